Background: an optimization exercise with open tools, aiming at small area. Do not read the settings as production practice.
RTL that was checked went through simulation tests only; none was proved equivalent to the original.
The runs stand in the order in which they began. Some may have run side by side, so a run need not build on the results above it, and the first need not be the original design.
Not every run is shown, and edits may drop behaviour that the tests do not exercise.
For run 13, only the layout was checked, not whether the RTL still works.
Power figures rest on the tool's default switching activity, not on a simulated workload.

<file path="run.sh">
#!/bin/bash
# synth_recipe.tcl (not shown) runs the flow's synth.tcl, then flattens the netlist and writes it again
# the make line also repeats each setting of config.mk as NAME=value (left out here)
make -C /OpenROAD-flow-scripts/flow DESIGN_CONFIG=/design/flow/config.mk WORK_HOME=/design/flow/orfs CLKGATE_MAP_FILE= SYNTH_SCRIPT=/design/flow/synth_recipe.tcl finish
</file>
<file path="design.v">
module regfile(
        addr1, addr2, addr3, data1, data2, data3, clk, wr, rst
    );
    input clk, wr, rst;
    input [1:0] addr1, addr2, addr3;
    input [32-1:0] data3;
    output [32-1:0] data1, data2;
    reg [32-1:0] register[3:0];
    assign data1 = register[addr1];
    assign data2 = register[addr2];
    always @(posedge clk) begin
        if(rst) begin
            register[0] <= 32'h12345678;
            register[1] <= 32'h9ABCDEF0;
            register[2] <= 32'hFFFFFFFF;
            register[3] <= 32'h00000001;
        end
        if(wr) begin
            register[addr3] <= data3;
        end
    end
endmodule
module ZeroExtender(
    input  wire       in,     
    output wire [31:0] out     
);
    assign out = {31'b0, in};
endmodule
module Adder(
    input  wire [31:0] A,
    input  wire [31:0] B,
    output wire [31:0] Result
);
    assign Result = A + B;
endmodule
module Subtractor(
    input  wire [31:0] A,
    input  wire [31:0] B,
    output wire [31:0] Result
);
    assign Result = A - B;
endmodule
module And32(
    input  wire [31:0] A,
    input  wire [31:0] B,
    output wire [31:0] Result
);
    assign Result = A & B;
endmodule
module Xor32(
    input  wire [31:0] A,
    input  wire [31:0] B,
    output wire [31:0] Result
);
    assign Result = A ^ B;
endmodule
module SLT(
    input  wire [31:0] A,
    input  wire [31:0] B,
    output wire [31:0] Result
);
    wire less_bit;
    assign less_bit = (A < B) ? 1'b1 : 1'b0;
    ZeroExtender ze(.in(less_bit), .out(Result));
endmodule
module ALU(
    input  wire [31:0] A,
    input  wire [31:0] B,
    input  wire [2:0]  ALUControl,
    output reg  [31:0] Result,
    output wire        Zero
);
    wire [31:0] addRes, subRes, andRes, xorRes, sltRes;
    Adder       add(.A(A), .B(B),           .Result(addRes));
    Subtractor  sub(.A(A), .B(B),           .Result(subRes));
    And32       _and(.A(A), .B(B),          .Result(andRes));
    Xor32       _xor(.A(A), .B(B),          .Result(xorRes));
    SLT         slt(.A(A), .B(B),           .Result(sltRes));
    always @(*) begin
        case (ALUControl)
            3'b000: Result = addRes;
            3'b001: Result = subRes;
            3'b010: Result = andRes;
            3'b011: Result = xorRes;
            3'b101: Result = sltRes;
            default: Result = 32'b0;
        endcase
    end
    assign Zero = (Result == 32'b0);
endmodule
module Datapath(
    input  wire           clk,
    input  wire           rst,
    input  wire           wr,
    input  wire [2:0]     ALUControl,
    input  wire [1:0]     addr1,
    input  wire [1:0]     addr2,
    input  wire [1:0]     addr3,
    output wire           Zero,
    output wire [31:0]    Result
);
    wire [31:0] data1;
    wire [31:0] data2;
    wire [31:0] alu_result;
    assign Result = alu_result;
    regfile rf (
        .addr1(addr1),
        .addr2(addr2),
        .addr3(addr3),
        .data1(data1),
        .data2(data2),
        .data3(alu_result),
        .clk(clk),
        .wr(wr),
        .rst(rst)
    );
    ALU alu_unit (
        .A(data1),
        .B(data2),
        .ALUControl(ALUControl),
        .Result(alu_result),
        .Zero(Zero)
    );
endmodule
</file>
<file path="config.mk">
export PLATFORM = sky130hd
export DESIGN_NAME = Datapath
export DESIGN_NICKNAME = Datapath
export VERILOG_FILES = /design/flow/design.v
export SDC_FILE = /design/flow/constraint.sdc
export NUM_CORES = 4
export LEC_CHECK = 0
export CAP_MARGIN = 20
export CORE_MARGIN = 2
export CORE_UTILIZATION = 40
export SLEW_MARGIN = 20
</file>
<file path="constraint.sdc">
create_clock -name core_clock -period 8.5 [get_ports {clk}]
set_input_delay 1.7000 -clock core_clock [delete_from_list [all_inputs] [get_ports {clk}]]
set_output_delay 1.7000 -clock core_clock [all_outputs]
set_load 0.01 [all_outputs]
</file>
==> metrics.yaml, run 1 <==
finish:
  regMostFlops: "rf.register"
  synthToLayoutAreaGrowth_pct: 18.09
  final_cell_area_mm2: 0.01314
  nets: 1305
  finalCoreUtilization_pct: 47.69
  largest_reg_flops: 128
  diodes: 0
  final_layout_size_suffix_gt1_share_pct: 20.81
  top_regs: "rf.register x128"
  fill_cells: 2604
logic_synthesis:
  async_flop_share_pct: 0
  synth.area.mux_share_pct: 15.48
  synth_commonest_cells: "131 x nor2_1, 128 x edfxtp_1, 111 x nand2_1"
  synth_top_area_share_pct: 34.54
  ys_types: 91
  synth_top_cell_by_area: "edfxtp_1"
  synthTopCellsByArea: "edfxtp_1 35%, mux4_2 13%, ha_1 7.2%, nor2_1 4.4%, nand2_1 3.7%"
  synth_top_family_by_area: "compound AO/OA/AOI/OAI gates"
  synth-xor-area-share_pct: 1.259
  yosysWarningCount: 2
  synthAdderAreaFrac_pct: 7.557
  synth_compound_area_share_pct: 17.87
  synth_edf_count: 128
  synthCells: 1144
  ys_seq_area_share_pct: 34.54
  ys.flop_type: "edfxtp_1"
  yosysMostFrequentCell: "nor2_1"
  yosys.area_share.simple_pct: 17.15
  netlist_area_mm2: 0.01113
  synth-seq-cells: 128
  synth.avg_cell_area_um2: 9.726
sta:
  skew_ns: 0.01475
  setup_violations: 0
  finalMaxSlewViolations: 0
  tightest_slew_ns: 1.185
  holdWs_ns: 1.232
  rsz0062_at_grt: "no"
  fin_ws_ns: 0.2956
  max-slew-margin-rel_pct: 20.68
  hold_violations: 0
  fin_crit_ns: 8.204
  min_period_over_period_pct: 96.52
  clock.fmax_mhz: 121.9
placement:
  port_buffers: 44
  dp_slack_ns: -0.01262
  place_congestion: 0.9476
  place_area_mm2: 0.01249
  place_hpwl_um: 28020
detailed_routing:
  routedWlPerCell_um: 23.84
  drtPass1Iterations: 7
  ant_nets: 0
  wl_um: 38570
  via_per_inst: 6.186
  drc: 0
  drtIter0Drc: 1216
  vias: 10010
global_routing:
  grt_pass1_wl_um: 58240
  grt_max_degree: 43
  grt_pass1_vias: 9596
  overflow: 0
  track_usage_pct: 26.64
  antenna_found_initial: 0
min_path:
  holdCritStartpoint: "rf.register[0][2]"
  hold_path_class: "reg2reg"
power_and_ir_drop:
  combPwrFrac_pct: 44.6
  switching_share_pct: 37.86
  p_leak_uw: 0.005089
  seq_power_share_pct: 28.3
  pwr-share-clk_pct: 27.0
  switchingPower_uw: 1011
  ir_worst_vdd_uv: 135.9
  power.total_uw: 2671
  power_per_cell_area_mw_per_mm2: 203.3
  internal-power_uw: 1660
critical_path:
  endpoint_kind: "primary output"
  startpoint: "addr1[0]"
  r2r_cells: 14
  crit_type: "in2out"
  max_stage_delay_ns: 0.56
  slowest_stage: "or4_4"
  cp_cell_sequence: "buf_2 > buf_12 > mux4_2 > ha_1 > buf_4 > or4_4 > a21oi_4 > a2111oi_2 > buf_4 > or3_1 > a21oi_1 > nor3_1 > o32a_1 > a31oi_2 > buf_4 > inv_1 > clkdlybuf4s50_1"
  critPathCapture: "Result[30]"
  r2r_start: "rf.register[3][4]"
  cp.arrival_ns: 6.50
  cp_max_fo: 9
  cp-start-kind: "input pin"
  path_common_cell: "buf_4"
  worstPathRequired_ns: 6.80
  r2r-end: "rf.register[0][30]"
  r2r_slack_ns: 3.91
clock_network:
  root_buffer: "clkbuf_16"
  post_cts_buffers: 0
  clock_latency_ns: 0.42
  clk_pin_slew_worst_paths_ns: 0.05
  h-tree-depth: 4
  tritoncts: "yes"
  cts_num_sinks: 128
  clock_path_buffers: 2
  cts_buffers: 17
floorplan:
  ios: 45
  die_x_um: 170.8
  rows: 61
  fp.dieH_um: 170.8
  core_mm2: 0.02755
  die_area_mm2: 0.02917
  start_util_pct: 40.38
outcome:
  status: "finished clean"
run:
  drv_cap: 0
[per-layer routing]
metal | share of wire, % | vias up | track usage (%)
li1 | - | 4448 | -
met1 | 43 | 4935 | 38.35
met2 | 45 | 552 | 41.58
met3 | 9.0 | 74 | 3.493
met4 | 2.8 | 0 | 8.770
met5 | 0 | - | 0
[final cells by class]
cell class | count | area (µm²) | share of cell area [%]
Clock buffer | 17 | 425.4 | 3.237
Clock inverter | 15 | 160.2 | 1.219
Inverter | 97 | 364.1 | 2.771
Multi-Input combinational cell | 842 | 6678 | 50.82
Sequential cell | 128 | 3844 | 29.25
Tap cell | 378 | 473.0 | 3.599
Timing Repair Buffer | 141 | 1196 | 9.103
[placed cells by master, fill, tap and decap left out, drive strengths merged, types with 5 or more instances in the layout]
master | synthesis | layout
xnor2 | 13 | 13
a211oi | 17 | 17
mux2i | 21 | 21
a211o | 7 | 7
clkdlybuf4s50 | 0 | 39
nor4 | 14 | 14
and3 | 10 | 10
inv | 96 | 99
o21ai | 36 | 36
a2111oi | 6 | 6
and2 | 5 | 5
edfxtp | 128 | 128
o211a | 5 | 5
a21o | 16 | 16
buf | 26 | 101
a22oi | 8 | 8
ha | 64 | 64
or2 | 7 | 7
nand2b | 26 | 26
o211ai | 7 | 7
nor3 | 28 | 28
a221oi | 9 | 9
o21a | 10 | 10
mux4 | 65 | 65
or3 | 11 | 11
o21bai | 9 | 9
clkinvlp | 0 | 5
nand2 | 111 | 111
o22ai | 7 | 7
nand4 | 13 | 13
a31oi | 13 | 13
nand3 | 16 | 16
clkbuf | 51 | 17
clkinv | 1 | 6
nor2 | 131 | 131
o31ai | 7 | 7
a21oi | 61 | 61
nor2b | 12 | 12
[power groups by stage]
stage	sequential [µW]	clock, µW	combinational (µW)
6_report	756	722	1190
5_1_grt	760	753	1270
4_1_cts	756	725	1160
3_5_place_dp	769	0	1150
3_3_place_gp	766	0	1150
2_1_floorplan	761	0	727
[through the flow]
step           cells  setup TNS, ns
6_report        1618              0
5_1_grt         1618              0
4_1_cts         1618              0
3_5_place_dp    1586       -0.01262
3_3_place_gp    1586     -0.0009979
2_1_floorplan   1144              0
[worst min-delay path by stage]
stage                        endpoint  slack (ns)  cells past startpoint
global route        rf.register[2][2]        1.33                      5
detailed placement  rf.register[2][2]        1.21                      5
floorplan           rf.register[2][2]        1.06                      4
finish              rf.register[2][2]        1.23                      5
CTS                 rf.register[2][2]        1.23                      5
global placement    rf.register[2][2]        1.20                      5
[critical path, delay by kind of cell]
kind,cells,cell delay [ns]
buffers and inverters,7,1.43
AO/OA/AOI/OAI,5,1.37
AND/OR/NAND/NOR,3,1.02
multiplexers,1,0.53
adder cells (fa/ha/maj),1,0.41
[logic make-up after synthesis]
kind of cell             after synthesis
buffers and inverters                174
AO/OA/AOI/OAI                        268
multiplexers                          90
AND/OR/NAND/NOR                      402
flip-flops                           128
adder cells (fa/ha/maj)               66
XOR/XNOR                              16
[timing repair]
| action | CTS | global route |
|---|---|---|
| resized for setup | 1 | 13 |
| setup endpoints to repair | 1 | 2 |
| pin swaps | 0 | 4 |
| cloned | 0 | 0 |
| hold buffers | 0 | 0 |
==> inputs of run 2 (changes only) <==
==> design.v (replaced) <==
module regfile(
    input  wire        clk,
    input  wire        rst,
    input  wire        wr,
    input  wire [1:0]  addr1,
    input  wire [1:0]  addr2,
    input  wire [1:0]  addr3,
    input  wire [31:0] data3,
    output wire [31:0] data1,
    output wire [31:0] data2
);
    localparam [31:0] C0 = 32'h12345678;
    localparam [31:0] C1 = 32'h9ABCDEF0;
    localparam [31:0] C2 = 32'hFFFFFFFF;
    localparam [31:0] C3 = 32'h00000001;
    reg [31:0] register [0:3];
    wire [31:0] keep = {32{~rst}};
    wire [31:0] load = {32{rst}};
    always @(posedge clk) begin
        register[0] <= (register[0] & keep) | (C0 & load);
        register[1] <= (register[1] & keep) | (C1 & load);
        register[2] <= (register[2] & keep) | (C2 & load);
        register[3] <= (register[3] & keep) | (C3 & load);
        if (wr)
            register[addr3] <= data3;
    end
    assign data1 = register[addr1];
    assign data2 = register[addr2];
endmodule
module ALU(
    input  wire [31:0] A,
    input  wire [31:0] B,
    input  wire [2:0]  ALUControl,
    output wire [31:0] Result,
    output wire        Zero
);
    wire op_add = (ALUControl == 3'b000);
    wire op_sub = (ALUControl == 3'b001);
    wire op_and = (ALUControl == 3'b010);
    wire op_xor = (ALUControl == 3'b011);
    wire op_slt = (ALUControl == 3'b101);
    wire inv    = op_sub | op_slt;       
    wire arith  = op_add | op_sub;
    wire [31:0] bx = B ^ {32{inv}};
    wire [31:0] p  = A ^ bx;
    wire [31:0] g  = A & bx;
    wire [7:0] bg, bp;
    genvar k, j;
    generate
        for (k = 0; k < 8; k = k + 1) begin : blk
            assign bg[k] = g[4*k+3] | (p[4*k+3] & g[4*k+2]) |
                           (p[4*k+3] & p[4*k+2] & g[4*k+1]) |
                           (p[4*k+3] & p[4*k+2] & p[4*k+1] & g[4*k]);
            assign bp[k] = &p[4*k+3:4*k];
        end
    endgenerate
    wire [7:0] g0 = {bg[7:1], bg[0] | (bp[0] & inv)};
    wire [7:0] p0 = {bp[7:1], 1'b0};
    wire [7:0] g1, p1;
    wire [7:0] g2, p2;
    wire [7:0] g3, p3;
    generate
        for (k = 0; k < 8; k = k + 1) begin : l1
            if (k % 2 == 1) begin : m
                assign g1[k] = g0[k] | (p0[k] & g0[k-1]);
                assign p1[k] = p0[k] & p0[k-1];
            end else begin : n
                assign g1[k] = g0[k];
                assign p1[k] = p0[k];
            end
        end
        for (k = 0; k < 8; k = k + 1) begin : l2
            if (k % 4 >= 2) begin : m
                assign g2[k] = g1[k] | (p1[k] & g1[(k/4)*4+1]);
                assign p2[k] = p1[k] & p1[(k/4)*4+1];
            end else begin : n
                assign g2[k] = g1[k];
                assign p2[k] = p1[k];
            end
        end
        for (k = 0; k < 8; k = k + 1) begin : l3
            if (k >= 4) begin : m
                assign g3[k] = g2[k] | (p2[k] & g2[3]);
                assign p3[k] = p2[k] & p2[3];
            end else begin : n
                assign g3[k] = g2[k];
                assign p3[k] = p2[k];
            end
        end
    endgenerate
    wire [32:0] c;
    assign c[0] = inv;
    generate
        for (k = 0; k < 8; k = k + 1) begin : bc
            if (k > 0) begin : cin
                assign c[4*k] = g3[k-1];
            end
            for (j = 1; j < 4; j = j + 1) begin : rip
                assign c[4*k+j] = g[4*k+j-1] | (p[4*k+j-1] & c[4*k+j-1]);
            end
        end
    endgenerate
    assign c[32] = g3[7];
    wire [31:0] sum = p ^ c[31:0];
    wire less = ~c[32];                  
    assign Result = ({32{arith}} & sum) | ({32{op_and}} & g) |
                    ({32{op_xor}} & p) | {31'b0, op_slt & less};
    assign Zero = ~|Result;
endmodule
module Datapath(
    input  wire           clk,
    input  wire           rst,
    input  wire           wr,
    input  wire [2:0]     ALUControl,
    input  wire [1:0]     addr1,
    input  wire [1:0]     addr2,
    input  wire [1:0]     addr3,
    output wire           Zero,
    output wire [31:0]    Result
);
    wire [31:0] data1;
    wire [31:0] data2;
    regfile rf (
        .clk(clk), .rst(rst), .wr(wr),
        .addr1(addr1), .addr2(addr2), .addr3(addr3),
        .data3(Result), .data1(data1), .data2(data2)
    );
    ALU alu_unit (
        .A(data1), .B(data2), .ALUControl(ALUControl),
        .Result(Result), .Zero(Zero)
    );
endmodule
--- a/config.mk
+++ b/config.mk
@@ -5,6 +5,7 @@
 export SDC_FILE = /design/flow/constraint.sdc
 export NUM_CORES = 4
 export LEC_CHECK = 0
+export ABC_AREA = 1
 export CAP_MARGIN = 20
 export CORE_MARGIN = 2
 export CORE_UTILIZATION = 40
==> run 2 against run 1 <==
- flip-flop and latch count unchanged
- clock power is 7.3% higher
- via count decreased by 10%
- cell count increased by 4.7%
- die area is 21% lower
- cell area decreased by 17%
- critical path type unchanged
- fmax down 1.1%
- sequential share of layout area fell by 5.8 points
- largest power group unchanged
- synthesized cell count rose by 13%
- largest cell class unchanged
- global-route usage is 1.1 points lower
- register-to-register slack improved by 0.07 ns
==> metrics.yaml, run 2 <==
logic_synthesis:
  synth-seq-cells: 128  # unchanged
  yosysWarningCount: 1  # -1
  async_flop_share_pct: 0  # unchanged
  synth_commonest_cells: "254 x inv_1, 173 x nand2_1, 128 x dfxtp_1, 128 x nor2_1, 123 x o21ai_0"
  ys.flop_type: "dfxtp_1"
  synth_top_area_share_pct: 29.27  # -5.3 points
  synthTopCellsByArea: "dfxtp_1 29%, inv_1 11%, nand2_1 7.4%, o21ai_0 7.0%, a21oi_1 6.2%"
  ys_seq_area_share_pct: 29.27  # -5.3 points
  synth.avg_cell_area_um2: 6.781  # -30%
  synth_top_cell_by_area: "dfxtp_1"
  netlist_area_mm2: 0.008755  # -21%
  yosysMostFrequentCell: "inv_1"
  ys_types: 34  # -63%
  synth_edf_count: 0  # -100%
  synthCells: 1291  # +13%
power_and_ir_drop:
  pwr-share-clk_pct: 32.9  # +5.9 points
  seq_power_share_pct: 28.9  # +0.6 points
  p_leak_uw: 0.005531  # +8.7%
  switching_share_pct: 34.88  # -3.0 points
  power_per_cell_area_mw_per_mm2: 214.9  # +5.7%
  switchingPower_uw: 820.8  # -19%
  ir_worst_vdd_uv: 99.70  # -27%
  combPwrFrac_pct: 38.1  # -6.5 points
  internal-power_uw: 1533  # -7.7%
floorplan:
  fp.dieH_um: 151.9  # -11%
  die_area_mm2: 0.02309  # -21%
  rows: 54  # -11%
  start_util_pct: 40.49  # +0.11 points
  core_mm2: 0.02162  # -22%
  ios: 45  # unchanged
  die_x_um: 151.9  # -11%
sta:
  finalMaxSlewViolations: 0  # unchanged
  max-slew-margin-rel_pct: 35.16  # +14 points
  rsz0062_at_grt: "yes"
  fin_ws_ns: 0.2071  # -0.08846 ns
  skew_ns: 0.01797  # +0.003220 ns
  tightest_slew_ns: 0.9703  # -0.2152 ns
  hold_violations: 0  # unchanged
  min_period_over_period_pct: 97.56  # +1.0 points
  fin_crit_ns: 8.293  # +0.08845 ns
  setup_violations: 0  # unchanged
  clock.fmax_mhz: 120.6  # -1.1%
critical_path:
  cp_max_fo: 10  # +1
  worstPathRequired_ns: 6.80  # about the same
  slowest_stage: "clkdlybuf4s50_1"
  crit_type: "in2out"
  cp-start-kind: "input pin"
  max_stage_delay_ns: 0.50  # -0.06 ns
  r2r_cells: 24  # +10
  r2r_start: "rf.register[1][0]"
  endpoint_kind: "primary output"
  cp.arrival_ns: 6.59  # +0.09 ns
  startpoint: "addr2[1]"
clock_network:
  cts_buffers: 17  # unchanged
  cts_num_sinks: 128  # unchanged
  tritoncts: "yes"
  root_buffer: "clkbuf_16"
  clk_pin_slew_worst_paths_ns: 0.06  # about the same
  clock_path_buffers: 2  # unchanged
  clock_latency_ns: 0.44  # +0.02 ns
  h-tree-depth: 4  # unchanged
finish:
  nets: 1467  # +12%
  fill_cells: 2162  # -17%
  final_layout_size_suffix_gt1_share_pct: 13.94  # -6.9 points
  largest_reg_flops: 128  # unchanged
  synthToLayoutAreaGrowth_pct: 25.07
  regMostFlops: "rf.register"
  final_cell_area_mm2: 0.01095  # -17%
  final_common_cell: "inv_1"
  top_regs: "rf.register x128"
  layout_common_cells: "254 x inv_1, 172 x nand2_1, 128 x dfxtp_1"
detailed_routing:
  routedWlPerCell_um: 17.14  # -28%
  via_per_inst: 5.295  # -14%
  vias: 8970  # -10%
  drc: 0  # unchanged
  ant_nets: 0  # unchanged
  drtIter0Drc: 750  # -38%
  wl_um: 29040  # -25%
  drtPass1Iterations: 5  # -2
global_routing:
  antenna_found_initial: 0  # unchanged
  grt_pass1_wl_um: 47150  # -19%
  grt_pass1_vias: 8700  # -9.3%
  grt_max_degree: 54  # +26%
  overflow: 0  # unchanged
  track_usage_pct: 25.51  # -1.1 points
min_path:
  holdCritStartpoint: "rf.register[1][0]"
  hold_depth: 2  # -3
  hold_path_class: "reg2reg"
placement:
  port_buffers: 44  # unchanged
  dp_slack_ns: -0.2706  # -0.2579 ns
  place_hpwl_um: 19850  # -29%
  place_congestion: 0.9262  # -2.3%
  place_area_mm2: 0.01022  # -18%
outcome:
  status: "finished clean"
run:
  drv_cap: 0  # unchanged
-- run 2: critical path: cells and delay by family --
family                     cells  cell delay, ns
xor gates and xnor gates       1            0.20
AOI/OAI and AO/OA              7            0.83
buffers and inverters          6            1.10
and+or+nand+nor                9            1.12
adders and majority gates      4            1.65
-- run 2: power groups by stage --
stage	registers, µW	logic, µW	clock network [µW]
floorplan	685	519	0
global placement	691	859	0
detailed placement	692	868	0
CTS	679	879	784
global route	686	1010	810
finish	680	898	775
-- run 2: area by class of cell --
class,count,area [µm²],share of cell area (%)
clock inverters,9,130.1,1.188
multi-input cells,832,5010,45.75
clock buffers,23,488.0,4.457
flip-flops and latches,128,2562,23.40
diodes,1,2.502,0.02285
inverters,261,982.2,8.970
repair buffers,160,1424,13.00
well taps,280,350.3,3.200
-- run 2: worst paths after layout --
check,endpoint,slack (ns)
hold / removal,rf.register[1][0],0.48
setup reg to reg,rf.register[2][31],3.98
hold reg to reg,rf.register[1][0],0.48
setup / recovery,Zero,0.21
-- run 2: routing by layer --
layer,track usage [%],vias to the layer above,wire [µm]
li1,-,4431,-
met1,35.84,4165,13620
met2,39.73,326,12890
met3,4.250,48,1871
met4,8.901,0,656
met5,0,-,0
-- run 2: through the flow --
step / setup TNS (ns) / utilization, % / hold WS, ns / std cells / total power (µW)
floorplan: 0 / - / 0.4410 / 1291 / 1204
finish: 0 / 50.64 / 0.4751 / 1694 / 2353
CTS: 0 / 50.24 / 0.4718 / 1690 / 2342
global route: -0.1363 / 50.63 / 0.4882 / 1693 / 2506
detailed placement: -0.2706 / 47.25 / 0.4626 / 1656 / 1560
global placement: -0.2716 / 47.25 / 0.4580 / 1656 / 1551
-- run 2: timing repair --
item,4_1_cts,5_1_grt
setup endpoints to repair,1,10
gates resized for setup,6,20
hold buffers,0,0
pin swaps,1,7
setup buffers,2,3
-- run 2: kinds of logic (layout without fill, tap and decap cells) --
| logic type | count (synthesis) | after routing | share of synthesized area [%] |
|---|---|---|---|
| AND/OR/NAND/NOR | 381 | 381 | 18.88 |
| AO/OA/AOI/OAI | 361 | 361 | 24.10 |
| buffers and inverters | 331 | 453 | 14.42 |
| flip-flops | 128 | 128 | 29.27 |
| adder cells (fa/ha/maj) | 55 | 55 | 9.833 |
| XOR/XNOR | 35 | 35 | 3.501 |
| other | 0 | 1 | 0 |
==> inputs of run 3 (changes only) <==
--- a/design.v
+++ b/design.v
@@ -24,8 +24,16 @@
         if (wr)
             register[addr3] <= data3;
     end
-    assign data1 = register[addr1];
-    assign data2 = register[addr2];
+    wire [3:0] s1 = 4'b0001 << addr1;
+    wire [3:0] s2 = 4'b0001 << addr2;
+    wire [31:0] r0 = register[0];
+    wire [31:0] r1 = register[1];
+    wire [31:0] r2 = register[2];
+    wire [31:0] r3 = register[3];
+    assign data1 = ({32{s1[0]}} & r0) | ({32{s1[1]}} & r1) |
+                   ({32{s1[2]}} & r2) | ({32{s1[3]}} & r3);
+    assign data2 = ({32{s2[0]}} & r0) | ({32{s2[1]}} & r1) |
+                   ({32{s2[2]}} & r2) | ({32{s2[3]}} & r3);
 endmodule
 module ALU(
     input  wire [31:0] A,
@@ -41,9 +49,9 @@
     wire op_slt = (ALUControl == 3'b101);
     wire inv    = op_sub | op_slt;       
     wire arith  = op_add | op_sub;
-    wire [31:0] bx = B ^ {32{inv}};
-    wire [31:0] p  = A ^ bx;
-    wire [31:0] g  = A & bx;
+    wire en_s   = arith | op_xor;       
+    wire [31:0] p  = A ^ B ^ {32{inv}};
+    wire [31:0] g  = A & ~p & {32{~op_xor}};
     wire [7:0] bg, bp;
     genvar k, j;
     generate
@@ -103,8 +111,8 @@
     assign c[32] = g3[7];
     wire [31:0] sum = p ^ c[31:0];
     wire less = ~c[32];                  
-    assign Result = ({32{arith}} & sum) | ({32{op_and}} & g) |
-                    ({32{op_xor}} & p) | {31'b0, op_slt & less};
+    assign Result = ({32{en_s}} & sum) | ({32{op_and}} & g) |
+                    {31'b0, op_slt & less};
     assign Zero = ~|Result;
 endmodule
 module Datapath(
==> flow/run.sh (new file) <==
#!/bin/bash
# Own flow: the standard synthesis, then its combinational logic re-mapped
# by ABC with an area-oriented script (flip-flops untouched), then the
# standard layout steps from floorplan to finish.
set -euo pipefail
W=$PWD
R=$W/orfs/results/$FLOW_PLATFORM/Datapath/base
LIB=$FLOW_HOME/platforms/$FLOW_PLATFORM/lib/sky130_fd_sc_hd__tt_025C_1v80.lib

bash standard.sh synth > $W/synth_standard.log 2>&1
cp $R/1_2_yosys.v $W/synth_standard.v

DONTUSE=$(sed -n '/DONT_USE_CELLS +=/,/^#/p' $FLOW_HOME/platforms/$FLOW_PLATFORM/config.mk \
    | grep -o 'sky130_fd_sc_hd__[a-z0-9_]*' | sed 's/^/-dont_use /' | tr '\n' ' ')
sed -e "s#@IN@#$W/synth_standard.v#" -e "s#@OUT@#$W/synth_remap.v#" -e "s#@LIB@#$LIB#g" \
    -e "s#@ABC@#$W/flow/remap.abc#" -e "s#@DONTUSE@#$DONTUSE#" $W/flow/remap.ys > $W/remap_run.ys
yosys -q -l $W/remap.log $W/remap_run.ys > /dev/null 2>&1

cp $W/synth_remap.v $R/1_2_yosys.v
rm -f $R/1_synth.odb
bash standard.sh synth > $W/synth_odb.log 2>&1
bash standard.sh "BUFFER_PORTS_ARGS=-buffer_cell sky130_fd_sc_hd__buf_1" finish > $W/layout.log 2>&1
==> flow/remap.abc (new file) <==
strash
&get -n
&dch -f
&nf -R 1000
&put
topo
stime -c
==> flow/remap.ys (new file) <==
# Re-map the combinational logic of the standard synthesis netlist with a
# different ABC script; the flip-flops (kept as black boxes) and their
# names are left exactly as the standard synthesis made them.
read_verilog @IN@
read_liberty -overwrite -ignore_miss_func @LIB@
setattr -mod -set blackbox 1 sky130_fd_sc_hd__df* sky130_fd_sc_hd__edf* sky130_fd_sc_hd__sdf* sky130_fd_sc_hd__sedf*
hierarchy -top Datapath
flatten
opt_clean -purge
abc -liberty @LIB@ @DONTUSE@ -script @ABC@
read_liberty -lib -overwrite -ignore_miss_func @LIB@
opt_clean -purge
splitnets
opt_clean -purge
hilomap -singleton -hicell sky130_fd_sc_hd__conb_1 HI -locell sky130_fd_sc_hd__conb_1 LO
insbuf -buf sky130_fd_sc_hd__buf_4 A X
check -assert
stat -liberty @LIB@
select Datapath
write_verilog -noattr -nohex -nodec -selected @OUT@
==> standard.sh (new file) <==
#!/bin/bash
# synth_recipe.tcl (not shown) runs the flow's synth.tcl, then flattens the netlist and writes it again
# the make line also repeats each setting of config.mk as NAME=value (left out here)
make -C /OpenROAD-flow-scripts/flow DESIGN_CONFIG=/design/flow/config.mk WORK_HOME=/design/flow/orfs CLKGATE_MAP_FILE= SYNTH_SCRIPT=/design/flow/synth_recipe.tcl "${@:-finish}"
--- a/config.mk
+++ b/config.mk
@@ -9,4 +9,6 @@
 export CAP_MARGIN = 20
 export CORE_MARGIN = 2
 export CORE_UTILIZATION = 40
+export CTS_BUF_LIST = sky130_fd_sc_hd__clkbuf_8
+export GPL_TIMING_DRIVEN = 0
 export SLEW_MARGIN = 20
removed: run.sh
==> run 3 against run 2 <==
- still clean on timing, DRC and antenna
- die area shrank 18%
- total power fell by 11%
- routed wire length is 6.0% lower
- combinational power down 3.6%
- cell count fell by 25%
- sequential share of layout area grew 5.4 points
- synthesized cell count fell by 29%
- critical path depth fell by 1
- hold slack better by 0.0068 ns
- area after synthesis shrank 18%
- critical path type unchanged
- critical endpoint unchanged
==> metrics.yaml, run 3 <==
min_path:
  hold_depth: 2  # unchanged
  holdCritStartpoint: "rf.register[3][5]"
  whs_endpoint: "rf.register[3][5]"
  hold_path_class: "reg2reg"
floorplan:
  start_util_pct: 41.16  # +0.66 points
  core_mm2: 0.01742  # -19%
  fp.dieH_um: 137.9  # -9.3%
  rows: 48  # -11%
  ios: 45  # unchanged
  die_area_mm2: 0.01901  # -18%
  die_x_um: 137.9  # -9.3%
critical_path:
  r2r-end: "rf.register[0][31]"
  slowest_stage: "or4_4"
  crit_buf_inv: 3  # -3
  cp_max_fo: 7  # -3
  r2r_slack_ns: 3.86  # -0.12 ns
  r2r_start: "rf.register[0][0]"
  startpoint: "addr2[1]"
  max_stage_delay_ns: 0.45  # -0.05 ns
  cp.arrival_ns: 6.60  # about the same
  r2r_cells: 24  # unchanged
  cp-start-kind: "input pin"
  worstPathRequired_ns: 6.80  # about the same
  path_delay_family: "simple AND/OR/NAND/NOR gates"
  crit_type: "in2out"
  path_common_cell: "a21oi_2"
  endpoint_kind: "primary output"
sta:
  finalMaxSlewViolations: 0  # unchanged
  hold_violations: 0  # unchanged
  tightest_slew_ns: 1.198  # +0.2281 ns
  min_period_over_period_pct: 97.64  # about the same
  fin_crit_ns: 8.300  # +0.006761 ns
  rsz0062_at_grt: "yes"
  setup_violations: 0  # unchanged
  max-slew-margin-rel_pct: 19.81  # -15 points
  skew_ns: 0.01194  # -0.006029 ns
  clock.fmax_mhz: 120.5  # about the same
detailed_routing:
  drtPass1Iterations: 10  # +5
  drc: 0  # unchanged
  routed.top_layer: "met4"
  via_per_inst: 6.049  # +14%
  dr_wl_met3_um: 2696  # +44%
  route.met2.wl_um: 12410  # -3.8%
  drtIter0Drc: 1040  # +39%
  wl_met1_um: 11150  # -18%
  vias: 7718  # -14%
  ant_nets: 0  # unchanged
  wl_um: 27290  # -6.0%
  routedWlPerCell_um: 21.39  # +25%
clock_network:
  clock_path_buffers: 2  # unchanged
  tritoncts: "yes"
  clk_pin_slew_worst_paths_ns: 0.07  # about the same
  cts_num_sinks: 128  # unchanged
  clock_latency_ns: 0.45  # about the same
  cts_buffers: 17  # unchanged
  root_buffer: "clkbuf_8"
  h-tree-depth: 4  # unchanged
finish:
  nets: 1050  # -28%
  regMostFlops: "rf.register"
  top_regs: "rf.register x128"
  final_layout_size_suffix_gt1_share_pct: 17.13  # +3.2 points
  diodes: 0  # -1
  final_common_cell: "nand2_1"
  final_cell_area_mm2: 0.008900  # -19%
  largest_reg_flops: 128  # unchanged
  finalCoreUtilization_pct: 51.10  # +0.46 points
  layout_common_cells: "196 x nand2_1, 128 x dfxtp_1, 78 x nor2_1"
  synthToLayoutAreaGrowth_pct: 24.16
global_routing:
  grt_pass1_wl_um: 40490  # -14%
  antenna_found_initial: 0  # unchanged
  track_usage_pct: 28.81  # +3.3 points
  overflow: 0  # unchanged
  grt_pass1_vias: 6859  # -21%
  grt_max_degree: 23  # -57%
placement:
  place_congestion: 0.8670  # -6.4%
  port_buffers: 44  # unchanged
  place_hpwl_um: 15420  # -22%
  place_area_mm2: 0.007895  # -23%
logic_synthesis:
  netlist_area_mm2: 0.007168  # -18%
  synth.avg_cell_area_um2: 7.783  # +15%
  synthCells: 921  # -29%
  yosysWarningCount: 1  # unchanged
power_and_ir_drop:
  power.total_uw: 2103  # -11%
  power_per_cell_area_mw_per_mm2: 236.3  # +10%
  ir_worst_vdd_uv: 126.2  # +27%
  p_leak_uw: 0.003374  # -39%
run:
  drv_cap: 0  # unchanged
outcome:
  status: "finished clean"
-- run 3: metal layers --
layer,vias up,global-route usage (%)
li1,3592,-
met1,3622,36.66
met2,433,46.23
met3,71,7.200
met4,0,12.59
met5,-,0
-- run 3: layout make-up --
class	instances	area [µm²]
flip-flops and latches	128	2562
clock buffers	20	275.3
repair buffers	92	676.9
fillers	1704	8517
inverters	32	122.6
plain buffers	32	240.2
clock inverters	12	117.6
well taps	225	281.5
multi-input cells	735	4623
-- run 3: metrics by stage --
stage | hold slack, ns | instances | TNS [ns] | setup WS [ns]
floorplan | 0.4425 | 921 | 0 | 0.02504
global route | 0.5016 | 1276 | -0.07619 | -0.07619
global placement | 0.4612 | 1190 | -19.74 | -2.244
finish | 0.4818 | 1276 | 0 | 0.2003
detailed placement | 0.4715 | 1198 | -11.01 | -1.928
CTS | 0.4860 | 1261 | 0 | 0.004406
-- run 3: timing repair --
item	4_1_cts	5_1_grt
pin swaps	17	28
gates cloned	6	0
setup buffers	25	16
hold buffers	0	0
endpoints found under the setup margin	22	2
gates resized for setup	35	33
-- run 3: power by group --
group / internal (µW) / switching, µW
sequential: 660 / 46.3
clock: 280 / 251
combinational: 364 / 502
-- run 3: how the worst max path moves through the flow --
stage               depth (start not counted)   end  slack (ns)
detailed placement                         27  Zero       -1.93
global route                               27  Zero       -0.08
finish                                     26  Zero        0.20
global placement                           27  Zero       -2.24
floorplan                                  25  Zero        0.03
CTS                                        27  Zero       0.004
-- run 3: tightest hold or removal path, delay by kind of cell, from the launching register on --
| family | cells | cell delay, ns |
|---|---|---|
| flip-flops | 1 | 0.32 |
| AND/OR/NAND/NOR | 1 | 0.05 |
| AO/OA/AOI/OAI | 1 | 0.06 |
==> inputs of run 4 (changes only) <==
--- a/flow/run.sh
+++ b/flow/run.sh
@@ -19,4 +19,7 @@
 cp $W/synth_remap.v $R/1_2_yosys.v
 rm -f $R/1_synth.odb
 bash standard.sh synth > $W/synth_odb.log 2>&1
-bash standard.sh "BUFFER_PORTS_ARGS=-buffer_cell sky130_fd_sc_hd__buf_1" finish > $W/layout.log 2>&1
+bash standard.sh REMOVE_ABC_BUFFERS=1 \
+    "BUFFER_PORTS_ARGS=-buffer_cell sky130_fd_sc_hd__buf_1" \
+    "CTS_ARGS=-sink_clustering_enable -repair_clock_nets -buf_list sky130_fd_sc_hd__clkbuf_8 -dont_use_dummy_load" \
+    finish > $W/layout.log 2>&1
--- a/config.mk
+++ b/config.mk
@@ -9,6 +9,4 @@
 export CAP_MARGIN = 20
 export CORE_MARGIN = 2
 export CORE_UTILIZATION = 40
-export CTS_BUF_LIST = sky130_fd_sc_hd__clkbuf_8
-export GPL_TIMING_DRIVEN = 0
 export SLEW_MARGIN = 20
==> run 4 against run 3 <==
- cell count shrank 2.0%
- worst setup slack gained 0.031 ns
- core utilization shrank 3.2 points
- flip-flop and latch count is the same
- synthesized cell count is the same
- area after synthesis is the same
- hold slack is essentially flat
- still clean on timing, DRC and antenna
- combinational power shrank 7.2%
- sequential share of layout area grew 1.9 points
- register-to-register slack gained 0.22 ns
- clock power shrank 26%
==> metrics.yaml, run 4 <==
outcome:
  status: "finished clean"
floorplan:
  die_area_mm2: 0.01901  # unchanged
  start_util_pct: 41.16  # unchanged
  fp.dieH_um: 137.9  # unchanged
  core_mm2: 0.01742  # unchanged
  die_x_um: 137.9  # unchanged
  rows: 48  # unchanged
  ios: 45  # unchanged
sta:
  tightest_slew_ns: 0.9068  # -0.2917 ns
  setup_violations: 0  # unchanged
  hold_violations: 0  # unchanged
  finalMaxSlewViolations: 0  # unchanged
  skew_ns: 0.02200  # +0.01006 ns
  fin_crit_ns: 8.269  # -0.03087 ns
  max-slew-margin-rel_pct: 39.40  # +20 points
  min_period_over_period_pct: 97.28  # -0.36 points
  clock.fmax_mhz: 120.9  # +0.37%
  holdWs_ns: 0.4815  # -0.0002780 ns
global_routing:
  grt_max_degree: 32  # +39%
  overflow: 0  # unchanged
  track_usage_pct: 28.64  # -0.17 points
  antenna_found_initial: 2  # +2
  grt_pass1_wl_um: 40770  # +0.70%
  grt_pass1_vias: 6939  # +1.2%
power_and_ir_drop:
  internal-power_uw: 1160  # -11%
  switchingPower_uw: 745.7  # -6.7%
  seq_power_share_pct: 37.2  # +3.6 points
  ir_worst_vdd_uv: 110.8  # -12%
  pwr-share-clk_pct: 20.6  # -4.6 points
  combPwrFrac_pct: 42.2  # +1.0 points
  power.total_uw: 1905  # -9.4%
  p_leak_uw: 0.003119  # -7.6%
  power_per_cell_area_mw_per_mm2: 228.3  # -3.4%
  switching_share_pct: 39.13  # +1.1 points
clock_network:
  clk_pin_slew_worst_paths_ns: 0.07  # about the same
  cts_buffers: 17  # unchanged
  clock_latency_ns: 0.46  # about the same
  root_buffer: "clkbuf_8"
  clock_path_buffers: 2  # unchanged
  h-tree-depth: 4  # unchanged
  cts_num_sinks: 128  # unchanged
  tritoncts: "yes"
critical_path:
  cp_max_fo: 15  # +8
  endpoint_kind: "primary output"
  cp-start-kind: "input pin"
  worstPathRequired_ns: 6.80  # about the same
  crit_type: "in2out"
  cp.arrival_ns: 6.57  # -0.03 ns
logic_synthesis:
  yosysWarningCount: 1  # unchanged
  synthCells: 921  # unchanged
  netlist_area_mm2: 0.007168  # unchanged
  synth.avg_cell_area_um2: 7.783  # unchanged
detailed_routing:
  routedWlPerCell_um: 21.38  # about the same
  drtPass1Iterations: 7  # -3
  wl_um: 26750  # -2.0%
  via_per_inst: 6.074  # +0.43%
  ant_nets: 0  # unchanged
  drc: 0  # unchanged
  drtIter0Drc: 1113  # +7.0%
  vias: 7599  # -1.5%
finish:
  finalCoreUtilization_pct: 47.92  # -3.2 points
  final_cell_area_mm2: 0.008347  # -6.2%
  final_layout_size_suffix_gt1_share_pct: 12.30  # -4.8 points
  nets: 1038  # -1.1%
  layout_common_cells: "197 x nand2_1, 128 x dfxtp_1, 81 x nor2_1"
  synthToLayoutAreaGrowth_pct: 16.44
  top_regs: "rf.register x128"
  stdcell_count: 1251  # -2.0%
  regMostFlops: "rf.register"
  largest_reg_flops: 128  # unchanged
  final_common_cell: "nand2_1"
min_path:
  hold_path_class: "reg2reg"
run:
  drv_cap: 0  # unchanged
placement:
  port_buffers: 44  # unchanged
  place_inst: 1229  # +2.6%
  place_area_mm2: 0.007970  # +0.95%
  place_congestion: 0.9297  # +7.2%
  place_hpwl_um: 17180  # +11%
run 4: per-layer routing:
layer	up-vias	GRT usage, %	share of wire, %
met3	64	6.579	10
li1	3544	-	-
met4	0	12.36	3.9
met1	3543	39.21	43
met2	448	43.10	43
met5	-	0	0
run 4: through the flow:
step           setup WS [ns]  setup TNS [ns]
2_1_floorplan        -0.7063         -0.7063
3_3_place_gp         0.02929               0
3_5_place_dp         -0.1109         -0.1109
6_report              0.2312               0
5_1_grt             -0.02195        -0.02195
4_1_cts              0.03563               0
run 4: worst max-delay path, stage by stage:
cell and delay (ns):
buf_1 0.12, and2_1 0.20, buf_4 0.14, buf_4 0.20, a222oi_1 0.28, a21boi_0 0.38, xnor2_1 0.18, or3_1 0.45
nor3_1 0.20, nor3_1 0.10, o21ai_4 0.08, nand4_1 0.10, nand2_1 0.07, a21oi_1 0.07, o21ai_1 0.20, buf_4 0.15
nand3_1 0.08, a222oi_1 0.43, nand3_1 0.16, nor3_2 0.17, nand3_1 0.11, nor4_1 0.31, nand4_1 0.19, nor4_2 0.31
buf_2 0.18
run 4: layout make-up:
class	count	area (µm²)
repair buffers	118	759.5
flip-flops and latches	128	2562
inverters	32	120.1
fillers	1775	9070
well taps	225	281.5
multi-input cells	729	4384
diodes	2	5.005
clock buffers	17	234.0
run 4: final timing paths:
path	startpoint	end	cells after the start	slack, ns
hold / removal	rf.register[3][23]	rf.register[3][23]	2	0.48
setup reg to reg	rf.register[2][0]	rf.register[0][31]	25	4.08
setup / recovery	addr1[1]	Zero	25	0.23
hold reg to reg	rf.register[3][23]	rf.register[3][23]	2	0.48
run 4: power groups by stage:
| stage | Combinational (µW) | Sequential [µW] | Clock (µW) |
|---|---|---|---|
| 2_1_floorplan | 492 | 706 | 0 |
| 3_3_place_gp | 749 | 719 | 0 |
| 3_5_place_dp | 752 | 720 | 0 |
| 4_1_cts | 758 | 707 | 400 |
| 5_1_grt | 876 | 716 | 423 |
| 6_report | 804 | 709 | 393 |
run 4: what timing repair did:
item | 4_1_cts | 5_1_grt
endpoints found under the hold margin | 0 | 0
gates resized for setup | 3 | 32
buffers inserted | 0 | 3
hold buffers | 0 | 0
endpoints found under the setup margin | 1 | 2
pin swaps | 0 | 15
==> inputs of run 5 (changes only) <==
--- a/flow/run.sh
+++ b/flow/run.sh
@@ -21,5 +21,5 @@
 bash standard.sh synth > $W/synth_odb.log 2>&1
 bash standard.sh REMOVE_ABC_BUFFERS=1 \
     "BUFFER_PORTS_ARGS=-buffer_cell sky130_fd_sc_hd__buf_1" \
-    "CTS_ARGS=-sink_clustering_enable -repair_clock_nets -buf_list sky130_fd_sc_hd__clkbuf_8 -dont_use_dummy_load" \
+    "CTS_ARGS=-sink_clustering_enable -repair_clock_nets -buf_list sky130_fd_sc_hd__clkbuf_8 -sink_clustering_size 24 -sink_clustering_max_diameter 80 -dont_use_dummy_load" \
     finish > $W/layout.log 2>&1
==> run 5 against run 4 <==
- still clean
- flip-flop and latch count stayed put
- count of clock-buffer cells in the layout stayed put
- clock skew stayed put
- routed wire length stayed put
- critical path depth stayed put
- via count stayed put
- register-to-register slack hardly changed
- non-clock buffer count stayed put
- die area stayed put
- worst setup slack stayed put
- global-route usage stayed put
==> metrics.yaml, run 5 <==
power_and_ir_drop:
  ir_worst_vdd_uv: 110.8  # unchanged
  p_leak_uw: 0.003119  # unchanged
  power_per_cell_area_mw_per_mm2: 228.3  # unchanged
  power.total_uw: 1905  # unchanged
  switchingPower_uw: 745.7  # unchanged
  switching_share_pct: 39.13  # unchanged
  internal-power_uw: 1160  # unchanged
  combPwrFrac_pct: 42.2  # about the same
  seq_power_share_pct: 37.2  # about the same
  pwr-share-clk_pct: 20.6  # about the same
placement:
  port_buffers: 44  # unchanged
  place_hpwl_um: 17180  # unchanged
  place_congestion: 0.9297  # unchanged
  place_inst: 1229  # unchanged
global_routing:
  overflow: 0  # unchanged
  track_usage_pct: 28.64  # unchanged
  grt_pass1_wl_um: 40770  # unchanged
  grt_max_degree: 32  # unchanged
  antenna_found_initial: 2  # unchanged
  grt_pass1_vias: 6939  # unchanged
sta:
  tightest_slew_ns: 0.9068  # unchanged
  setup_violations: 0  # unchanged
  fin_crit_ns: 8.269  # unchanged
  setup_tns_ns: 0  # unchanged
  hold_violations: 0  # unchanged
  finalMaxSlewViolations: 0  # unchanged
  max-slew-margin-rel_pct: 39.40  # unchanged
  clock.fmax_mhz: 120.9  # unchanged
  min_period_over_period_pct: 97.28  # unchanged
  skew_ns: 0.02200  # unchanged
min_path:
  holdCritStartpoint: "rf.register[3][23]"
  hold_path_class: "reg2reg"
clock_network:
  cts_buffers: 17  # unchanged
  clk_pin_slew_worst_paths_ns: 0.07  # about the same
  tritoncts: "yes"
  clock_latency_ns: 0.46  # about the same
  h-tree-depth: 4  # unchanged
  root_buffer: "clkbuf_8"
  cts_num_sinks: 128  # unchanged
  clock_path_buffers: 2  # unchanged
critical_path:
  endpoint_kind: "primary output"
  crit_type: "in2out"
  cp.arrival_ns: 6.57  # about the same
  cp_max_fo: 15  # unchanged
  worstPathRequired_ns: 6.80  # about the same
  cp-start-kind: "input pin"
  startpoint: "addr1[1]"
  r2r_start: "rf.register[2][0]"
finish:
  final_common_cell: "nand2_1"
  largest_reg_flops: 128  # unchanged
  final_layout_size_suffix_gt1_share_pct: 12.30  # unchanged
  stdcell_count: 1251  # unchanged
  layout_common_cells: "197 x nand2_1, 128 x dfxtp_1, 81 x nor2_1"
  nets: 1038  # unchanged
  top_regs: "rf.register x128"
  synthToLayoutAreaGrowth_pct: 16.44  # unchanged
  regMostFlops: "rf.register"
floorplan:
  rows: 48  # unchanged
  die_area_mm2: 0.01901  # unchanged
  die_x_um: 137.9  # unchanged
  core_mm2: 0.01742  # unchanged
  ios: 45  # unchanged
  start_util_pct: 41.16  # unchanged
  fp.dieH_um: 137.9  # unchanged
logic_synthesis:
  netlist_area_mm2: 0.007168  # unchanged
  synthCells: 921  # unchanged
  synth.avg_cell_area_um2: 7.783  # unchanged
  yosysWarningCount: 1  # unchanged
detailed_routing:
  wl_um: 26750  # unchanged
  drc: 0  # unchanged
  drtPass1Iterations: 7  # unchanged
  drtIter0Drc: 1113  # unchanged
  ant_nets: 0  # unchanged
  via_per_inst: 6.074  # unchanged
  vias: 7599  # unchanged
  routedWlPerCell_um: 21.38  # unchanged
outcome:
  status: "finished clean"
run:
  drv_cap: 0  # unchanged
run 5: final timing paths:
kind / end / slack (ns) / depth (start not counted)
max: Zero / 0.23 / 25
max reg2reg: rf.register[0][31] / 4.08 / 25
min: rf.register[3][23] / 0.48 / 2
min reg2reg: rf.register[3][23] / 0.48 / 2
run 5: layer usage:
layer / vias up / GRT usage (%) / part of all wire, % / routed length, µm
met5: - / 0 / 0 / 0
met4: 0 / 12.36 / 3.9 / 1039
met3: 64 / 6.579 / 10 / 2687
met2: 448 / 43.10 / 43 / 11450
met1: 3543 / 39.21 / 43 / 11570
li1: 3544 / - / - / -
run 5: worst max-delay path, stage by stage:
cell      delay [ns]
buf_1           0.12
and2_1          0.20
buf_4           0.14
buf_4           0.20
a222oi_1        0.28
a21boi_0        0.38
xnor2_1         0.18
or3_1           0.45
nor3_1          0.20
nor3_1          0.10
o21ai_4         0.08
nand4_1         0.10
nand2_1         0.07
a21oi_1         0.07
o21ai_1         0.20
buf_4           0.15
nand3_1         0.08
a222oi_1        0.43
nand3_1         0.16
nor3_2          0.17
nand3_1         0.11
nor4_1          0.31
nand4_1         0.19
nor4_2          0.31
buf_2           0.18
run 5: area by class of cell:
class / count / area [µm²]
Clock buffer: 17 / 234.0
Tap cell: 225 / 281.5
Antenna cell: 2 / 5.005
Sequential cell: 128 / 2562
Inverter: 32 / 120.1
Timing Repair Buffer: 118 / 759.5
Fill cell: 1775 / 9070
Multi-Input combinational cell: 729 / 4384
run 5: repair_timing:
| action | in CTS | in global routing |
|---|---|---|
| hold buffers | 0 | 0 |
| pin swaps | 0 | 15 |
| endpoints found under the setup margin | 1 | 2 |
| resized for setup | 3 | 32 |
| setup buffers | 0 | 3 |
run 5: through the flow:
step                utilization, %  cell area (µm²)  setup slack (ns)  hold slack [ns]
floorplan                        -             6928           -0.7063           0.4425
global placement             45.76             7970           0.02929           0.4599
detailed placement           45.76             7970           -0.1109           0.4699
CTS                          47.18             8218           0.03563           0.4822
global route                 47.92             8347          -0.02195           0.4888
finish                       47.92             8347            0.2312           0.4815
run 5: power groups by stage:
| stage | Sequential [µW] | Clock (µW) | Combinational [µW] |
|---|---|---|---|
| final | 709 | 393 | 804 |
| after global routing | 716 | 423 | 876 |
| after CTS | 707 | 400 | 758 |
| after detailed placement | 720 | 0 | 752 |
| after global placement | 719 | 0 | 749 |
| after floorplan | 706 | 0 | 492 |
==> inputs of run 6 (changes only) <==
--- a/flow/run.sh
+++ b/flow/run.sh
@@ -21,5 +21,5 @@
 bash standard.sh synth > $W/synth_odb.log 2>&1
 bash standard.sh REMOVE_ABC_BUFFERS=1 \
     "BUFFER_PORTS_ARGS=-buffer_cell sky130_fd_sc_hd__buf_1" \
-    "CTS_ARGS=-sink_clustering_enable -repair_clock_nets -buf_list sky130_fd_sc_hd__clkbuf_8 -sink_clustering_size 24 -sink_clustering_max_diameter 80 -dont_use_dummy_load" \
+    "CTS_ARGS=-sink_clustering_enable -repair_clock_nets -buf_list sky130_fd_sc_hd__clkbuf_8 -dont_use_dummy_load" \
     finish > $W/layout.log 2>&1
==> flow/remap.abc (replaced) <==
strash
&get -n
&dch -f
&nf -R 60
&put
topo
stime -c
==> run 6 against run 5 <==
- sequential power hardly changed
- synthesized cell count is 0.22% higher
- routed wire length is 1.8% lower
- hold slack hardly changed
- largest power group unchanged
- highest routed layer unchanged
==> metrics.yaml, run 6 <==
power_and_ir_drop:
  internal-power_uw: 1187  # +2.3%
  switchingPower_uw: 760.1  # +1.9%
  switching_share_pct: 39.05  # -0.089 points
  pwr-share-clk_pct: 20.0  # -0.6 points
  ir_worst_vdd_uv: 115.8  # +4.6%
  seq_power_share_pct: 36.5  # -0.7 points
  combPwrFrac_pct: 43.4  # +1.2 points
  power_per_cell_area_mw_per_mm2: 229.1  # +0.37%
  p_leak_uw: 0.003216  # +3.1%
sta:
  fin_crit_ns: 8.256  # -0.01247 ns
  min_period_over_period_pct: 97.13  # -0.15 points
  skew_ns: 0.02594  # +0.003936 ns
  clock.fmax_mhz: 121.1  # +0.15%
  holdWs_ns: 0.4813  # -0.0002300 ns
  setup_violations: 0  # unchanged
  tightest_slew_ns: 1.095  # +0.1879 ns
  hold_violations: 0  # unchanged
  setup_tns_ns: 0  # unchanged
  max-slew-margin-rel_pct: 27.02  # -12 points
  fin_ws_ns: 0.2437  # +0.01247 ns
  finalMaxSlewViolations: 0  # unchanged
finish:
  final_layout_size_suffix_gt1_share_pct: 13.26  # +0.95 points
  nets: 1040  # +0.19%
  stdcell_count: 1255  # +0.32%
  diodes: 0  # -2
  final_common_cell: "nand2_1"
  layout_common_cells: "199 x nand2_1, 128 x dfxtp_1, 82 x nor2_1"
  top_regs: "rf.register x128"
  largest_reg_flops: 128  # unchanged
  synthToLayoutAreaGrowth_pct: 17.82
  regMostFlops: "rf.register"
  fill_cells: 1827  # +2.9%
placement:
  port_buffers: 44  # unchanged
  place_congestion: 0.9452  # +1.7%
  place_inst: 1235  # +0.49%
  dp_slack_ns: 0.04647  # +0.1574 ns
  place_hpwl_um: 16830  # -2.0%
clock_network:
  tritoncts: "yes"
  clock_latency_ns: 0.46  # about the same
  cts.hold.buffers_added: 0  # unchanged
  clock_path_buffers: 2  # unchanged
  cts_buffers: 17  # unchanged
  h-tree-depth: 4  # unchanged
  root_buffer: "clkbuf_8"
  clk_pin_slew_worst_paths_ns: 0.07  # about the same
  cts_num_sinks: 128  # unchanged
global_routing:
  overflow: 0  # unchanged
  antenna_found_initial: 0  # -2
  track_usage_pct: 26.73  # -1.9 points
  grt_max_degree: 33  # +3.1%
  grt_pass1_wl_um: 40420  # -0.86%
  grt_pass1_vias: 7152  # +3.1%
detailed_routing:
  route.met2.wl_um: 11760  # +2.7%
  drtIter0Drc: 1025  # -7.9%
  wl_um: 26260  # -1.8%
  vias: 7636  # +0.49%
  dr_wl_met3_um: 2366  # -12%
  drtPass1Iterations: 8  # +1
  ant_nets: 0  # unchanged
  wl_met1_um: 11370  # -1.7%
  routed.top_layer: "met4"
  routedWlPerCell_um: 20.93  # -2.1%
  drc: 0  # unchanged
  via_per_inst: 6.084  # +0.17%
logic_synthesis:
  synth.avg_cell_area_um2: 7.812  # +0.38%
  synthCells: 923  # +0.22%
  yosysWarningCount: 1  # unchanged
  netlist_area_mm2: 0.007211  # +0.59%
critical_path:
  r2r_slack_ns: 4.05  # -0.03 ns
  cp.arrival_ns: 6.56  # about the same
  r2r-end: "rf.register[0][31]"
  cp_max_fo: 4  # -11
  cp-start-kind: "input pin"
  endpoint_kind: "primary output"
  worstPathRequired_ns: 6.80  # about the same
  r2r_start: "rf.register[2][1]"
  crit_type: "in2out"
  r2r_cells: 23  # -8.0%
floorplan:
  die_area_mm2: 0.01912  # +0.58%
  start_util_pct: 40.42  # -0.74 points
  rows: 49  # +2.1%
  core_mm2: 0.01784  # +2.4%
  ios: 45  # unchanged
  die_x_um: 138.3  # +0.29%
  fp.dieH_um: 138.3  # +0.29%
min_path:
  hold_depth: 2  # unchanged
  whs_endpoint: "rf.register[3][31]"
  holdCritStartpoint: "rf.register[3][31]"
  hold_path_class: "reg2reg"
run:
  drv_cap: 0  # unchanged
outcome:
  status: "finished clean"
==> run 6: critical path, cell delays in order <==
cell and delay [ns]:
clkbuf_2 0.12, and2_4 0.18, a222oi_1 0.27, nand2_1 0.17
xnor2_2 0.24, xnor2_2 0.13, nand2b_4 0.15, nor2_1 0.09
a21oi_1 0.06, or2_1 0.27, o221ai_2 0.25, nand2_2 0.14
a21oi_4 0.20, nor2b_4 0.18, o32a_1 0.17, clkinv_1 0.09
or4_1 0.53, or4_4 0.44, nor3_4 0.21, nand3_2 0.13
nor4_4 0.21, nand4_1 0.14, nor4_2 0.30, buf_2 0.18
==> run 6: power by group through the flow <==
stage | Combinational [µW] | Sequential (µW) | Clock, µW
final | 846 | 711 | 390
after global placement | 773 | 721 | 0
after floorplan | 514 | 708 | 0
after detailed placement | 779 | 721 | 0
after global routing | 918 | 719 | 421
after CTS | 783 | 709 | 395
==> run 6: layout make-up <==
class	count	area [µm²]	area share, %
clock buffer	17	234.0	2.754
tap	229	286.5	3.373
sequential	128	2562	30.16
multi-input combinational	731	4502	52.99
timing repair buffer	118	790.8	9.308
inverter	32	120.1	1.414
==> run 6: worst max-delay path by stage <==
stage,startpoint,endpoint,slack (ns)
2_1_floorplan,addr2[1],Zero,-0.35
3_3_place_gp,addr1[1],Zero,0.15
3_5_place_dp,addr1[1],Zero,0.05
4_1_cts,addr1[1],Zero,0.02
5_1_grt,addr1[1],Zero,-0.06
6_report,addr1[1],Zero,0.24
==> run 6: metal layers <==
metal,vias up,track usage [%]
met5,-,0
met4,0,9.774
met3,62,5.923
met2,397,42.97
met1,3635,35.38
li1,3542,-
==> run 6: per-stage QoR <==
stage / power (µW) / cell area (µm²) / util [%]
2_1_floorplan: 1222 / 6970 / -
6_report: 1947 / 8496 / 47.62
4_1_cts: 1887 / 8279 / 46.41
3_3_place_gp: 1494 / 8045 / 45.09
3_5_place_dp: 1501 / 8045 / 45.09
5_1_grt: 2057 / 8496 / 47.62
==> run 6: repair_timing <==
item	in CTS	in global routing
endpoints found under the setup margin	0	1
buffers inserted	0	3
resized for setup	0	45
==> inputs of run 7 (changes only) <==
==> flow/remap.abc (replaced) <==
strash
&get -n
&dch -f
&nf -R 1000
&put
topo
stime -c
--- a/config.mk
+++ b/config.mk
@@ -8,5 +8,6 @@
 export ABC_AREA = 1
 export CAP_MARGIN = 20
 export CORE_MARGIN = 2
-export CORE_UTILIZATION = 40
+export CORE_UTILIZATION = 60
+export PLACE_DENSITY = 0.72
 export SLEW_MARGIN = 20
==> run 7 against run 6 <==
- non-clock buffer count decreased by 12
- worst setup slack got worse by 0.053 ns
- global-route usage increased by 13 points
- die area decreased by 33%
- routed wire length decreased by 2.3%
- critical endpoint unchanged
- highest routed layer unchanged
==> metrics.yaml, run 7 <==
placement:
  dp_slack_ns: -0.2882  # -0.3347 ns
  port_buffers: 44  # unchanged
  place_hpwl_um: 16340  # -2.9%
  place_congestion: 0.9441  # -0.12%
power_and_ir_drop:
  switching_share_pct: 39.27  # +0.23 points
  p_leak_uw: 0.003079  # -4.3%
  power.total_uw: 1901  # -2.3%
  switchingPower_uw: 746.7  # -1.8%
  combPwrFrac_pct: 42.6  # -0.8 points
  internal-power_uw: 1155  # -2.7%
  power_per_cell_area_mw_per_mm2: 231.7  # +1.1%
  seq_power_share_pct: 37.3  # +0.8 points
  ir_worst_vdd_uv: 160.1  # +38%
  pwr-share-clk_pct: 20.1  # about the same
global_routing:
  overflow: 0  # unchanged
  grt_pass1_wl_um: 39540  # -2.2%
  track_usage_pct: 39.80  # +13 points
  antenna_found_initial: 0  # unchanged
  grt_pass1_vias: 7504  # +4.9%
  grt_max_degree: 32  # -3.0%
critical_path:
  r2r_cells: 25  # +8.7%
  path_delay_family: "simple AND/OR/NAND/NOR gates"
  cp_max_fo: 5  # +1
  cp-start-kind: "input pin"
  r2r-end: "rf.register[0][31]"
  crit_type: "in2out"
  cp.arrival_ns: 6.61  # +0.05 ns
  r2r_start: "rf.register[2][0]"
  endpoint_kind: "primary output"
  crit_buf_inv: 3  # unchanged
  worstPathRequired_ns: 6.80  # about the same
  slowest_stage: "or4_4"
  max_stage_delay_ns: 0.55  # +0.02 ns
  r2r_slack_ns: 3.92  # -0.13 ns
clock_network:
  clock_path_buffers: 2  # unchanged
  h-tree-depth: 4  # unchanged
  clock_latency_ns: 0.46  # about the same
  clk_pin_slew_worst_paths_ns: 0.07  # about the same
  root_buffer: "clkbuf_8"
  tritoncts: "yes"
  cts_num_sinks: 128  # unchanged
  cts_buffers: 17  # unchanged
  cts.hold.buffers_added: 0  # unchanged
sta:
  min_period_over_period_pct: 97.76  # +0.62 points
  max-slew-margin-rel_pct: 18.13  # -8.9 points
  tightest_slew_ns: 1.228  # +0.1333 ns
  fin_crit_ns: 8.309  # +0.05292 ns
  fin_ws_ns: 0.1908  # -0.05292 ns
  hold_violations: 0  # unchanged
  finalMaxSlewViolations: 0  # unchanged
  setup_violations: 0  # unchanged
  clock.fmax_mhz: 120.3  # -0.64%
  skew_ns: 0.02254  # -0.003399 ns
floorplan:
  fp.dieH_um: 113.3  # -18%
  core_mm2: 0.01152  # -35%
  die_area_mm2: 0.01284  # -33%
  ios: 45  # unchanged
  start_util_pct: 62.24  # +22 points
  rows: 39  # -20%
  die_x_um: 113.3  # -18%
logic_synthesis:
  synth.avg_cell_area_um2: 7.783  # -0.37%
  yosysWarningCount: 1  # unchanged
  netlist_area_mm2: 0.007168  # -0.59%
  synthCells: 921  # -0.22%
min_path:
  whs_endpoint: "rf.register[3][7]"
  hold_path_class: "reg2reg"
  holdCritStartpoint: "rf.register[3][7]"
  hold_depth: 2  # unchanged
outcome:
  status: "finished clean"
detailed_routing:
  via_per_inst: 6.881  # +13%
  ant_nets: 0  # unchanged
  vias: 7948  # +4.1%
  routedWlPerCell_um: 22.22  # +6.2%
  drtIter0Drc: 1347  # +31%
  drtPass1Iterations: 8  # unchanged
  wl_um: 25660  # -2.3%
  drc: 0  # unchanged
finish:
  nets: 1026  # -1.3%
  synthToLayoutAreaGrowth_pct: 14.45
  regMostFlops: "rf.register"
  multi_input_area_mm2: 0.004456  # -1.0%
  top_regs: "rf.register x128"
  fill_cells: 986  # -46%
  final_layout_size_suffix_gt1_share_pct: 11.66  # -1.6 points
  largest_reg_flops: 128  # unchanged
  layout_common_cells: "196 x nand2_1, 128 x dfxtp_1, 82 x nor2_1"
  final_common_cell: "nand2_1"
  diodes: 0  # unchanged
  seq_area_mm2: 0.002562  # unchanged
run:
  drv_cap: 0  # unchanged
[run 7: power by group through the flow]
stage	sequential, µW	clock [µW]	combinational [µW]
2_1_floorplan	706	0	492
3_3_place_gp	715	0	715
3_5_place_dp	719	0	732
4_1_cts	706	383	744
5_1_grt	714	409	869
6_report	709	382	810
[run 7: routing by layer]
layer  track usage, %  vias up  part of all wire (%)
met5                0        -                     0
met4            22.11        0                   5.2
met3            11.57      134                    14
met2            60.72      631                    43
met1            50.64     3663                    38
li1                 -     3520                     -
[run 7: what timing repair did]
action,in CTS,in global routing
pin swaps,1,20
resized for setup,7,40
buffers inserted,0,3
endpoints found under the setup margin,1,1
[run 7: cell type report]
class	count	share of cell area, %
clock buffers	17	2.852
inverters	32	1.464
multi-input cells	729	54.31
flip-flops and latches	128	31.23
well taps	143	2.181
repair buffers	106	7.961
[run 7: worst max-delay path by stage]
stage / slack, ns / to / startpoint / depth (start not counted)
4_1_cts: 0.02 / Zero / addr1[1] / 27
3_3_place_gp: -0.03 / Zero / addr1[1] / 27
6_report: 0.19 / Zero / addr2[1] / 26
2_1_floorplan: -0.71 / Zero / addr2[1] / 25
3_5_place_dp: -0.29 / Zero / addr1[1] / 27
5_1_grt: -0.04 / Zero / addr2[1] / 26
[run 7: worst reg2reg max path, cell delays in order (launching register included)]
cell and delay [ns]:
dfxtp_1 0.33, a222oi_1 0.37, nand2_1 0.16, xor2_2 0.22, o211ai_1 0.17, a21oi_4 0.16, o21bai_4 0.15, a21oi_2 0.09
or2_4 0.26, o221ai_4 0.23, nand2_4 0.10, o21ai_4 0.19, nand4_1 0.12, nand2_2 0.11, a21oi_4 0.05, o21ai_0 0.26
o21ai_1 0.16, o22ai_1 0.23, buf_4 0.15, a21oi_1 0.07, o21ai_0 0.23, xor2_1 0.17, nor2_1 0.06, a21oi_1 0.18
buf_4 0.16, o21ai_0 0.08
[run 7: per-stage QoR]
step / instance area (µm²) / util [%] / hold slack, ns / instances / setup TNS (ns)
after detailed placement: 7760 / 67.38 / 0.4707 / 1135 / -0.2882
after global routing: 8204 / 71.24 / 0.5079 / 1155 / -0.03965
after floorplan: 6928 / - / 0.4425 / 889 / -0.7063
final: 8204 / 71.24 / 0.4838 / 1155 / 0
after global placement: 7745 / 67.25 / 0.4565 / 1134 / -0.02791
after CTS: 8021 / 69.65 / 0.4829 / 1152 / 0
==> inputs of run 8 (changes only) <==
--- a/flow/run.sh
+++ b/flow/run.sh
@@ -19,7 +19,7 @@
 cp $W/synth_remap.v $R/1_2_yosys.v
 rm -f $R/1_synth.odb
 bash standard.sh synth > $W/synth_odb.log 2>&1
-bash standard.sh REMOVE_ABC_BUFFERS=1 \
+bash standard.sh REMOVE_ABC_BUFFERS=1 GPL_KEEP_OVERFLOW=0 \
     "BUFFER_PORTS_ARGS=-buffer_cell sky130_fd_sc_hd__buf_1" \
-    "CTS_ARGS=-sink_clustering_enable -repair_clock_nets -buf_list sky130_fd_sc_hd__clkbuf_8 -dont_use_dummy_load" \
+    "CTS_ARGS=-sink_clustering_enable -repair_clock_nets -root_buf sky130_fd_sc_hd__clkbuf_16 -buf_list sky130_fd_sc_hd__clkbuf_4 -dont_use_dummy_load" \
     finish > $W/layout.log 2>&1
--- a/config.mk
+++ b/config.mk
@@ -8,6 +8,6 @@
 export ABC_AREA = 1
 export CAP_MARGIN = 20
 export CORE_MARGIN = 2
-export CORE_UTILIZATION = 60
-export PLACE_DENSITY = 0.72
+export CORE_UTILIZATION = 40
+export SETUP_SLACK_MARGIN = 0.05
 export SLEW_MARGIN = 20
==> run 8 against run 7 <==
- combinational power decreased by 3.5%
- register-to-register slack improved by 0.05 ns
- clock power decreased by 19%
- area after synthesis did not move
- core utilization decreased by 23 points
- largest power group unchanged
- synthesized cell count unchanged
- via count fell by 4.4%
- critical path type unchanged
==> metrics.yaml, run 8 <==
detailed_routing:
  routedWlPerCell_um: 21.49  # -3.3%
  drc: 0  # unchanged
  drtIter0Drc: 1136  # -16%
  wl_um: 26370  # +2.7%
  via_per_inst: 6.190  # -10%
  vias: 7595  # -4.4%
  drtPass1Iterations: 7  # -1
  ant_nets: 0  # unchanged
clock_network:
  clock_latency_ns: 0.40  # -0.06 ns
  cts_buffers: 17  # unchanged
  root_buffer: "clkbuf_16"
  cts.hold.buffers_added: 0  # unchanged
  tritoncts: "yes"
  cts_num_sinks: 128  # unchanged
  clock_path_buffers: 2  # unchanged
  h-tree-depth: 4  # unchanged
  clk_pin_slew_worst_paths_ns: 0.10  # +0.03 ns
placement:
  place_hpwl_um: 16230  # -0.62%
  port_buffers: 44  # unchanged
  place_area_mm2: 0.007745  # -0.19%
  dp_slack_ns: -1.243  # -0.9548 ns
  place_congestion: 0.8856  # -6.2%
floorplan:
  start_util_pct: 41.16  # -21 points
  die_area_mm2: 0.01901  # +48%
  fp.dieH_um: 137.9  # +22%
  rows: 48  # +23%
  die_x_um: 137.9  # +22%
  ios: 45  # unchanged
  core_mm2: 0.01742  # +51%
sta:
  setup_tns_ns: 0  # unchanged
  clock.fmax_mhz: 119.8  # -0.47%
  finalMaxSlewViolations: 0  # unchanged
  fin_ws_ns: 0.1519  # -0.03882 ns
  hold_violations: 0  # unchanged
  rsz0062_at_grt: "yes"
  tightest_slew_ns: 1.228  # -0.0001267 ns
  setup_violations: 0  # unchanged
  min_period_over_period_pct: 98.21  # +0.46 points
  max-slew-margin-rel_pct: 18.14  # about the same
  skew_ns: 0.03519  # +0.01265 ns
  fin_crit_ns: 8.348  # +0.03882 ns
critical_path:
  endpoint_kind: "primary output"
  r2r_cells: 21  # -16%
  r2r-end: "rf.register[1][30]"
  cp_max_fo: 5  # unchanged
  crit_type: "in2out"
  worstPathRequired_ns: 6.80  # about the same
  cp.arrival_ns: 6.65  # +0.04 ns
  r2r_slack_ns: 3.97  # +0.05 ns
  cp-start-kind: "input pin"
  r2r_start: "rf.register[2][0]"
global_routing:
  overflow: 0  # unchanged
  grt_pass1_vias: 6848  # -8.7%
  antenna_found_initial: 0  # unchanged
  grt_pass1_wl_um: 38960  # -1.4%
  grt_max_degree: 33  # +3.1%
  track_usage_pct: 27.27  # -13 points
finish:
  final_layout_size_suffix_gt1_share_pct: 12.97  # +1.3 points
  top_regs: "rf.register x128"
  synthToLayoutAreaGrowth_pct: 17.47
  nets: 1016  # -0.97%
  diodes: 0  # unchanged
  regMostFlops: "rf.register"
  largest_reg_flops: 128  # unchanged
  layout_common_cells: "197 x nand2_1, 128 x dfxtp_1, 78 x nor2_1"
  final_common_cell: "nand2_1"
  final_cell_area_mm2: 0.008421  # +2.6%
power_and_ir_drop:
  power.total_uw: 1802  # -5.2%
  power_per_cell_area_mw_per_mm2: 214.0  # -7.7%
  p_leak_uw: 0.003104  # +0.81%
  ir_worst_vdd_uv: 106.6  # -33%
outcome:
  status: "finished clean"
min_path:
  holdCritStartpoint: "rf.register[3][20]"
  hold_depth: 2  # unchanged
  whs_endpoint: "rf.register[3][20]"
  hold_path_class: "reg2reg"
run:
  drv_cap: 0  # unchanged
logic_synthesis:
  synth.avg_cell_area_um2: 7.783  # unchanged
  synthCells: 921  # unchanged
  yosysWarningCount: 1  # unchanged
  netlist_area_mm2: 0.007168  # unchanged
==> run 8: cell count changes in the layout (fill, tap and decap cells not counted), moves of 4 or more <==
cell       previous run  this run
buf_6                 0         4
buf_4                60        36
nor2_1               82        78
nor4_2                4         0
clkbuf_16             0         4
clkbuf_8             17         0
a21oi_2               2         6
nor2_4                0         6
buf_16                0         4
clkbuf_4              0        16
==> run 8: per-layer routing <==
| layer | global-route usage [%] | share of wire, % | vias up |
|---|---|---|---|
| met5 | 0 | 0 | - |
| met4 | 10.83 | 3.0 | 0 |
| met3 | 5.629 | 9.5 | 74 |
| met2 | 41.39 | 44 | 424 |
| met1 | 37.82 | 43 | 3592 |
| li1 | - | - | 3505 |
==> run 8: through the flow <==
step                      instances  utilization [%]  hold slack [ns]
after floorplan                 889                -           0.4425
after global placement         1158            42.34           0.4619
after detailed placement       1170            44.47           0.4709
after CTS                      1198            46.25           0.4867
after global routing           1227            48.35           0.5055
final                          1227            48.35           0.4868
==> run 8: area by class of cell <==
| type | instances | area, µm² |
|---|---|---|
| tap | 225 | 281.5 |
| inverter | 32 | 120.1 |
| timing repair buffer | 95 | 777.0 |
| sequential | 128 | 2562 |
| multi-input combinational | 730 | 4534 |
| fill | 1735 | 8996 |
| clock buffer | 17 | 145.1 |
==> run 8: what timing repair did <==
item,in CTS,in global routing
resized for setup,27,41
pin swaps,9,26
gates cloned,1,2
buffers inserted,10,27
setup endpoints to repair,10,1
==> run 8: critical path: stages <==
cell and delay [ns]:
buf_12 0.11, nor2b_4 0.13, clkbuf_16 0.14, a222oi_1 0.35, nand2_1 0.15, xor2_2 0.22, o211ai_1 0.11, a21oi_2 0.16
o21bai_4 0.16, a21oi_2 0.08, or2_1 0.27, o221ai_2 0.25, nand2_2 0.11, o21ai_2 0.19, nand4_1 0.12, nand2_2 0.12
a21oi_4 0.06, o31a_1 0.29, nor2_1 0.17, nor2_1 0.08, a2bb2oi_2 0.20, clkinv_1 0.11, or4_4 0.50, nor4_4 0.26
nand4_1 0.17, nor4_1 0.24, buf_2 0.18
==> run 8: worst max path at each step <==
stage                  start   end  slack [ns]  cells past startpoint
global route        addr2[0]  Zero       -0.09                     28
floorplan           addr2[1]  Zero       -0.71                     25
finish              addr2[1]  Zero        0.15                     27
CTS                 addr1[0]  Zero        0.05                     28
detailed placement  addr1[0]  Zero       -1.24                     26
global placement    addr2[1]  Zero       -2.68                     26
==> run 8: where the power goes <==
part,total [µW],internal (µW),switching [µW]
clock network,311,109,202
logic,782,301,482
registers,708,660,48.4
total,1800,1070,732
==> inputs of run 9 (changes only) <==
--- a/flow/run.sh
+++ b/flow/run.sh
@@ -13,13 +13,13 @@
 DONTUSE=$(sed -n '/DONT_USE_CELLS +=/,/^#/p' $FLOW_HOME/platforms/$FLOW_PLATFORM/config.mk \
     | grep -o 'sky130_fd_sc_hd__[a-z0-9_]*' | sed 's/^/-dont_use /' | tr '\n' ' ')
 sed -e "s#@IN@#$W/synth_standard.v#" -e "s#@OUT@#$W/synth_remap.v#" -e "s#@LIB@#$LIB#g" \
-    -e "s#@ABC@#$W/flow/remap.abc#" -e "s#@DONTUSE@#$DONTUSE#" $W/flow/remap.ys > $W/remap_run.ys
+    -e "s#@ABC@#$W/flow/remap.abc#" -e "s#@ZABC@#$W/flow/zero.abc#" -e "s#@DONTUSE@#$DONTUSE#" $W/flow/remap.ys > $W/remap_run.ys
 yosys -q -l $W/remap.log $W/remap_run.ys > /dev/null 2>&1
 
 cp $W/synth_remap.v $R/1_2_yosys.v
 rm -f $R/1_synth.odb
 bash standard.sh synth > $W/synth_odb.log 2>&1
-bash standard.sh REMOVE_ABC_BUFFERS=1 GPL_KEEP_OVERFLOW=0 \
+bash standard.sh REMOVE_ABC_BUFFERS=1 \
     "BUFFER_PORTS_ARGS=-buffer_cell sky130_fd_sc_hd__buf_1" \
     "CTS_ARGS=-sink_clustering_enable -repair_clock_nets -root_buf sky130_fd_sc_hd__clkbuf_16 -buf_list sky130_fd_sc_hd__clkbuf_4 -dont_use_dummy_load" \
     finish > $W/layout.log 2>&1
==> flow/remap.abc (replaced) <==
strash
&get -n
&dch -f
&nf -R 1000 -C 32
&put
topo
stime -c
==> flow/remap.ys (replaced) <==
# Re-map the combinational logic of the standard synthesis netlist with
# ABC; the flip-flops (kept as black boxes) and their names are left exactly
# as the standard synthesis made them. The gates that only feed the Zero
# output (the all-zero detector) are mapped on their own for delay, the
# rest for area.
read_verilog @IN@
read_liberty -overwrite -ignore_miss_func @LIB@
setattr -mod -set blackbox 1 sky130_fd_sc_hd__df* sky130_fd_sc_hd__edf* sky130_fd_sc_hd__sdf* sky130_fd_sc_hd__sedf*
hierarchy -top Datapath
flatten
opt_clean -purge
select -set zc o:Zero %ci*:-sky130_fd_sc_hd__dfxtp_1
select -set oc o:Result %ci*:-sky130_fd_sc_hd__dfxtp_1 t:sky130_fd_sc_hd__dfxtp_1 %ci1 %ci*:-sky130_fd_sc_hd__dfxtp_1 %u
select -set zonly @zc @oc %d
select -set zcells @zonly t:* %i
select -set main t:* @zcells %d
abc -liberty @LIB@ @DONTUSE@ -script @ABC@ @main
read_liberty -lib -overwrite -ignore_miss_func @LIB@
select -clear
abc -liberty @LIB@ @DONTUSE@ -script @ZABC@ @zcells
read_liberty -lib -overwrite -ignore_miss_func @LIB@
select -clear
opt_clean -purge
splitnets
opt_clean -purge
hilomap -singleton -hicell sky130_fd_sc_hd__conb_1 HI -locell sky130_fd_sc_hd__conb_1 LO
insbuf -buf sky130_fd_sc_hd__buf_4 A X
check -assert
stat -liberty @LIB@
select Datapath
write_verilog -noattr -nohex -nodec -selected @OUT@
==> flow/zero.abc (new file) <==
strash
&get -n
&b
&nf -R 0
&put
topo
stime -c
--- a/config.mk
+++ b/config.mk
@@ -9,5 +9,4 @@
 export CAP_MARGIN = 20
 export CORE_MARGIN = 2
 export CORE_UTILIZATION = 40
-export SETUP_SLACK_MARGIN = 0.05
 export SLEW_MARGIN = 20
==> run 9 against run 8 <==
- critical path type unchanged
- die area is 0.30% higher
- critical endpoint unchanged
- worst setup slack better by 0.20 ns
- via count down 1.9%
- core utilization down 1.2 points
- clock skew increased by 0.0080 ns
- combinational power grew 11%
- synthesized cell count shrank 3.1%
- non-clock buffer count up 35
- largest power group unchanged
- cell area is 0.48% lower
- critical path depth down 4
- fmax is 2.4% higher
==> metrics.yaml, run 9 <==
critical_path:
  r2r_start: "rf.register[2][0]"
  startpoint: "addr1[1]"
  cp.arrival_ns: 6.45  # -0.20 ns
  endpoint_kind: "primary output"
  cp_cell_sequence: "clkbuf_2 > nor2b_2 > buf_4 > a222oi_1 > a21boi_0 > xor2_1 > xnor2_1 > nor2b_1 > nand3_1 > nor4_1 > nor2_1 > o21ai_2 > a31oi_4 > nor4b_2 > or3_4 > a31oi_1 > nor2_1 > clkinv_1 > nor4bb_2 > nand4_1 > nor4_1 > buf_4 > clkbuf_2"
  max_stage_delay_ns: 0.44  # -0.06 ns
  slowest_stage: "a21boi_0"
  cp_max_fo: 17  # +12
  worstPathRequired_ns: 6.80  # about the same
  cp-start-kind: "input pin"
  crit_type: "in2out"
clock_network:
  root_buffer: "clkbuf_16"
  clock_path_buffers: 2  # unchanged
  cts_num_sinks: 128  # unchanged
  cts_buffers: 17  # unchanged
  cts.hold.buffers_added: 0  # unchanged
  tritoncts: "yes"
  h-tree-depth: 4  # unchanged
  clk_pin_slew_worst_paths_ns: 0.08  # -0.02 ns
  clock_latency_ns: 0.38  # -0.02 ns
global_routing:
  track_usage_pct: 27.24  # -0.031 points
  grt_max_degree: 32  # -3.0%
  antenna_found_initial: 0  # unchanged
  overflow: 0  # unchanged
  grt_pass1_wl_um: 40660  # +4.4%
  grt_pass1_vias: 6966  # +1.7%
detailed_routing:
  routedWlPerCell_um: 21.29  # -0.91%
  wl_um: 26320  # -0.19%
  via_per_inst: 6.029  # -2.6%
  drtPass1Iterations: 10  # +3
  ant_nets: 0  # unchanged
  drc: 0  # unchanged
  vias: 7452  # -1.9%
  drtIter0Drc: 1068  # -6.0%
finish:
  final_common_cell: "nand2_1"
  diodes: 0  # unchanged
  synthToLayoutAreaGrowth_pct: 16.55
  fill_cells: 1807  # +4.1%
  top_regs: "rf.register x128"
  nets: 1021  # +0.49%
  final_layout_size_suffix_gt1_share_pct: 14.10  # +1.1 points
  largest_reg_flops: 128  # unchanged
  multi_input_area_mm2: 0.004428  # -2.3%
  regMostFlops: "rf.register"
  seq_area_mm2: 0.002562  # unchanged
  layout_common_cells: "146 x nand2_1, 128 x dfxtp_1, 85 x nor2_1"
  finalCoreUtilization_pct: 47.14  # -1.2 points
power_and_ir_drop:
  power_per_cell_area_mw_per_mm2: 224.2  # +4.8%
  p_leak_uw: 0.003062  # -1.3%
  ir_worst_vdd_uv: 93.43  # -12%
sta:
  setup_violations: 0  # unchanged
  max-slew-margin-rel_pct: 21.94  # +3.8 points
  tightest_slew_ns: 1.171  # -0.05699 ns
  min_period_over_period_pct: 95.90  # -2.3 points
  clock.fmax_mhz: 122.7  # +2.4%
  finalMaxSlewViolations: 0  # unchanged
  hold_violations: 0  # unchanged
  setup_tns_ns: 0  # unchanged
  fin_crit_ns: 8.151  # -0.1966 ns
  skew_ns: 0.04319  # +0.008000 ns
floorplan:
  rows: 49  # +2.1%
  ios: 45  # unchanged
  die_x_um: 138.1  # +0.15%
  start_util_pct: 40.44  # -0.71 points
  core_mm2: 0.01778  # +2.1%
  fp.dieH_um: 138.1  # +0.15%
  die_area_mm2: 0.01906  # +0.30%
min_path:
  holdCritStartpoint: "rf.register[3][22]"
  hold_path_class: "reg2reg"
outcome:
  status: "finished clean"
run:
  drv_cap: 0  # unchanged
placement:
  place_congestion: 0.9281  # +4.8%
  place_hpwl_um: 17640  # +8.7%
  port_buffers: 44  # unchanged
logic_synthesis:
  yosysWarningCount: 1  # unchanged
  synth.avg_cell_area_um2: 8.061  # +3.6%
  netlist_area_mm2: 0.007191  # +0.31%
  synthCells: 892  # -3.1%
[run 9: through the flow]
step	cell area [µm²]	cells	total power, µW	worst slack, ns	hold WS [ns]
5_1_grt	8381	1236	1993	-0.02072	0.5029
6_report	8381	1236	1879	0.3486	0.4824
2_1_floorplan	6950	860	1219	-0.5842	0.4408
4_1_cts	8237	1233	1836	0.0004743	0.4827
3_5_place_dp	8048	1213	1524	-0.1272	0.4666
3_3_place_gp	8033	1212	1520	-0.08807	0.4607
[run 9: worst paths after layout]
| path | cells after the start | slack [ns] | end |
|---|---|---|---|
| setup / recovery | 23 | 0.35 | Zero |
| hold / removal | 2 | 0.48 | rf.register[3][22] |
| setup reg to reg | 28 | 3.70 | rf.register[0][31] |
| hold reg to reg | 2 | 0.48 | rf.register[3][22] |
[run 9: timing repair]
item,CTS,global route
endpoints found under the setup margin,1,4
buffers inserted,3,3
resized for setup,6,38
pin swaps,1,17
gates cloned,0,0
[run 9: worst max-delay path: cells and delay by family]
family,cells,cell delay [ns]
buffers and inverters,5,0.86
AND/OR/NAND/NOR,11,2.33
XOR/XNOR,2,0.37
AO/OA/AOI/OAI,5,1.19
[run 9: cell type report]
cell class,instances,share of cell area (%)
Sequential cell,128,30.58
Tap cell,229,3.419
Timing Repair Buffer,130,10.00
Inverter,32,1.433
Multi-Input combinational cell,700,52.84
Clock buffer,17,1.732
[run 9: layer usage]
metal  routed length [µm]  vias up  GRT usage, %
met4                  699        0         10.69
met1                11400     3515         36.94
li1                     -     3495             -
met5                    0        -             0
met3                 2692       49         8.209
met2                11520      393         40.78
[run 9: power breakdown]
group / total [µW] / switching [µW] / leakage (µW) / internal, µW
Combinational: 865 / 497 / 0.00193 / 368
Sequential: 708 / 47.4 / 0.00105 / 661
Clock: 305 / 196 / 0.0000859 / 109
==> inputs of run 10 (changes only) <==
--- a/design.v
+++ b/design.v
@@ -49,66 +49,102 @@
     wire op_slt = (ALUControl == 3'b101);
     wire inv    = op_sub | op_slt;       
     wire arith  = op_add | op_sub;
-    wire en_s   = arith | op_xor;       
+    wire en_s   = arith | op_xor;        
     wire [31:0] p  = A ^ B ^ {32{inv}};
     wire [31:0] g  = A & ~p & {32{~op_xor}};
     wire [7:0] bg, bp;
-    genvar k, j;
-    generate
-        for (k = 0; k < 8; k = k + 1) begin : blk
-            assign bg[k] = g[4*k+3] | (p[4*k+3] & g[4*k+2]) |
-                           (p[4*k+3] & p[4*k+2] & g[4*k+1]) |
-                           (p[4*k+3] & p[4*k+2] & p[4*k+1] & g[4*k]);
-            assign bp[k] = &p[4*k+3:4*k];
-        end
-    endgenerate
-    wire [7:0] g0 = {bg[7:1], bg[0] | (bp[0] & inv)};
-    wire [7:0] p0 = {bp[7:1], 1'b0};
-    wire [7:0] g1, p1;
-    wire [7:0] g2, p2;
-    wire [7:0] g3, p3;
-    generate
-        for (k = 0; k < 8; k = k + 1) begin : l1
-            if (k % 2 == 1) begin : m
-                assign g1[k] = g0[k] | (p0[k] & g0[k-1]);
-                assign p1[k] = p0[k] & p0[k-1];
-            end else begin : n
-                assign g1[k] = g0[k];
-                assign p1[k] = p0[k];
-            end
-        end
-        for (k = 0; k < 8; k = k + 1) begin : l2
-            if (k % 4 >= 2) begin : m
-                assign g2[k] = g1[k] | (p1[k] & g1[(k/4)*4+1]);
-                assign p2[k] = p1[k] & p1[(k/4)*4+1];
-            end else begin : n
-                assign g2[k] = g1[k];
-                assign p2[k] = p1[k];
-            end
-        end
-        for (k = 0; k < 8; k = k + 1) begin : l3
-            if (k >= 4) begin : m
-                assign g3[k] = g2[k] | (p2[k] & g2[3]);
-                assign p3[k] = p2[k] & p2[3];
-            end else begin : n
-                assign g3[k] = g2[k];
-                assign p3[k] = p2[k];
-            end
-        end
-    endgenerate
+    assign bg[0] = (g[3]) |
+                   (p[3] & g[2]) |
+                   (p[3] & p[2] & g[1]) |
+                   (p[3] & p[2] & p[1] & g[0]);
+    assign bp[0] = &p[3:0];
+    assign bg[1] = (g[7]) |
+                   (p[7] & g[6]) |
+                   (p[7] & p[6] & g[5]) |
+                   (p[7] & p[6] & p[5] & g[4]);
+    assign bp[1] = &p[7:4];
+    assign bg[2] = (g[11]) |
+                   (p[11] & g[10]) |
+                   (p[11] & p[10] & g[9]) |
+                   (p[11] & p[10] & p[9] & g[8]);
+    assign bp[2] = &p[11:8];
+    assign bg[3] = (g[15]) |
+                   (p[15] & g[14]) |
+                   (p[15] & p[14] & g[13]) |
+                   (p[15] & p[14] & p[13] & g[12]);
+    assign bp[3] = &p[15:12];
+    assign bg[4] = (g[19]) |
+                   (p[19] & g[18]) |
+                   (p[19] & p[18] & g[17]) |
+                   (p[19] & p[18] & p[17] & g[16]);
+    assign bp[4] = &p[19:16];
+    assign bg[5] = (g[23]) |
+                   (p[23] & g[22]) |
+                   (p[23] & p[22] & g[21]) |
+                   (p[23] & p[22] & p[21] & g[20]);
+    assign bp[5] = &p[23:20];
+    assign bg[6] = (g[27]) |
+                   (p[27] & g[26]) |
+                   (p[27] & p[26] & g[25]) |
+                   (p[27] & p[26] & p[25] & g[24]);
+    assign bp[6] = &p[27:24];
+    assign bg[7] = (g[31]) |
+                   (p[31] & g[30]) |
+                   (p[31] & p[30] & g[29]) |
+                   (p[31] & p[30] & p[29] & g[28]);
+    assign bp[7] = &p[31:28];
+    wire cb0 = bg[0] | (bp[0] & inv);
+    wire pg1 = bg[1] | (bp[1] & cb0);
+    wire pg2 = bg[3] | (bp[3] & bg[2]);
+    wire pp2 = bp[3] & bp[2];
+    wire pg3 = bg[5] | (bp[5] & bg[4]);
+    wire pp3 = bp[5] & bp[4];
+    wire pg4 = bg[7] | (bp[7] & bg[6]);
+    wire pp4 = bp[7] & bp[6];
+    wire pg5 = bg[2] | (bp[2] & pg1);
+    wire pg6 = pg2 | (pp2 & pg1);
+    wire pg7 = bg[6] | (bp[6] & pg3);
+    wire pp7 = bp[6] & pp3;
+    wire pg8 = pg4 | (pp4 & pg3);
+    wire pp8 = pp4 & pp3;
+    wire pg9 = bg[4] | (bp[4] & pg6);
+    wire pg10 = pg3 | (pp3 & pg6);
+    wire pg11 = pg7 | (pp7 & pg6);
+    wire pg12 = pg8 | (pp8 & pg6);
     wire [32:0] c;
     assign c[0] = inv;
-    generate
-        for (k = 0; k < 8; k = k + 1) begin : bc
-            if (k > 0) begin : cin
-                assign c[4*k] = g3[k-1];
-            end
-            for (j = 1; j < 4; j = j + 1) begin : rip
-                assign c[4*k+j] = g[4*k+j-1] | (p[4*k+j-1] & c[4*k+j-1]);
-            end
-        end
-    endgenerate
-    assign c[32] = g3[7];
+    assign c[1] = g[0] | (p[0] & c[0]);
+    assign c[2] = g[1] | (p[1] & c[1]);
+    assign c[3] = g[2] | (p[2] & c[2]);
+    assign c[4] = cb0;
+    assign c[5] = g[4] | (p[4] & c[4]);
+    assign c[6] = g[5] | (p[5] & c[5]);
+    assign c[7] = g[6] | (p[6] & c[6]);
+    assign c[8] = pg1;
+    assign c[9] = g[8] | (p[8] & c[8]);
+    assign c[10] = g[9] | (p[9] & c[9]);
+    assign c[11] = g[10] | (p[10] & c[10]);
+    assign c[12] = pg5;
+    assign c[13] = g[12] | (p[12] & c[12]);
+    assign c[14] = g[13] | (p[13] & c[13]);
+    assign c[15] = g[14] | (p[14] & c[14]);
+    assign c[16] = pg6;
+    assign c[17] = g[16] | (p[16] & c[16]);
+    assign c[18] = g[17] | (p[17] & c[17]);
+    assign c[19] = g[18] | (p[18] & c[18]);
+    assign c[20] = pg9;
+    assign c[21] = g[20] | (p[20] & c[20]);
+    assign c[22] = g[21] | (p[21] & c[21]);
+    assign c[23] = g[22] | (p[22] & c[22]);
+    assign c[24] = pg10;
+    assign c[25] = g[24] | (p[24] & c[24]);
+    assign c[26] = g[25] | (p[25] & c[25]);
+    assign c[27] = g[26] | (p[26] & c[26]);
+    assign c[28] = pg11;
+    assign c[29] = g[28] | (p[28] & c[28]);
+    assign c[30] = g[29] | (p[29] & c[29]);
+    assign c[31] = g[30] | (p[30] & c[30]);
+    assign c[32] = pg12;
     wire [31:0] sum = p ^ c[31:0];
     wire less = ~c[32];                  
     assign Result = ({32{en_s}} & sum) | ({32{op_and}} & g) |
==> run 10 against run 9 <==
- still clean
- routed wire length is 0.11% lower
- synthesized cell count grew 3.3%
- critical path depth up 4
- flip-flop and latch count unchanged
- worst setup slack worse by 0.046 ns
- combinational power down 2.5%
- total power down 1.3%
- non-clock buffer count up 3
- clock skew decreased by 0.013 ns
==> metrics.yaml, run 10 <==
outcome:
  status: "finished clean"
detailed_routing:
  wl_met1_um: 11450  # +0.46%
  dr_wl_met3_um: 2414  # -10%
  via_per_inst: 6.004  # -0.42%
  routed.top_layer: "met4"
  route.met2.wl_um: 11760  # +2.0%
  vias: 7613  # +2.2%
  drtPass1Iterations: 9  # -1
  drc: 0  # unchanged
  drtIter0Drc: 1042  # -2.4%
  ant_nets: 0  # unchanged
  wl_um: 26290  # -0.11%
  routedWlPerCell_um: 20.73  # -2.6%
critical_path:
  r2r_start: "rf.register[3][0]"
  worst-path-stages: 27  # +17%
  r2r_slack_ns: 3.81  # +0.11 ns
  endpoint_kind: "primary output"
  crit_buf_inv: 7  # +2
  worstPathRequired_ns: 6.80  # about the same
  path_delay_family: "simple AND/OR/NAND/NOR gates"
  slowest_stage: "a222oi_1"
  r2r_cells: 27  # -3.6%
  cp_max_fo: 12  # -5
  max_stage_delay_ns: 0.34  # -0.10 ns
  crit_type: "in2out"
  cp-start-kind: "input pin"
  r2r-end: "rf.register[1][31]"
  cp.arrival_ns: 6.50  # +0.05 ns
logic_synthesis:
  synthCells: 921  # +3.3%
  yosysWarningCount: 1  # unchanged
  synth.avg_cell_area_um2: 7.833  # -2.8%
  netlist_area_mm2: 0.007214  # +0.33%
clock_network:
  h-tree-depth: 4  # unchanged
  clock_latency_ns: 0.37  # about the same
  clock_path_buffers: 2  # unchanged
  tritoncts: "yes"
  cts_buffers: 17  # unchanged
  root_buffer: "clkbuf_16"
  cts.hold.buffers_added: 0  # unchanged
  cts_num_sinks: 128  # unchanged
  clk_pin_slew_worst_paths_ns: 0.08  # about the same
sta:
  min_period_over_period_pct: 96.44  # +0.54 points
  clock.fmax_mhz: 122.0  # -0.56%
  setup_violations: 0  # unchanged
  skew_ns: 0.02996  # -0.01322 ns
  finalMaxSlewViolations: 0  # unchanged
  hold_violations: 0  # unchanged
  max-slew-margin-rel_pct: 41.44  # +20 points
  fin_crit_ns: 8.197  # +0.04576 ns
  tightest_slew_ns: 0.8763  # -0.2946 ns
finish:
  layout_common_cells: "156 x nand2_1, 128 x dfxtp_1, 95 x nor2_1"
  stdcell_count: 1268  # +2.6%
  synthToLayoutAreaGrowth_pct: 17.55
  top_regs: "rf.register x128"
  fill_cells: 1792  # -0.83%
  regMostFlops: "rf.register"
  largest_reg_flops: 128  # unchanged
  nets: 1053  # +3.1%
  final_cell_area_mm2: 0.008481  # +1.2%
  final_common_cell: "nand2_1"
  final_layout_size_suffix_gt1_share_pct: 14.05  # -0.049 points
  multi_input_area_mm2: 0.004444  # +0.37%
  seq_area_mm2: 0.002562  # unchanged
  diodes: 0  # unchanged
global_routing:
  grt_pass1_wl_um: 40680  # about the same
  overflow: 0  # unchanged
  antenna_found_initial: 0  # unchanged
  grt_pass1_vias: 6972  # +0.086%
  track_usage_pct: 27.09  # -0.16 points
  grt_max_degree: 30  # -6.3%
run:
  drv_cap: 0  # unchanged
floorplan:
  ios: 45  # unchanged
  core_mm2: 0.01784  # +0.34%
  die_area_mm2: 0.01913  # +0.33%
  fp.dieH_um: 138.3  # +0.16%
  die_x_um: 138.3  # +0.16%
  start_util_pct: 40.44  # about the same
  rows: 49  # unchanged
placement:
  place_area_mm2: 0.008157  # +1.4%
  port_buffers: 44  # unchanged
  place_inst: 1246  # +2.7%
  place_congestion: 0.9424  # +1.5%
  place_hpwl_um: 17460  # -1.0%
min_path:
  hold_path_class: "reg2reg"
  whs_endpoint: "rf.register[1][8]"
  hold_depth: 2  # unchanged
  holdCritStartpoint: "rf.register[1][8]"
power_and_ir_drop:
  power_per_cell_area_mw_per_mm2: 218.7  # -2.4%
  p_leak_uw: 0.003183  # +3.9%
  ir_worst_vdd_uv: 106.1  # +14%
## run 10: report_power, final
| part | switching (µW) | internal [µW] | total, µW | leakage [µW] |
|---|---|---|---|---|
| Combinational | 491 | 353 | 843 | 0.00205 |
| Clock | 194 | 109 | 303 | 0.0000859 |
| Sequential | 47.9 | 660 | 708 | 0.00105 |
| Total | 733 | 1120 | 1860 | 0.00318 |
## run 10: final cells by class
cell class                 instances  area share [%]
clock buffer                      17           1.711
sequential                       128           30.22
tap                              229           3.379
timing repair buffer             133           10.74
inverter                          35           1.549
multi-input combinational        726           52.40
## run 10: how the worst max path moves through the flow
stage              from    to
4_1_cts        addr1[0]  Zero
3_3_place_gp   addr1[0]  Zero
6_report       addr2[1]  Zero
3_5_place_dp   addr1[0]  Zero
5_1_grt        addr1[0]  Zero
2_1_floorplan  addr2[1]  Zero
## run 10: stage by stage
stage	setup WS, ns	total power, µW	hold slack [ns]	TNS, ns	util, %
6_report	0.3028	1855	0.4837	0	47.53
5_1_grt	-0.03983	1965	0.5060	-0.03983	47.53
4_1_cts	0.01691	1810	0.4852	0	46.61
3_5_place_dp	-0.07820	1502	0.4704	-0.07820	45.72
3_3_place_gp	0.07456	1499	0.4602	0	45.72
2_1_floorplan	-0.3455	1201	0.4408	-0.3455	-
## run 10: repair_timing
item | 4_1_cts | 5_1_grt
hold endpoints to repair | 0 | 0
pin swaps | 0 | 14
buffers inserted | 0 | 5
resized for setup | 6 | 35
setup endpoints to repair | 1 | 1
## run 10: tightest hold or removal path, delay by kind of cell (launching register included)
kind / cells / cell delay, ns
simple gates: 1 / 0.05
compound gates: 1 / 0.06
flops: 1 / 0.33
## run 10: routing by layer
metal  up-vias  global-route usage, %
met4         0                  9.237
met1      3587                  37.60
met2       403                  41.95
met3        50                  5.715
li1       3573                      -
met5         -                      0
==> inputs of run 11 (changes only) <==
==> design.v: back to that of run 3 <==
--- a/flow/run.sh
+++ b/flow/run.sh
@@ -13,7 +13,7 @@
 DONTUSE=$(sed -n '/DONT_USE_CELLS +=/,/^#/p' $FLOW_HOME/platforms/$FLOW_PLATFORM/config.mk \
     | grep -o 'sky130_fd_sc_hd__[a-z0-9_]*' | sed 's/^/-dont_use /' | tr '\n' ' ')
 sed -e "s#@IN@#$W/synth_standard.v#" -e "s#@OUT@#$W/synth_remap.v#" -e "s#@LIB@#$LIB#g" \
-    -e "s#@ABC@#$W/flow/remap.abc#" -e "s#@ZABC@#$W/flow/zero.abc#" -e "s#@DONTUSE@#$DONTUSE#" $W/flow/remap.ys > $W/remap_run.ys
+    -e "s#@ABC@#$W/flow/remap.abc#" -e "s#@DONTUSE@#$DONTUSE#" $W/flow/remap.ys > $W/remap_run.ys
 yosys -q -l $W/remap.log $W/remap_run.ys > /dev/null 2>&1
 
 cp $W/synth_remap.v $R/1_2_yosys.v
==> flow/remap.abc (replaced) <==
strash
&get -n
&dch -f
&nf -R 1000
&put
topo
stime -c
==> flow/remap.ys (replaced) <==
# Re-map the combinational logic of the standard synthesis netlist with a
# different ABC script; the flip-flops (kept as black boxes) and their
# names are left exactly as the standard synthesis made them.
read_verilog @IN@
read_liberty -overwrite -ignore_miss_func @LIB@
setattr -mod -set blackbox 1 sky130_fd_sc_hd__df* sky130_fd_sc_hd__edf* sky130_fd_sc_hd__sdf* sky130_fd_sc_hd__sedf*
hierarchy -top Datapath
flatten
opt_clean -purge
abc -liberty @LIB@ @DONTUSE@ -script @ABC@
read_liberty -lib -overwrite -ignore_miss_func @LIB@
opt_clean -purge
splitnets
opt_clean -purge
hilomap -singleton -hicell sky130_fd_sc_hd__conb_1 HI -locell sky130_fd_sc_hd__conb_1 LO
insbuf -buf sky130_fd_sc_hd__buf_4 A X
check -assert
stat -liberty @LIB@
select Datapath
write_verilog -noattr -nohex -nodec -selected @OUT@
removed: flow/zero.abc
==> run 11 against run 10 <==
- via count fell by 0.62%
- largest cell class unchanged
- register-to-register slack improved by 0.24 ns
- critical endpoint unchanged
- total power fell by 1.9%
- fmax fell by 1.2%
- count of clock-buffer cells in the layout did not move
- critical path type unchanged
- worst setup slack got worse by 0.096 ns
==> metrics.yaml, run 11 <==
finish:
  synthToLayoutAreaGrowth_pct: 15.06
  top_regs: "rf.register x128"
  final_common_cell: "nand2_1"
  regMostFlops: "rf.register"
  final_layout_size_suffix_gt1_share_pct: 12.10  # -2.0 points
  largest_reg_flops: 128  # unchanged
  nets: 1039  # -1.3%
  layout_common_cells: "197 x nand2_1, 128 x dfxtp_1, 82 x nor2_1"
floorplan:
  ios: 45  # unchanged
  fp.dieH_um: 137.9  # -0.31%
  rows: 48  # -2.0%
  die_x_um: 137.9  # -0.31%
  start_util_pct: 41.16  # +0.72 points
  die_area_mm2: 0.01901  # -0.63%
  core_mm2: 0.01742  # -2.4%
placement:
  dp_slack_ns: -0.1109  # -0.03273 ns
  place_congestion: 0.9297  # -1.3%
  place_hpwl_um: 17180  # -1.6%
  port_buffers: 44  # unchanged
sta:
  finalMaxSlewViolations: 0  # unchanged
  skew_ns: 0.03847  # +0.008501 ns
  setup_tns_ns: 0  # unchanged
  hold_violations: 0  # unchanged
  setup_violations: 0  # unchanged
  min_period_over_period_pct: 97.57  # +1.1 points
  fin_ws_ns: 0.2065  # -0.09638 ns
  clock.fmax_mhz: 120.6  # -1.2%
  max-slew-margin-rel_pct: 37.21  # -4.2 points
  tightest_slew_ns: 0.9395  # +0.06319 ns
  fin_crit_ns: 8.294  # +0.09638 ns
power_and_ir_drop:
  power_per_cell_area_mw_per_mm2: 220.6  # +0.85%
  p_leak_uw: 0.003081  # -3.2%
  power.total_uw: 1819  # -1.9%
  ir_worst_vdd_uv: 101.0  # -4.8%
clock_network:
  root_buffer: "clkbuf_16"
  clock_latency_ns: 0.38  # about the same
  h-tree-depth: 4  # unchanged
  cts_num_sinks: 128  # unchanged
  cts.hold.buffers_added: 0  # unchanged
  clk_pin_slew_worst_paths_ns: 0.08  # about the same
  cts_buffers: 17  # unchanged
  clock_path_buffers: 2  # unchanged
  tritoncts: "yes"
global_routing:
  grt_max_degree: 32  # +6.7%
  track_usage_pct: 28.49  # +1.4 points
  overflow: 0  # unchanged
  antenna_found_initial: 2  # +2
  grt_pass1_vias: 6928  # -0.63%
  grt_pass1_wl_um: 40600  # -0.19%
detailed_routing:
  drtIter0Drc: 1214  # +17%
  vias: 7566  # -0.62%
  routedWlPerCell_um: 21.13  # +1.9%
  drtPass1Iterations: 9  # unchanged
  via_per_inst: 6.043  # +0.65%
  ant_nets: 0  # unchanged
  wl_um: 26450  # +0.62%
  drc: 0  # unchanged
critical_path:
  crit_buf_inv: 5  # -2
  r2r-end: "rf.register[0][31]"
  slowest_stage: "or3_1"
  r2r_cells: 25  # -7.4%
  endpoint_kind: "primary output"
  cp-start-kind: "input pin"
  path_delay_family: "simple AND/OR/NAND/NOR gates"
  startpoint: "addr1[1]"
  worst-path-stages: 25  # -7.4%
  cp_max_fo: 15  # +3
  worstPathRequired_ns: 6.80  # about the same
  r2r_start: "rf.register[2][0]"
  cp.arrival_ns: 6.59  # +0.09 ns
  crit_type: "in2out"
  r2r_slack_ns: 4.05  # +0.24 ns
  critPathCapture: "Zero"
  max_stage_delay_ns: 0.45  # +0.11 ns
min_path:
  hold_path_class: "reg2reg"
logic_synthesis:
  synthCells: 921  # unchanged
  netlist_area_mm2: 0.007168  # -0.64%
  yosysWarningCount: 1  # unchanged
  synth.avg_cell_area_um2: 7.783  # -0.64%
outcome:
  status: "finished clean"
run:
  drv_cap: 0  # unchanged
run 11: worst reg2reg max path: stages, from the launching register on:
cell	delay, ns
dfxtp_1	0.36
a222oi_1	0.35
nand2_1	0.17
xor2_2	0.21
buf_4	0.15
a21oi_2	0.14
o21bai_2	0.15
a21oi_1	0.11
or2_1	0.24
o221ai_2	0.23
nand2_2	0.13
o21ai_4	0.18
nand4_1	0.09
nand2_1	0.07
a21oi_1	0.06
buf_4	0.17
o21ai_0	0.15
o21ai_0	0.18
o22ai_2	0.19
a21oi_1	0.12
o21ai_1	0.17
xor2_1	0.16
nor2_1	0.05
a21oi_1	0.20
buf_4	0.19
o21ai_0	0.08
run 11: through the flow:
stage	area (µm²)	util, %	hold slack (ns)	instances
floorplan	6928	-	0.4425	889
global route	8248	47.36	0.4944	1252
finish	8248	47.36	0.4835	1252
CTS	8123	46.64	0.4872	1246
detailed placement	7970	45.76	0.4699	1229
global placement	7970	45.76	0.4599	1229
run 11: power breakdown:
part	leakage [µW]	internal [µW]	switching (µW)	total, µW
logic	0.00195	323	475	798
clock network	0.0000859	109	204	313
registers	0.00105	660	48.4	708
total	0.00308	1090	727	1820
run 11: layout make-up:
type / count / area [µm²]
flip-flops and latches: 128 / 2562
well taps: 225 / 281.5
diodes: 2 / 5.005
inverters: 32 / 120.1
clock buffers: 17 / 145.1
fillers: 1795 / 9169
multi-input cells: 729 / 4367
repair buffers: 119 / 767.0
run 11: metal layers:
metal	vias to the layer above	part of all wire [%]	GRT usage, %
met5	-	0	0
met4	0	3.7	11.56
met3	60	9.9	6.177
met2	414	43	43.01
met1	3549	43	39.41
li1	3543	-	-
run 11: worst min path at each step:
stage | slack [ns] | cells past startpoint | to | from
6_report | 0.48 | 2 | rf.register[3][13] | rf.register[3][13]
5_1_grt | 0.49 | 2 | rf.register[3][7] | rf.register[3][7]
4_1_cts | 0.49 | 2 | rf.register[3][13] | rf.register[3][13]
3_5_place_dp | 0.47 | 2 | rf.register[0][7] | rf.register[0][7]
3_3_place_gp | 0.46 | 2 | rf.register[3][7] | rf.register[3][7]
2_1_floorplan | 0.44 | 2 | rf.register[0][31] | rf.register[0][31]
run 11: timing repair:
| action | CTS | global route |
|---|---|---|
| setup buffers | 0 | 4 |
| endpoints found under the setup margin | 1 | 2 |
| pin swaps | 0 | 14 |
| gates resized for setup | 2 | 29 |
==> inputs of run 12 (changes only) <==
==> design.v: back to that of run 10 <==
==> flow/remap.abc (replaced) <==
strash
&get -n
&dch -f
&nf -R 1000 -C 32
&put
topo
stime -c
==> run 12 against run 11 <==
- count of clock-buffer cells in the layout unchanged
- register-to-register slack got worse by 0.06 ns
- fmax rose by 2.1%
- flip-flop and latch count is the same
- sequential share of layout area up 0.40 points
- clock skew is 0.0076 ns lower
- total power is 2.5% lower
- hold slack got worse by 0.0042 ns
- routed wire length down 5.8%
- cell area down 1.3%
- still clean
- die area is 0.14% higher
- combinational power decreased by 5.5%
==> metrics.yaml, run 12 <==
outcome:
  status: "finished clean"
detailed_routing:
  via_per_inst: 6.027  # -0.27%
  drc: 0  # unchanged
  routedWlPerCell_um: 20.20  # -4.4%
  ant_nets: 0  # unchanged
  drtIter0Drc: 915  # -25%
  vias: 7431  # -1.8%
  drtPass1Iterations: 6  # -3
  wl_um: 24910  # -5.8%
sta:
  max-slew-margin-rel_pct: 20.62  # -17 points
  hold_violations: 0  # unchanged
  finalMaxSlewViolations: 0  # unchanged
  skew_ns: 0.03091  # -0.007561 ns
  holdWs_ns: 0.4793  # -0.004182 ns
  clock.fmax_mhz: 123.1  # +2.1%
  setup_violations: 0  # unchanged
  fin_crit_ns: 8.122  # -0.1713 ns
  tightest_slew_ns: 1.191  # +0.2512 ns
  min_period_over_period_pct: 95.56  # -2.0 points
finish:
  layout_common_cells: "150 x nand2_1, 128 x dfxtp_1, 109 x nor2_1"
  diodes: 0  # -2
  synthToLayoutAreaGrowth_pct: 13.46
  final_layout_size_suffix_gt1_share_pct: 10.12  # -2.0 points
  multi_input_area_mm2: 0.004347  # -0.46%
  regMostFlops: "rf.register"
  nets: 1022  # -1.6%
  seq_area_mm2: 0.002562  # unchanged
  top_regs: "rf.register x128"
  largest_reg_flops: 128  # unchanged
  final_common_cell: "nand2_1"
  fill_cells: 1798  # +0.17%
clock_network:
  h-tree-depth: 4  # unchanged
  clk_pin_slew_worst_paths_ns: 0.08  # about the same
  clock_path_buffers: 2  # unchanged
  tritoncts: "yes"
  root_buffer: "clkbuf_16"
  clock_latency_ns: 0.39  # about the same
  cts.hold.buffers_added: 0  # unchanged
  cts_num_sinks: 128  # unchanged
  cts_buffers: 17  # unchanged
placement:
  place_congestion: 0.9535  # +2.6%
  port_buffers: 44  # unchanged
  place_hpwl_um: 16580  # -3.4%
critical_path:
  worstPathRequired_ns: 6.80  # about the same
  crit_buf_inv: 4  # -1
  endpoint_kind: "primary output"
  path_delay_family: "compound AO/OA/AOI/OAI gates"
  cp_max_fo: 4  # -11
  max_stage_delay_ns: 0.34  # -0.11 ns
  slowest_stage: "a222oi_1"
  r2r_start: "rf.register[3][0]"
  r2r_slack_ns: 3.99  # -0.06 ns
  cp.arrival_ns: 6.42  # -0.17 ns
  cp-start-kind: "input pin"
  crit_type: "in2out"
  startpoint: "addr1[1]"
power_and_ir_drop:
  power_per_cell_area_mw_per_mm2: 217.9  # -1.2%
  p_leak_uw: 0.002980  # -3.3%
  ir_worst_vdd_uv: 101.9  # +0.83%
  power.total_uw: 1774  # -2.5%
logic_synthesis:
  yosysWarningCount: 1  # unchanged
  synthCells: 917  # -0.43%
  netlist_area_mm2: 0.007178  # +0.14%
  synth.avg_cell_area_um2: 7.828  # +0.58%
floorplan:
  core_mm2: 0.01742  # unchanged
  start_util_pct: 41.21  # +0.057 points
  die_x_um: 138.0  # about the same
  die_area_mm2: 0.01903  # +0.14%
  rows: 48  # unchanged
  ios: 45  # unchanged
  fp.dieH_um: 138.0  # about the same
global_routing:
  track_usage_pct: 26.85  # -1.6 points
  antenna_found_initial: 0  # -2
  grt_max_degree: 32  # unchanged
  overflow: 0  # unchanged
  grt_pass1_wl_um: 38280  # -5.7%
  grt_pass1_vias: 6802  # -1.8%
run:
  drv_cap: 0  # unchanged
min_path:
  hold_path_class: "reg2reg"
  holdCritStartpoint: "rf.register[1][16]"
==> run 12: what timing repair did <==
action	CTS	global route
setup endpoints to repair	1	4
hold endpoints to repair	0	0
cloned	0	0
gates resized for setup	1	17
buffers inserted	0	1
pin swaps	0	2
==> run 12: per-layer routing <==
metal  wire length, µm  vias up  GRT usage, %
met3              2337       54         6.762
met4               604        0         9.070
met1             10820     3487         35.84
met5                 0        -             0
met2             11150      382         42.27
li1                  -     3508             -
==> run 12: stage by stage <==
| step | setup slack, ns | instance area (µm²) | util [%] | std cells | setup TNS [ns] |
|---|---|---|---|---|---|
| floorplan | 0.07351 | 6938 | - | 885 | 0 |
| global placement | 0.06830 | 7915 | 45.45 | 1215 | 0 |
| detailed placement | -0.02976 | 7915 | 45.45 | 1215 | -0.02976 |
| CTS | 0.06259 | 8066 | 46.31 | 1232 | 0 |
| global route | -0.0008802 | 8144 | 46.76 | 1233 | -0.0008802 |
| finish | 0.3778 | 8144 | 46.76 | 1233 | 0 |
==> run 12: worst paths after layout <==
check | endpoint | cells after the start
setup / recovery | Zero | 25
hold / removal | rf.register[1][16] | 2
setup reg to reg | rf.register[3][31] | 25
hold reg to reg | rf.register[1][16] | 2
==> run 12: final cells by class <==
| type | count | area share (%) |
|---|---|---|
| clock buffers | 17 | 1.782 |
| inverters | 34 | 1.567 |
| flip-flops and latches | 128 | 31.46 |
| repair buffers | 106 | 8.358 |
| well taps | 225 | 3.457 |
| multi-input cells | 723 | 53.37 |
==> run 12: power breakdown <==
| part | switching (µW) | leakage (µW) | internal [µW] |
|---|---|---|---|
| Sequential | 47.8 | 0.00105 | 660 |
| Clock | 203 | 0.0000859 | 109 |
| Combinational | 455 | 0.00184 | 298 |
| Total | 707 | 0.00298 | 1070 |
==> run 12: worst register-to-register path, delay by kind of cell (launching register included) <==
| kind | cells | cell delay, ns |
|---|---|---|
| AO/OA/AOI/OAI | 10 | 1.90 |
| AND/OR/NAND/NOR | 11 | 1.54 |
| buffers and inverters | 2 | 0.33 |
| flip-flops | 1 | 0.36 |
| XOR/XNOR | 2 | 0.28 |
==> inputs of run 13 (changes only) <==
--- a/design.v
+++ b/design.v
@@ -95,22 +95,12 @@
     assign bp[7] = &p[31:28];
     wire cb0 = bg[0] | (bp[0] & inv);
     wire pg1 = bg[1] | (bp[1] & cb0);
-    wire pg2 = bg[3] | (bp[3] & bg[2]);
-    wire pp2 = bp[3] & bp[2];
-    wire pg3 = bg[5] | (bp[5] & bg[4]);
-    wire pp3 = bp[5] & bp[4];
-    wire pg4 = bg[7] | (bp[7] & bg[6]);
-    wire pp4 = bp[7] & bp[6];
-    wire pg5 = bg[2] | (bp[2] & pg1);
-    wire pg6 = pg2 | (pp2 & pg1);
-    wire pg7 = bg[6] | (bp[6] & pg3);
-    wire pp7 = bp[6] & pp3;
-    wire pg8 = pg4 | (pp4 & pg3);
-    wire pp8 = pp4 & pp3;
-    wire pg9 = bg[4] | (bp[4] & pg6);
-    wire pg10 = pg3 | (pp3 & pg6);
-    wire pg11 = pg7 | (pp7 & pg6);
-    wire pg12 = pg8 | (pp8 & pg6);
+    wire pg2 = bg[2] | (bp[2] & pg1);
+    wire pg3 = bg[3] | (bp[3] & pg2);
+    wire pg4 = bg[4] | (bp[4] & pg3);
+    wire pg5 = bg[5] | (bp[5] & pg4);
+    wire pg6 = bg[6] | (bp[6] & pg5);
+    wire pg7 = bg[7] | (bp[7] & pg6);
     wire [32:0] c;
     assign c[0] = inv;
     assign c[1] = g[0] | (p[0] & c[0]);
@@ -124,27 +114,27 @@
     assign c[9] = g[8] | (p[8] & c[8]);
     assign c[10] = g[9] | (p[9] & c[9]);
     assign c[11] = g[10] | (p[10] & c[10]);
-    assign c[12] = pg5;
+    assign c[12] = pg2;
     assign c[13] = g[12] | (p[12] & c[12]);
     assign c[14] = g[13] | (p[13] & c[13]);
     assign c[15] = g[14] | (p[14] & c[14]);
-    assign c[16] = pg6;
+    assign c[16] = pg3;
     assign c[17] = g[16] | (p[16] & c[16]);
     assign c[18] = g[17] | (p[17] & c[17]);
     assign c[19] = g[18] | (p[18] & c[18]);
-    assign c[20] = pg9;
+    assign c[20] = pg4;
     assign c[21] = g[20] | (p[20] & c[20]);
     assign c[22] = g[21] | (p[21] & c[21]);
     assign c[23] = g[22] | (p[22] & c[22]);
-    assign c[24] = pg10;
+    assign c[24] = pg5;
     assign c[25] = g[24] | (p[24] & c[24]);
     assign c[26] = g[25] | (p[25] & c[25]);
     assign c[27] = g[26] | (p[26] & c[26]);
-    assign c[28] = pg11;
+    assign c[28] = pg6;
     assign c[29] = g[28] | (p[28] & c[28]);
     assign c[30] = g[29] | (p[29] & c[29]);
     assign c[31] = g[30] | (p[30] & c[30]);
-    assign c[32] = pg12;
+    assign c[32] = pg7;
     wire [31:0] sum = p ^ c[31:0];
     wire less = ~c[32];                  
     assign Result = ({32{en_s}} & sum) | ({32{op_and}} & g) |
==> run 13 against run 12 <==
- flip-flop and latch count did not move
- critical path depth rose by 5
- sequential share of layout area fell by 2.4 points
- hold slack improved by 0.0061 ns
- worst setup slack got worse by 0.58 ns
- cell count fell by 0.49%
- via count barely moved
- now fails the layout checks on setup timing
- largest cell class unchanged
- register-to-register slack got worse by 0.88 ns
- count of clock-buffer cells in the layout did not move
- routed wire length rose by 1.3%
==> metrics.yaml, run 13 <==
outcome:
  status: "complete, but fails checks"
  violatedChecks: "setup timing"
detailed_routing:
  via_per_inst: 6.060  # +0.56%
  drtIter0Drc: 989  # +8.1%
  dr_wl_met3_um: 2026  # -13%
  routed.top_layer: "met4"
  route.met2.wl_um: 11580  # +3.9%
  wl_um: 25220  # +1.3%
  ant_nets: 0  # unchanged
  vias: 7436  # +0.067%
  drtPass1Iterations: 9  # +3
  wl_met1_um: 10790  # -0.22%
  routedWlPerCell_um: 20.56  # +1.8%
  drc: 0  # unchanged
global_routing:
  grt_pass1_wl_um: 38450  # +0.43%
  overflow: 0  # unchanged
  grt_max_degree: 22  # -31%
  track_usage_pct: 27.06  # +0.21 points
  antenna_found_initial: 1  # +1
  grt_pass1_vias: 7049  # +3.6%
floorplan:
  die_x_um: 136.9  # -0.78%
  core_mm2: 0.01730  # -0.69%
  ios: 45  # unchanged
  start_util_pct: 40.83  # -0.38 points
  die_area_mm2: 0.01874  # -1.6%
  fp.dieH_um: 136.9  # -0.78%
  rows: 48  # unchanged
logic_synthesis:
  synth.avg_cell_area_um2: 8.520  # +8.8%
  synthCells: 829  # -9.6%
  yosysWarningCount: 1  # unchanged
  netlist_area_mm2: 0.007063  # -1.6%
power_and_ir_drop:
  switching_share_pct: 38.05  # -1.8 points
  pwr-share-clk_pct: 15.9  # -1.7 points
  switchingPower_uw: 745.4  # +5.5%
  internal-power_uw: 1214  # +14%
  p_leak_uw: 0.003411  # +14%
  power_per_cell_area_mw_per_mm2: 222.0  # +1.9%
  ir_worst_vdd_uv: 115.5  # +13%
  seq_power_share_pct: 36.3  # -3.6 points
  combPwrFrac_pct: 47.8  # +5.3 points
clock_network:
  tritoncts: "yes"
  h-tree-depth: 4  # unchanged
  clk_pin_slew_worst_paths_ns: 0.09  # about the same
  clock_latency_ns: 0.39  # about the same
  cts_num_sinks: 128  # unchanged
  root_buffer: "clkbuf_16"
  clock_path_buffers: 2  # unchanged
  cts_buffers: 17  # unchanged
finish:
  finalCoreUtilization_pct: 51.03  # +4.3 points
  layout_common_cells: "135 x buf_4, 129 x nand2_1, 128 x dfxtp_1"
  final_cell_area_mm2: 0.008827  # +8.4%
  seq_area_mm2: 0.002562  # unchanged
  nets: 1015  # -0.68%
  top_regs: "rf.register x128"
  largest_reg_flops: 128  # unchanged
  multi_input_area_mm2: 0.004419  # +1.7%
  synthToLayoutAreaGrowth_pct: 24.98
  final_layout_size_suffix_gt1_share_pct: 21.48  # +11 points
  fill_cells: 1705  # -5.2%
  regMostFlops: "rf.register"
  final_common_cell: "buf_4"
critical_path:
  crit_buf_inv: 7  # +3
  cp-start-kind: "input pin"
  max_stage_delay_ns: 0.39  # +0.05 ns
  crit_type: "in2out"
  cp_max_fo: 4  # unchanged
  slowest_stage: "o41ai_4"
  cp.arrival_ns: 7.00  # +0.58 ns
  worstPathRequired_ns: 6.80  # about the same
  endpoint_kind: "primary output"
  path_delay_family: "compound AO/OA/AOI/OAI gates"
sta:
  tightest_slew_ns: 0.9917  # -0.1990 ns
  setup_tns_ns: -0.2138  # -0.2138 ns
  min_period_over_period_pct: 102.4  # +6.8 points
  holdWs_ns: 0.4854  # +0.006132 ns
  finalMaxSlewViolations: 0  # unchanged
  max-slew-margin-rel_pct: 33.64  # +13 points
  fin_crit_ns: 8.701  # +0.5784 ns
  skew_ns: 0.03550  # +0.004598 ns
  hold_violations: 0  # unchanged
  rsz0062_at_grt: "yes"
  fin_ws_ns: -0.2006  # -0.5784 ns
  clock.fmax_mhz: 114.9  # -6.6%
  setup_violations: 2  # +2
run:
  drv_cap: 0  # unchanged
placement:
  place_hpwl_um: 16800  # +1.3%
  place_area_mm2: 0.008220  # +3.9%
  place_congestion: 0.9422  # -1.2%
  port_buffers: 44  # unchanged
min_path:
  hold_path_class: "reg2reg"
==> run 13: timing repair <==
item | in CTS | in global routing
gates resized for setup | 33 | 51
endpoints found under the setup margin | 9 | 10
setup buffers | 20 | 7
pin swaps | 22 | 23
hold buffers | 0 | 0
==> run 13: layout make-up <==
cell class | instances | area share (%)
multi-input cells | 644 | 50.06
flip-flops and latches | 128 | 29.03
repair buffers | 187 | 14.98
well taps | 225 | 3.189
clock buffers | 17 | 1.644
inverters | 25 | 1.063
diodes | 1 | 0.02835
==> run 13: through the flow <==
step           instances  total power (µW)  worst slack, ns
6_report            1227              1959          -0.2006
2_1_floorplan        797              1206           -1.671
5_1_grt             1227              2066          -0.5494
3_5_place_dp        1190              1541          -0.8622
4_1_cts             1227              1896          -0.2259
3_3_place_gp        1190              1535          -0.7017
==> run 13: layer usage <==
metal	track usage (%)	up-vias
met5	0	-
met4	10.48	0
met3	6.333	67
met2	44.03	370
met1	34.73	3515
li1	-	3484
==> run 13: final timing paths <==
kind	startpoint	to	slack [ns]	cells after the start
worst min register to register	rf.register[1][29]	rf.register[1][29]	0.49	2
worst max-delay path	addr1[1]	Zero	-0.20	30
worst max register to register	rf.register[3][0]	rf.register[2][30]	3.11	27
worst min-delay path	rf.register[1][29]	rf.register[1][29]	0.49	2
==> run 13: tightest hold or removal path: stages, from the launching register on <==
cell     delay (ns)
dfxtp_1        0.35
nand2_1        0.05
o21ai_0        0.06
==> run 13: power by group through the flow <==
stage,sequential (µW),clock (µW),combinational (µW)
floorplan,707,0,499
detailed placement,723,0,818
global route,718,336,1010
global placement,722,0,813
CTS,709,314,872
finish,711,312,936
==> inputs of run 14 (changes only) <==
--- a/design.v
+++ b/design.v
@@ -95,12 +95,22 @@
     assign bp[7] = &p[31:28];
     wire cb0 = bg[0] | (bp[0] & inv);
     wire pg1 = bg[1] | (bp[1] & cb0);
-    wire pg2 = bg[2] | (bp[2] & pg1);
-    wire pg3 = bg[3] | (bp[3] & pg2);
-    wire pg4 = bg[4] | (bp[4] & pg3);
-    wire pg5 = bg[5] | (bp[5] & pg4);
-    wire pg6 = bg[6] | (bp[6] & pg5);
-    wire pg7 = bg[7] | (bp[7] & pg6);
+    wire pg2 = bg[3] | (bp[3] & bg[2]);
+    wire pp2 = bp[3] & bp[2];
+    wire pg3 = bg[5] | (bp[5] & bg[4]);
+    wire pp3 = bp[5] & bp[4];
+    wire pg4 = bg[7] | (bp[7] & bg[6]);
+    wire pp4 = bp[7] & bp[6];
+    wire pg5 = bg[2] | (bp[2] & pg1);
+    wire pg6 = pg2 | (pp2 & pg1);
+    wire pg7 = bg[6] | (bp[6] & pg3);
+    wire pp7 = bp[6] & pp3;
+    wire pg8 = pg4 | (pp4 & pg3);
+    wire pp8 = pp4 & pp3;
+    wire pg9 = bg[4] | (bp[4] & pg6);
+    wire pg10 = pg3 | (pp3 & pg6);
+    wire pg11 = pg7 | (pp7 & pg6);
+    wire pg12 = pg8 | (pp8 & pg6);
     wire [32:0] c;
     assign c[0] = inv;
     assign c[1] = g[0] | (p[0] & c[0]);
@@ -114,27 +124,27 @@
     assign c[9] = g[8] | (p[8] & c[8]);
     assign c[10] = g[9] | (p[9] & c[9]);
     assign c[11] = g[10] | (p[10] & c[10]);
-    assign c[12] = pg2;
+    assign c[12] = pg5;
     assign c[13] = g[12] | (p[12] & c[12]);
     assign c[14] = g[13] | (p[13] & c[13]);
     assign c[15] = g[14] | (p[14] & c[14]);
-    assign c[16] = pg3;
+    assign c[16] = pg6;
     assign c[17] = g[16] | (p[16] & c[16]);
     assign c[18] = g[17] | (p[17] & c[17]);
     assign c[19] = g[18] | (p[18] & c[18]);
-    assign c[20] = pg4;
+    assign c[20] = pg9;
     assign c[21] = g[20] | (p[20] & c[20]);
     assign c[22] = g[21] | (p[21] & c[21]);
     assign c[23] = g[22] | (p[22] & c[22]);
-    assign c[24] = pg5;
+    assign c[24] = pg10;
     assign c[25] = g[24] | (p[24] & c[24]);
     assign c[26] = g[25] | (p[25] & c[25]);
     assign c[27] = g[26] | (p[26] & c[26]);
-    assign c[28] = pg6;
+    assign c[28] = pg11;
     assign c[29] = g[28] | (p[28] & c[28]);
     assign c[30] = g[29] | (p[29] & c[29]);
     assign c[31] = g[30] | (p[30] & c[30]);
-    assign c[32] = pg7;
+    assign c[32] = pg12;
     wire [31:0] sum = p ^ c[31:0];
     wire less = ~c[32];                  
     assign Result = ({32{en_s}} & sum) | ({32{op_and}} & g) |
--- a/config.mk
+++ b/config.mk
@@ -9,4 +9,5 @@
 export CAP_MARGIN = 20
 export CORE_MARGIN = 2
 export CORE_UTILIZATION = 40
+export PLACE_DENSITY = 0.5
 export SLEW_MARGIN = 20
==> run 14 against run 13 <==
- now clean on timing, DRC and antenna
- register-to-register slack better by 0.83 ns
- critical path depth down 5
- total power is 7.1% lower
- first-iteration DRC count fell by 0.30%
- non-clock buffer count down 78
- flip-flop and latch count did not move
- critical endpoint unchanged
- largest cell class unchanged
==> metrics.yaml, run 14 <==
critical_path:
  slowest_stage: "a222oi_1"
  cp.arrival_ns: 6.47  # -0.53 ns
  cp-start-kind: "input pin"
  worstPathRequired_ns: 6.80  # about the same
  max_stage_delay_ns: 0.35  # -0.04 ns
  endpoint_kind: "primary output"
  cp_max_fo: 12  # +8
  crit_type: "in2out"
  path_common_cell: "buf_4"
clock_network:
  clk_pin_slew_worst_paths_ns: 0.06  # -0.03 ns
  cts_buffers: 17  # unchanged
  h-tree-depth: 4  # unchanged
  tritoncts: "yes"
  root_buffer: "clkbuf_16"
  cts_num_sinks: 128  # unchanged
  cts.hold.buffers_added: 0  # unchanged
  clock_latency_ns: 0.38  # about the same
  clock_path_buffers: 2  # unchanged
detailed_routing:
  drtPass1Iterations: 6  # -3
  wl_met1_um: 11910  # +10%
  vias: 7657  # +3.0%
  drc: 0  # unchanged
  dr_wl_met3_um: 2361  # +17%
  route.met2.wl_um: 12790  # +10%
  routed.top_layer: "met4"
  wl_um: 27600  # +9.4%
  ant_nets: 0  # unchanged
  via_per_inst: 6.195  # +2.2%
  routedWlPerCell_um: 22.33  # +8.6%
  drtIter0Drc: 986  # -0.30%
placement:
  port_buffers: 44  # unchanged
  place_hpwl_um: 17870  # +6.3%
  place_inst: 1217  # +2.3%
  place_congestion: 0.9403  # -0.20%
  dp_slack_ns: -0.1709  # +0.6912 ns
floorplan:
  die_x_um: 138.0  # +0.79%
  core_mm2: 0.01742  # +0.69%
  fp.dieH_um: 138.0  # +0.79%
  rows: 48  # unchanged
  die_area_mm2: 0.01903  # +1.6%
  start_util_pct: 41.21  # +0.38 points
  ios: 45  # unchanged
global_routing:
  grt_max_degree: 32  # +45%
  antenna_found_initial: 0  # -1
  overflow: 0  # unchanged
  grt_pass1_wl_um: 42130  # +9.6%
  grt_pass1_vias: 7339  # +4.1%
  track_usage_pct: 29.59  # +2.5 points
sta:
  hold_violations: 0  # unchanged
  clock.fmax_mhz: 122.4  # +6.5%
  fin_ws_ns: 0.3299  # +0.5305 ns
  fin_crit_ns: 8.170  # -0.5305 ns
  skew_ns: 0.05227  # +0.01676 ns
  setup_violations: 0  # -2
  finalMaxSlewViolations: 0  # unchanged
  max-slew-margin-rel_pct: 27.74  # -5.9 points
  tightest_slew_ns: 1.084  # +0.09224 ns
  min_period_over_period_pct: 96.12  # -6.2 points
finish:
  largest_reg_flops: 128  # unchanged
  nets: 1025  # +0.99%
  diodes: 0  # -1
  final_common_cell: "nand2_1"
  fill_cells: 1787  # +4.8%
  multi_input_area_mm2: 0.004441  # +0.48%
  finalCoreUtilization_pct: 47.36  # -3.7 points
  final_layout_size_suffix_gt1_share_pct: 11.67  # -9.8 points
  layout_common_cells: "150 x nand2_1, 128 x dfxtp_1, 109 x nor2_1"
  stdcell_count: 1236  # +0.73%
  synthToLayoutAreaGrowth_pct: 14.90
  top_regs: "rf.register x128"
  regMostFlops: "rf.register"
  seq_area_mm2: 0.002562  # unchanged
power_and_ir_drop:
  power.total_uw: 1820  # -7.1%
  ir_worst_vdd_uv: 129.6  # +12%
  power_per_cell_area_mw_per_mm2: 220.7  # -0.56%
  p_leak_uw: 0.003025  # -11%
logic_synthesis:
  netlist_area_mm2: 0.007178  # +1.6%
  synth.avg_cell_area_um2: 7.828  # -8.1%
  synthCells: 917  # +11%
  yosysWarningCount: 1  # unchanged
outcome:
  status: "finished clean"
run:
  drv_cap: 0  # unchanged
min_path:
  hold_path_class: "reg2reg"
run 14: changes by cell type in the layout (fill, tap and decap cells not counted), moves of 10 or more:
cell,previous run,this run
buf_4,135,62
nor2_1,52,109
o21ai_0,34,65
a21oi_1,45,70
a22o_1,37,12
o22a_1,36,12
nand2_1,129,150
buf_6,13,0
xnor2_1,71,60
buf_1,34,44
clkinv_1,21,31
o22ai_1,13,3
run 14: report_power, final:
group          switching, µW  internal [µW]
Clock                    207            110
Combinational            486            311
Sequential              47.3            660
Total                    740           1080
run 14: through the flow:
stage	hold WS [ns]	setup TNS (ns)	instance area [µm²]
detailed placement	0.4692	-0.1709	7918
CTS	0.4842	0	8107
finish	0.4828	0	8248
floorplan	0.4408	0	6938
global placement	0.4528	-0.1557	7910
global route	0.5008	-0.05517	8248
run 14: worst max-delay path, delay by kind of cell:
family / cells / cell delay, ns
buf+inv: 6 / 1.07
compound gates: 7 / 1.72
xor+xnor: 3 / 0.52
simple gates: 9 / 1.44
run 14: final cells by class:
| type | count | area share (%) |
|---|---|---|
| clock buffers | 17 | 1.760 |
| multi-input cells | 723 | 53.84 |
| flip-flops and latches | 128 | 31.07 |
| well taps | 225 | 3.413 |
| inverters | 34 | 1.547 |
| repair buffers | 109 | 8.374 |
run 14: timing repair:
item / 4_1_cts / 5_1_grt
pin swaps: 1 / 4
endpoints found under the setup margin: 1 / 1
buffers inserted: 1 / 1
gates resized for setup: 6 / 31
endpoints found under the hold margin: 0 / 0
run 14: final timing paths:
check	from	end	slack (ns)	cells past startpoint
max	addr1[0]	Zero	0.33	25
max reg2reg	rf.register[0][0]	rf.register[3][31]	3.94	25
min	rf.register[1][29]	rf.register[1][29]	0.48	2
min reg2reg	rf.register[1][29]	rf.register[1][29]	0.48	2
run 14: per-layer routing:
| layer | track usage [%] | up-vias |
|---|---|---|
| li1 | - | 3516 |
| met1 | 39.63 | 3709 |
| met2 | 47.39 | 383 |
| met3 | 6.177 | 49 |
| met4 | 9.977 | 0 |
| met5 | 0 | - |
==> inputs of run 15 (changes only) <==
--- a/config.mk
+++ b/config.mk
@@ -9,5 +9,5 @@
 export CAP_MARGIN = 20
 export CORE_MARGIN = 2
 export CORE_UTILIZATION = 40
-export PLACE_DENSITY = 0.5
+export PLACE_DENSITY = 0.92
 export SLEW_MARGIN = 20
==> run 15 against run 14 <==
- die area is the same
- critical endpoint unchanged
- largest power group unchanged
- highest routed layer unchanged
- total power is 0.36% lower
- via count grew 3.1%
- register-to-register slack worse by 0.19 ns
- cell area down 0.61%
- global-route usage fell by 3.3 points
- routed wire length down 10%
- critical path depth did not move
- core utilization down 0.29 points
- hold slack got worse by 0.0027 ns
- synthesized cell count stayed put
- cell count shrank 0.40%
==> metrics.yaml, run 15 <==
outcome:
  status: "finished clean"
detailed_routing:
  drtPass1Iterations: 10  # +4
  routedWlPerCell_um: 20.10  # -10%
  via_per_inst: 6.412  # +3.5%
  ant_nets: 0  # unchanged
  wl_um: 24750  # -10%
  vias: 7893  # +3.1%
  drc: 0  # unchanged
  drtIter0Drc: 1400  # +42%
critical_path:
  startpoint: "addr1[1]"
  worstPathRequired_ns: 6.80  # about the same
  cp_max_fo: 4  # -8
  cp-start-kind: "input pin"
  r2r_start: "rf.register[3][0]"
  cp.arrival_ns: 6.64  # +0.17 ns
  endpoint_kind: "primary output"
  crit_type: "in2out"
sta:
  max-slew-margin-rel_pct: 31.51  # +3.8 points
  holdWs_ns: 0.4800  # -0.002717 ns
  skew_ns: 0.04108  # -0.01118 ns
  tightest_slew_ns: 1.027  # -0.05664 ns
  setup_tns_ns: 0  # unchanged
  fin_ws_ns: 0.1620  # -0.1679 ns
  setup_violations: 0  # unchanged
  finalMaxSlewViolations: 0  # unchanged
  min_period_over_period_pct: 98.09  # +2.0 points
  clock.fmax_mhz: 119.9  # -2.0%
  fin_crit_ns: 8.338  # +0.1679 ns
  hold_violations: 0  # unchanged
clock_network:
  clk_pin_slew_worst_paths_ns: 0.08  # +0.02 ns
  cts_num_sinks: 128  # unchanged
  clock_latency_ns: 0.39  # about the same
  tritoncts: "yes"
  root_buffer: "clkbuf_16"
  cts.hold.buffers_added: 0  # unchanged
  h-tree-depth: 4  # unchanged
  cts_buffers: 17  # unchanged
  clock_path_buffers: 2  # unchanged
placement:
  dp_slack_ns: -0.1897  # -0.01877 ns
  place_hpwl_um: 16340  # -8.5%
  place_congestion: 0.9822  # +4.5%
  port_buffers: 44  # unchanged
finish:
  synthToLayoutAreaGrowth_pct: 14.21
  regMostFlops: "rf.register"
  diodes: 0  # unchanged
  layout_common_cells: "149 x nand2_1, 128 x dfxtp_1, 106 x nor2_1"
  top_regs: "rf.register x128"
  nets: 1020  # -0.49%
  final_layout_size_suffix_gt1_share_pct: 11.83  # +0.16 points
  finalCoreUtilization_pct: 47.07  # -0.29 points
  final_common_cell: "nand2_1"
  largest_reg_flops: 128  # unchanged
global_routing:
  grt_pass1_wl_um: 38540  # -8.5%
  track_usage_pct: 26.29  # -3.3 points
  overflow: 0  # unchanged
  grt_pass1_vias: 7512  # +2.4%
  antenna_found_initial: 0  # unchanged
  grt_max_degree: 32  # unchanged
logic_synthesis:
  netlist_area_mm2: 0.007178  # unchanged
  yosysWarningCount: 1  # unchanged
  synth.avg_cell_area_um2: 7.828  # unchanged
  synthCells: 917  # unchanged
min_path:
  holdCritStartpoint: "rf.register[0][15]"
  hold_path_class: "reg2reg"
floorplan:
  start_util_pct: 41.21  # unchanged
  ios: 45  # unchanged
  fp.dieH_um: 138.0  # unchanged
  rows: 48  # unchanged
  core_mm2: 0.01742  # unchanged
  die_x_um: 138.0  # unchanged
  die_area_mm2: 0.01903  # unchanged
run:
  drv_cap: 0  # unchanged
power_and_ir_drop:
  power.total_uw: 1814  # -0.36%
  p_leak_uw: 0.002993  # -1.1%
  power_per_cell_area_mw_per_mm2: 221.3  # +0.25%
  ir_worst_vdd_uv: 84.63  # -35%
==> run 15: cell count changes in the layout (fill, tap and decap cells not counted), moves of 2 or more <==
cell	delta
nor2_2	+3
buf_12	-3
o21ai_1	+2
o21ai_0	-2
a21oi_2	-2
nor2_1	-3
buf_4	-2
==> run 15: routing by layer <==
metal	track usage (%)	routed length [µm]
met2	39.60	10750
met4	18.20	1536
met1	31.55	9122
met3	8.772	3333
met5	0	0
==> run 15: cell type report <==
| cell class | count | area (µm²) |
|---|---|---|
| multi-input combinational | 723 | 4464 |
| timing repair buffer | 104 | 616.8 |
| inverter | 34 | 127.6 |
| fill | 1632 | 9219 |
| sequential | 128 | 2562 |
| tap | 225 | 281.5 |
| clock buffer | 17 | 145.1 |
==> run 15: through the flow <==
| step | std cells | cell area [µm²] |
|---|---|---|
| finish | 1231 | 8198 |
| global route | 1231 | 8198 |
| CTS | 1225 | 8004 |
| detailed placement | 1208 | 7812 |
| global placement | 1208 | 7812 |
| floorplan | 885 | 6938 |
==> run 15: worst paths after layout <==
path         depth (start not counted)  slack (ns)                 end
max                                 25        0.16                Zero
min                                  2        0.48  rf.register[0][15]
max reg2reg                         25        3.75  rf.register[3][31]
min reg2reg                          2        0.48  rf.register[0][15]
==> run 15: worst max-delay path, cell delays in order <==
cell,delay [ns]
buf_1,0.11
and2_1,0.19
a222oi_1,0.44
nand2_1,0.18
xnor2_2,0.25
buf_4,0.17
a211oi_4,0.07
a21o_1,0.20
a21oi_2,0.16
nor2_2,0.08
a32o_1,0.21
and2_1,0.18
a21oi_4,0.22
nor2_1,0.10
or2_0,0.29
a21oi_2,0.21
o21ai_1,0.10
xnor2_1,0.17
a22oi_2,0.25
clkinv_1,0.17
nor4_2,0.26
buf_4,0.16
nand4_1,0.27
nor3_2,0.33
clkbuf_2,0.17
==> run 15: timing repair <==
item,CTS,global route
buffers inserted,0,6
cloned,0,0
endpoints found under the setup margin,1,7
resized for setup,7,41
pin swaps,0,10
==> run 15: where the power goes <==
part           internal (µW)  switching [µW]  leakage, µW
combinational            309             492      0.00186
sequential               660            49.8      0.00105
clock                    109             194    0.0000859
total                   1080             736      0.00299
==> inputs of run 16 (changes only) <==
--- a/config.mk
+++ b/config.mk
@@ -9,5 +9,5 @@
 export CAP_MARGIN = 20
 export CORE_MARGIN = 2
 export CORE_UTILIZATION = 40
-export PLACE_DENSITY = 0.92
+export PLACE_DENSITY = 0.85
 export SLEW_MARGIN = 20
==> run 16 against run 15 <==
- register-to-register slack better by 0.10 ns
- total power is 1.0% lower
- clock power barely moved
- global-route usage down 0.099 points
- combinational power down 2%
- fmax increased by 0.38%
- core utilization down 0.18 points
- clock skew shrank 0.0078 ns
- critical path depth unchanged
- sequential power barely moved
==> metrics.yaml, run 16 <==
sta:
  holdWs_ns: 0.4827  # +0.002711 ns
  skew_ns: 0.03329  # -0.007790 ns
  finalMaxSlewViolations: 0  # unchanged
  min_period_over_period_pct: 97.72  # -0.37 points
  hold_violations: 0  # unchanged
  tightest_slew_ns: 1.114  # +0.08697 ns
  fin_crit_ns: 8.306  # -0.03182 ns
  clock.fmax_mhz: 120.4  # +0.38%
  setup_violations: 0  # unchanged
  max-slew-margin-rel_pct: 25.71  # -5.8 points
critical_path:
  endpoint_kind: "primary output"
  max_stage_delay_ns: 0.35  # -0.09 ns
  worstPathRequired_ns: 6.80  # about the same
  crit_type: "in2out"
  slowest_stage: "a222oi_1"
  cp.arrival_ns: 6.61  # -0.03 ns
  path_common_cell: "nand2_1"
  cp-start-kind: "input pin"
  cp_max_fo: 7  # +3
finish:
  fill_cells: 1686  # +3.3%
  layout_common_cells: "150 x nand2_1, 128 x dfxtp_1, 108 x nor2_1"
  final_common_cell: "nand2_1"
  final_layout_size_suffix_gt1_share_pct: 11.01  # -0.82 points
  stdcell_count: 1234  # +0.24%
  finalCoreUtilization_pct: 46.89  # -0.18 points
  multi_input_area_mm2: 0.004404  # -1.3%
  nets: 1022  # +0.20%
  seq_area_mm2: 0.002562  # unchanged
  top_regs: "rf.register x128"
  synthToLayoutAreaGrowth_pct: 13.77
  regMostFlops: "rf.register"
  largest_reg_flops: 128  # unchanged
clock_network:
  h-tree-depth: 4  # unchanged
  tritoncts: "yes"
  cts_buffers: 17  # unchanged
  clock_latency_ns: 0.38  # about the same
  clk_pin_slew_worst_paths_ns: 0.08  # about the same
  cts_num_sinks: 128  # unchanged
  cts.hold.buffers_added: 0  # unchanged
  root_buffer: "clkbuf_16"
  clock_path_buffers: 2  # unchanged
global_routing:
  track_usage_pct: 26.19  # -0.099 points
  grt_pass1_wl_um: 38580  # about the same
  grt_max_degree: 33  # +3.1%
  overflow: 0  # unchanged
  grt_pass1_vias: 7576  # +0.85%
  antenna_found_initial: 0  # unchanged
outcome:
  status: "finished clean"
placement:
  place_inst: 1213  # +0.41%
  port_buffers: 44  # unchanged
  place_congestion: 0.9129  # -7.1%
  place_hpwl_um: 15940  # -2.5%
floorplan:
  fp.dieH_um: 138.0  # unchanged
  start_util_pct: 41.21  # unchanged
  core_mm2: 0.01742  # unchanged
  rows: 48  # unchanged
  ios: 45  # unchanged
  die_x_um: 138.0  # unchanged
  die_area_mm2: 0.01903  # unchanged
power_and_ir_drop:
  power.total_uw: 1795  # -1.0%
  ir_worst_vdd_uv: 82.43  # -2.6%
  power_per_cell_area_mw_per_mm2: 219.8  # -0.66%
  p_leak_uw: 0.002996  # +0.11%
logic_synthesis:
  yosysWarningCount: 1  # unchanged
  synthCells: 917  # unchanged
  netlist_area_mm2: 0.007178  # unchanged
  synth.avg_cell_area_um2: 7.828  # unchanged
detailed_routing:
  vias: 7768  # -1.6%
  drc: 0  # unchanged
  drtPass1Iterations: 11  # +1
  via_per_inst: 6.295  # -1.8%
  ant_nets: 0  # unchanged
  drtIter0Drc: 1299  # -7.2%
  routedWlPerCell_um: 20.10  # about the same
  wl_um: 24800  # +0.22%
min_path:
  hold_path_class: "reg2reg"
run:
  drv_cap: 0  # unchanged
-- run 16: cell types whose count changed in the layout (fill, tap and decap cells not counted), sizes merged --
cell,previous run,this run
buf,103,106
clkbuf,18,17
diode,0,1
-- run 16: per-layer routing --
metal	track usage (%)	vias to the layer above	wire, µm
li1	-	3507	-
met1	32.75	3594	9454
met2	40.59	558	10890
met3	7.164	109	3277
met4	14.91	0	1175
met5	0	-	0
-- run 16: layout make-up --
| class | instances | share of cell area [%] |
|---|---|---|
| antenna | 1 | 0.03064 |
| clock buffer | 17 | 1.777 |
| inverter | 34 | 1.563 |
| multi-input combinational | 723 | 53.93 |
| sequential | 128 | 31.38 |
| tap | 225 | 3.447 |
| timing repair buffer | 106 | 7.875 |
-- run 16: path summary, 6_finish.rpt --
check | slack (ns) | endpoint | cells past startpoint | startpoint
hold / removal | 0.48 | rf.register[3][9] | 2 | rf.register[3][9]
hold reg to reg | 0.48 | rf.register[3][9] | 2 | rf.register[3][9]
setup / recovery | 0.19 | Zero | 25 | addr2[1]
setup reg to reg | 3.85 | rf.register[3][31] | 25 | rf.register[3][0]
-- run 16: repair_timing --
action                                 4_1_cts  5_1_grt
pin swaps                                    0        3
resized for setup                            3       32
endpoints found under the hold margin        0        0
cloned                                       0        0
setup endpoints to repair                    1        5
buffers inserted                             0        3
-- run 16: where the power goes --
group / switching [µW] / total [µW] / internal, µW
logic: 477 / 782 / 305
clock network: 195 / 305 / 109
registers: 48.1 / 708 / 660
total: 721 / 1800 / 1070
-- run 16: critical path: cells and delay by family --
family          cells  cell delay [ns]
simple gates       10             1.87
xor+xnor            3             0.65
compound gates      7             1.49
buf+inv             5             0.85
-- run 16: through the flow --
stage	setup WS [ns]	TNS, ns	cell area, µm²
global route	-0.05607	-0.05607	8164
floorplan	0.07351	0	6938
finish	0.1938	0	8167
detailed placement	-0.07436	-0.07436	7868
CTS	0.06153	0	8031
global placement	0.02497	0	7863
==> inputs of run 17 (changes only) <==
--- a/config.mk
+++ b/config.mk
@@ -9,5 +9,5 @@
 export CAP_MARGIN = 20
 export CORE_MARGIN = 2
 export CORE_UTILIZATION = 40
-export PLACE_DENSITY = 0.85
+export PLACE_DENSITY = 0.75
 export SLEW_MARGIN = 20
==> run 17 against run 16 <==
- die area unchanged
- core utilization decreased by 0.37 points
- routed wire length is 0.54% lower
- total power decreased by 1.4%
- via count decreased by 3.3%
- clock power barely moved
- register-to-register slack improved by 0.18 ns
- cell area shrank 0.78%
- worst setup slack gained 0.14 ns
- largest power group unchanged
==> metrics.yaml, run 17 <==
critical_path:
  path_delay_family: "compound AO/OA/AOI/OAI gates"
  worstPathRequired_ns: 6.80  # about the same
  crit_buf_inv: 4  # -1
  cp_max_fo: 32  # +25
  endpoint_kind: "primary output"
  slowest_stage: "a222oi_1"
  path_common_cell: "a21oi_1"
  cp-start-kind: "input pin"
  max_stage_delay_ns: 0.37  # +0.02 ns
  r2r_slack_ns: 4.03  # +0.18 ns
  r2r_start: "rf.register[3][0]"
  r2r-end: "rf.register[3][31]"
  cp.arrival_ns: 6.47  # -0.14 ns
  crit_type: "in2out"
  r2r_cells: 25  # unchanged
  cp_cell_sequence: "buf_1 > and2_1 > buf_12 > a222oi_1 > a21boi_0 > xnor2_1 > xor2_1 > nand2_1 > nor2_1 > nand2_1 > nand3_1 > a21oi_4 > nor2_1 > a21oi_1 > o21bai_1 > a21oi_1 > o21ai_0 > xnor2_1 > a21oi_1 > clkinv_1 > nor4_2 > nand3_1 > nor3_2 > buf_1"
power_and_ir_drop:
  ir_worst_vdd_uv: 90.42  # +9.7%
  power_per_cell_area_mw_per_mm2: 218.4  # -0.64%
  power.total_uw: 1770  # -1.4%
  p_leak_uw: 0.002958  # -1.3%
outcome:
  status: "finished clean"
finish:
  diodes: 0  # -1
  seq_area_mm2: 0.002562  # unchanged
  synthToLayoutAreaGrowth_pct: 12.88
  fill_cells: 1802  # +6.9%
  largest_reg_flops: 128  # unchanged
  top_regs: "rf.register x128"
  layout_common_cells: "149 x nand2_1, 128 x dfxtp_1, 108 x nor2_1"
  final_layout_size_suffix_gt1_share_pct: 9.713  # -1.3 points
  stdcell_count: 1234  # unchanged
  multi_input_area_mm2: 0.004335  # -1.6%
  nets: 1023  # +0.098%
  regMostFlops: "rf.register"
  final_common_cell: "nand2_1"
detailed_routing:
  drc: 0  # unchanged
  drtIter0Drc: 1072  # -17%
  vias: 7511  # -3.3%
  wl_um: 24670  # -0.54%
  drtPass1Iterations: 6  # -5
  routedWlPerCell_um: 19.99  # -0.54%
  via_per_inst: 6.087  # -3.3%
  ant_nets: 0  # unchanged
floorplan:
  rows: 48  # unchanged
  die_area_mm2: 0.01903  # unchanged
  start_util_pct: 41.21  # unchanged
  ios: 45  # unchanged
  core_mm2: 0.01742  # unchanged
  fp.dieH_um: 138.0  # unchanged
  die_x_um: 138.0  # unchanged
clock_network:
  h-tree-depth: 4  # unchanged
  cts_buffers: 17  # unchanged
  clock_path_buffers: 2  # unchanged
  root_buffer: "clkbuf_16"
  clock_latency_ns: 0.39  # about the same
  clk_pin_slew_worst_paths_ns: 0.06  # -0.02 ns
  cts_num_sinks: 128  # unchanged
  cts.hold.buffers_added: 0  # unchanged
  tritoncts: "yes"
min_path:
  holdCritStartpoint: "rf.register[3][19]"
  whs_endpoint: "rf.register[3][19]"
  hold_path_class: "reg2reg"
  hold_depth: 2  # unchanged
sta:
  hold_violations: 0  # unchanged
  skew_ns: 0.04832  # +0.01502 ns
  max-slew-margin-rel_pct: 25.72  # about the same
  min_period_over_period_pct: 96.08  # -1.6 points
  finalMaxSlewViolations: 0  # unchanged
  setup_violations: 0  # unchanged
  clock.fmax_mhz: 122.4  # +1.7%
  fin_crit_ns: 8.167  # -0.1394 ns
  rsz0062_at_grt: "no"
  setup_tns_ns: 0  # unchanged
  tightest_slew_ns: 1.103  # -0.01175 ns
logic_synthesis:
  synth.avg_cell_area_um2: 7.828  # unchanged
  netlist_area_mm2: 0.007178  # unchanged
  yosysWarningCount: 1  # unchanged
  synthCells: 917  # unchanged
placement:
  place_inst: 1215  # +0.16%
  place_congestion: 0.9217  # +0.96%
  port_buffers: 44  # unchanged
  place_hpwl_um: 16480  # +3.4%
global_routing:
  grt_pass1_vias: 7254  # -4.3%
  grt_pass1_wl_um: 38180  # -1.0%
  antenna_found_initial: 0  # unchanged
  track_usage_pct: 26.38  # +0.19 points
  overflow: 0  # unchanged
  grt_max_degree: 33  # unchanged
run:
  drv_cap: 0  # unchanged
run 17: per-layer routing:
metal,global-route usage [%],vias up,wire length [µm]
met2,41.67,416,11070
met5,0,-,0
met1,32.32,3511,10090
met3,6.835,75,2541
li1,-,3509,-
met4,15.65,0,969
run 17: worst max-delay path by stage:
stage          startpoint   end  cells past startpoint
6_report         addr2[1]  Zero                     24
3_5_place_dp     addr1[1]  Zero                     26
4_1_cts          addr1[1]  Zero                     26
3_3_place_gp     addr1[1]  Zero                     26
2_1_floorplan    addr2[1]  Zero                     23
5_1_grt          addr2[1]  Zero                     23
run 17: report_power, final:
group | internal (µW) | total, µW | switching, µW
logic | 297 | 758 | 461
clock network | 109 | 304 | 194
registers | 660 | 708 | 48.5
run 17: layout make-up:
| class | instances | area share [%] |
|---|---|---|
| Multi-Input combinational cell | 723 | 53.51 |
| Sequential cell | 128 | 31.62 |
| Timing Repair Buffer | 107 | 8.030 |
| Tap cell | 225 | 3.474 |
| Clock buffer | 17 | 1.791 |
| Inverter | 34 | 1.575 |
run 17: worst reg2reg max path, cell delays in order, from the launching register on:
cell and delay [ns]:
dfxtp_1 0.37, a222oi_1 0.32, nand2_1 0.16, xnor2_2 0.24, nor2_1 0.07, a211oi_1 0.30
a21o_1 0.16, a21oi_1 0.10, nor2_2 0.17, a32o_1 0.16, and2_1 0.21, a21oi_4 0.10
o31ai_4 0.22, nand4_1 0.14, nand2_2 0.14, a31oi_1 0.12, nor2_1 0.17, nor2_1 0.08
nor2_1 0.14, nor2_1 0.07, nor2_1 0.16, nor2_1 0.08, xnor2_1 0.13, o22ai_1 0.13
buf_4 0.19, a22o_1 0.23
run 17: through the flow:
stage | setup WS (ns) | hold WS [ns] | area [µm²] | util (%)
3_5_place_dp | 0.08199 | 0.4667 | 7878 | 45.23
5_1_grt | 0.006339 | 0.4938 | 8103 | 46.52
3_3_place_gp | 0.2785 | 0.4558 | 7878 | 45.23
6_report | 0.3332 | 0.4792 | 8103 | 46.52
2_1_floorplan | 0.07351 | 0.4408 | 6938 | -
4_1_cts | 0.07148 | 0.4820 | 8023 | 46.06
run 17: what timing repair did:
action / CTS / global route
buffers inserted: 0 / 2
resized for setup: 0 / 14
setup endpoints to repair: 0 / 4
==> inputs of run 18 (changes only) <==
--- a/config.mk
+++ b/config.mk
@@ -9,5 +9,6 @@
 export CAP_MARGIN = 20
 export CORE_MARGIN = 2
 export CORE_UTILIZATION = 40
+export GPL_ROUTABILITY_DRIVEN = 0
 export PLACE_DENSITY = 0.75
 export SLEW_MARGIN = 20
==> run 18 against run 17 <==
- cell count about the same
- area after synthesis unchanged
- largest power group unchanged
- sequential power about the same
- critical endpoint unchanged
==> metrics.yaml, run 18 <==
sta:
  fin_ws_ns: 0.2681  # -0.06513 ns
  max-slew-margin-rel_pct: 23.93  # -1.8 points
  clock.fmax_mhz: 121.5  # -0.79%
  skew_ns: 0.04549  # -0.002823 ns
  hold_violations: 0  # unchanged
  fin_crit_ns: 8.232  # +0.06513 ns
  finalMaxSlewViolations: 0  # unchanged
  min_period_over_period_pct: 96.85  # +0.77 points
  setup_violations: 0  # unchanged
  tightest_slew_ns: 1.129  # +0.02665 ns
power_and_ir_drop:
  ir_worst_vdd_uv: 86.72  # -4.1%
  power_per_cell_area_mw_per_mm2: 218.0  # -0.18%
  p_leak_uw: 0.002974  # +0.54%
detailed_routing:
  drtIter0Drc: 1311  # +22%
  ant_nets: 0  # unchanged
  routedWlPerCell_um: 19.94  # -0.26%
  drtPass1Iterations: 9  # +3
  via_per_inst: 6.173  # +1.4%
  vias: 7611  # +1.3%
  wl_um: 24580  # -0.34%
  drc: 0  # unchanged
critical_path:
  slowest_stage: "or4_1"
  crit_type: "in2out"
  endpoint_kind: "primary output"
  r2r-end: "rf.register[0][23]"
  cp_cell_sequence: "buf_1 > nor2b_2 > buf_4 > a222oi_1 > a21boi_1 > and2_0 > or3_1 > nand2_1 > nor2_2 > or3_1 > a31oi_1 > clkinv_1 > or4_1 > nor3_1 > nand3_1 > nor4_1 > nand3_1 > nor4_2 > nand3_1 > nor3_2 > buf_1"
  r2r_start: "rf.register[3][0]"
  critPathCapture: "Zero"
  r2r_slack_ns: 3.97  # -0.06 ns
  startpoint: "addr2[0]"
  max_stage_delay_ns: 0.57  # +0.20 ns
  path_common_cell: "nand3_1"
  cp-start-kind: "input pin"
  cp_max_fo: 14  # -56%
  worstPathRequired_ns: 6.80  # about the same
  cp.arrival_ns: 6.53  # +0.06 ns
  r2r_cells: 21  # -16%
global_routing:
  grt_pass1_wl_um: 38610  # +1.1%
  grt_pass1_vias: 7276  # +0.30%
  antenna_found_initial: 0  # unchanged
  overflow: 0  # unchanged
  grt_max_degree: 32  # -3.0%
  track_usage_pct: 26.63  # +0.25 points
logic_synthesis:
  synth.avg_cell_area_um2: 7.828  # unchanged
  netlist_area_mm2: 0.007178  # unchanged
  synthCells: 917  # unchanged
  yosysWarningCount: 1  # unchanged
clock_network:
  cts.hold.buffers_added: 0  # unchanged
  h-tree-depth: 4  # unchanged
  root_buffer: "clkbuf_16"
  cts_num_sinks: 128  # unchanged
  clk_pin_slew_worst_paths_ns: 0.06  # about the same
  clock_latency_ns: 0.39  # about the same
  tritoncts: "yes"
  clock_path_buffers: 2  # unchanged
  cts_buffers: 17  # unchanged
floorplan:
  fp.dieH_um: 138.0  # unchanged
  start_util_pct: 41.21  # unchanged
  ios: 45  # unchanged
  core_mm2: 0.01742  # unchanged
  die_x_um: 138.0  # unchanged
  rows: 48  # unchanged
  die_area_mm2: 0.01903  # unchanged
placement:
  port_buffers: 44  # unchanged
  place_hpwl_um: 16280  # -1.2%
  dp_slack_ns: -0.1465  # -0.2285 ns
finish:
  synthToLayoutAreaGrowth_pct: 13.21
  finalCoreUtilization_pct: 46.66  # +0.14 points
  final_layout_size_suffix_gt1_share_pct: 10.22  # +0.51 points
  nets: 1022  # -0.098%
  final_common_cell: "nand2_1"
  largest_reg_flops: 128  # unchanged
  diodes: 0  # unchanged
  layout_common_cells: "149 x nand2_1, 128 x dfxtp_1, 108 x nor2_1"
  top_regs: "rf.register x128"
  regMostFlops: "rf.register"
outcome:
  status: "finished clean"
run:
  drv_cap: 0  # unchanged
min_path:
  hold_path_class: "reg2reg"
-- run 18: timing repair --
item / 4_1_cts / 5_1_grt
cloned: 0 / 0
endpoints found under the hold margin: 0 / 0
setup endpoints to repair: 1 / 2
setup buffers: 0 / 2
pin swaps: 0 / 4
gates resized for setup: 3 / 21
-- run 18: layout make-up --
type	count	area (µm²)
Tap cell	225	281.5
Inverter	34	127.6
Timing Repair Buffer	106	643.1
Clock buffer	17	145.1
Multi-Input combinational cell	723	4367
Sequential cell	128	2562
Fill cell	1745	9290
-- run 18: worst max-delay path, delay by kind of cell --
kind                   cells  cell delay (ns)
buffers and inverters      4             0.78
AO/OA/AOI/OAI              3             0.62
AND/OR/NAND/NOR           14             3.41
-- run 18: power by group --
| group | switching, µW | total, µW | internal [µW] |
|---|---|---|---|
| combinational | 456 | 755 | 299 |
| sequential | 49.5 | 709 | 660 |
| clock | 198 | 307 | 109 |
-- run 18: worst min path at each step --
stage / startpoint / endpoint / slack [ns] / cells after the start
finish: rf.register[0][19] / rf.register[0][19] / 0.48 / 2
global route: rf.register[0][26] / rf.register[0][26] / 0.51 / 2
CTS: rf.register[0][11] / rf.register[0][11] / 0.48 / 2
detailed placement: rf.register[1][24] / rf.register[1][24] / 0.47 / 2
global placement: rf.register[3][28] / rf.register[3][28] / 0.46 / 2
floorplan: rf.register[0][17] / rf.register[0][17] / 0.44 / 2
-- run 18: through the flow --
step	std cells	TNS, ns	total power (µW)	hold slack (ns)	instance area [µm²]
after floorplan	885	0	1190	0.4408	6938
after global placement	1214	0	1430	0.4587	7870
after detailed placement	1214	-0.1465	1440	0.4653	7870
after CTS	1231	0	1743	0.4825	8031
after global routing	1233	-0.07908	1875	0.5074	8127
final	1233	0	1772	0.4841	8127
-- run 18: routing by layer --
layer | track usage (%) | vias to the layer above | wire, µm
met4 | 16.33 | 0 | 1381
met5 | 0 | - | 0
met2 | 40.29 | 472 | 10690
met3 | 8.370 | 122 | 2817
met1 | 32.96 | 3510 | 9692
li1 | - | 3507 | -
==> inputs of run 19 (changes only) <==
--- a/flow/run.sh
+++ b/flow/run.sh
@@ -21,5 +21,5 @@
 bash standard.sh synth > $W/synth_odb.log 2>&1
 bash standard.sh REMOVE_ABC_BUFFERS=1 \
     "BUFFER_PORTS_ARGS=-buffer_cell sky130_fd_sc_hd__buf_1" \
-    "CTS_ARGS=-sink_clustering_enable -repair_clock_nets -root_buf sky130_fd_sc_hd__clkbuf_16 -buf_list sky130_fd_sc_hd__clkbuf_4 -dont_use_dummy_load" \
+    "CTS_ARGS=-sink_clustering_enable -repair_clock_nets -root_buf sky130_fd_sc_hd__clkbuf_8 -buf_list sky130_fd_sc_hd__clkbuf_4 -dont_use_dummy_load" \
     finish > $W/layout.log 2>&1
--- a/config.mk
+++ b/config.mk
@@ -9,6 +9,5 @@
 export CAP_MARGIN = 20
 export CORE_MARGIN = 2
 export CORE_UTILIZATION = 40
-export GPL_ROUTABILITY_DRIVEN = 0
 export PLACE_DENSITY = 0.75
 export SLEW_MARGIN = 20
==> run 19 against run 18 <==
- critical path depth up 2
- global-route usage decreased by 0.16 points
- synthesized cell count did not move
- die area unchanged
- combinational power is essentially flat
- area after synthesis unchanged
- worst setup slack improved by 0.093 ns
- critical path type unchanged
- critical endpoint unchanged
- largest cell class unchanged
- highest routed layer unchanged
==> metrics.yaml, run 19 <==
finish:
  synthToLayoutAreaGrowth_pct: 12.72
  final_common_cell: "nand2_1"
  final_layout_size_suffix_gt1_share_pct: 9.713  # -0.51 points
  multi_input_area_mm2: 0.004335  # -0.72%
  seq_area_mm2: 0.002562  # unchanged
  fill_cells: 1804  # +3.4%
  largest_reg_flops: 128  # unchanged
  finalCoreUtilization_pct: 46.46  # -0.20 points
  layout_common_cells: "149 x nand2_1, 128 x dfxtp_1, 108 x nor2_1"
  regMostFlops: "rf.register"
  nets: 1023  # +0.098%
  diodes: 0  # unchanged
  top_regs: "rf.register x128"
  stdcell_count: 1234  # +0.081%
floorplan:
  fp.dieH_um: 138.0  # unchanged
  ios: 45  # unchanged
  rows: 48  # unchanged
  die_x_um: 138.0  # unchanged
  core_mm2: 0.01742  # unchanged
  die_area_mm2: 0.01903  # unchanged
  start_util_pct: 41.21  # unchanged
detailed_routing:
  drtIter0Drc: 1029  # -22%
  routedWlPerCell_um: 19.96  # +0.13%
  via_per_inst: 6.122  # -0.82%
  wl_um: 24630  # +0.21%
  vias: 7555  # -0.74%
  drc: 0  # unchanged
  drtPass1Iterations: 6  # -3
  ant_nets: 0  # unchanged
sta:
  rsz0062_at_grt: "no"
  min_period_over_period_pct: 95.75  # -1.1 points
  fin_crit_ns: 8.139  # -0.09295 ns
  hold_violations: 0  # unchanged
  setup_tns_ns: 0  # unchanged
  max-slew-margin-rel_pct: 27.18  # +3.3 points
  clock.fmax_mhz: 122.9  # +1.1%
  setup_violations: 0  # unchanged
  finalMaxSlewViolations: 0  # unchanged
  tightest_slew_ns: 1.081  # -0.04833 ns
  skew_ns: 0.04934  # +0.003846 ns
critical_path:
  slowest_stage: "or4_1"
  startpoint: "addr2[1]"
  path_common_cell: "nand3_1"
  cp_max_fo: 5  # -9
  max_stage_delay_ns: 0.60  # +0.03 ns
  cp.arrival_ns: 6.44  # -0.09 ns
  endpoint_kind: "primary output"
  worstPathRequired_ns: 6.80  # about the same
  r2r_start: "rf.register[3][0]"
  cp-start-kind: "input pin"
  cp_cell_sequence: "buf_1 > nor2_2 > a222oi_1 > nand2_1 > xnor2_2 > nor2_1 > a211oi_1 > a21o_1 > a21oi_1 > nor2_2 > a32o_1 > and2_1 > o31a_1 > clkinv_1 > or4_1 > nor3_1 > nand3_1 > nor4_2 > nand3_1 > nor4_2 > nand3_1 > nor3_2 > buf_1"
  crit_type: "in2out"
power_and_ir_drop:
  power_per_cell_area_mw_per_mm2: 217.2  # -0.36%
  p_leak_uw: 0.002953  # -0.71%
  ir_worst_vdd_uv: 91.38  # +5.4%
  power.total_uw: 1758  # -0.79%
global_routing:
  grt.busiest_layer: "met2"
  grtUsageMet3_pct: 7.529  # -0.84 points
  met2_usage_pct: 41.56  # +1.3 points
  grt_max_degree: 33  # +3.1%
  overflow: 0  # unchanged
  track_usage_pct: 26.47  # -0.16 points
  grt_pass1_wl_um: 38250  # -0.93%
  antenna_found_initial: 0  # unchanged
  grt_pass1_vias: 7240  # -0.49%
  grtUsageMet1_pct: 32.50  # -0.47 points
clock_network:
  clock_latency_ns: 0.46  # +0.07 ns
  cts_num_sinks: 128  # unchanged
  h-tree-depth: 4  # unchanged
  cts.hold.buffers_added: 0  # unchanged
  tritoncts: "yes"
  cts_buffers: 17  # unchanged
  root_buffer: "clkbuf_8"
  clock_path_buffers: 2  # unchanged
  clk_pin_slew_worst_paths_ns: 0.06  # about the same
placement:
  port_buffers: 44  # unchanged
  place_hpwl_um: 16480  # +1.2%
  place_inst: 1215  # +0.082%
  place_congestion: 0.9217
outcome:
  status: "finished clean"
logic_synthesis:
  netlist_area_mm2: 0.007178  # unchanged
  synth.avg_cell_area_um2: 7.828  # unchanged
  synthCells: 917  # unchanged
  yosysWarningCount: 1  # unchanged
run:
  drv_cap: 0  # unchanged
min_path:
  holdCritStartpoint: "rf.register[3][19]"
  hold_path_class: "reg2reg"
==> run 19: final timing paths <==
| kind | endpoint | slack, ns | depth (start not counted) |
|---|---|---|---|
| worst max register to register | rf.register[3][31] | 4.01 | 25 |
| worst max-delay path | Zero | 0.36 | 23 |
| worst min-delay path | rf.register[3][19] | 0.48 | 2 |
| worst min register to register | rf.register[3][19] | 0.48 | 2 |
==> run 19: metal layers <==
metal | routed length [µm] | vias up
met1 | 9885 | 3511
met3 | 2738 | 96
met2 | 10950 | 429
met4 | 1060 | 0
li1 | - | 3519
met5 | 0 | -
==> run 19: layout make-up <==
class,instances,area share (%)
multi-input cells,723,53.58
inverters,34,1.577
clock buffers,17,1.655
well taps,225,3.479
flip-flops and latches,128,31.67
repair buffers,107,8.041
==> run 19: where the power goes <==
group          switching (µW)  internal [µW]  total (µW)
Combinational             459            297         756
Clock                     195           97.6         293
Sequential               48.6            660         709
==> run 19: worst max-delay path: cells and delay by family <==
kind            cells  cell delay, ns
compound gates      6            1.32
buf+inv             3            0.52
simple gates       13            2.63
xor+xnor            1            0.26
==> run 19: what timing repair did <==
action	CTS	global route
gates resized for setup	0	14
setup endpoints to repair	0	4
setup buffers	0	2
==> run 19: stage by stage <==
stage	hold WS, ns	instance area (µm²)	setup slack [ns]
3_5_place_dp	0.4667	7878	0.08199
6_report	0.4788	8092	0.3610
4_1_cts	0.4822	8011	0.07148
2_1_floorplan	0.4408	6938	0.07351
5_1_grt	0.4939	8092	0.006282
3_3_place_gp	0.4558	7878	0.2785

what the ideal ports hide:
In the flow no input, the clock included, has a driving cell. The finished layouts below were timed again as built, in two steps.
Step 1, drivers: a clkbuf_16 drives clk and a buf_2 each remaining input, both assumed.
Step 2 also shifts input and output timing later by t, the mid clock arrival at the registers, as if the neighbouring blocks saw the same clock.
Three values: ideal ports, drivers, drivers and shift; two values: the first two.
run	t, ns	setup WS [ns]	worst setup path at the end	worst register clock-pin slew, ns
run 1	0.450	0.296 / 0.265 / 0.265	input to output	0.06 / 0.06
run 2	0.470	0.207 / 0.177 / 0.177	input to output	0.06 / 0.06
run 3	0.486	0.200 / 0.178 / 0.178	input to output	0.08 / 0.08
run 4	0.488	0.231 / 0.168 / 0.168	input to output	0.07 / 0.07
run 5	0.488	0.231 / 0.168 / 0.168	input to output	0.07 / 0.07
run 6	0.492	0.244 / 0.222 / 0.222	input to output	0.08 / 0.08
run 7	0.485	0.191 / 0.166 / 0.166	input to output	0.08 / 0.08
run 8	0.421	0.152 / 0.102 / 0.102	input to output	0.12 / 0.12
run 9	0.406	0.349 / 0.325 / 0.325	input to output	0.12 / 0.12
run 10	0.403	0.303 / 0.263 / 0.263	input to output	0.11 / 0.11
run 11	0.404	0.206 / 0.143 / 0.143	input to output	0.11 / 0.11
run 12	0.419	0.378 / 0.358 / 0.358	input to output	0.11 / 0.11
run 13	0.416	-0.201 / -0.239 / -0.239	input to output	0.12 / 0.12
run 14	0.402	0.330 / 0.305 / 0.305	input to output	0.13 / 0.13
run 15	0.412	0.162 / 0.140 / 0.140	input to output	0.11 / 0.11
run 16	0.412	0.194 / 0.164 / 0.164	input to output	0.11 / 0.11
run 17	0.413	0.333 / 0.296 / 0.296	input to output	0.12 / 0.12
run 18	0.409	0.268 / 0.166 / 0.166	input to output	0.12 / 0.12
run 19	0.474	0.361 / 0.318 / 0.318	input to output	0.12 / 0.12
For run 18, which loses most, drivers alone change the setup slack by -0.102 ns; drivers and shift together by -0.102 ns.
